From an optimization exercise on the open Yosys and OpenROAD flow, aimed at small area; shortcuts taken in it are not production practice.
Function was checked by simulation only, so behaviour that the tests miss may differ from the original.
Runs are listed by start time; runs that overlapped did not see each other's results, and the first one shown may already differ from the original design.
Some runs may be left out. An edit can pass the tests and still lose a function that they never use.
Power is estimated from default activity; no workload was simulated.

### flow/run.sh
#!/bin/bash
# synth_recipe.tcl (not shown) runs the flow's synth.tcl, then flattens the netlist and writes it again
# the make line also repeats each setting of config.mk as NAME=value (left out here)
make -C /OpenROAD-flow-scripts/flow DESIGN_CONFIG=/design/flow/config.mk WORK_HOME=/design/flow/orfs CLKGATE_MAP_FILE= SYNTH_SCRIPT=/design/flow/synth_recipe.tcl finish
### flow/config.mk
export PLATFORM = sky130hd
export DESIGN_NAME = systolic_pe_array
export DESIGN_NICKNAME = systolic_pe_array
export VERILOG_FILES = /design/flow/design.v
export SDC_FILE = /design/flow/constraint.sdc
export NUM_CORES = 4
export LEC_CHECK = 0
export CAP_MARGIN = 20
export CORE_MARGIN = 2
export CORE_UTILIZATION = 40
export SLEW_MARGIN = 20
### flow/constraint.sdc
create_clock -name core_clock -period 6.5 [get_ports {clk}]
set_input_delay 1.3000 -clock core_clock [delete_from_list [all_inputs] [get_ports {clk}]]
set_output_delay 1.3000 -clock core_clock [all_outputs]
set_load 0.01 [all_outputs]
### flow/design.v
module pe
#(
	parameter int IN_DATA_WIDTH = 8,
	parameter int OUT_DATA_WIDTH = 24
)
(
	input logic clk,
	input logic rst,
	input logic i_hit,
	input logic [IN_DATA_WIDTH-1:0] i_load_data,
	input logic i_pop,
	input logic [IN_DATA_WIDTH-1:0] i_left_data,
	input logic [OUT_DATA_WIDTH-1:0] i_sum,
	output logic [OUT_DATA_WIDTH-1:0] o_sum
);
logic lp;
logic pp;
logic [IN_DATA_WIDTH-1:0] b0;
logic [IN_DATA_WIDTH-1:0] b1;
logic [IN_DATA_WIDTH-1:0] wgt;
always_ff @(posedge clk) begin
	if (rst)
		lp <= 1'b0;
	else if (i_hit)
		lp <= ~lp;
end
always_ff @(posedge clk) begin
	if (rst)
		pp <= 1'b0;
	else if (i_pop)
		pp <= ~pp;
end
always_ff @(posedge clk) begin
	if (i_hit && !lp)
		b0 <= i_load_data;
	if (i_hit && lp)
		b1 <= i_load_data;
end
assign wgt = pp ? b1 : b0;
assign o_sum = i_sum + i_left_data * wgt;
endmodule
module systolic_pe_array
#(
	parameter int PE_ARRAY_W = 8,
	parameter int PE_ARRAY_H = 8,
	parameter int IN_DATA_WIDTH = 8,
	parameter int OUT_DATA_WIDTH = 24
)
(
	input logic clk,
	input logic rst,
	input logic [PE_ARRAY_W-1:0] i_load_vld,
	input logic [PE_ARRAY_W*$clog2(PE_ARRAY_H)-1:0] i_load_id,
	input logic [PE_ARRAY_W*IN_DATA_WIDTH-1:0] i_load_data,
	input logic [PE_ARRAY_W-1:0] i_pop_vld,
	input logic [PE_ARRAY_W*OUT_DATA_WIDTH-1:0] i_up_data,
	input logic [PE_ARRAY_H*IN_DATA_WIDTH-1:0] i_left_data,
	output logic [PE_ARRAY_W*OUT_DATA_WIDTH-1:0] o_down_data
);
localparam int IDW = $clog2(PE_ARRAY_H);
localparam int W = PE_ARRAY_W;
localparam int H = PE_ARRAY_H;
localparam int DW = IN_DATA_WIDTH;
localparam int SW = OUT_DATA_WIDTH;
localparam int NS = 4*H;         
localparam int PN = 3;           
logic rst_d1, rst_d2;
always_ff @(posedge clk) begin
	rst_d1 <= rst;
	rst_d2 <= rst_d1;
end
logic [H*W*DW-1:0] sr;
generate
	for (genvar i = 0; i < H; i++) begin: gen_row
		always_ff @(posedge clk) begin
			sr[i*W*DW +: DW] <= i_left_data[i*DW +: DW];
			sr[i*W*DW+DW +: (W-1)*DW] <= sr[i*W*DW +: (W-1)*DW];
		end
	end
endgenerate
generate
	for (genvar j = 0; j < W; j++) begin: gen_col
		logic [H-1:0] vld;
		logic [H*IDW-1:0] id;
		logic [H*DW-1:0] data;
		logic [H-1:0] hit;
		logic [H-1:0] pop;
		logic [NS*SW-1:0] ps;
		logic [H*SW-1:0] sum;
		logic ld_vld_d1, pop_d1;
		logic [IDW-1:0] ld_id_d1;
		logic [DW-1:0] ld_data_d1;
		always_ff @(posedge clk) begin
			ld_vld_d1 <= i_load_vld[j];
			vld[0] <= ld_vld_d1;
			ld_id_d1 <= i_load_id[j*IDW +: IDW];
			id[0 +: IDW] <= ld_id_d1;
			ld_data_d1 <= i_load_data[j*DW +: DW];
			data[0 +: DW] <= ld_data_d1;
			pop_d1 <= i_pop_vld[j];
			pop[0] <= pop_d1;
		end
		for (genvar r = 0; r < H; r++) begin: gen_pe
			assign hit[r] = vld[r] && id[r*IDW +: IDW] == r;
			if (r > 0) begin: gen_stage
				logic [PN-2:0] pv;
				always_ff @(posedge clk) begin
					if (rst_d2)
						vld[r] <= 1'b0;
					else
						vld[r] <= vld[r-1] && !hit[r-1];
					id[r*IDW +: IDW] <= id[(r-1)*IDW +: IDW];
					data[r*DW +: DW] <= data[(r-1)*DW +: DW];
					if (rst_d2) begin
						pv <= '0;
						pop[r] <= 1'b0;
					end else begin
						pv <= {pv, pop[r-1]};
						pop[r] <= pv[PN-2];
					end
				end
			end
			pe #(.IN_DATA_WIDTH(DW), .OUT_DATA_WIDTH(SW)) u_pe (
				.clk(clk),
				.rst(rst_d2),
				.i_hit(hit[r]),
				.i_load_data(data[r*DW +: DW]),
				.i_pop(pop[r]),
				.i_left_data(sr[(r*W+j)*DW +: DW]),
				.i_sum(r == 0 ? i_up_data[j*SW +: SW] : ps[(4*r-1)*SW +: SW]),
				.o_sum(sum[r*SW +: SW])
			);
			always_ff @(posedge clk) begin
				ps[4*r*SW +: SW] <= sum[r*SW +: SW];
				ps[(4*r+1)*SW +: 3*SW] <= ps[4*r*SW +: 3*SW];
			end
		end
		assign o_down_data[j*SW +: SW] = ps[(NS-1)*SW +: SW];
	end
endgenerate
endmodule
==> reports/results.tsv, run 1 <==
stage	metric	value	unit
finish	FF+latch area	188000	um^2
cts	H-tree depth	6	
logic_synthesis	Yosys Warn Count	2	
logic_synthesis	Avg Inst Size Synth	11.7	um^2
sta	hold slack	0.256	ns
cts	CTS Buffer Depth	5	
cts	# hold bufs at CTS	0	
power	peak supply drop	466	uV
place	HPWL after detailed placement	635	mm
drt	via count	223000	
die	Die Wd	987	um
logic_synthesis	ys async rst share	0	%
drt	DR pass1 iterations	7	
logic_synthesis	synthesized flop and latch total	8858	
setup_path	slowest cell delay on critical path	0.55	ns
logic_synthesis	post-synthesis sequential area ratio	48.5	%
place	placed insts	46700	
sta	final period utilization	95.4	%
setup_path	crit-path max FO	8	
die	I/O pin total	554	
drt	vias per std cell	4.61	
die	Starting Density	40.1	%
grt	GRT Util Overall	16.1	%
setup_path	worst setup path class	reg2reg	
logic_synthesis	Post-synth EDFFs	1024	
grt	initial antenna violation count	97	
sta	final slew viol count	0	
die	total core area	965000	um^2
sta	fmax	0.161	GHz
logic_synthesis	Main synth FF type	dfxtp_1	
logic_synthesis	Yosys cell types	89	
cts	clock sinks	8858	
grt	pin count of the biggest net entering global routing	115	
finish	fraction of final layout cells with drive strength greater than 1	6.69	%
cts	TritonCTS clock tree	yes	
sta	Slew headroom	23.6	%
setup_path	crit end category	flop	
power	Leak	197	nW
finish	nets@finish	40900	
setup_path	Worst Path Arrival	7.14	ns
die	Chip Height	987	um
setup_path	CP Launch Type	flop	
worst_hold_path	HP Class	reg2reg	
drt	Antenna Nets Post-Route	0	
logic_synthesis	post-synthesis cell count	33000	
power	Pwr per Cell Area	482	nW/um^2
finish	Non-Filler Instances	48400	
cts	CTS Buf Count	897	
sta	final-report setup violation count	0	
setup_path	Slowest-stage cell, CP	fa_1	
logic_synthesis	Cell Area, Synth	387000	um^2
grt	number of global-route vias before repair	228000	
grt	global-route wire length before repair	1260	mm
setup_path	Worst Path Required	7.44	ns
finish	area grow syn2layout	14.5	%
run_status	status	complete, no violations	
grt	GRT Residual Overflow	0	
sta	crit path time final	6.20	ns
sta	Slew @ Worst Pin	1.15	ns
cts	worst skew pair latency	1.11	ns
die	die area	975000	um^2
place	port buffer count	553	
die	cell row count	361	
sta	clk_skew	0.0958	ns
drt	DRT iter0 DRCs	10200	
finish	area of the multi-input gates	184000	um^2
logic_synthesis	syn nets	39200	
flow_run	max_cap viols	0	
finish	# fillers	87300	
sta	Final Hold Fails	0	
cts	CTS root buf	clkbuf_16	
place	Placer Congestion	0.867	
drt	wire length per cell	16.5	um
drt	Post-Route WL	800	mm
drt	DRC viols	0	
finish	final core occ	45.9	%
cts	Reg clk slew, reported paths	0.06	ns
## logic make-up (layout without fill, tap and decap cells)
group | count (synthesis) | count (layout) | share of synthesized area (%)
compound gates | 4016 | 4016 | 6.61
simple gates | 7572 | 7572 | 10.9
flops | 8858 | 8858 | 48.5
mux | 514 | 514 | 1.35
other cells | 0 | 46 | 0
xor+xnor | 2219 | 2219 | 5.03
fa+ha+maj | 5824 | 5824 | 23.4
buf+inv | 4038 | 6505 | 4.11
## sequential cells by signal, indices dropped and copies added (netlist names), 112 cells and up
name and flops:
gen_col.ps 6144, gen_col.data 512, gen_col.gen_pe.u_pe.b0 512, gen_col.gen_pe.u_pe.b1 512, sr 512, gen_col.id 192, gen_col.gen_pe.gen_stage.pv 112
## per-stage QoR
stage | power [W] | setup TNS [ns] | area (um^2) | setup WS (ns)
2_1_floorplan | 0.139 | 0 | 387000 | 0.206
3_3_place_gp | 0.160 | 0 | 411000 | 0.0529
3_5_place_dp | 0.161 | -0.0361 | 411000 | -0.0361
4_1_cts | 0.215 | 0 | 442000 | 0.0357
5_1_grt | 0.229 | -0.00402 | 442000 | -0.00402
6_report | 0.213 | 0 | 443000 | 0.296
## worst max-delay path: cells and delay by family, from the launching register on
family,cells,cell delay [ns]
AO/OA/AOI/OAI,9,1.79
XOR/XNOR,2,0.27
adder cells (fa/ha/maj),6,2.58
buffers and inverters,6,0.59
flip-flops,1,0.40
multiplexers,1,0.19
AND/OR/NAND/NOR,2,0.26
## report_power, final
group	total (W)	switching, W	internal (W)
sequential	0.0835	0.00848	0.0750
clock	0.0529	0.0219	0.0310
combinational	0.0769	0.0425	0.0343
## what timing repair did
item | in CTS | in global routing
pin swaps | 0 | 13
setup buffers | 0 | 5
resized for setup | 3 | 166
setup endpoints to repair | 7 | 301
## cells in the final DEF, fill, tap and decap left out, types with 708 or more instances in the layout
| cell type | count |
|---|---|
| a21oi_1 | 1403 |
| clkbuf_16 | 932 |
| dfxtp_1 | 7793 |
| edfxtp_1 | 1024 |
| fa_1 | 2368 |
| ha_1 | 3452 |
| inv_1 | 3681 |
| nand2_1 | 949 |
| nor2_1 | 934 |
| nor2b_1 | 3506 |
| xnor2_1 | 1510 |
| xor2_1 | 708 |
## final cells by class
class                      instances  share of cell area, %
tap                            12900                   3.64
clock inverter                   500                   1.33
clock buffer                    1178                   5.71
sequential                      8858                   42.4
timing repair buffer            1144                   2.26
inverter                        3683                   3.12
antenna                           46                 0.0260
multi-input combinational      20100                   41.5
## synth_stat cells (all sizes together) (64+ instances only)
cell type / instances / area share (%)
a211oi: 128 / 0.25
a21o: 708 / 1.4
a21oi: 1431 / 1.9
a31oi: 121 / 0.20
and2: 395 / 0.64
and3: 274 / 0.44
buf: 192 / 0.37
clkbuf: 163 / 0.16
dfxtp: 7834 / 41
edfxtp: 1024 / 8.0
fa: 2368 / 12
ha: 3456 / 11
inv: 3682 / 3.6
mux2: 64 / 0.19
mux2i: 450 / 1.2
nand2: 949 / 0.92
nand2b: 578 / 0.94
nand3: 359 / 0.46
nand4: 111 / 0.18
nor2: 935 / 0.91
nor2b: 3506 / 5.7
nor3: 186 / 0.24
nor3b: 123 / 0.24
o211ai: 74 / 0.14
o21a: 163 / 0.32
o21ai: 631 / 0.82
o21bai: 259 / 0.50
xnor2: 1511 / 3.4
xor2: 708 / 1.6
## final timing paths
check / startpoint / endpoint / slack (ns) / depth (start not counted)
setup / recovery: gen_col[0].gen_pe[1].u_pe.pp / gen_col[0].ps[118] / 0.30 / 26
setup reg to reg: gen_col[0].gen_pe[1].u_pe.pp / gen_col[0].ps[118] / 0.30 / 26
hold / removal: gen_col[2].ps[452] / gen_col[2].ps[476] / 0.26 / 0
hold reg to reg: gen_col[2].ps[452] / gen_col[2].ps[476] / 0.26 / 0
## per-layer routing
| layer | vias to the layer above | track usage, % | share of wire [%] |
|---|---|---|---|
| met3 | 1145 | 2.43 | 4.1 |
| met1 | 107000 | 23.4 | 50 |
| met4 | 20 | 4.62 | 2.8 |
| li1 | 111000 | - | - |
| met2 | 3669 | 24.8 | 43 |
| met5 | - | 0 | 0.017 |
==> run 2: changes to the inputs <==
==> flow/design.v (replaced) <==
module pe
#(
	parameter int WDLY = 0       
)
(
	input logic clk,
	input logic rst,
	input logic i_hit,
	input logic [7:0] i_load_data,
	input logic i_pop,
	input logic [7:0] i_left_data,
	input logic [23:0] i_sum,
	output logic [23:0] o_sum,
	output logic [2:0] o_pend
);
logic lp;
logic pp;
logic [7:0] b0;
logic [7:0] b1;
logic [7:0] wgt;
always_ff @(posedge clk) begin
	if (rst)
		lp <= 1'b0;
	else if (i_hit)
		lp <= ~lp;
end
always_ff @(posedge clk) begin
	if (rst)
		pp <= 1'b0;
	else if (i_pop)
		pp <= ~pp;
end
always_ff @(posedge clk) begin
	if (i_hit && !lp)
		b0 <= i_load_data;
	if (i_hit && lp)
		b1 <= i_load_data;
end
generate
	if (WDLY == 0) begin: gen_w0
		assign wgt = pp ? b1 : b0;
	end else begin: gen_wd
		logic [WDLY*8-1:0] wd;
		always_ff @(posedge clk)
			wd <= {wd, pp ? b1 : b0};
		assign wgt = wd[(WDLY-1)*8 +: 8];
	end
endgenerate
logic s1, c1, s2, c2, s3, c3, s4, c4, s5, c5, s6, c6, s7, c7, s8, c8, s9, c9, s10, c10, s11, c11, s12, c12, s13, c13, s14, c14, s15, c15, s16, c16, s17, c17, s18, c18, s19, c19, s20, c20, s21, c21, s22, c22, s23, c23, s24, c24, s25, c25, s26, c26, s27, c27, s28, c28, s29, c29, s30, c30, s31, c31, s32, c32, s33, c33, s34, c34, s35, c35, s36, c36, s37, c37, s38, c38, s39, c39, s40, c40, s41, c41, s42, c42, s43, c43, s44, c44, s45, c45, s46, c46, s47, c47, s48, c48, s49, c49, s50, c50, s51, c51, s52, c52, s53, c53, s54, c54, s55, c55, s56, c56, s57, c57, s58, c58, s59, c59, s60, c60, s61, c61, s62, c62, s63, c63, s64, c64, s65, c65, s66, c66, s67, c67, s68, c68, s69, c69, s70, c70, s71, c71, s72, c72;
ha_p1 u_1 (.x0(i_left_data[0]), .y0(wgt[0]), .i1(i_sum[0]), .s(s1), .co(c1));
fa_p2 u_2 (.x0(i_left_data[0]), .y0(wgt[1]), .x1(i_left_data[1]), .y1(wgt[0]), .i2(i_sum[1]), .s(s2), .co(c2));
ha_p0 u_3 (.i0(c1), .i1(s2), .s(s3), .co(c3));
fa_p2 u_4 (.x0(i_left_data[0]), .y0(wgt[2]), .x1(i_left_data[1]), .y1(wgt[1]), .i2(i_sum[2]), .s(s4), .co(c4));
fa_p1 u_5 (.x0(i_left_data[2]), .y0(wgt[0]), .i1(c2), .i2(s4), .s(s5), .co(c5));
ha_p0 u_6 (.i0(c3), .i1(s5), .s(s6), .co(c6));
fa_p2 u_7 (.x0(i_left_data[0]), .y0(wgt[3]), .x1(i_left_data[1]), .y1(wgt[2]), .i2(i_sum[3]), .s(s7), .co(c7));
fa_p2 u_8 (.x0(i_left_data[2]), .y0(wgt[1]), .x1(i_left_data[3]), .y1(wgt[0]), .i2(c4), .s(s8), .co(c8));
fa_p0 u_9 (.i0(s7), .i1(c5), .i2(s8), .s(s9), .co(c9));
ha_p0 u_10 (.i0(c6), .i1(s9), .s(s10), .co(c10));
fa_p2 u_11 (.x0(i_left_data[0]), .y0(wgt[4]), .x1(i_left_data[1]), .y1(wgt[3]), .i2(i_sum[4]), .s(s11), .co(c11));
fa_p3 u_12 (.x0(i_left_data[2]), .y0(wgt[2]), .x1(i_left_data[3]), .y1(wgt[1]), .x2(i_left_data[4]), .y2(wgt[0]), .s(s12), .co(c12));
fa_p0 u_13 (.i0(c7), .i1(s11), .i2(s12), .s(s13), .co(c13));
fa_p0 u_14 (.i0(c8), .i1(s13), .i2(c9), .s(s14), .co(c14));
ha_p0 u_15 (.i0(c10), .i1(s14), .s(s15), .co(c15));
fa_p2 u_16 (.x0(i_left_data[0]), .y0(wgt[5]), .x1(i_left_data[1]), .y1(wgt[4]), .i2(i_sum[5]), .s(s16), .co(c16));
fa_p3 u_17 (.x0(i_left_data[2]), .y0(wgt[3]), .x1(i_left_data[3]), .y1(wgt[2]), .x2(i_left_data[4]), .y2(wgt[1]), .s(s17), .co(c17));
fa_p1 u_18 (.x0(i_left_data[5]), .y0(wgt[0]), .i1(c11), .i2(c12), .s(s18), .co(c18));
fa_p0 u_19 (.i0(s16), .i1(s17), .i2(c13), .s(s19), .co(c19));
fa_p0 u_20 (.i0(s18), .i1(s19), .i2(c14), .s(s20), .co(c20));
ha_p0 u_21 (.i0(c15), .i1(s20), .s(s21), .co(c21));
fa_p2 u_22 (.x0(i_left_data[0]), .y0(wgt[6]), .x1(i_left_data[1]), .y1(wgt[5]), .i2(i_sum[6]), .s(s22), .co(c22));
fa_p3 u_23 (.x0(i_left_data[2]), .y0(wgt[4]), .x1(i_left_data[3]), .y1(wgt[3]), .x2(i_left_data[4]), .y2(wgt[2]), .s(s23), .co(c23));
fa_p2 u_24 (.x0(i_left_data[5]), .y0(wgt[1]), .x1(i_left_data[6]), .y1(wgt[0]), .i2(c16), .s(s24), .co(c24));
fa_p0 u_25 (.i0(c17), .i1(s22), .i2(s23), .s(s25), .co(c25));
fa_p0 u_26 (.i0(c18), .i1(s24), .i2(s25), .s(s26), .co(c26));
fa_p0 u_27 (.i0(c19), .i1(s26), .i2(c20), .s(s27), .co(c27));
ha_p0 u_28 (.i0(c21), .i1(s27), .s(s28), .co(c28));
fa_p2 u_29 (.x0(i_left_data[0]), .y0(wgt[7]), .x1(i_left_data[1]), .y1(wgt[6]), .i2(i_sum[7]), .s(s29), .co(c29));
fa_p3 u_30 (.x0(i_left_data[2]), .y0(wgt[5]), .x1(i_left_data[3]), .y1(wgt[4]), .x2(i_left_data[4]), .y2(wgt[3]), .s(s30), .co(c30));
fa_p3 u_31 (.x0(i_left_data[5]), .y0(wgt[2]), .x1(i_left_data[6]), .y1(wgt[1]), .x2(i_left_data[7]), .y2(wgt[0]), .s(s31), .co(c31));
fa_p0 u_32 (.i0(c22), .i1(c23), .i2(s29), .s(s32), .co(c32));
fa_p0 u_33 (.i0(s30), .i1(s31), .i2(c24), .s(s33), .co(c33));
fa_p0 u_34 (.i0(c25), .i1(s32), .i2(s33), .s(s34), .co(c34));
fa_p0 u_35 (.i0(c26), .i1(s34), .i2(c27), .s(s35), .co(c35));
ha_p0 u_36 (.i0(c28), .i1(s35), .s(s36), .co(c36));
fa_p2 u_37 (.x0(i_left_data[1]), .y0(wgt[7]), .x1(i_left_data[2]), .y1(wgt[6]), .i2(i_sum[8]), .s(s37), .co(c37));
fa_p3 u_38 (.x0(i_left_data[3]), .y0(wgt[5]), .x1(i_left_data[4]), .y1(wgt[4]), .x2(i_left_data[5]), .y2(wgt[3]), .s(s38), .co(c38));
fa_p2 u_39 (.x0(i_left_data[6]), .y0(wgt[2]), .x1(i_left_data[7]), .y1(wgt[1]), .i2(c29), .s(s39), .co(c39));
fa_p0 u_40 (.i0(c30), .i1(c31), .i2(s37), .s(s40), .co(c40));
fa_p0 u_41 (.i0(s38), .i1(c32), .i2(s39), .s(s41), .co(c41));
fa_p0 u_42 (.i0(s40), .i1(c33), .i2(s41), .s(s42), .co(c42));
fa_p0 u_43 (.i0(c34), .i1(s42), .i2(c35), .s(s43), .co(c43));
ha_p0 u_44 (.i0(c36), .i1(s43), .s(s44), .co(c44));
fa_p2 u_45 (.x0(i_left_data[2]), .y0(wgt[7]), .x1(i_left_data[3]), .y1(wgt[6]), .i2(i_sum[9]), .s(s45), .co(c45));
fa_p3 u_46 (.x0(i_left_data[4]), .y0(wgt[5]), .x1(i_left_data[5]), .y1(wgt[4]), .x2(i_left_data[6]), .y2(wgt[3]), .s(s46), .co(c46));
fa_p1 u_47 (.x0(i_left_data[7]), .y0(wgt[2]), .i1(c37), .i2(c38), .s(s47), .co(c47));
fa_p0 u_48 (.i0(s45), .i1(s46), .i2(c39), .s(s48), .co(c48));
fa_p0 u_49 (.i0(c40), .i1(s47), .i2(c41), .s(s49), .co(c49));
fa_p0 u_50 (.i0(s48), .i1(s49), .i2(c42), .s(s50), .co(c50));
fa_p0 u_51 (.i0(s50), .i1(c43), .i2(c44), .s(s51), .co(c51));
fa_p2 u_52 (.x0(i_left_data[3]), .y0(wgt[7]), .x1(i_left_data[4]), .y1(wgt[6]), .i2(i_sum[10]), .s(s52), .co(c52));
fa_p3 u_53 (.x0(i_left_data[5]), .y0(wgt[5]), .x1(i_left_data[6]), .y1(wgt[4]), .x2(i_left_data[7]), .y2(wgt[3]), .s(s53), .co(c53));
fa_p0 u_54 (.i0(c45), .i1(c46), .i2(s52), .s(s54), .co(c54));
fa_p0 u_55 (.i0(s53), .i1(c47), .i2(s54), .s(s55), .co(c55));
fa_p0 u_56 (.i0(c48), .i1(s55), .i2(c49), .s(s56), .co(c56));
ha_p0 u_57 (.i0(s56), .i1(c50), .s(s57), .co(c57));
fa_p2 u_58 (.x0(i_left_data[4]), .y0(wgt[7]), .x1(i_left_data[5]), .y1(wgt[6]), .i2(i_sum[11]), .s(s58), .co(c58));
fa_p2 u_59 (.x0(i_left_data[6]), .y0(wgt[5]), .x1(i_left_data[7]), .y1(wgt[4]), .i2(c52), .s(s59), .co(c59));
fa_p0 u_60 (.i0(c53), .i1(s58), .i2(c54), .s(s60), .co(c60));
fa_p0 u_61 (.i0(s59), .i1(c55), .i2(s60), .s(s61), .co(c61));
ha_p0 u_62 (.i0(s61), .i1(c56), .s(s62), .co(c62));
fa_p2 u_63 (.x0(i_left_data[5]), .y0(wgt[7]), .x1(i_left_data[6]), .y1(wgt[6]), .i2(i_sum[12]), .s(s63), .co(c63));
fa_p1 u_64 (.x0(i_left_data[7]), .y0(wgt[5]), .i1(c58), .i2(s63), .s(s64), .co(c64));
fa_p0 u_65 (.i0(c59), .i1(s64), .i2(c60), .s(s65), .co(c65));
fa_p0 u_66 (.i0(s65), .i1(c61), .i2(c62), .s(s66), .co(c66));
fa_p2 u_67 (.x0(i_left_data[6]), .y0(wgt[7]), .x1(i_left_data[7]), .y1(wgt[6]), .i2(i_sum[13]), .s(s67), .co(c67));
fa_p0 u_68 (.i0(c63), .i1(s67), .i2(c64), .s(s68), .co(c68));
fa_p0 u_69 (.i0(s68), .i1(c65), .i2(c66), .s(s69), .co(c69));
fa_p1 u_70 (.x0(i_left_data[7]), .y0(wgt[7]), .i1(i_sum[14]), .i2(c67), .s(s70), .co(c70));
fa_p0 u_71 (.i0(s70), .i1(c68), .i2(c69), .s(s71), .co(c71));
fa_p0 u_72 (.i0(i_sum[15]), .i1(c70), .i2(c71), .s(s72), .co(c72));
assign o_sum[0] = s1;
assign o_sum[1] = s3;
assign o_sum[2] = s6;
assign o_sum[3] = s10;
assign o_sum[4] = s15;
assign o_sum[5] = s21;
assign o_sum[6] = s28;
assign o_sum[7] = s36;
assign o_sum[8] = s44;
assign o_sum[9] = s51;
assign o_sum[10] = s57;
assign o_sum[11] = s62;
assign o_sum[12] = s66;
assign o_sum[13] = s69;
assign o_sum[14] = s71;
assign o_sum[15] = s72;
assign o_sum[23:16] = i_sum[23:16];
assign o_pend[0] = c51;    
assign o_pend[1] = c57;    
assign o_pend[2] = c72;    
endmodule
module pe_fix
(
	input logic [23:0] i_sum,
	input logic [2:0] i_pend,
	output logic [23:0] o_sum
);
logic s1, c1, s2, c2, s3, c3, s4, c4, s5, c5, s6, c6, s7, c7, s8, c8, s9, c9, s10, c10, s11, c11, s12, c12, s13, c13, s14, c14;
ha_p0 u_1 (.i0(i_sum[10]), .i1(i_pend[0]), .s(s1), .co(c1));
fa_p0 u_2 (.i0(i_sum[11]), .i1(i_pend[1]), .i2(c1), .s(s2), .co(c2));
ha_p0 u_3 (.i0(i_sum[12]), .i1(c2), .s(s3), .co(c3));
ha_p0 u_4 (.i0(i_sum[13]), .i1(c3), .s(s4), .co(c4));
ha_p0 u_5 (.i0(i_sum[14]), .i1(c4), .s(s5), .co(c5));
ha_p0 u_6 (.i0(i_sum[15]), .i1(c5), .s(s6), .co(c6));
fa_p0 u_7 (.i0(i_sum[16]), .i1(i_pend[2]), .i2(c6), .s(s7), .co(c7));
ha_p0 u_8 (.i0(i_sum[17]), .i1(c7), .s(s8), .co(c8));
ha_p0 u_9 (.i0(i_sum[18]), .i1(c8), .s(s9), .co(c9));
ha_p0 u_10 (.i0(i_sum[19]), .i1(c9), .s(s10), .co(c10));
ha_p0 u_11 (.i0(i_sum[20]), .i1(c10), .s(s11), .co(c11));
ha_p0 u_12 (.i0(i_sum[21]), .i1(c11), .s(s12), .co(c12));
ha_p0 u_13 (.i0(i_sum[22]), .i1(c12), .s(s13), .co(c13));
ha_p0 u_14 (.i0(i_sum[23]), .i1(c13), .s(s14), .co(c14));
assign o_sum[9:0] = i_sum[9:0];
assign o_sum[10] = s1;
assign o_sum[11] = s2;
assign o_sum[12] = s3;
assign o_sum[13] = s4;
assign o_sum[14] = s5;
assign o_sum[15] = s6;
assign o_sum[16] = s7;
assign o_sum[17] = s8;
assign o_sum[18] = s9;
assign o_sum[19] = s10;
assign o_sum[20] = s11;
assign o_sum[21] = s12;
assign o_sum[22] = s13;
assign o_sum[23] = s14;
endmodule
module pe_top
#(
	parameter int WDLY = 0       
)
(
	input logic clk,
	input logic rst,
	input logic i_hit,
	input logic [7:0] i_load_data,
	input logic i_pop,
	input logic [7:0] i_left_data,
	input logic [23:0] i_sum,
	output logic [23:0] o_sum,
	output logic [3:0] o_pend
);
logic lp;
logic pp;
logic [7:0] b0;
logic [7:0] b1;
logic [7:0] wgt;
always_ff @(posedge clk) begin
	if (rst)
		lp <= 1'b0;
	else if (i_hit)
		lp <= ~lp;
end
always_ff @(posedge clk) begin
	if (rst)
		pp <= 1'b0;
	else if (i_pop)
		pp <= ~pp;
end
always_ff @(posedge clk) begin
	if (i_hit && !lp)
		b0 <= i_load_data;
	if (i_hit && lp)
		b1 <= i_load_data;
end
generate
	if (WDLY == 0) begin: gen_w0
		assign wgt = pp ? b1 : b0;
	end else begin: gen_wd
		logic [WDLY*8-1:0] wd;
		always_ff @(posedge clk)
			wd <= {wd, pp ? b1 : b0};
		assign wgt = wd[(WDLY-1)*8 +: 8];
	end
endgenerate
logic s1, c1, s2, c2, s3, c3, s4, c4, s5, c5, s6, c6, s7, c7, s8, c8, s9, c9, s10, c10, s11, c11, s12, c12, s13, c13, s14, c14, s15, c15, s16, c16, s17, c17, s18, c18, s19, c19, s20, c20, s21, c21, s22, c22, s23, c23, s24, c24, s25, c25, s26, c26, s27, c27, s28, c28, s29, c29, s30, c30, s31, c31, s32, c32, s33, c33, s34, c34, s35, c35, s36, c36, s37, c37, s38, c38, s39, c39, s40, c40, s41, c41, s42, c42, s43, c43, s44, c44, s45, c45, s46, c46, s47, c47, s48, c48, s49, c49, s50, c50, s51, c51, s52, c52, s53, c53, s54, c54, s55, c55, s56, c56, s57, c57, s58, c58, s59, c59, s60, c60, s61, c61, s62, c62, s63, c63, s64, c64, s65, c65, s66, c66, s67, c67, s68, c68;
ha_p1 u_1 (.x0(i_left_data[0]), .y0(wgt[0]), .i1(i_sum[0]), .s(s1), .co(c1));
fa_p2 u_2 (.x0(i_left_data[0]), .y0(wgt[1]), .x1(i_left_data[1]), .y1(wgt[0]), .i2(i_sum[1]), .s(s2), .co(c2));
ha_p0 u_3 (.i0(c1), .i1(s2), .s(s3), .co(c3));
fa_p3 u_4 (.x0(i_left_data[0]), .y0(wgt[2]), .x1(i_left_data[1]), .y1(wgt[1]), .x2(i_left_data[2]), .y2(wgt[0]), .s(s4), .co(c4));
fa_p0 u_5 (.i0(s4), .i1(i_sum[2]), .i2(c2), .s(s5), .co(c5));
ha_p0 u_6 (.i0(c3), .i1(s5), .s(s6), .co(c6));
fa_p3 u_7 (.x0(i_left_data[0]), .y0(wgt[3]), .x1(i_left_data[1]), .y1(wgt[2]), .x2(i_left_data[2]), .y2(wgt[1]), .s(s7), .co(c7));
fa_p1 u_8 (.x0(i_left_data[3]), .y0(wgt[0]), .i1(c4), .i2(s7), .s(s8), .co(c8));
fa_p0 u_9 (.i0(i_sum[3]), .i1(s8), .i2(c5), .s(s9), .co(c9));
ha_p0 u_10 (.i0(c6), .i1(s9), .s(s10), .co(c10));
fa_p3 u_11 (.x0(i_left_data[0]), .y0(wgt[4]), .x1(i_left_data[1]), .y1(wgt[3]), .x2(i_left_data[2]), .y2(wgt[2]), .s(s11), .co(c11));
fa_p2 u_12 (.x0(i_left_data[3]), .y0(wgt[1]), .x1(i_left_data[4]), .y1(wgt[0]), .i2(c7), .s(s12), .co(c12));
fa_p0 u_13 (.i0(s11), .i1(i_sum[4]), .i2(c8), .s(s13), .co(c13));
fa_p0 u_14 (.i0(s12), .i1(s13), .i2(c9), .s(s14), .co(c14));
ha_p0 u_15 (.i0(c10), .i1(s14), .s(s15), .co(c15));
fa_p3 u_16 (.x0(i_left_data[0]), .y0(wgt[5]), .x1(i_left_data[1]), .y1(wgt[4]), .x2(i_left_data[2]), .y2(wgt[3]), .s(s16), .co(c16));
fa_p3 u_17 (.x0(i_left_data[3]), .y0(wgt[2]), .x1(i_left_data[4]), .y1(wgt[1]), .x2(i_left_data[5]), .y2(wgt[0]), .s(s17), .co(c17));
fa_p0 u_18 (.i0(c11), .i1(s16), .i2(s17), .s(s18), .co(c18));
fa_p0 u_19 (.i0(i_sum[5]), .i1(c12), .i2(s18), .s(s19), .co(c19));
fa_p0 u_20 (.i0(c13), .i1(s19), .i2(c14), .s(s20), .co(c20));
fa_p3 u_21 (.x0(i_left_data[0]), .y0(wgt[6]), .x1(i_left_data[1]), .y1(wgt[5]), .x2(i_left_data[2]), .y2(wgt[4]), .s(s21), .co(c21));
fa_p3 u_22 (.x0(i_left_data[3]), .y0(wgt[3]), .x1(i_left_data[4]), .y1(wgt[2]), .x2(i_left_data[5]), .y2(wgt[1]), .s(s22), .co(c22));
fa_p1 u_23 (.x0(i_left_data[6]), .y0(wgt[0]), .i1(c16), .i2(c17), .s(s23), .co(c23));
fa_p0 u_24 (.i0(s21), .i1(s22), .i2(i_sum[6]), .s(s24), .co(c24));
fa_p0 u_25 (.i0(c18), .i1(s23), .i2(s24), .s(s25), .co(c25));
ha_p0 u_26 (.i0(c19), .i1(s25), .s(s26), .co(c26));
fa_p3 u_27 (.x0(i_left_data[0]), .y0(wgt[7]), .x1(i_left_data[1]), .y1(wgt[6]), .x2(i_left_data[2]), .y2(wgt[5]), .s(s27), .co(c27));
fa_p3 u_28 (.x0(i_left_data[3]), .y0(wgt[4]), .x1(i_left_data[4]), .y1(wgt[3]), .x2(i_left_data[5]), .y2(wgt[2]), .s(s28), .co(c28));
fa_p2 u_29 (.x0(i_left_data[6]), .y0(wgt[1]), .x1(i_left_data[7]), .y1(wgt[0]), .i2(c21), .s(s29), .co(c29));
fa_p0 u_30 (.i0(c22), .i1(s27), .i2(s28), .s(s30), .co(c30));
fa_p0 u_31 (.i0(i_sum[7]), .i1(c23), .i2(s29), .s(s31), .co(c31));
fa_p0 u_32 (.i0(s30), .i1(c24), .i2(s31), .s(s32), .co(c32));
fa_p0 u_33 (.i0(c25), .i1(s32), .i2(c26), .s(s33), .co(c33));
fa_p3 u_34 (.x0(i_left_data[1]), .y0(wgt[7]), .x1(i_left_data[2]), .y1(wgt[6]), .x2(i_left_data[3]), .y2(wgt[5]), .s(s34), .co(c34));
fa_p3 u_35 (.x0(i_left_data[4]), .y0(wgt[4]), .x1(i_left_data[5]), .y1(wgt[3]), .x2(i_left_data[6]), .y2(wgt[2]), .s(s35), .co(c35));
fa_p1 u_36 (.x0(i_left_data[7]), .y0(wgt[1]), .i1(c27), .i2(c28), .s(s36), .co(c36));
fa_p0 u_37 (.i0(s34), .i1(s35), .i2(i_sum[8]), .s(s37), .co(c37));
fa_p0 u_38 (.i0(c29), .i1(c30), .i2(s36), .s(s38), .co(c38));
fa_p0 u_39 (.i0(c31), .i1(s37), .i2(s38), .s(s39), .co(c39));
fa_p0 u_40 (.i0(c32), .i1(s39), .i2(c33), .s(s40), .co(c40));
fa_p3 u_41 (.x0(i_left_data[2]), .y0(wgt[7]), .x1(i_left_data[3]), .y1(wgt[6]), .x2(i_left_data[4]), .y2(wgt[5]), .s(s41), .co(c41));
fa_p3 u_42 (.x0(i_left_data[5]), .y0(wgt[4]), .x1(i_left_data[6]), .y1(wgt[3]), .x2(i_left_data[7]), .y2(wgt[2]), .s(s42), .co(c42));
fa_p0 u_43 (.i0(c34), .i1(c35), .i2(s41), .s(s43), .co(c43));
fa_p0 u_44 (.i0(s42), .i1(i_sum[9]), .i2(c36), .s(s44), .co(c44));
fa_p0 u_45 (.i0(s43), .i1(c37), .i2(c38), .s(s45), .co(c45));
fa_p0 u_46 (.i0(s44), .i1(s45), .i2(c39), .s(s46), .co(c46));
ha_p0 u_47 (.i0(s46), .i1(c40), .s(s47), .co(c47));
fa_p3 u_48 (.x0(i_left_data[3]), .y0(wgt[7]), .x1(i_left_data[4]), .y1(wgt[6]), .x2(i_left_data[5]), .y2(wgt[5]), .s(s48), .co(c48));
fa_p2 u_49 (.x0(i_left_data[6]), .y0(wgt[4]), .x1(i_left_data[7]), .y1(wgt[3]), .i2(c41), .s(s49), .co(c49));
fa_p0 u_50 (.i0(c42), .i1(s48), .i2(i_sum[10]), .s(s50), .co(c50));
fa_p0 u_51 (.i0(c43), .i1(s49), .i2(c44), .s(s51), .co(c51));
fa_p0 u_52 (.i0(s50), .i1(c45), .i2(s51), .s(s52), .co(c52));
fa_p0 u_53 (.i0(s52), .i1(c46), .i2(c47), .s(s53), .co(c53));
fa_p3 u_54 (.x0(i_left_data[4]), .y0(wgt[7]), .x1(i_left_data[5]), .y1(wgt[6]), .x2(i_left_data[6]), .y2(wgt[5]), .s(s54), .co(c54));
fa_p1 u_55 (.x0(i_left_data[7]), .y0(wgt[4]), .i1(c48), .i2(s54), .s(s55), .co(c55));
fa_p0 u_56 (.i0(i_sum[11]), .i1(c49), .i2(s55), .s(s56), .co(c56));
fa_p0 u_57 (.i0(c50), .i1(s56), .i2(c51), .s(s57), .co(c57));
ha_p0 u_58 (.i0(c52), .i1(s57), .s(s58), .co(c58));
fa_p3 u_59 (.x0(i_left_data[5]), .y0(wgt[7]), .x1(i_left_data[6]), .y1(wgt[6]), .x2(i_left_data[7]), .y2(wgt[5]), .s(s59), .co(c59));
fa_p0 u_60 (.i0(c54), .i1(s59), .i2(i_sum[12]), .s(s60), .co(c60));
fa_p0 u_61 (.i0(c55), .i1(s60), .i2(c56), .s(s61), .co(c61));
fa_p0 u_62 (.i0(s61), .i1(c57), .i2(c58), .s(s62), .co(c62));
fa_p2 u_63 (.x0(i_left_data[6]), .y0(wgt[7]), .x1(i_left_data[7]), .y1(wgt[6]), .i2(c59), .s(s63), .co(c63));
fa_p0 u_64 (.i0(i_sum[13]), .i1(s63), .i2(c60), .s(s64), .co(c64));
fa_p0 u_65 (.i0(s64), .i1(c61), .i2(c62), .s(s65), .co(c65));
fa_p1 u_66 (.x0(i_left_data[7]), .y0(wgt[7]), .i1(i_sum[14]), .i2(c63), .s(s66), .co(c66));
fa_p0 u_67 (.i0(s66), .i1(c64), .i2(c65), .s(s67), .co(c67));
fa_p0 u_68 (.i0(i_sum[15]), .i1(c66), .i2(c67), .s(s68), .co(c68));
assign o_sum[0] = s1;
assign o_sum[1] = s3;
assign o_sum[2] = s6;
assign o_sum[3] = s10;
assign o_sum[4] = s15;
assign o_sum[5] = s20;
assign o_sum[6] = s26;
assign o_sum[7] = s33;
assign o_sum[8] = s40;
assign o_sum[9] = s47;
assign o_sum[10] = s53;
assign o_sum[11] = s58;
assign o_sum[12] = s62;
assign o_sum[13] = s65;
assign o_sum[14] = s67;
assign o_sum[15] = s68;
assign o_sum[23:16] = i_sum[23:16];
assign o_pend[0] = c15;    
assign o_pend[1] = c20;    
assign o_pend[2] = c53;    
assign o_pend[3] = c68;    
endmodule
module pe_top_fix
(
	input logic [23:0] i_sum,
	input logic [3:0] i_pend,
	output logic [23:0] o_sum
);
logic s1, c1, s2, c2, s3, c3, s4, c4, s5, c5, s6, c6, s7, c7, s8, c8, s9, c9, s10, c10, s11, c11, s12, c12, s13, c13, s14, c14, s15, c15, s16, c16, s17, c17, s18, c18, s19, c19;
ha_p0 u_1 (.i0(i_sum[5]), .i1(i_pend[0]), .s(s1), .co(c1));
fa_p0 u_2 (.i0(i_sum[6]), .i1(i_pend[1]), .i2(c1), .s(s2), .co(c2));
ha_p0 u_3 (.i0(i_sum[7]), .i1(c2), .s(s3), .co(c3));
ha_p0 u_4 (.i0(i_sum[8]), .i1(c3), .s(s4), .co(c4));
ha_p0 u_5 (.i0(i_sum[9]), .i1(c4), .s(s5), .co(c5));
ha_p0 u_6 (.i0(i_sum[10]), .i1(c5), .s(s6), .co(c6));
fa_p0 u_7 (.i0(i_sum[11]), .i1(i_pend[2]), .i2(c6), .s(s7), .co(c7));
ha_p0 u_8 (.i0(i_sum[12]), .i1(c7), .s(s8), .co(c8));
ha_p0 u_9 (.i0(i_sum[13]), .i1(c8), .s(s9), .co(c9));
ha_p0 u_10 (.i0(i_sum[14]), .i1(c9), .s(s10), .co(c10));
ha_p0 u_11 (.i0(i_sum[15]), .i1(c10), .s(s11), .co(c11));
fa_p0 u_12 (.i0(i_sum[16]), .i1(i_pend[3]), .i2(c11), .s(s12), .co(c12));
ha_p0 u_13 (.i0(i_sum[17]), .i1(c12), .s(s13), .co(c13));
ha_p0 u_14 (.i0(i_sum[18]), .i1(c13), .s(s14), .co(c14));
ha_p0 u_15 (.i0(i_sum[19]), .i1(c14), .s(s15), .co(c15));
ha_p0 u_16 (.i0(i_sum[20]), .i1(c15), .s(s16), .co(c16));
ha_p0 u_17 (.i0(i_sum[21]), .i1(c16), .s(s17), .co(c17));
ha_p0 u_18 (.i0(i_sum[22]), .i1(c17), .s(s18), .co(c18));
ha_p0 u_19 (.i0(i_sum[23]), .i1(c18), .s(s19), .co(c19));
assign o_sum[4:0] = i_sum[4:0];
assign o_sum[5] = s1;
assign o_sum[6] = s2;
assign o_sum[7] = s3;
assign o_sum[8] = s4;
assign o_sum[9] = s5;
assign o_sum[10] = s6;
assign o_sum[11] = s7;
assign o_sum[12] = s8;
assign o_sum[13] = s9;
assign o_sum[14] = s10;
assign o_sum[15] = s11;
assign o_sum[16] = s12;
assign o_sum[17] = s13;
assign o_sum[18] = s14;
assign o_sum[19] = s15;
assign o_sum[20] = s16;
assign o_sum[21] = s17;
assign o_sum[22] = s18;
assign o_sum[23] = s19;
endmodule
module fa_p0 (input logic i0, input logic i1, input logic i2, output logic s, output logic co);
logic t0;
assign t0 = i0;
logic t1;
assign t1 = i1;
logic t2;
assign t2 = i2;
assign {co, s} = t0 + t1 + t2;
endmodule
module fa_p1 (input logic x0, input logic y0, input logic i1, input logic i2, output logic s, output logic co);
assign s = ~(~(x0 & y0) ^ ~i1 ^ ~i2);
assign co = ~((~(x0 & y0) & ~i1) | (~(x0 & y0) & ~i2) | (~i1 & ~i2));
endmodule
module fa_p2 (input logic x0, input logic y0, input logic x1, input logic y1, input logic i2, output logic s, output logic co);
logic t0;
assign t0 = (x0 & y0);
logic t1;
assign t1 = (x1 & y1);
logic t2;
assign t2 = i2;
assign {co, s} = t0 + t1 + t2;
endmodule
module fa_p3 (input logic x0, input logic y0, input logic x1, input logic y1, input logic x2, input logic y2, output logic s, output logic co);
logic t0;
assign t0 = (x0 & y0);
logic t1;
assign t1 = (x1 & y1);
logic t2;
assign t2 = (x2 & y2);
assign {co, s} = t0 + t1 + t2;
endmodule
module ha_p0 (input logic i0, input logic i1, output logic s, output logic co);
logic t0;
assign t0 = i0;
logic t1;
assign t1 = i1;
assign {co, s} = t0 + t1;
endmodule
module ha_p1 (input logic x0, input logic y0, input logic i1, output logic s, output logic co);
logic t0;
assign t0 = (x0 & y0);
logic t1;
assign t1 = i1;
assign {co, s} = t0 + t1;
endmodule
module systolic_pe_array
#(
	parameter int PE_ARRAY_W = 8,
	parameter int PE_ARRAY_H = 8,
	parameter int IN_DATA_WIDTH = 8,
	parameter int OUT_DATA_WIDTH = 24
)
(
	input logic clk,
	input logic rst,
	input logic [PE_ARRAY_W-1:0] i_load_vld,
	input logic [PE_ARRAY_W*$clog2(PE_ARRAY_H)-1:0] i_load_id,
	input logic [PE_ARRAY_W*IN_DATA_WIDTH-1:0] i_load_data,
	input logic [PE_ARRAY_W-1:0] i_pop_vld,
	input logic [PE_ARRAY_W*OUT_DATA_WIDTH-1:0] i_up_data,
	input logic [PE_ARRAY_H*IN_DATA_WIDTH-1:0] i_left_data,
	output logic [PE_ARRAY_W*OUT_DATA_WIDTH-1:0] o_down_data
);
localparam int IDW = $clog2(PE_ARRAY_H);
localparam int W = PE_ARRAY_W;
localparam int H = PE_ARRAY_H;
localparam int DW = IN_DATA_WIDTH;
localparam int SW = OUT_DATA_WIDTH;
localparam int NS = 4*H;         
localparam int PN = 3;           
localparam int CW = $clog2(H+1);  
localparam int NP_TOP = 4;       
localparam int NP_MID = 3;       
logic rst_d1, rst_d2;
always_ff @(posedge clk) begin
	rst_d1 <= rst;
	rst_d2 <= rst_d1;
end
logic [H*W*DW-1:0] sr;
generate
	for (genvar i = 0; i < H; i++) begin: gen_row
		localparam int NSR = (i == 0) ? W : W - 2;
		always_ff @(posedge clk) begin
			sr[i*W*DW +: DW] <= i_left_data[i*DW +: DW];
			sr[i*W*DW+DW +: (NSR-1)*DW] <= sr[i*W*DW +: (NSR-1)*DW];
		end
		if (NSR < W) begin: gen_unused
			assign sr[i*W*DW+NSR*DW +: (W-NSR)*DW] = '0;
		end
	end
endgenerate
generate
	for (genvar j = 0; j < W; j++) begin: gen_col
		localparam int DL = (j < 2) ? 2 - j : 0;    
		logic [H*CW-1:0] code;
		logic [H*DW-1:0] data;
		logic [H-1:0] hit;
		logic [H-1:0] pop;
		logic rst_c;
		logic [NS*SW-1:0] ps;
		logic [H*SW-1:0] sum;
		logic [H*SW-1:0] fix;
		if (DL == 2) begin: gen_dl2
			logic vld_d1, vld_d2, pop_d1, pop_d2;
			logic [IDW-1:0] id_d1, id_d2;
			logic [DW-1:0] data_d1, data_d2;
			always_ff @(posedge clk) begin
				vld_d1 <= i_load_vld[j];
				vld_d2 <= vld_d1;
				id_d1 <= i_load_id[j*IDW +: IDW];
				id_d2 <= id_d1;
				data_d1 <= i_load_data[j*DW +: DW];
				data_d2 <= data_d1;
				pop_d1 <= i_pop_vld[j];
				pop_d2 <= pop_d1;
			end
			assign code[0 +: CW] = vld_d2 ? CW'(id_d2) + 1'b1 : '0;
			assign data[0 +: DW] = data_d2;
			assign pop[0] = pop_d2;
			assign rst_c = rst_d2;
		end else if (DL == 1) begin: gen_dl1
			logic vld_d1, pop_d1;
			logic [IDW-1:0] id_d1;
			logic [DW-1:0] data_d1;
			always_ff @(posedge clk) begin
				vld_d1 <= i_load_vld[j];
				id_d1 <= i_load_id[j*IDW +: IDW];
				data_d1 <= i_load_data[j*DW +: DW];
				pop_d1 <= i_pop_vld[j];
			end
			assign code[0 +: CW] = vld_d1 ? CW'(id_d1) + 1'b1 : '0;
			assign data[0 +: DW] = data_d1;
			assign pop[0] = pop_d1;
			assign rst_c = rst_d1;
		end else begin: gen_dl0
			assign code[0 +: CW] = i_load_vld[j] ? CW'(i_load_id[j*IDW +: IDW]) + 1'b1 : '0;
			assign data[0 +: DW] = i_load_data[j*DW +: DW];
			assign pop[0] = i_pop_vld[j];
			assign rst_c = rst;
		end
		for (genvar r = 0; r < H; r++) begin: gen_pe
			localparam int CWR = (r == 0) ? CW : $clog2(H - r + 1);
			localparam int OFS = (r == 0) ? 0 : DL - 2;
			assign hit[r] = code[r*CW +: CW] == 1;
			if (r > 0) begin: gen_stage
				logic [PN-2:0] pv;
				logic [CWR-1:0] cr;
				always_ff @(posedge clk) begin
					if (rst_c || code[(r-1)*CW +: CW] < 2)
						cr <= '0;
					else
						cr <= CWR'(code[(r-1)*CW +: CW] - 1'b1);
					data[r*DW +: DW] <= data[(r-1)*DW +: DW];
					if (rst_c) begin
						pv <= '0;
						pop[r] <= 1'b0;
					end else begin
						pv <= {pv, pop[r-1]};
						pop[r] <= pv[PN-2];
					end
				end
				assign code[r*CW +: CW] = CW'(cr);
			end
			if (r == 0) begin: gen_top
				logic [NP_TOP-1:0] pend, pend_r;
				pe_top #(.WDLY(2 - DL)) u_pe (
					.clk(clk),
					.rst(rst_c),
					.i_hit(hit[r]),
					.i_load_data(data[r*DW +: DW]),
					.i_pop(pop[r]),
					.i_left_data(sr[(r*W+j)*DW +: DW]),
					.i_sum(i_up_data[j*SW +: SW]),
					.o_sum(sum[r*SW +: SW]),
					.o_pend(pend)
				);
				pe_top_fix u_fix (
					.i_sum(ps[(4*r+OFS)*SW +: SW]),
					.i_pend(pend_r),
					.o_sum(fix[r*SW +: SW])
				);
				always_ff @(posedge clk)
					pend_r <= pend;
			end else begin: gen_mid
				logic [NP_MID-1:0] pend, pend_r;
				pe u_pe (
					.clk(clk),
					.rst(rst_c),
					.i_hit(hit[r]),
					.i_load_data(data[r*DW +: DW]),
					.i_pop(pop[r]),
					.i_left_data(sr[(r*W+j+DL-2)*DW +: DW]),
					.i_sum(ps[(4*r+OFS-1)*SW +: SW]),
					.o_sum(sum[r*SW +: SW]),
					.o_pend(pend)
				);
				pe_fix u_fix (
					.i_sum(ps[(4*r+OFS)*SW +: SW]),
					.i_pend(pend_r),
					.o_sum(fix[r*SW +: SW])
				);
				always_ff @(posedge clk)
					pend_r <= pend;
			end
			always_ff @(posedge clk) begin
				ps[(4*r+OFS)*SW +: SW] <= sum[r*SW +: SW];
				ps[(4*r+OFS+1)*SW +: SW] <= fix[r*SW +: SW];
			end
		end
		for (genvar k = 2; k < NS; k++) begin: gen_delay
			if (!((k - DL + 2) % 4 == 0 && k - DL + 2 <= 4*(H-1)) && !((k - DL + 1) % 4 == 0 && k - DL + 1 <= 4*(H-1))) begin: gen_d
				always_ff @(posedge clk)
					ps[k*SW +: SW] <= ps[(k-1)*SW +: SW];
			end
		end
		assign o_down_data[j*SW +: SW] = ps[(NS-1)*SW +: SW];
	end
endgenerate
endmodule
--- a/flow/config.mk
+++ b/flow/config.mk
@@ -8,4 +8,8 @@
 export CAP_MARGIN = 20
 export CORE_MARGIN = 2
 export CORE_UTILIZATION = 40
+export CTS_CLUSTER_DIAMETER = 120
+export CTS_CLUSTER_SIZE = 22
 export SLEW_MARGIN = 20
+export SYNTH_HIERARCHICAL = 1
+export SYNTH_MINIMUM_KEEP_SIZE = 0
==> run 2 against run 1 <==
Effect of this change:
- routed wire length shrank 27%
- setup slack gained 0.53 ns
- critical path depth shrank 14
- global-route usage shrank 3.0 points
- die area shrank 8.8%
- highest routed layer unchanged
- still clean on timing, DRC and antenna
- register-to-register slack gained 0.53 ns
- design area shrank 19%
- count of clock-buffer cells in the layout shrank 521
- final cell count shrank 32%
- worst hold slack gained 0.023 ns
- sequential share of layout area grew 9.5 points
- largest cell class unchanged
- core utilization shrank 5.0 points
==> reports/results.tsv, run 2 <==
stage	metric	value	unit
grt	GRT Util Overall	13.0	%
logic_synthesis	ys async rst share	0	%
finish	area grow syn2layout	1.82	%
cts	# hold bufs at CTS	0	
die	Die Wd	943	um
die	total core area	878000	um^2
setup_path	Critical R2R Launch	gen_col[2].gen_pe[7].gen_mid.u_pe.pp	
power	peak supply drop	257	uV
sta	Slew @ Worst Pin	1.14	ns
drt	DRC viols	0	
die	cell row count	344	
cts	H-tree depth	5	
sta	fmax	0.176	GHz
worst_hold_path	Worst Hold End	gen_col[6].ps[131]	
setup_path	Worst Path Required	7.44	ns
cts	worst skew pair latency	1.08	ns
grt	GRT Residual Overflow	0	
die	Starting Density	40.2	%
drt	Post-Route WL	581	mm
setup_path	worst setup path class	reg2reg	
setup_path	crit-path max FO	9	
logic_synthesis	top cell type by total area after synthesis	dfxtp_1	
place	HPWL after detailed placement	450	mm
grt	pin count of the biggest net entering global routing	94	
worst_hold_path	Hold Crit Depth	0	
setup_path	Worst Reg-to-Reg Cells	12	
sta	final period utilization	87.4	%
power	Pwr per Cell Area	438	nW/um^2
cts	Post-CTS Resized	0	
setup_path	Worst Path Arrival	6.62	ns
drt	vias per std cell	4.15	
sta	hold slack	0.279	ns
finish	commonest non-fill, non-tap cells in the layout	7760 x dfxtp_1, 4167 x and2_1, 4032 x fa_1, 1559 x ha_1, 1024 x edfxtp_1	
grt	global-route wire length before repair	912	mm
logic_synthesis	Yosys cell types	44	
grt	initial antenna violation count	72	
sta	Slew headroom	24.1	%
setup_path	crit end category	flop	
drt	DR pass1 iterations	7	
die	die area	889000	um^2
cts	TritonCTS clock tree	yes	
finish	max reg flops	6144	
setup_path	CP Launch Type	flop	
cts	CTS Buf Count	445	
drt	DRT iter0 DRCs	6580	
logic_synthesis	syn nets	29500	
logic_synthesis	Cell Area, Synth	352000	um^2
worst_hold_path	HP Class	reg2reg	
drt	via count	137000	
die	Chip Height	943	um
place	port buffer count	553	
logic_synthesis	post-synthesis cell count	23500	
run_status	status	complete, no violations	
logic_synthesis	Main synth FF type	dfxtp_1	
setup_path	R2R Setup Slk	0.82	ns
finish	fraction of final layout cells with drive strength greater than 1	5.13	%
flow_run	max_cap viols	0	
cts	Reg clk slew, reported paths	0.09	ns
logic_synthesis	Synth top area share	44.1	%
finish	nets@finish	27000	
die	I/O pin total	554	
logic_synthesis	most common cell in the synthesized netlist	dfxtp_1	
sta	crit path time final	5.68	ns
sta	Fin Setup TNS	0	ns
setup_path	Worst setup startpoint	gen_col[2].gen_pe[7].gen_mid.u_pe.pp	
place	Placer Congestion	0.841	
sta	final slew viol count	0	
finish	Most flops, register	gen_col.ps	
cts	clock sinks	8793	
logic_synthesis	post-synthesis sequential area ratio	52.9	%
power	Leak	149	nW
logic_synthesis	most frequent cells after synthesis	7769 x dfxtp_1, 4167 x and2_1, 4032 x fa_1, 3465 x buf_4, 1559 x ha_1	
logic_synthesis	synth top area cells	dfxtp_1 44%, fa_1 23%, edfxtp_1 8.7%, and2_1 7.4%, buf_4 7.4%	
grt	number of global-route vias before repair	152000	
sta	clk_skew	0.0600	ns
sta	final-report setup violation count	0	
logic_synthesis	synthesized flop and latch total	8793	
sta	unrepaired setup endpoints after global routing	no	
sta	Final Hold Fails	0	
logic_synthesis	Post-synth EDFFs	1024	
cts	Post-CTS Setup Inserts	0	
worst_hold_path	Worst Hold Launch	gen_col[6].ps[107]	
logic_synthesis	Yosys Warn Count	18	
drt	wire length per cell	17.7	um
drt	Antenna Nets Post-Route	0	
cts	CTS Buffer Depth	4	
cts	CTS root buf	clkbuf_16	
finish	commonest non-fill, non-tap cell in the layout	dfxtp_1	
logic_synthesis	Avg Inst Size Synth	15.0	um^2
setup_path	R2R Path End	gen_col[2].ps[633]	
-- run 2: cell count changes after synthesis, moves of 920 or more --
cell | previous run | this run
ha_1 | 3456 | 1559
nand2_1 | 949 | 29
nor2b_1 | 3506 | 270
inv_1 | 3682 | 82
fa_1 | 2368 | 4032
xnor2_1 | 1511 | 132
a21oi_1 | 1429 | 24
buf_4 | 192 | 3465
and2_1 | 395 | 4167
-- run 2: worst max-delay path by stage --
stage / slack, ns / to
after floorplan: 1.18 / gen_col[0].ps[15]
after global placement: 0.83 / gen_col[0].ps[15]
after detailed placement: 0.78 / gen_col[2].ps[633]
after global routing: 0.60 / gen_col[2].ps[633]
after CTS: 0.73 / gen_col[2].ps[633]
final: 0.82 / gen_col[2].ps[633]
-- run 2: Yosys stat by module (local to each module, per instance), a selection --
module | area [um^2] | flip-flops and latches
pe_fix | 180 | 0
systolic_pe_array | 157000 | 7537
pe | 892 | 18
ha_p0 | 12.5 | 0
pe_top_fix | 180 | 0
fa_p1 | 26.3 | 0
fa_p3 | 38.8 | 0
fa_p2 | 32.5 | 0
-- run 2: cell type report --
| class | count | area (um^2) |
|---|---|---|
| clock inverter | 40 | 656 |
| timing repair buffer | 603 | 5940 |
| clock buffer | 657 | 12100 |
| tap | 11600 | 14500 |
| fill | 79000 | 519000 |
| sequential | 8793 | 186000 |
| inverter | 82 | 308 |
| multi-input combinational | 11100 | 139000 |
| antenna | 36 | 90.1 |
-- run 2: kinds of logic (layout without fill, tap and decap cells) --
group / after synthesis / count (layout) / synth area share (%)
flops: 8793 / 8793 / 52.9
fa+ha+maj: 5591 / 5591 / 28.4
simple gates: 4750 / 4750 / 8.28
buf+inv: 3638 / 1382 / 7.71
mux: 525 / 525 / 2.22
xor+xnor: 136 / 136 / 0.338
compound gates: 79 / 79 / 0.163
other cells: 0 / 36 / 0
-- run 2: critical path, cell delays in order, from the launching register on --
cell and delay [ns]:
dfxtp_1 0.69, mux2_4 0.39, and2_1 0.17, fa_1 0.49, fa_1 0.43, fa_1 0.48, fa_1 0.44, fa_1 0.42
fa_1 0.44, fa_1 0.43, fa_1 0.47, ha_1 0.24, fa_1 0.46
-- run 2: routing by layer --
metal	up-vias	track usage, %	share of wire, %
met2	1775	19.0	40
met3	667	1.74	3.5
met4	12	2.58	2.0
met5	-	0	0.011
li1	65600	-	-
met1	68400	20.8	54
-- run 2: power breakdown --
| part | internal [W] | total (W) | switching [W] |
|---|---|---|---|
| registers | 0.0748 | 0.0819 | 0.00708 |
| logic | 0.0224 | 0.0454 | 0.0230 |
| clock network | 0.0131 | 0.0298 | 0.0167 |
| total | 0.110 | 0.157 | 0.0468 |
-- run 2: stage by stage --
stage / instances / worst slack [ns] / power [W] / utilization (%) / instance area (um^2)
after floorplan: 23500 / 1.18 / 0.144 / - / 352000
after global placement: 32200 / 0.826 / 0.130 / 39.4 / 346000
after global routing: 32800 / 0.600 / 0.172 / 40.9 / 359000
after CTS: 32800 / 0.727 / 0.161 / 40.9 / 359000
final: 32900 / 0.821 / 0.157 / 40.9 / 359000
after detailed placement: 32200 / 0.780 / 0.130 / 39.4 / 346000
==> run 3: changes to the inputs <==
==> flow/design.v (replaced) <==
module pe
#(
	parameter int WDLY = 0       
)
(
	input logic clk,
	input logic rst,
	input logic i_hit,
	input logic [7:0] i_load_data,
	input logic i_pop,
	input logic [7:0] i_left_data,
	input logic [23:0] i_sum,
	output logic [23:0] o_sum,
	output logic [2:0] o_pend
);
logic lp;
logic pp;
logic [7:0] b0;
logic [7:0] b1;
logic [7:0] wgt;
always_ff @(posedge clk) begin
	if (rst)
		lp <= 1'b0;
	else if (i_hit)
		lp <= ~lp;
end
always_ff @(posedge clk) begin
	if (rst)
		pp <= 1'b0;
	else if (i_pop)
		pp <= ~pp;
end
always_ff @(posedge clk) begin
	if (i_hit && !lp)
		b0 <= i_load_data;
	if (i_hit && lp)
		b1 <= i_load_data;
end
generate
	if (WDLY == 0) begin: gen_w0
		assign wgt = pp ? b1 : b0;
	end else begin: gen_wd
		logic [WDLY*8-1:0] wd;
		always_ff @(posedge clk)
			wd <= {wd, pp ? b1 : b0};
		assign wgt = wd[(WDLY-1)*8 +: 8];
	end
endgenerate
logic p1, s2, c2, p3, p4, s5, c5, s6, c6, p7, p8, s9, c9, p10, s11, c11, s12, c12, p13, p14, s15, c15, p16, p17, s18, c18, s19, c19, s20, c20, p21, p22, s23, c23, p24, p25, p26, s27, c27, s28, c28, s29, c29, s30, c30, p31, p32, s33, c33, p34, p35, p36, s37, c37, p38, s39, c39, s40, c40, s41, c41, s42, c42, p43, p44, s45, c45, p46, p47, p48, s49, c49, p50, p51, s52, c52, s53, c53, s54, c54, s55, c55, s56, c56, p57, p58, s59, c59, p60, p61, p62, s63, c63, p64, p65, p66, s67, c67, s68, c68, s69, c69, s70, c70, s71, c71, s72, c72, p73, p74, s75, c75, p76, p77, p78, s79, c79, p80, p81, s82, c82, s83, c83, s84, c84, s85, c85, s86, c86, s87, c87, p88, p89, s90, c90, p91, p92, p93, s94, c94, p95, s96, c96, s97, c97, s98, c98, s99, c99, s100, c100, p101, p102, s103, c103, p104, p105, p106, s107, c107, s108, c108, s109, c109, s110, c110, s111, c111, p112, p113, s114, c114, p115, p116, s117, c117, s118, c118, s119, c119, s120, c120, p121, p122, s123, c123, p124, s125, c125, s126, c126, s127, c127, p128, p129, s130, c130, s131, c131, s132, c132, p133, s134, c134, s135, c135, s136, c136;
nd2 u_1 (.a(i_left_data[0]), .b(wgt[0]), .y(p1));
xn2 u_2x (.a(i_sum[0]), .b(p1), .y(s2));
or2 u_2o (.a(i_sum[0]), .b(p1), .y(c2));
nd2 u_3 (.a(i_left_data[0]), .b(wgt[1]), .y(p3));
nd2 u_4 (.a(i_left_data[1]), .b(wgt[0]), .y(p4));
fa u_5 (.a(i_sum[1]), .b(p3), .c(p4), .s(s5), .co(c5));
xn2 u_6x (.a(c2), .b(s5), .y(s6));
or2 u_6o (.a(c2), .b(s5), .y(c6));
nd2 u_7 (.a(i_left_data[0]), .b(wgt[2]), .y(p7));
nd2 u_8 (.a(i_left_data[1]), .b(wgt[1]), .y(p8));
fa u_9 (.a(i_sum[2]), .b(p7), .c(p8), .s(s9), .co(c9));
nd2 u_10 (.a(i_left_data[2]), .b(wgt[0]), .y(p10));
fa u_11 (.a(p10), .b(c5), .c(s9), .s(s11), .co(c11));
xn2 u_12x (.a(c6), .b(s11), .y(s12));
or2 u_12o (.a(c6), .b(s11), .y(c12));
nd2 u_13 (.a(i_left_data[0]), .b(wgt[3]), .y(p13));
nd2 u_14 (.a(i_left_data[1]), .b(wgt[2]), .y(p14));
fa u_15 (.a(i_sum[3]), .b(p13), .c(p14), .s(s15), .co(c15));
nd2 u_16 (.a(i_left_data[2]), .b(wgt[1]), .y(p16));
nd2 u_17 (.a(i_left_data[3]), .b(wgt[0]), .y(p17));
fa u_18 (.a(p16), .b(p17), .c(c9), .s(s18), .co(c18));
fa u_19 (.a(s15), .b(c11), .c(s18), .s(s19), .co(c19));
xn2 u_20x (.a(c12), .b(s19), .y(s20));
or2 u_20o (.a(c12), .b(s19), .y(c20));
nd2 u_21 (.a(i_left_data[0]), .b(wgt[4]), .y(p21));
nd2 u_22 (.a(i_left_data[1]), .b(wgt[3]), .y(p22));
fa u_23 (.a(i_sum[4]), .b(p21), .c(p22), .s(s23), .co(c23));
nd2 u_24 (.a(i_left_data[2]), .b(wgt[2]), .y(p24));
nd2 u_25 (.a(i_left_data[3]), .b(wgt[1]), .y(p25));
nd2 u_26 (.a(i_left_data[4]), .b(wgt[0]), .y(p26));
fa u_27 (.a(p24), .b(p25), .c(p26), .s(s27), .co(c27));
fa u_28 (.a(c15), .b(s23), .c(s27), .s(s28), .co(c28));
fa u_29 (.a(c18), .b(s28), .c(c19), .s(s29), .co(c29));
xn2 u_30x (.a(c20), .b(s29), .y(s30));
or2 u_30o (.a(c20), .b(s29), .y(c30));
nd2 u_31 (.a(i_left_data[0]), .b(wgt[5]), .y(p31));
nd2 u_32 (.a(i_left_data[1]), .b(wgt[4]), .y(p32));
fa u_33 (.a(i_sum[5]), .b(p31), .c(p32), .s(s33), .co(c33));
nd2 u_34 (.a(i_left_data[2]), .b(wgt[3]), .y(p34));
nd2 u_35 (.a(i_left_data[3]), .b(wgt[2]), .y(p35));
nd2 u_36 (.a(i_left_data[4]), .b(wgt[1]), .y(p36));
fa u_37 (.a(p34), .b(p35), .c(p36), .s(s37), .co(c37));
nd2 u_38 (.a(i_left_data[5]), .b(wgt[0]), .y(p38));
fa u_39 (.a(p38), .b(c23), .c(c27), .s(s39), .co(c39));
fa u_40 (.a(s33), .b(s37), .c(c28), .s(s40), .co(c40));
fa u_41 (.a(s39), .b(s40), .c(c29), .s(s41), .co(c41));
xn2 u_42x (.a(c30), .b(s41), .y(s42));
or2 u_42o (.a(c30), .b(s41), .y(c42));
nd2 u_43 (.a(i_left_data[0]), .b(wgt[6]), .y(p43));
nd2 u_44 (.a(i_left_data[1]), .b(wgt[5]), .y(p44));
fa u_45 (.a(i_sum[6]), .b(p43), .c(p44), .s(s45), .co(c45));
nd2 u_46 (.a(i_left_data[2]), .b(wgt[4]), .y(p46));
nd2 u_47 (.a(i_left_data[3]), .b(wgt[3]), .y(p47));
nd2 u_48 (.a(i_left_data[4]), .b(wgt[2]), .y(p48));
fa u_49 (.a(p46), .b(p47), .c(p48), .s(s49), .co(c49));
nd2 u_50 (.a(i_left_data[5]), .b(wgt[1]), .y(p50));
nd2 u_51 (.a(i_left_data[6]), .b(wgt[0]), .y(p51));
fa u_52 (.a(p50), .b(p51), .c(c33), .s(s52), .co(c52));
fa u_53 (.a(c37), .b(s45), .c(s49), .s(s53), .co(c53));
fa u_54 (.a(c39), .b(s52), .c(s53), .s(s54), .co(c54));
fa u_55 (.a(c40), .b(s54), .c(c41), .s(s55), .co(c55));
xn2 u_56x (.a(c42), .b(s55), .y(s56));
or2 u_56o (.a(c42), .b(s55), .y(c56));
nd2 u_57 (.a(i_left_data[0]), .b(wgt[7]), .y(p57));
nd2 u_58 (.a(i_left_data[1]), .b(wgt[6]), .y(p58));
fa u_59 (.a(i_sum[7]), .b(p57), .c(p58), .s(s59), .co(c59));
nd2 u_60 (.a(i_left_data[2]), .b(wgt[5]), .y(p60));
nd2 u_61 (.a(i_left_data[3]), .b(wgt[4]), .y(p61));
nd2 u_62 (.a(i_left_data[4]), .b(wgt[3]), .y(p62));
fa u_63 (.a(p60), .b(p61), .c(p62), .s(s63), .co(c63));
nd2 u_64 (.a(i_left_data[5]), .b(wgt[2]), .y(p64));
nd2 u_65 (.a(i_left_data[6]), .b(wgt[1]), .y(p65));
nd2 u_66 (.a(i_left_data[7]), .b(wgt[0]), .y(p66));
fa u_67 (.a(p64), .b(p65), .c(p66), .s(s67), .co(c67));
fa u_68 (.a(c45), .b(c49), .c(s59), .s(s68), .co(c68));
fa u_69 (.a(s63), .b(s67), .c(c52), .s(s69), .co(c69));
fa u_70 (.a(c53), .b(s68), .c(s69), .s(s70), .co(c70));
fa u_71 (.a(c54), .b(s70), .c(c55), .s(s71), .co(c71));
xn2 u_72x (.a(c56), .b(s71), .y(s72));
or2 u_72o (.a(c56), .b(s71), .y(c72));
nd2 u_73 (.a(i_left_data[1]), .b(wgt[7]), .y(p73));
nd2 u_74 (.a(i_left_data[2]), .b(wgt[6]), .y(p74));
fa u_75 (.a(i_sum[8]), .b(p73), .c(p74), .s(s75), .co(c75));
nd2 u_76 (.a(i_left_data[3]), .b(wgt[5]), .y(p76));
nd2 u_77 (.a(i_left_data[4]), .b(wgt[4]), .y(p77));
nd2 u_78 (.a(i_left_data[5]), .b(wgt[3]), .y(p78));
fa u_79 (.a(p76), .b(p77), .c(p78), .s(s79), .co(c79));
nd2 u_80 (.a(i_left_data[6]), .b(wgt[2]), .y(p80));
nd2 u_81 (.a(i_left_data[7]), .b(wgt[1]), .y(p81));
fa u_82 (.a(p80), .b(p81), .c(c59), .s(s82), .co(c82));
fa u_83 (.a(c63), .b(c67), .c(s75), .s(s83), .co(c83));
fa u_84 (.a(s79), .b(c68), .c(s82), .s(s84), .co(c84));
fa u_85 (.a(s83), .b(c69), .c(s84), .s(s85), .co(c85));
fa u_86 (.a(c70), .b(s85), .c(c71), .s(s86), .co(c86));
xn2 u_87x (.a(c72), .b(s86), .y(s87));
or2 u_87o (.a(c72), .b(s86), .y(c87));
nd2 u_88 (.a(i_left_data[2]), .b(wgt[7]), .y(p88));
nd2 u_89 (.a(i_left_data[3]), .b(wgt[6]), .y(p89));
fa u_90 (.a(i_sum[9]), .b(p88), .c(p89), .s(s90), .co(c90));
nd2 u_91 (.a(i_left_data[4]), .b(wgt[5]), .y(p91));
nd2 u_92 (.a(i_left_data[5]), .b(wgt[4]), .y(p92));
nd2 u_93 (.a(i_left_data[6]), .b(wgt[3]), .y(p93));
fa u_94 (.a(p91), .b(p92), .c(p93), .s(s94), .co(c94));
nd2 u_95 (.a(i_left_data[7]), .b(wgt[2]), .y(p95));
fa u_96 (.a(p95), .b(c75), .c(c79), .s(s96), .co(c96));
fa u_97 (.a(s90), .b(s94), .c(c82), .s(s97), .co(c97));
fa u_98 (.a(c83), .b(s96), .c(c84), .s(s98), .co(c98));
fa u_99 (.a(s97), .b(s98), .c(c85), .s(s99), .co(c99));
fa u_100 (.a(s99), .b(c86), .c(c87), .s(s100), .co(c100));
nd2 u_101 (.a(i_left_data[3]), .b(wgt[7]), .y(p101));
nd2 u_102 (.a(i_left_data[4]), .b(wgt[6]), .y(p102));
fa u_103 (.a(i_sum[10]), .b(p101), .c(p102), .s(s103), .co(c103));
nd2 u_104 (.a(i_left_data[5]), .b(wgt[5]), .y(p104));
nd2 u_105 (.a(i_left_data[6]), .b(wgt[4]), .y(p105));
nd2 u_106 (.a(i_left_data[7]), .b(wgt[3]), .y(p106));
fa u_107 (.a(p104), .b(p105), .c(p106), .s(s107), .co(c107));
fa u_108 (.a(c90), .b(c94), .c(s103), .s(s108), .co(c108));
fa u_109 (.a(s107), .b(c96), .c(s108), .s(s109), .co(c109));
fa u_110 (.a(c97), .b(s109), .c(c98), .s(s110), .co(c110));
xn2 u_111x (.a(s110), .b(c99), .y(s111));
or2 u_111o (.a(s110), .b(c99), .y(c111));
nd2 u_112 (.a(i_left_data[4]), .b(wgt[7]), .y(p112));
nd2 u_113 (.a(i_left_data[5]), .b(wgt[6]), .y(p113));
fa u_114 (.a(i_sum[11]), .b(p112), .c(p113), .s(s114), .co(c114));
nd2 u_115 (.a(i_left_data[6]), .b(wgt[5]), .y(p115));
nd2 u_116 (.a(i_left_data[7]), .b(wgt[4]), .y(p116));
fa u_117 (.a(p115), .b(p116), .c(c103), .s(s117), .co(c117));
fa u_118 (.a(c107), .b(s114), .c(c108), .s(s118), .co(c118));
fa u_119 (.a(s117), .b(c109), .c(s118), .s(s119), .co(c119));
xn2 u_120x (.a(s119), .b(c110), .y(s120));
or2 u_120o (.a(s119), .b(c110), .y(c120));
nd2 u_121 (.a(i_left_data[5]), .b(wgt[7]), .y(p121));
nd2 u_122 (.a(i_left_data[6]), .b(wgt[6]), .y(p122));
fa u_123 (.a(i_sum[12]), .b(p121), .c(p122), .s(s123), .co(c123));
nd2 u_124 (.a(i_left_data[7]), .b(wgt[5]), .y(p124));
fa u_125 (.a(p124), .b(c114), .c(s123), .s(s125), .co(c125));
fa u_126 (.a(c117), .b(s125), .c(c118), .s(s126), .co(c126));
fa u_127 (.a(s126), .b(c119), .c(c120), .s(s127), .co(c127));
nd2 u_128 (.a(i_left_data[6]), .b(wgt[7]), .y(p128));
nd2 u_129 (.a(i_left_data[7]), .b(wgt[6]), .y(p129));
fa u_130 (.a(i_sum[13]), .b(p128), .c(p129), .s(s130), .co(c130));
fa u_131 (.a(c123), .b(s130), .c(c125), .s(s131), .co(c131));
fa u_132 (.a(s131), .b(c126), .c(c127), .s(s132), .co(c132));
nd2 u_133 (.a(i_left_data[7]), .b(wgt[7]), .y(p133));
fa u_134 (.a(i_sum[14]), .b(p133), .c(c130), .s(s134), .co(c134));
fa u_135 (.a(s134), .b(c131), .c(c132), .s(s135), .co(c135));
fa u_136 (.a(i_sum[15]), .b(c134), .c(c135), .s(s136), .co(c136));
assign o_sum[0] = s2;
assign o_sum[1] = s6;
assign o_sum[2] = s12;
assign o_sum[3] = s20;
assign o_sum[4] = s30;
assign o_sum[5] = s42;
assign o_sum[6] = s56;
assign o_sum[7] = s72;
assign o_sum[8] = s87;
assign o_sum[9] = s100;
assign o_sum[10] = s111;
assign o_sum[11] = s120;
assign o_sum[12] = s127;
assign o_sum[13] = s132;
assign o_sum[14] = s135;
assign o_sum[15] = s136;
assign o_sum[23:16] = i_sum[23:16];
assign o_pend[0] = c100;    
assign o_pend[1] = c111;    
assign o_pend[2] = c136;    
endmodule
module pe_fix
(
	input logic [23:0] i_sum,
	input logic [2:0] i_pend,
	output logic [23:0] o_sum
);
logic s1, c1, s2, c2, s3, c3, s4, c4, s5, c5, s6, c6, s7, c7, s8, c8, s9, c9, s10, c10, s11, c11, s12, c12, s13, c13, s14, c14;
xn2 u_1x (.a(i_sum[10]), .b(i_pend[0]), .y(s1));
or2 u_1o (.a(i_sum[10]), .b(i_pend[0]), .y(c1));
fa u_2 (.a(i_sum[11]), .b(i_pend[1]), .c(c1), .s(s2), .co(c2));
xn2 u_3x (.a(i_sum[12]), .b(c2), .y(s3));
or2 u_3o (.a(i_sum[12]), .b(c2), .y(c3));
xn2 u_4x (.a(i_sum[13]), .b(c3), .y(s4));
or2 u_4o (.a(i_sum[13]), .b(c3), .y(c4));
xn2 u_5x (.a(i_sum[14]), .b(c4), .y(s5));
or2 u_5o (.a(i_sum[14]), .b(c4), .y(c5));
xn2 u_6x (.a(i_sum[15]), .b(c5), .y(s6));
or2 u_6o (.a(i_sum[15]), .b(c5), .y(c6));
fa u_7 (.a(i_sum[16]), .b(i_pend[2]), .c(c6), .s(s7), .co(c7));
xn2 u_8x (.a(i_sum[17]), .b(c7), .y(s8));
or2 u_8o (.a(i_sum[17]), .b(c7), .y(c8));
xn2 u_9x (.a(i_sum[18]), .b(c8), .y(s9));
or2 u_9o (.a(i_sum[18]), .b(c8), .y(c9));
xn2 u_10x (.a(i_sum[19]), .b(c9), .y(s10));
or2 u_10o (.a(i_sum[19]), .b(c9), .y(c10));
xn2 u_11x (.a(i_sum[20]), .b(c10), .y(s11));
or2 u_11o (.a(i_sum[20]), .b(c10), .y(c11));
xn2 u_12x (.a(i_sum[21]), .b(c11), .y(s12));
or2 u_12o (.a(i_sum[21]), .b(c11), .y(c12));
xn2 u_13x (.a(i_sum[22]), .b(c12), .y(s13));
or2 u_13o (.a(i_sum[22]), .b(c12), .y(c13));
xn2 u_14x (.a(i_sum[23]), .b(c13), .y(s14));
or2 u_14o (.a(i_sum[23]), .b(c13), .y(c14));
assign o_sum[9:0] = i_sum[9:0];
assign o_sum[10] = s1;
assign o_sum[11] = s2;
assign o_sum[12] = s3;
assign o_sum[13] = s4;
assign o_sum[14] = s5;
assign o_sum[15] = s6;
assign o_sum[16] = s7;
assign o_sum[17] = s8;
assign o_sum[18] = s9;
assign o_sum[19] = s10;
assign o_sum[20] = s11;
assign o_sum[21] = s12;
assign o_sum[22] = s13;
assign o_sum[23] = s14;
endmodule
module pe_top
#(
	parameter int WDLY = 0       
)
(
	input logic clk,
	input logic rst,
	input logic i_hit,
	input logic [7:0] i_load_data,
	input logic i_pop,
	input logic [7:0] i_left_data,
	input logic [23:0] i_sum,
	output logic [23:0] o_sum,
	output logic [3:0] o_pend
);
logic lp;
logic pp;
logic [7:0] b0;
logic [7:0] b1;
logic [7:0] wgt;
always_ff @(posedge clk) begin
	if (rst)
		lp <= 1'b0;
	else if (i_hit)
		lp <= ~lp;
end
always_ff @(posedge clk) begin
	if (rst)
		pp <= 1'b0;
	else if (i_pop)
		pp <= ~pp;
end
always_ff @(posedge clk) begin
	if (i_hit && !lp)
		b0 <= i_load_data;
	if (i_hit && lp)
		b1 <= i_load_data;
end
generate
	if (WDLY == 0) begin: gen_w0
		assign wgt = pp ? b1 : b0;
	end else begin: gen_wd
		logic [WDLY*8-1:0] wd;
		always_ff @(posedge clk)
			wd <= {wd, pp ? b1 : b0};
		assign wgt = wd[(WDLY-1)*8 +: 8];
	end
endgenerate
logic p1, s2, c2, p3, p4, s5, c5, s6, c6, p7, p8, p9, s10, c10, s11, c11, s12, c12, p13, p14, p15, s16, c16, p17, s18, c18, s19, c19, s20, c20, p21, p22, p23, s24, c24, p25, p26, s27, c27, s28, c28, s29, c29, s30, c30, p31, p32, p33, s34, c34, p35, p36, p37, s38, c38, s39, c39, s40, c40, s41, c41, p42, p43, p44, s45, c45, p46, p47, p48, s49, c49, p50, s51, c51, s52, c52, s53, c53, s54, c54, p55, p56, p57, s58, c58, p59, p60, p61, s62, c62, p63, p64, s65, c65, s66, c66, s67, c67, s68, c68, s69, c69, p70, p71, p72, s73, c73, p74, p75, p76, s77, c77, p78, s79, c79, s80, c80, s81, c81, s82, c82, s83, c83, p84, p85, p86, s87, c87, p88, p89, p90, s91, c91, s92, c92, s93, c93, s94, c94, s95, c95, s96, c96, p97, p98, p99, s100, c100, p101, p102, s103, c103, s104, c104, s105, c105, s106, c106, s107, c107, p108, p109, p110, s111, c111, p112, s113, c113, s114, c114, s115, c115, s116, c116, p117, p118, p119, s120, c120, s121, c121, s122, c122, s123, c123, p124, p125, s126, c126, s127, c127, s128, c128, p129, s130, c130, s131, c131, s132, c132;
nd2 u_1 (.a(i_left_data[0]), .b(wgt[0]), .y(p1));
xn2 u_2x (.a(p1), .b(i_sum[0]), .y(s2));
or2 u_2o (.a(p1), .b(i_sum[0]), .y(c2));
nd2 u_3 (.a(i_left_data[0]), .b(wgt[1]), .y(p3));
nd2 u_4 (.a(i_left_data[1]), .b(wgt[0]), .y(p4));
fa u_5 (.a(p3), .b(p4), .c(i_sum[1]), .s(s5), .co(c5));
xn2 u_6x (.a(c2), .b(s5), .y(s6));
or2 u_6o (.a(c2), .b(s5), .y(c6));
nd2 u_7 (.a(i_left_data[0]), .b(wgt[2]), .y(p7));
nd2 u_8 (.a(i_left_data[1]), .b(wgt[1]), .y(p8));
nd2 u_9 (.a(i_left_data[2]), .b(wgt[0]), .y(p9));
fa u_10 (.a(p7), .b(p8), .c(p9), .s(s10), .co(c10));
fa u_11 (.a(s10), .b(i_sum[2]), .c(c5), .s(s11), .co(c11));
xn2 u_12x (.a(c6), .b(s11), .y(s12));
or2 u_12o (.a(c6), .b(s11), .y(c12));
nd2 u_13 (.a(i_left_data[0]), .b(wgt[3]), .y(p13));
nd2 u_14 (.a(i_left_data[1]), .b(wgt[2]), .y(p14));
nd2 u_15 (.a(i_left_data[2]), .b(wgt[1]), .y(p15));
fa u_16 (.a(p13), .b(p14), .c(p15), .s(s16), .co(c16));
nd2 u_17 (.a(i_left_data[3]), .b(wgt[0]), .y(p17));
fa u_18 (.a(p17), .b(c10), .c(s16), .s(s18), .co(c18));
fa u_19 (.a(i_sum[3]), .b(s18), .c(c11), .s(s19), .co(c19));
xn2 u_20x (.a(c12), .b(s19), .y(s20));
or2 u_20o (.a(c12), .b(s19), .y(c20));
nd2 u_21 (.a(i_left_data[0]), .b(wgt[4]), .y(p21));
nd2 u_22 (.a(i_left_data[1]), .b(wgt[3]), .y(p22));
nd2 u_23 (.a(i_left_data[2]), .b(wgt[2]), .y(p23));
fa u_24 (.a(p21), .b(p22), .c(p23), .s(s24), .co(c24));
nd2 u_25 (.a(i_left_data[3]), .b(wgt[1]), .y(p25));
nd2 u_26 (.a(i_left_data[4]), .b(wgt[0]), .y(p26));
fa u_27 (.a(p25), .b(p26), .c(c16), .s(s27), .co(c27));
fa u_28 (.a(s24), .b(i_sum[4]), .c(c18), .s(s28), .co(c28));
fa u_29 (.a(s27), .b(s28), .c(c19), .s(s29), .co(c29));
xn2 u_30x (.a(c20), .b(s29), .y(s30));
or2 u_30o (.a(c20), .b(s29), .y(c30));
nd2 u_31 (.a(i_left_data[0]), .b(wgt[5]), .y(p31));
nd2 u_32 (.a(i_left_data[1]), .b(wgt[4]), .y(p32));
nd2 u_33 (.a(i_left_data[2]), .b(wgt[3]), .y(p33));
fa u_34 (.a(p31), .b(p32), .c(p33), .s(s34), .co(c34));
nd2 u_35 (.a(i_left_data[3]), .b(wgt[2]), .y(p35));
nd2 u_36 (.a(i_left_data[4]), .b(wgt[1]), .y(p36));
nd2 u_37 (.a(i_left_data[5]), .b(wgt[0]), .y(p37));
fa u_38 (.a(p35), .b(p36), .c(p37), .s(s38), .co(c38));
fa u_39 (.a(c24), .b(s34), .c(s38), .s(s39), .co(c39));
fa u_40 (.a(i_sum[5]), .b(c27), .c(s39), .s(s40), .co(c40));
fa u_41 (.a(c28), .b(s40), .c(c29), .s(s41), .co(c41));
nd2 u_42 (.a(i_left_data[0]), .b(wgt[6]), .y(p42));
nd2 u_43 (.a(i_left_data[1]), .b(wgt[5]), .y(p43));
nd2 u_44 (.a(i_left_data[2]), .b(wgt[4]), .y(p44));
fa u_45 (.a(p42), .b(p43), .c(p44), .s(s45), .co(c45));
nd2 u_46 (.a(i_left_data[3]), .b(wgt[3]), .y(p46));
nd2 u_47 (.a(i_left_data[4]), .b(wgt[2]), .y(p47));
nd2 u_48 (.a(i_left_data[5]), .b(wgt[1]), .y(p48));
fa u_49 (.a(p46), .b(p47), .c(p48), .s(s49), .co(c49));
nd2 u_50 (.a(i_left_data[6]), .b(wgt[0]), .y(p50));
fa u_51 (.a(p50), .b(c34), .c(c38), .s(s51), .co(c51));
fa u_52 (.a(s45), .b(s49), .c(i_sum[6]), .s(s52), .co(c52));
fa u_53 (.a(c39), .b(s51), .c(s52), .s(s53), .co(c53));
xn2 u_54x (.a(c40), .b(s53), .y(s54));
or2 u_54o (.a(c40), .b(s53), .y(c54));
nd2 u_55 (.a(i_left_data[0]), .b(wgt[7]), .y(p55));
nd2 u_56 (.a(i_left_data[1]), .b(wgt[6]), .y(p56));
nd2 u_57 (.a(i_left_data[2]), .b(wgt[5]), .y(p57));
fa u_58 (.a(p55), .b(p56), .c(p57), .s(s58), .co(c58));
nd2 u_59 (.a(i_left_data[3]), .b(wgt[4]), .y(p59));
nd2 u_60 (.a(i_left_data[4]), .b(wgt[3]), .y(p60));
nd2 u_61 (.a(i_left_data[5]), .b(wgt[2]), .y(p61));
fa u_62 (.a(p59), .b(p60), .c(p61), .s(s62), .co(c62));
nd2 u_63 (.a(i_left_data[6]), .b(wgt[1]), .y(p63));
nd2 u_64 (.a(i_left_data[7]), .b(wgt[0]), .y(p64));
fa u_65 (.a(p63), .b(p64), .c(c45), .s(s65), .co(c65));
fa u_66 (.a(c49), .b(s58), .c(s62), .s(s66), .co(c66));
fa u_67 (.a(i_sum[7]), .b(c51), .c(s65), .s(s67), .co(c67));
fa u_68 (.a(s66), .b(c52), .c(s67), .s(s68), .co(c68));
fa u_69 (.a(c53), .b(s68), .c(c54), .s(s69), .co(c69));
nd2 u_70 (.a(i_left_data[1]), .b(wgt[7]), .y(p70));
nd2 u_71 (.a(i_left_data[2]), .b(wgt[6]), .y(p71));
nd2 u_72 (.a(i_left_data[3]), .b(wgt[5]), .y(p72));
fa u_73 (.a(p70), .b(p71), .c(p72), .s(s73), .co(c73));
nd2 u_74 (.a(i_left_data[4]), .b(wgt[4]), .y(p74));
nd2 u_75 (.a(i_left_data[5]), .b(wgt[3]), .y(p75));
nd2 u_76 (.a(i_left_data[6]), .b(wgt[2]), .y(p76));
fa u_77 (.a(p74), .b(p75), .c(p76), .s(s77), .co(c77));
nd2 u_78 (.a(i_left_data[7]), .b(wgt[1]), .y(p78));
fa u_79 (.a(p78), .b(c58), .c(c62), .s(s79), .co(c79));
fa u_80 (.a(s73), .b(s77), .c(i_sum[8]), .s(s80), .co(c80));
fa u_81 (.a(c65), .b(c66), .c(s79), .s(s81), .co(c81));
fa u_82 (.a(c67), .b(s80), .c(s81), .s(s82), .co(c82));
fa u_83 (.a(c68), .b(s82), .c(c69), .s(s83), .co(c83));
nd2 u_84 (.a(i_left_data[2]), .b(wgt[7]), .y(p84));
nd2 u_85 (.a(i_left_data[3]), .b(wgt[6]), .y(p85));
nd2 u_86 (.a(i_left_data[4]), .b(wgt[5]), .y(p86));
fa u_87 (.a(p84), .b(p85), .c(p86), .s(s87), .co(c87));
nd2 u_88 (.a(i_left_data[5]), .b(wgt[4]), .y(p88));
nd2 u_89 (.a(i_left_data[6]), .b(wgt[3]), .y(p89));
nd2 u_90 (.a(i_left_data[7]), .b(wgt[2]), .y(p90));
fa u_91 (.a(p88), .b(p89), .c(p90), .s(s91), .co(c91));
fa u_92 (.a(c73), .b(c77), .c(s87), .s(s92), .co(c92));
fa u_93 (.a(s91), .b(i_sum[9]), .c(c79), .s(s93), .co(c93));
fa u_94 (.a(s92), .b(c80), .c(c81), .s(s94), .co(c94));
fa u_95 (.a(s93), .b(s94), .c(c82), .s(s95), .co(c95));
xn2 u_96x (.a(s95), .b(c83), .y(s96));
or2 u_96o (.a(s95), .b(c83), .y(c96));
nd2 u_97 (.a(i_left_data[3]), .b(wgt[7]), .y(p97));
nd2 u_98 (.a(i_left_data[4]), .b(wgt[6]), .y(p98));
nd2 u_99 (.a(i_left_data[5]), .b(wgt[5]), .y(p99));
fa u_100 (.a(p97), .b(p98), .c(p99), .s(s100), .co(c100));
nd2 u_101 (.a(i_left_data[6]), .b(wgt[4]), .y(p101));
nd2 u_102 (.a(i_left_data[7]), .b(wgt[3]), .y(p102));
fa u_103 (.a(p101), .b(p102), .c(c87), .s(s103), .co(c103));
fa u_104 (.a(c91), .b(s100), .c(i_sum[10]), .s(s104), .co(c104));
fa u_105 (.a(c92), .b(s103), .c(c93), .s(s105), .co(c105));
fa u_106 (.a(s104), .b(c94), .c(s105), .s(s106), .co(c106));
fa u_107 (.a(s106), .b(c95), .c(c96), .s(s107), .co(c107));
nd2 u_108 (.a(i_left_data[4]), .b(wgt[7]), .y(p108));
nd2 u_109 (.a(i_left_data[5]), .b(wgt[6]), .y(p109));
nd2 u_110 (.a(i_left_data[6]), .b(wgt[5]), .y(p110));
fa u_111 (.a(p108), .b(p109), .c(p110), .s(s111), .co(c111));
nd2 u_112 (.a(i_left_data[7]), .b(wgt[4]), .y(p112));
fa u_113 (.a(p112), .b(c100), .c(s111), .s(s113), .co(c113));
fa u_114 (.a(i_sum[11]), .b(c103), .c(s113), .s(s114), .co(c114));
fa u_115 (.a(c104), .b(s114), .c(c105), .s(s115), .co(c115));
xn2 u_116x (.a(c106), .b(s115), .y(s116));
or2 u_116o (.a(c106), .b(s115), .y(c116));
nd2 u_117 (.a(i_left_data[5]), .b(wgt[7]), .y(p117));
nd2 u_118 (.a(i_left_data[6]), .b(wgt[6]), .y(p118));
nd2 u_119 (.a(i_left_data[7]), .b(wgt[5]), .y(p119));
fa u_120 (.a(p117), .b(p118), .c(p119), .s(s120), .co(c120));
fa u_121 (.a(c111), .b(s120), .c(i_sum[12]), .s(s121), .co(c121));
fa u_122 (.a(c113), .b(s121), .c(c114), .s(s122), .co(c122));
fa u_123 (.a(s122), .b(c115), .c(c116), .s(s123), .co(c123));
nd2 u_124 (.a(i_left_data[6]), .b(wgt[7]), .y(p124));
nd2 u_125 (.a(i_left_data[7]), .b(wgt[6]), .y(p125));
fa u_126 (.a(p124), .b(p125), .c(c120), .s(s126), .co(c126));
fa u_127 (.a(i_sum[13]), .b(s126), .c(c121), .s(s127), .co(c127));
fa u_128 (.a(s127), .b(c122), .c(c123), .s(s128), .co(c128));
nd2 u_129 (.a(i_left_data[7]), .b(wgt[7]), .y(p129));
fa u_130 (.a(p129), .b(i_sum[14]), .c(c126), .s(s130), .co(c130));
fa u_131 (.a(s130), .b(c127), .c(c128), .s(s131), .co(c131));
fa u_132 (.a(i_sum[15]), .b(c130), .c(c131), .s(s132), .co(c132));
assign o_sum[0] = s2;
assign o_sum[1] = s6;
assign o_sum[2] = s12;
assign o_sum[3] = s20;
assign o_sum[4] = s30;
assign o_sum[5] = s41;
assign o_sum[6] = s54;
assign o_sum[7] = s69;
assign o_sum[8] = s83;
assign o_sum[9] = s96;
assign o_sum[10] = s107;
assign o_sum[11] = s116;
assign o_sum[12] = s123;
assign o_sum[13] = s128;
assign o_sum[14] = s131;
assign o_sum[15] = s132;
assign o_sum[23:16] = i_sum[23:16];
assign o_pend[0] = c30;    
assign o_pend[1] = c41;    
assign o_pend[2] = c107;    
assign o_pend[3] = c132;    
endmodule
module pe_top_fix
(
	input logic [23:0] i_sum,
	input logic [3:0] i_pend,
	output logic [23:0] o_sum
);
logic s1, c1, s2, c2, s3, c3, s4, c4, s5, c5, s6, c6, s7, c7, s8, c8, s9, c9, s10, c10, s11, c11, s12, c12, s13, c13, s14, c14, s15, c15, s16, c16, s17, c17, s18, c18, s19, c19;
xn2 u_1x (.a(i_sum[5]), .b(i_pend[0]), .y(s1));
or2 u_1o (.a(i_sum[5]), .b(i_pend[0]), .y(c1));
fa u_2 (.a(i_sum[6]), .b(i_pend[1]), .c(c1), .s(s2), .co(c2));
xn2 u_3x (.a(i_sum[7]), .b(c2), .y(s3));
or2 u_3o (.a(i_sum[7]), .b(c2), .y(c3));
xn2 u_4x (.a(i_sum[8]), .b(c3), .y(s4));
or2 u_4o (.a(i_sum[8]), .b(c3), .y(c4));
xn2 u_5x (.a(i_sum[9]), .b(c4), .y(s5));
or2 u_5o (.a(i_sum[9]), .b(c4), .y(c5));
xn2 u_6x (.a(i_sum[10]), .b(c5), .y(s6));
or2 u_6o (.a(i_sum[10]), .b(c5), .y(c6));
fa u_7 (.a(i_sum[11]), .b(i_pend[2]), .c(c6), .s(s7), .co(c7));
xn2 u_8x (.a(i_sum[12]), .b(c7), .y(s8));
or2 u_8o (.a(i_sum[12]), .b(c7), .y(c8));
xn2 u_9x (.a(i_sum[13]), .b(c8), .y(s9));
or2 u_9o (.a(i_sum[13]), .b(c8), .y(c9));
xn2 u_10x (.a(i_sum[14]), .b(c9), .y(s10));
or2 u_10o (.a(i_sum[14]), .b(c9), .y(c10));
xn2 u_11x (.a(i_sum[15]), .b(c10), .y(s11));
or2 u_11o (.a(i_sum[15]), .b(c10), .y(c11));
fa u_12 (.a(i_sum[16]), .b(i_pend[3]), .c(c11), .s(s12), .co(c12));
xn2 u_13x (.a(i_sum[17]), .b(c12), .y(s13));
or2 u_13o (.a(i_sum[17]), .b(c12), .y(c13));
xn2 u_14x (.a(i_sum[18]), .b(c13), .y(s14));
or2 u_14o (.a(i_sum[18]), .b(c13), .y(c14));
xn2 u_15x (.a(i_sum[19]), .b(c14), .y(s15));
or2 u_15o (.a(i_sum[19]), .b(c14), .y(c15));
xn2 u_16x (.a(i_sum[20]), .b(c15), .y(s16));
or2 u_16o (.a(i_sum[20]), .b(c15), .y(c16));
xn2 u_17x (.a(i_sum[21]), .b(c16), .y(s17));
or2 u_17o (.a(i_sum[21]), .b(c16), .y(c17));
xn2 u_18x (.a(i_sum[22]), .b(c17), .y(s18));
or2 u_18o (.a(i_sum[22]), .b(c17), .y(c18));
xn2 u_19x (.a(i_sum[23]), .b(c18), .y(s19));
or2 u_19o (.a(i_sum[23]), .b(c18), .y(c19));
assign o_sum[4:0] = i_sum[4:0];
assign o_sum[5] = s1;
assign o_sum[6] = s2;
assign o_sum[7] = s3;
assign o_sum[8] = s4;
assign o_sum[9] = s5;
assign o_sum[10] = s6;
assign o_sum[11] = s7;
assign o_sum[12] = s8;
assign o_sum[13] = s9;
assign o_sum[14] = s10;
assign o_sum[15] = s11;
assign o_sum[16] = s12;
assign o_sum[17] = s13;
assign o_sum[18] = s14;
assign o_sum[19] = s15;
assign o_sum[20] = s16;
assign o_sum[21] = s17;
assign o_sum[22] = s18;
assign o_sum[23] = s19;
endmodule
module nd2 (input logic a, input logic b, output logic y);
assign y = ~(a & b);
endmodule
module xn2 (input logic a, input logic b, output logic y);
assign y = ~(a ^ b);
endmodule
module or2 (input logic a, input logic b, output logic y);
assign y = a | b;
endmodule
module fa (input logic a, input logic b, input logic c, output logic s, output logic co);
assign {co, s} = a + b + c;
endmodule
module systolic_pe_array
#(
	parameter int PE_ARRAY_W = 8,
	parameter int PE_ARRAY_H = 8,
	parameter int IN_DATA_WIDTH = 8,
	parameter int OUT_DATA_WIDTH = 24
)
(
	input logic clk,
	input logic rst,
	input logic [PE_ARRAY_W-1:0] i_load_vld,
	input logic [PE_ARRAY_W*$clog2(PE_ARRAY_H)-1:0] i_load_id,
	input logic [PE_ARRAY_W*IN_DATA_WIDTH-1:0] i_load_data,
	input logic [PE_ARRAY_W-1:0] i_pop_vld,
	input logic [PE_ARRAY_W*OUT_DATA_WIDTH-1:0] i_up_data,
	input logic [PE_ARRAY_H*IN_DATA_WIDTH-1:0] i_left_data,
	output logic [PE_ARRAY_W*OUT_DATA_WIDTH-1:0] o_down_data
);
localparam int IDW = $clog2(PE_ARRAY_H);
localparam int W = PE_ARRAY_W;
localparam int H = PE_ARRAY_H;
localparam int DW = IN_DATA_WIDTH;
localparam int SW = OUT_DATA_WIDTH;
localparam int NS = 4*H;         
localparam int PN = 3;           
localparam int CW = $clog2(H+1);  
localparam int NP_TOP = 4;       
localparam int NP_MID = 3;       
logic rst_d1, rst_d2;
always_ff @(posedge clk) begin
	rst_d1 <= rst;
	rst_d2 <= rst_d1;
end
logic [H*W*DW-1:0] sr;
generate
	for (genvar i = 0; i < H; i++) begin: gen_row
		localparam int NSR = (i == 0) ? W : W - 2;
		always_ff @(posedge clk) begin
			sr[i*W*DW +: DW] <= i_left_data[i*DW +: DW];
			sr[i*W*DW+DW +: (NSR-1)*DW] <= sr[i*W*DW +: (NSR-1)*DW];
		end
		if (NSR < W) begin: gen_unused
			assign sr[i*W*DW+NSR*DW +: (W-NSR)*DW] = '0;
		end
	end
endgenerate
generate
	for (genvar j = 0; j < W; j++) begin: gen_col
		localparam int DL = (j < 2) ? 2 - j : 0;    
		logic [H*CW-1:0] code;
		logic [H*DW-1:0] data;
		logic [H-1:0] hit;
		logic [H-1:0] pop;
		logic rst_c;
		logic [NS*SW-1:0] ps;
		logic [H*SW-1:0] sum;
		logic [H*SW-1:0] fix;
		if (DL == 2) begin: gen_dl2
			logic vld_d1, vld_d2, pop_d1, pop_d2;
			logic [IDW-1:0] id_d1, id_d2;
			logic [DW-1:0] data_d1, data_d2;
			always_ff @(posedge clk) begin
				vld_d1 <= i_load_vld[j];
				vld_d2 <= vld_d1;
				id_d1 <= i_load_id[j*IDW +: IDW];
				id_d2 <= id_d1;
				data_d1 <= i_load_data[j*DW +: DW];
				data_d2 <= data_d1;
				pop_d1 <= i_pop_vld[j];
				pop_d2 <= pop_d1;
			end
			assign code[0 +: CW] = vld_d2 ? CW'(id_d2) + 1'b1 : '0;
			assign data[0 +: DW] = data_d2;
			assign pop[0] = pop_d2;
			assign rst_c = rst_d2;
		end else if (DL == 1) begin: gen_dl1
			logic vld_d1, pop_d1;
			logic [IDW-1:0] id_d1;
			logic [DW-1:0] data_d1;
			always_ff @(posedge clk) begin
				vld_d1 <= i_load_vld[j];
				id_d1 <= i_load_id[j*IDW +: IDW];
				data_d1 <= i_load_data[j*DW +: DW];
				pop_d1 <= i_pop_vld[j];
			end
			assign code[0 +: CW] = vld_d1 ? CW'(id_d1) + 1'b1 : '0;
			assign data[0 +: DW] = data_d1;
			assign pop[0] = pop_d1;
			assign rst_c = rst_d1;
		end else begin: gen_dl0
			assign code[0 +: CW] = i_load_vld[j] ? CW'(i_load_id[j*IDW +: IDW]) + 1'b1 : '0;
			assign data[0 +: DW] = i_load_data[j*DW +: DW];
			assign pop[0] = i_pop_vld[j];
			assign rst_c = rst;
		end
		for (genvar r = 0; r < H; r++) begin: gen_pe
			localparam int CWR = (r == 0) ? CW : $clog2(H - r + 1);
			localparam int OFS = (r == 0) ? 0 : DL - 2;
			assign hit[r] = code[r*CW +: CW] == 1;
			if (r > 0) begin: gen_stage
				logic [PN-2:0] pv;
				logic [CWR-1:0] cr;
				always_ff @(posedge clk) begin
					if (rst_c || code[(r-1)*CW +: CW] < 2)
						cr <= '0;
					else
						cr <= CWR'(code[(r-1)*CW +: CW] - 1'b1);
					data[r*DW +: DW] <= data[(r-1)*DW +: DW];
					if (rst_c) begin
						pv <= '0;
						pop[r] <= 1'b0;
					end else begin
						pv <= {pv, pop[r-1]};
						pop[r] <= pv[PN-2];
					end
				end
				assign code[r*CW +: CW] = CW'(cr);
			end
			if (r == 0) begin: gen_top
				logic [NP_TOP-1:0] pend, pend_r;
				pe_top #(.WDLY(2 - DL)) u_pe (
					.clk(clk),
					.rst(rst_c),
					.i_hit(hit[r]),
					.i_load_data(data[r*DW +: DW]),
					.i_pop(pop[r]),
					.i_left_data(sr[(r*W+j)*DW +: DW]),
					.i_sum(~i_up_data[j*SW +: SW]),
					.o_sum(sum[r*SW +: SW]),
					.o_pend(pend)
				);
				pe_top_fix u_fix (
					.i_sum(ps[(4*r+OFS)*SW +: SW]),
					.i_pend(pend_r),
					.o_sum(fix[r*SW +: SW])
				);
				always_ff @(posedge clk)
					pend_r <= pend;
			end else begin: gen_mid
				logic [NP_MID-1:0] pend, pend_r;
				pe u_pe (
					.clk(clk),
					.rst(rst_c),
					.i_hit(hit[r]),
					.i_load_data(data[r*DW +: DW]),
					.i_pop(pop[r]),
					.i_left_data(sr[(r*W+j+DL-2)*DW +: DW]),
					.i_sum(ps[(4*r+OFS-1)*SW +: SW]),
					.o_sum(sum[r*SW +: SW]),
					.o_pend(pend)
				);
				pe_fix u_fix (
					.i_sum(ps[(4*r+OFS)*SW +: SW]),
					.i_pend(pend_r),
					.o_sum(fix[r*SW +: SW])
				);
				always_ff @(posedge clk)
					pend_r <= pend;
			end
			always_ff @(posedge clk) begin
				ps[(4*r+OFS)*SW +: SW] <= sum[r*SW +: SW];
				ps[(4*r+OFS+1)*SW +: SW] <= fix[r*SW +: SW];
			end
		end
		for (genvar k = 2; k < NS; k++) begin: gen_delay
			if (!((k - DL + 2) % 4 == 0 && k - DL + 2 <= 4*(H-1)) && !((k - DL + 1) % 4 == 0 && k - DL + 1 <= 4*(H-1))) begin: gen_d
				always_ff @(posedge clk)
					ps[k*SW +: SW] <= ps[(k-1)*SW +: SW];
			end
		end
		assign o_down_data[j*SW +: SW] = ~ps[(NS-1)*SW +: SW];
	end
endgenerate
endmodule
==> run 3 against run 2 <==
Effect of this change:
- sequential share of layout area up 0.75 points
- count of clock-buffer cells in the layout fell by 11
- fmax decreased by 4.1%
- clock skew is 0.0039 ns higher
- core utilization rose by 0.15 points
- flip-flop and latch count unchanged
- die area down 1.9%
- design area is 1.4% lower
- register-to-register slack got worse by 0.24 ns
- combinational power is 18% higher
- highest routed layer unchanged
==> reports/results.tsv, run 3 <==
stage	metric	value	unit
run_status	status	complete, no violations	
setup_path	Critical R2R Launch	gen_col[3].gen_pe[0].gen_top.pend_r[0]	
drt	Post-Route WL	575	mm
die	die area	872000	um^2
setup_path	Worst Reg-to-Reg Cells	19	
finish	max reg flops	6144	
cts	Post-CTS Resized	0	
drt	wire length per cell	16.6	um
logic_synthesis	Yosys Warn Count	18	
finish	Most flops, register	gen_col.ps	
grt	global-route wire length before repair	911	mm
worst_hold_path	Hold Crit Depth	0	
logic_synthesis	most common cell in the synthesized netlist	dfxtp_1	
grt	number of global-route vias before repair	158000	
power	peak supply drop	265	uV
flow_run	max_cap viols	0	
cts	Reg clk slew, reported paths	0.09	ns
setup_path	Worst Path Required	7.44	ns
sta	crit path time final	5.92	ns
finish	area grow syn2layout	2.35	%
place	placed insts	33900	
logic_synthesis	ys async rst share	0	%
logic_synthesis	post-synthesis cell count	25100	
die	I/O pin total	554	
cts	# hold bufs at CTS	0	
worst_hold_path	HP Class	reg2reg	
grt	pin count of the biggest net entering global routing	66	
drt	DR pass1 iterations	6	
sta	Fin Setup TNS	0	ns
setup_path	worst setup path endpoint	gen_col[3].ps[47]	
place	HPWL after detailed placement	449	mm
grt	GRT Util Overall	13.1	%
power	Leak	129	nW
logic_synthesis	synth top area cells	dfxtp_1 45%, fa_1 23%, edfxtp_1 8.9%, buf_4 7.1%, nand2_1 4.5%	
power	design internal power	0.116	W
finish	commonest non-fill, non-tap cell in the layout	dfxtp_1	
cts	CTS root buf	clkbuf_16	
die	cell row count	341	
logic_synthesis	syn nets	29600	
setup_path	crit end category	flop	
setup_path	crit-path max FO	2	
finish	Non-Filler Instances	34700	
setup_path	worst setup path class	reg2reg	
sta	hold slack	0.296	ns
cts	TritonCTS clock tree	yes	
sta	Slew @ Worst Pin	1.20	ns
power	PnR Total Power	0.166	W
drt	DRC viols	0	
sta	fmax	0.169	GHz
sta	Slew headroom	20.2	%
sta	clk_skew	0.0639	ns
place	Placer Congestion	0.823	
power	Psw	0.0499	W
drt	via count	145000	
finish	fraction of final layout cells with drive strength greater than 1	4.90	%
die	total core area	862000	um^2
logic_synthesis	top cell type by total area after synthesis	dfxtp_1	
cts	Post-CTS Setup Inserts	0	
setup_path	Worst setup startpoint	gen_col[3].gen_pe[0].gen_top.pend_r[0]	
power	Clock power frac	17.9	%
sta	unrepaired setup endpoints after global routing	no	
sta	final slew viol count	0	
cts	CTS Buffer Depth	4	
sta	final-report setup violation count	0	
logic_synthesis	Main synth FF type	dfxtp_1	
power	sequential group share of total power	49.9	%
setup_path	CP Launch Type	flop	
drt	vias per std cell	4.19	
die	Die Wd	934	um
cts	CTS Buf Count	445	
finish	nets@finish	27400	
setup_path	R2R Setup Slk	0.58	ns
finish	commonest non-fill, non-tap cells in the layout	7764 x dfxtp_1, 4121 x nand2_1, 4032 x fa_1, 1619 x xnor2_1, 1416 x or2_1	
sta	Final Hold Fails	0	
logic_synthesis	most frequent cells after synthesis	7769 x dfxtp_1, 4121 x nand2_1, 4032 x fa_1, 3272 x buf_4, 1619 x xnor2_1	
cts	worst skew pair latency	1.09	ns
power	Logic pwr share	32.2	%
die	Starting Density	40.1	%
logic_synthesis	post-synthesis sequential area ratio	53.9	%
die	Chip Height	934	um
setup_path	R2R Path End	gen_col[3].ps[47]	
drt	DRT iter0 DRCs	7913	
logic_synthesis	Synth top area share	45.0	%
power	Pwr per Cell Area	468	nW/um^2
logic_synthesis	Yosys cell types	36	
drt	Antenna Nets Post-Route	0	
logic_synthesis	Post-synth EDFFs	1024	
logic_synthesis	Cell Area, Synth	346000	um^2
grt	GRT Residual Overflow	0	
cts	clock sinks	8793	
grt	initial antenna violation count	69	
logic_synthesis	synthesized flop and latch total	8793	
setup_path	Worst Path Arrival	6.86	ns
logic_synthesis	Avg Inst Size Synth	13.8	um^2
cts	H-tree depth	5	
place	port buffer count	553	
sta	final period utilization	91.1	%
power	Switching Share	30.1	%
==> run 3: cell count changes after synthesis, moves of 385 or more <==
cell | before | now
nand2_1 | 29 | 4121
and2_1 | 4167 | 79
xnor2_1 | 132 | 1619
ha_1 | 1559 | 86
or2_1 | 0 | 1416
inv_1 | 82 | 467
==> run 3: Yosys stat by module, one instance, submodules excluded, excerpt <==
module / cells / cell area (um^2) / times used
pe_fix: 24 / 180 / 56
or2: 1 / 6.26 / 1416
pe: 60 / 892 / 56
fa: 1 / 20.0 / 4032
pe_top_fix: 24 / 180 / 8
systolic_pe_array: 8624 / 157000 / 1
xn2: 1 / 8.76 / 1480
nd2: 1 / 3.75 / 4096
==> run 3: final cells by class <==
cell class / instances / area, um^2
diodes: 69 / 173
clock buffers: 646 / 12000
clock inverters: 38 / 682
fillers: 79000 / 508000
inverters: 467 / 1750
multi-input cells: 12500 / 132000
flip-flops and latches: 8793 / 186000
well taps: 11500 / 14400
repair buffers: 652 / 6300
==> run 3: worst max-delay path: stages, from the launching register on <==
cell and delay (ns):
dfxtp_1 0.32, or2_1 0.24, fa_1 0.40, or2_1 0.26, or2_1 0.25, or2_1 0.26, or2_1 0.24, fa_1 0.41
or2_1 0.27, or2_1 0.25, or2_1 0.26, or2_1 0.25, fa_1 0.62, or2_1 0.34, or2_1 0.26, or2_1 0.26
or2_1 0.25, or2_1 0.25, or2_1 0.24, xnor2_1 0.13
==> run 3: power groups by stage <==
stage               Clock (W)  Combinational, W  Sequential (W)
global placement            0            0.0539          0.0841
floorplan                   0            0.0715          0.0812
global route           0.0331            0.0625          0.0847
detailed placement          0            0.0552          0.0844
finish                 0.0297            0.0534          0.0826
CTS                    0.0312            0.0552          0.0830
==> run 3: cell families after synthesis <==
logic type / after synthesis / share of synthesized area [%]
flip-flops: 8793 / 53.9
AND/OR/NAND/NOR: 6168 / 8.04
adder cells (fa/ha/maj): 4118 / 23.7
buffers and inverters: 3831 / 7.86
XOR/XNOR: 1623 / 4.11
multiplexers: 526 / 2.27
AO/OA/AOI/OAI: 77 / 0.160
==> run 3: per-stage QoR <==
step / utilization [%] / instance area [um^2] / setup slack [ns]
3_3_place_gp: 39.6 / 341000 / 0.495
2_1_floorplan: - / 346000 / 1.05
6_report: 41.0 / 354000 / 0.579
3_5_place_dp: 39.6 / 341000 / 0.596
5_1_grt: 41.0 / 354000 / 0.372
4_1_cts: 41.0 / 354000 / 0.548
==> run 3: worst min path at each step <==
stage	endpoint	slack [ns]	startpoint
floorplan	gen_col[0].gen_dl2.data_d2[0]	0.31	gen_col[0].gen_dl2.data_d1[0]
global placement	gen_col[6].ps[78]	0.31	gen_col[6].ps[54]
detailed placement	gen_col[0].ps[149]	0.31	gen_col[0].ps[125]
CTS	gen_col[2].ps[611]	0.29	gen_col[2].ps[587]
global route	gen_col[3].ps[604]	0.29	gen_col[3].ps[580]
finish	gen_col[6].ps[749]	0.30	gen_col[6].ps[725]
==> run 3: metal layers <==
layer  track usage [%]  vias to the layer above  share of wire [%]
met5                 0                        -              0.035
met4              3.24                       30                2.5
met3              2.09                      800                4.9
met2              19.6                     3221                 41
met1              20.0                    71700                 51
li1                  -                    69500                  -
==> run 4: changes to the inputs <==
==> flow/flow/run.sh (new file) <==
#!/bin/bash
# Standard layout (standard.sh, unchanged synthesis) with two changes:
# the port buffers are buf_1 cells, and CTS inserts no dummy loads.
set -euo pipefail
export BUFFER_PORTS_ARGS="-buffer_cell sky130_fd_sc_hd__buf_1"
export CTS_ARGS="-sink_clustering_enable -repair_clock_nets -dont_use_dummy_load -sink_clustering_size 22 -sink_clustering_max_diameter 120"
bash standard.sh > standard_flow.log 2>&1
==> flow/standard.sh (new file) <==
#!/bin/bash
# synth_recipe.tcl (not shown) runs the flow's synth.tcl, then flattens the netlist and writes it again
# the make line also repeats each setting of config.mk as NAME=value (left out here)
make -C /OpenROAD-flow-scripts/flow DESIGN_CONFIG=/design/flow/config.mk WORK_HOME=/design/flow/orfs CLKGATE_MAP_FILE= SYNTH_SCRIPT=/design/flow/synth_recipe.tcl "${@:-finish}"
removed: flow/run.sh
==> run 4 against run 3 <==
Effect of this change:
- still clean on timing, DRC and antenna
- fmax rose by 1.3%
- global-route usage fell by 0.053 points
- final cell count is 0.71% lower
- worst hold slack got worse by 0.061 ns
- synthesized cell count did not move
==> reports/results.tsv, run 4 <==
stage	metric	value	unit
cts	TritonCTS clock tree	yes	
die	I/O pin total	554	
power	design internal power	0.114	W
setup_path	worst setup path class	reg2reg	
run_status	status	complete, no violations	
logic_synthesis	Cell Area, Synth	346000	um^2
drt	DRT iter0 DRCs	7918	
logic_synthesis	Yosys Warn Count	18	
sta	fmax	0.171	GHz
sta	final-report setup violation count	0	
power	Logic pwr share	32.2	%
drt	Antenna Nets Post-Route	0	
die	total core area	862000	um^2
power	peak supply drop	273	uV
grt	GRT Residual Overflow	0	
finish	max reg flops	6144	
setup_path	Worst Path Required	7.42	ns
logic_synthesis	Synth top area share	45.0	%
die	die area	872000	um^2
sta	Slew headroom	24.3	%
flow_run	max_cap viols	0	
setup_path	R2R Setup Slk	0.65	ns
setup_path	Worst Path Arrival	6.77	ns
place	Placer Congestion	0.820	
place	HPWL after detailed placement	448	mm
logic_synthesis	most common cell in the synthesized netlist	dfxtp_1	
sta	unrepaired setup endpoints after global routing	no	
grt	pin count of the biggest net entering global routing	97	
finish	nets@finish	27300	
finish	# fillers	79200	
finish	area grow syn2layout	0.892	%
setup_path	crit-path max FO	2	
sta	final slew viol count	0	
drt	DR pass1 iterations	6	
drt	vias per std cell	4.21	
logic_synthesis	ys async rst share	0	%
logic_synthesis	syn nets	29600	
logic_synthesis	Yosys cell types	36	
finish	commonest non-fill, non-tap cell in the layout	dfxtp_1	
drt	Post-Route WL	573	mm
logic_synthesis	post-synthesis cell count	25100	
finish	area of the multi-input gates	132000	um^2
finish	fraction of final layout cells with drive strength greater than 1	4.75	%
cts	H-tree depth	5	
cts	Post-CTS Resized	0	
finish	final core occ	40.5	%
power	Psw	0.0492	W
power	Pwr per Cell Area	468	nW/um^2
finish	FF+latch area	186000	um^2
finish	commonest non-fill, non-tap cells in the layout	7766 x dfxtp_1, 4121 x nand2_1, 4032 x fa_1, 1619 x xnor2_1, 1416 x or2_1	
power	Leak	127	nW
logic_synthesis	most frequent cells after synthesis	7769 x dfxtp_1, 4121 x nand2_1, 4032 x fa_1, 3272 x buf_4, 1619 x xnor2_1	
die	Starting Density	40.1	%
logic_synthesis	Main synth FF type	dfxtp_1	
sta	Final Hold Fails	0	
logic_synthesis	synth top area cells	dfxtp_1 45%, fa_1 23%, edfxtp_1 8.9%, buf_4 7.1%, nand2_1 4.5%	
setup_path	slowest cell delay on critical path	0.60	ns
sta	Slew @ Worst Pin	1.13	ns
cts	CTS Buf Count	444	
logic_synthesis	post-synthesis sequential area ratio	53.9	%
grt	GRT Util Overall	13.1	%
power	sequential group share of total power	50.6	%
sta	final period utilization	90.0	%
setup_path	crit end category	flop	
cts	worst skew pair latency	1.06	ns
sta	Fin Setup TNS	0	ns
grt	number of global-route vias before repair	158000	
cts	CTS root buf	clkbuf_16	
die	Chip Height	934	um
setup_path	Slowest-stage cell, CP	fa_1	
logic_synthesis	Avg Inst Size Synth	13.8	um^2
setup_path	CP Launch Type	flop	
cts	Post-CTS Setup Inserts	0	
drt	wire length per cell	16.6	um
drt	DRC viols	0	
cts	Reg clk slew, reported paths	0.09	ns
worst_hold_path	HP Class	reg2reg	
finish	Most flops, register	gen_col.ps	
logic_synthesis	synthesized flop and latch total	8793	
cts	CTS Buffer Depth	4	
setup_path	crit path cell chain	or2_1 > fa_1 > or2_1 > or2_1 > or2_1 > or2_1 > fa_1 > or2_1 > or2_1 > or2_1 > or2_1 > fa_1 > or2_1 > or2_1 > or2_1 > or2_1 > or2_1 > or2_1 > xnor2_1	
drt	via count	145000	
grt	global-route wire length before repair	907	mm
die	cell row count	341	
sta	crit path time final	5.85	ns
logic_synthesis	Post-synth EDFFs	1024	
power	Clock power frac	17.2	%
power	Switching Share	30.1	%
die	Die Wd	934	um
cts	clock sinks	8793	
logic_synthesis	top cell type by total area after synthesis	dfxtp_1	
place	port buffer count	553	
sta	clk_skew	0.148	ns
setup_path	most used cell along the critical path	or2_1	
cts	# hold bufs at CTS	0	
grt	initial antenna violation count	80	
## run 4: power by group through the flow
stage	registers, W	logic (W)	clock network, W
final	0.0826	0.0526	0.0280
after global routing	0.0847	0.0618	0.0313
after CTS	0.0830	0.0544	0.0295
after detailed placement	0.0844	0.0544	0
after global placement	0.0841	0.0532	0
after floorplan	0.0812	0.0715	0
## run 4: per-stage QoR
| step | std cells | instance area (um^2) | hold WS [ns] | power, W | worst slack, ns |
|---|---|---|---|---|---|
| 2_1_floorplan | 25100 | 346000 | 0.310 | 0.153 | 1.05 |
| 3_3_place_gp | 33900 | 337000 | 0.310 | 0.137 | 0.480 |
| 3_5_place_dp | 33900 | 337000 | 0.312 | 0.139 | 0.610 |
| 4_1_cts | 34400 | 349000 | 0.149 | 0.167 | 0.582 |
| 5_1_grt | 34400 | 349000 | 0.212 | 0.178 | 0.357 |
| 6_report | 34400 | 349000 | 0.235 | 0.163 | 0.653 |
## run 4: final cells by class
cell class	instances	share of cell area (%)
flip-flops and latches	8793	53.4
inverters	467	0.503
clock buffers	444	3.19
repair buffers	650	0.812
well taps	11500	4.12
diodes	66	0.0474
multi-input cells	12500	37.9
## run 4: worst paths after layout
kind	from	end	cells past startpoint
min reg2reg	gen_col[7].gen_pe[0].gen_top.u_pe.gen_wd.wd[5]	gen_col[7].gen_pe[0].gen_top.u_pe.gen_wd.wd[13]	0
max reg2reg	gen_col[3].gen_pe[0].gen_top.pend_r[0]	gen_col[3].ps[47]	19
min	gen_col[7].gen_pe[0].gen_top.u_pe.gen_wd.wd[5]	gen_col[7].gen_pe[0].gen_top.u_pe.gen_wd.wd[13]	0
max	gen_col[3].gen_pe[0].gen_top.pend_r[0]	gen_col[3].ps[47]	19
## run 4: kinds of logic (layout without fill, tap and decap cells)
| kind of cell | after synthesis | count (layout) | share of synthesized area [%] |
|---|---|---|---|
| buf+inv | 3831 | 1561 | 7.86 |
| compound gates | 77 | 77 | 0.160 |
| simple gates | 6168 | 6168 | 8.04 |
| mux | 526 | 526 | 2.27 |
| other cells | 0 | 66 | 0 |
| xor+xnor | 1623 | 1623 | 4.11 |
| fa+ha+maj | 4118 | 4118 | 23.7 |
| flops | 8793 | 8793 | 53.9 |
## run 4: per-module statistics from Yosys, one instance, submodules excluded, a selection
module,times used,area [um^2],flops+latches
xn2,1480,8.76,0
nd2,4096,3.75,0
fa,4032,20.0,0
or2,1416,6.26,0
pe_top_fix,8,180,0
pe_fix,56,180,0
pe,56,892,18
systolic_pe_array,1,157000,7537
## run 4: routing by layer
layer	global-route usage (%)	routed length, um
met2	19.5	236000
met3	1.71	25600
met5	0	221
met1	20.0	295000
met4	3.51	16200
## run 4: worst max-delay path, delay by kind of cell (launching register included)
family / cells / cell delay (ns)
adder cells (fa/ha/maj): 3 / 1.39
flip-flops: 1 / 0.32
AND/OR/NAND/NOR: 15 / 3.86
XOR/XNOR: 1 / 0.13
==> run 5: changes to the inputs <==
--- a/flow/design.v
+++ b/flow/design.v
@@ -11,7 +11,7 @@
 	input logic [7:0] i_left_data,
 	input logic [23:0] i_sum,
 	output logic [23:0] o_sum,
-	output logic [2:0] o_pend
+	output logic [1:0] o_pend
 );
 logic lp;
 logic pp;
@@ -166,8 +166,7 @@
 fa u_108 (.a(c90), .b(c94), .c(s103), .s(s108), .co(c108));
 fa u_109 (.a(s107), .b(c96), .c(s108), .s(s109), .co(c109));
 fa u_110 (.a(c97), .b(s109), .c(c98), .s(s110), .co(c110));
-xn2 u_111x (.a(s110), .b(c99), .y(s111));
-or2 u_111o (.a(s110), .b(c99), .y(c111));
+fa u_111 (.a(s110), .b(c99), .c(c100), .s(s111), .co(c111));
 nd2 u_112 (.a(i_left_data[4]), .b(wgt[7]), .y(p112));
 nd2 u_113 (.a(i_left_data[5]), .b(wgt[6]), .y(p113));
 fa u_114 (.a(i_sum[11]), .b(p112), .c(p113), .s(s114), .co(c114));
@@ -211,58 +210,55 @@
 assign o_sum[14] = s135;
 assign o_sum[15] = s136;
 assign o_sum[23:16] = i_sum[23:16];
-assign o_pend[0] = c100;    
-assign o_pend[1] = c111;    
-assign o_pend[2] = c136;    
+assign o_pend[0] = c111;    
+assign o_pend[1] = c136;    
 endmodule
 module pe_fix
 (
 	input logic [23:0] i_sum,
-	input logic [2:0] i_pend,
+	input logic [1:0] i_pend,
 	output logic [23:0] o_sum
 );
-logic s1, c1, s2, c2, s3, c3, s4, c4, s5, c5, s6, c6, s7, c7, s8, c8, s9, c9, s10, c10, s11, c11, s12, c12, s13, c13, s14, c14;
-xn2 u_1x (.a(i_sum[10]), .b(i_pend[0]), .y(s1));
-or2 u_1o (.a(i_sum[10]), .b(i_pend[0]), .y(c1));
-fa u_2 (.a(i_sum[11]), .b(i_pend[1]), .c(c1), .s(s2), .co(c2));
-xn2 u_3x (.a(i_sum[12]), .b(c2), .y(s3));
-or2 u_3o (.a(i_sum[12]), .b(c2), .y(c3));
-xn2 u_4x (.a(i_sum[13]), .b(c3), .y(s4));
-or2 u_4o (.a(i_sum[13]), .b(c3), .y(c4));
-xn2 u_5x (.a(i_sum[14]), .b(c4), .y(s5));
-or2 u_5o (.a(i_sum[14]), .b(c4), .y(c5));
-xn2 u_6x (.a(i_sum[15]), .b(c5), .y(s6));
-or2 u_6o (.a(i_sum[15]), .b(c5), .y(c6));
-fa u_7 (.a(i_sum[16]), .b(i_pend[2]), .c(c6), .s(s7), .co(c7));
-xn2 u_8x (.a(i_sum[17]), .b(c7), .y(s8));
-or2 u_8o (.a(i_sum[17]), .b(c7), .y(c8));
-xn2 u_9x (.a(i_sum[18]), .b(c8), .y(s9));
-or2 u_9o (.a(i_sum[18]), .b(c8), .y(c9));
-xn2 u_10x (.a(i_sum[19]), .b(c9), .y(s10));
-or2 u_10o (.a(i_sum[19]), .b(c9), .y(c10));
-xn2 u_11x (.a(i_sum[20]), .b(c10), .y(s11));
-or2 u_11o (.a(i_sum[20]), .b(c10), .y(c11));
-xn2 u_12x (.a(i_sum[21]), .b(c11), .y(s12));
-or2 u_12o (.a(i_sum[21]), .b(c11), .y(c12));
-xn2 u_13x (.a(i_sum[22]), .b(c12), .y(s13));
-or2 u_13o (.a(i_sum[22]), .b(c12), .y(c13));
-xn2 u_14x (.a(i_sum[23]), .b(c13), .y(s14));
-or2 u_14o (.a(i_sum[23]), .b(c13), .y(c14));
-assign o_sum[9:0] = i_sum[9:0];
-assign o_sum[10] = s1;
-assign o_sum[11] = s2;
-assign o_sum[12] = s3;
-assign o_sum[13] = s4;
-assign o_sum[14] = s5;
-assign o_sum[15] = s6;
-assign o_sum[16] = s7;
-assign o_sum[17] = s8;
-assign o_sum[18] = s9;
-assign o_sum[19] = s10;
-assign o_sum[20] = s11;
-assign o_sum[21] = s12;
-assign o_sum[22] = s13;
-assign o_sum[23] = s14;
+logic s1, c1, s2, c2, s3, c3, s4, c4, s5, c5, s6, c6, s7, c7, s8, c8, s9, c9, s10, c10, s11, c11, s12, c12, s13, c13;
+xn2 u_1x (.a(i_sum[11]), .b(i_pend[0]), .y(s1));
+or2 u_1o (.a(i_sum[11]), .b(i_pend[0]), .y(c1));
+xn2 u_2x (.a(i_sum[12]), .b(c1), .y(s2));
+or2 u_2o (.a(i_sum[12]), .b(c1), .y(c2));
+xn2 u_3x (.a(i_sum[13]), .b(c2), .y(s3));
+or2 u_3o (.a(i_sum[13]), .b(c2), .y(c3));
+xn2 u_4x (.a(i_sum[14]), .b(c3), .y(s4));
+or2 u_4o (.a(i_sum[14]), .b(c3), .y(c4));
+xn2 u_5x (.a(i_sum[15]), .b(c4), .y(s5));
+or2 u_5o (.a(i_sum[15]), .b(c4), .y(c5));
+fa u_6 (.a(i_sum[16]), .b(i_pend[1]), .c(c5), .s(s6), .co(c6));
+xn2 u_7x (.a(i_sum[17]), .b(c6), .y(s7));
+or2 u_7o (.a(i_sum[17]), .b(c6), .y(c7));
+xn2 u_8x (.a(i_sum[18]), .b(c7), .y(s8));
+or2 u_8o (.a(i_sum[18]), .b(c7), .y(c8));
+xn2 u_9x (.a(i_sum[19]), .b(c8), .y(s9));
+or2 u_9o (.a(i_sum[19]), .b(c8), .y(c9));
+xn2 u_10x (.a(i_sum[20]), .b(c9), .y(s10));
+or2 u_10o (.a(i_sum[20]), .b(c9), .y(c10));
+xn2 u_11x (.a(i_sum[21]), .b(c10), .y(s11));
+or2 u_11o (.a(i_sum[21]), .b(c10), .y(c11));
+xn2 u_12x (.a(i_sum[22]), .b(c11), .y(s12));
+or2 u_12o (.a(i_sum[22]), .b(c11), .y(c12));
+xn2 u_13x (.a(i_sum[23]), .b(c12), .y(s13));
+or2 u_13o (.a(i_sum[23]), .b(c12), .y(c13));
+assign o_sum[10:0] = i_sum[10:0];
+assign o_sum[11] = s1;
+assign o_sum[12] = s2;
+assign o_sum[13] = s3;
+assign o_sum[14] = s4;
+assign o_sum[15] = s5;
+assign o_sum[16] = s6;
+assign o_sum[17] = s7;
+assign o_sum[18] = s8;
+assign o_sum[19] = s9;
+assign o_sum[20] = s10;
+assign o_sum[21] = s11;
+assign o_sum[22] = s12;
+assign o_sum[23] = s13;
 endmodule
 module pe_top
 #(
@@ -577,7 +573,7 @@
 localparam int PN = 3;           
 localparam int CW = $clog2(H+1);  
 localparam int NP_TOP = 4;       
-localparam int NP_MID = 3;       
+localparam int NP_MID = 2;       
 logic rst_d1, rst_d2;
 always_ff @(posedge clk) begin
 	rst_d1 <= rst;
==> run 5 against run 4 <==
Effect of this change:
- total power fell by 0.40%
- fmax decreased by 0.17%
- sequential share of layout area hardly changed
- die area down 0.69%
==> reports/results.tsv, run 5 <==
stage	metric	value	unit
run_status	status	complete, no violations	
setup_path	R2R Setup Slk	0.64	ns
grt	GRT Residual Overflow	0	
setup_path	crit-path max FO	2	
grt	initial antenna violation count	75	
setup_path	Worst Path Required	7.40	ns
logic_synthesis	XOR/XNOR Fraction of Synth Area	4.00	%
logic_synthesis	synthesized flop and latch total	8737	
finish	Most flops, register	gen_col.ps	
logic_synthesis	most frequent cells after synthesis	7713 x dfxtp_1, 4121 x nand2_1, 4032 x fa_1, 3216 x buf_4, 1563 x xnor2_1	
cts	H-tree depth	5	
die	Starting Density	40.1	%
worst_hold_path	Worst Hold End	gen_col[7].gen_pe[0].gen_top.u_pe.gen_wd.wd[12]	
setup_path	Worst Path Arrival	6.76	ns
sta	final slew viol count	0	
sta	fmax	0.171	GHz
setup_path	worst setup path class	reg2reg	
sta	clk_skew	0.151	ns
cts	Post-CTS Resized	0	
setup_path	Worst Reg-to-Reg Cells	19	
setup_path	Critical R2R Launch	gen_col[4].gen_pe[0].gen_top.pend_r[0]	
drt	DR pass1 iterations	6	
drt	DRC viols	0	
drt	wire length per cell	16.6	um
finish	nets@finish	27200	
place	Placer Congestion	0.827	
finish	commonest non-fill, non-tap cell in the layout	dfxtp_1	
sta	crit path time final	5.86	ns
sta	unrepaired setup endpoints after global routing	no	
finish	max reg flops	6144	
place	port buffer count	553	
finish	# fillers	78600	
finish	area grow syn2layout	0.987	%
die	die area	866000	um^2
cts	CTS Buf Count	442	
power	Leak	126	nW
place	pre-CTS setup slack	0.558	ns
logic_synthesis	Yosys cell types	36	
grt	number of global-route vias before repair	156000	
die	Die Wd	930	um
worst_hold_path	Hold Crit Depth	0	
setup_path	critical path's top delay family	simple AND/OR/NAND/NOR gates	
cts	CTS root buf	clkbuf_16	
logic_synthesis	syn nets	29400	
grt	GRT Util Overall	13.0	%
sta	Slew headroom	26.7	%
grt	global-route wire length before repair	895	mm
logic_synthesis	Post-synth EDFFs	1024	
finish	area of the multi-input gates	131000	um^2
finish	FF+latch area	185000	um^2
flow_run	max_cap viols	0	
cts	CTS Buffer Depth	4	
setup_path	Slowest-stage cell, CP	fa_1	
sta	final-report setup violation count	0	
logic_synthesis	top cell type by total area after synthesis	dfxtp_1	
finish	fraction of final layout cells with drive strength greater than 1	4.77	%
cts	worst skew pair latency	1.09	ns
logic_synthesis	Synth Area in Compound Gates	0.161	%
die	cell row count	340	
sta	setup ws final	0.643	ns
finish	commonest non-fill, non-tap cells in the layout	7709 x dfxtp_1, 4121 x nand2_1, 4032 x fa_1, 1563 x xnor2_1, 1360 x or2_1	
logic_synthesis	post-synthesis cell count	24900	
power	peak supply drop	262	uV
cts	# hold bufs at CTS	0	
worst_hold_path	Worst Hold Launch	gen_col[7].gen_pe[0].gen_top.u_pe.gen_wd.wd[4]	
logic_synthesis	Synth top area share	45.0	%
logic_synthesis	largest family of logic cells by synthesized area	adder cells	
setup_path	crit end category	flop	
sta	Fin Setup TNS	0	ns
cts	Post-CTS Setup Inserts	0	
logic_synthesis	Avg Inst Size Synth	13.8	um^2
sta	Slew @ Worst Pin	1.10	ns
setup_path	CP Launch Type	flop	
logic_synthesis	ys async rst share	0	%
setup_path	slowest cell delay on critical path	0.63	ns
die	Chip Height	930	um
grt	pin count of the biggest net entering global routing	100	
logic_synthesis	Main synth FF type	dfxtp_1	
logic_synthesis	synth top area cells	dfxtp_1 45%, fa_1 24%, edfxtp_1 9.0%, buf_4 7.0%, nand2_1 4.5%	
cts	TritonCTS clock tree	yes	
worst_hold_path	HP Class	reg2reg	
logic_synthesis	Post-Synth Adder-Cell Area	23.8	%
sta	Final Hold Fails	0	
place	placed instance area	335000	um^2
die	I/O pin total	554	
logic_synthesis	Simple-Gate Fraction of Synth Area	8.00	%
logic_synthesis	Cell Area, Synth	343000	um^2
drt	Post-Route WL	567	mm
setup_path	CP Buf/Inv Count	0	
logic_synthesis	mux contribution to synthesized area	2.29	%
sta	hold slack	0.215	ns
setup_path	most used cell along the critical path	or2_1	
logic_synthesis	most common cell in the synthesized netlist	dfxtp_1	
power	Pwr per Cell Area	469	nW/um^2
setup_path	R2R Path End	gen_col[4].ps[47]	
logic_synthesis	Yosys Warn Count	18	
cts	clock sinks	8737	
finish	final core occ	40.5	%
drt	DRT iter0 DRCs	7778	
setup_path	crit path cell chain	or2_1 > fa_1 > or2_1 > or2_1 > or2_1 > or2_1 > fa_1 > or2_1 > or2_1 > or2_1 > or2_1 > fa_1 > or2_1 > or2_1 > or2_1 > or2_1 > or2_1 > or2_1 > xnor2_1	
drt	Antenna Nets Post-Route	0	
place	HPWL after detailed placement	444	mm
cts	Reg clk slew, reported paths	0.09	ns
sta	final period utilization	90.1	%
drt	vias per std cell	4.20	
logic_synthesis	post-synthesis sequential area ratio	53.9	%
finish	design area	347000	um^2
die	total core area	856000	um^2
drt	via count	144000	
## run 5: layout make-up
type                       instances  share of cell area [%]
timing repair buffer             650                   0.821
multi-input combinational      12400                    37.9
tap                            11500                    4.14
inverter                         467                   0.506
clock buffer                     442                    3.19
sequential                      8737                    53.4
antenna                           51                  0.0368
## run 5: power breakdown
part | internal, W | total, W | leakage (nW) | switching, W
logic | 0.0270 | 0.0528 | 46.4 | 0.0258
registers | 0.0745 | 0.0820 | 74.2 | 0.00744
clock network | 0.0120 | 0.0279 | 5.45 | 0.0158
## run 5: logic make-up after synthesis
logic type,count (synthesis)
compound gates,77
xor+xnor,1567
fa+ha+maj,4118
buf+inv,3775
flops,8737
mux,526
simple gates,6112
## run 5: per-stage QoR
step	power, W	cells
after floorplan	0.152	24900
after global placement	0.137	33700
after detailed placement	0.138	33700
after CTS	0.166	34200
after global routing	0.177	34200
final	0.163	34200
## run 5: worst max path at each step
stage	cells after the start	from	end
global placement	19	gen_col[3].gen_pe[0].gen_top.pend_r[0]	gen_col[3].ps[47]
CTS	19	gen_col[0].gen_pe[0].gen_top.pend_r[0]	gen_col[0].ps[47]
floorplan	20	gen_col[0].gen_pe[0].gen_top.pend_r[0]	gen_col[0].ps[47]
global route	19	gen_col[0].gen_pe[0].gen_top.pend_r[0]	gen_col[0].ps[47]
detailed placement	19	gen_col[3].gen_pe[0].gen_top.pend_r[0]	gen_col[3].ps[47]
finish	19	gen_col[4].gen_pe[0].gen_top.pend_r[0]	gen_col[4].ps[47]
## run 5: per-module statistics from Yosys (local to each module, per instance), a selection
module             cell area [um^2]  flip-flops and latches
systolic_pe_array            156000                    7481
pe                              885                      18
pe_fix                          180                       0
pe_top_fix                      180                       0
fa                             20.0                       0
xn2                            8.76                       0
or2                            6.26                       0
nd2                            3.75                       0
## run 5: per-layer routing
| layer | track usage, % | share of wire (%) | vias up |
|---|---|---|---|
| met4 | 3.38 | 2.7 | 44 |
| li1 | - | - | 68700 |
| met3 | 2.00 | 4.8 | 831 |
| met1 | 19.6 | 51 | 70900 |
| met2 | 19.7 | 42 | 3125 |
| met5 | 0 | 0.049 | - |
==> run 6: changes to the inputs <==
==> flow/flow/run.sh (replaced) <==
#!/bin/bash
# Standard layout (standard.sh, unchanged synthesis) with three changes:
# the port buffers are buf_1 cells, CTS inserts no dummy loads, and the
# weight-select muxes start the floorplan at drive strength 1 (downsize.tcl).
set -euo pipefail
export BUFFER_PORTS_ARGS="-buffer_cell sky130_fd_sc_hd__buf_1"
export CTS_ARGS="-sink_clustering_enable -repair_clock_nets -dont_use_dummy_load -sink_clustering_size 22 -sink_clustering_max_diameter 120"
export PRE_FLOORPLAN_TCL="$PWD/flow/downsize.tcl"
bash standard.sh > standard_flow.log 2>&1
==> flow/flow/downsize.tcl (new file) <==
# Weight-select muxes come out of synthesis as mux2_4; start them at mux2_1 and
# let the flow's own repair size up any that need it.
set n 0
foreach inst [[ord::get_db_block] getInsts] {
  if {[[$inst getMaster] getName] eq "sky130_fd_sc_hd__mux2_4"} {
    replace_cell [get_cells [$inst getName]] sky130_fd_sc_hd__mux2_1
    incr n
  }
}
puts "downsize: replaced $n mux2_4 with mux2_1"
==> run 6 against run 5 <==
Effect of this change:
- still clean
- critical path depth up 1
- design area down 0.50%
- fmax down 3.5%
- critical endpoint is now gen_col[5].ps[47]
==> reports/results.tsv, run 6 <==
stage	metric	value	unit
run_status	status	complete, no violations	
power	Leak	125	nW
grt	GRT Residual Overflow	0	
logic_synthesis	top cell type by total area after synthesis	dfxtp_1	
grt	global-route wire length before repair	959	mm
die	Die Wd	928	um
power	Pwr per Cell Area	477	nW/um^2
die	total core area	851000	um^2
sta	final-report setup violation count	0	
die	cell row count	339	
setup_path	worst setup path class	reg2reg	
finish	fraction of final layout cells with drive strength greater than 1	2.64	%
logic_synthesis	syn nets	29400	
sta	final slew viol count	0	
cts	CTS Buffer Depth	4	
setup_path	Worst Path Arrival	7.01	ns
setup_path	crit-path max FO	2	
logic_synthesis	Main synth FF type	dfxtp_1	
die	die area	861000	um^2
cts	CTS Buf Count	443	
drt	wire length per cell	18.2	um
die	I/O pin total	554	
logic_synthesis	Post-synth EDFFs	1024	
logic_synthesis	Yosys Warn Count	18	
power	peak supply drop	288	uV
sta	final period utilization	93.4	%
logic_synthesis	synth top area cells	dfxtp_1 45%, fa_1 24%, edfxtp_1 9.0%, buf_4 7.0%, nand2_1 4.5%	
drt	DRC viols	0	
sta	crit path time final	6.07	ns
place	HPWL after detailed placement	494	mm
sta	fmax	0.165	GHz
grt	number of global-route vias before repair	161000	
finish	# fillers	78200	
sta	Fin Setup TNS	0	ns
setup_path	crit path cell chain	or2_1 > fa_1 > or2_1 > or2_1 > or2_1 > or2_1 > fa_1 > or2_1 > or2_1 > or2_1 > or2_1 > fa_1 > buf_4 > or2_1 > or2_1 > or2_1 > or2_1 > or2_1 > or2_1 > xnor2_1	
drt	via count	147000	
sta	unrepaired setup endpoints after global routing	no	
grt	GRT Util Overall	14.4	%
cts	clock sinks	8737	
grt	initial antenna violation count	107	
logic_synthesis	post-synthesis cell count	24900	
cts	TritonCTS clock tree	yes	
logic_synthesis	post-synthesis sequential area ratio	53.9	%
logic_synthesis	synthesized flop and latch total	8737	
logic_synthesis	Synth top area share	45.0	%
finish	max reg flops	6144	
cts	# hold bufs at CTS	0	
logic_synthesis	yosys stat chip area	343000	um^2
drt	DRT iter0 DRCs	8444	
place	port buffer count	553	
logic_synthesis	Yosys cell types	36	
drt	Antenna Nets Post-Route	0	
flow_run	max_cap viols	0	
grt	pin count of the biggest net entering global routing	46	
finish	nets@finish	27200	
logic_synthesis	most common cell in the synthesized netlist	dfxtp_1	
drt	vias per std cell	4.31	
sta	Slew @ Worst Pin	1.20	ns
setup_path	most used cell along the critical path	or2_1	
drt	Post-Route WL	620	mm
setup_path	Worst Path Required	7.44	ns
die	Starting Density	40.1	%
setup_path	Slowest-stage cell, CP	fa_1	
cts	Reg clk slew, reported paths	0.09	ns
finish	commonest non-fill, non-tap cells in the layout	7710 x dfxtp_1, 4121 x nand2_1, 4032 x fa_1, 1563 x xnor2_1, 1360 x or2_1	
finish	FF+latch area	185000	um^2
die	Chip Height	928	um
setup_path	R2R Setup Slk	0.43	ns
logic_synthesis	most frequent cells after synthesis	7713 x dfxtp_1, 4121 x nand2_1, 4032 x fa_1, 3216 x buf_4, 1563 x xnor2_1	
cts	H-tree depth	5	
sta	Slew headroom	19.8	%
setup_path	crit end category	flop	
worst_hold_path	HP Class	reg2reg	
cts	Post-CTS Resized	0	
finish	area of the multi-input gates	129000	um^2
cts	worst skew pair latency	1.13	ns
setup_path	CP Launch Type	flop	
finish	Most flops, register	gen_col.ps	
cts	Post-CTS Setup Inserts	0	
cts	CTS root buf	clkbuf_16	
logic_synthesis	ys async rst share	0	%
setup_path	slowest cell delay on critical path	0.50	ns
finish	commonest non-fill, non-tap cell in the layout	dfxtp_1	
drt	DR pass1 iterations	6	
place	Placer Congestion	0.845	
sta	clk_skew	0.172	ns
power	PnR Total Power	0.164	W
sta	Final Hold Fails	0	
run 6: cell counts after synthesis:
Identical to the previous run, type by type.
run 6: path summary, 6_finish.rpt:
path,end,cells after the start,from
max,gen_col[5].ps[47],20,gen_col[5].gen_pe[0].gen_top.pend_r[0]
min,gen_col[5].ps[97],0,gen_col[5].ps[73]
max reg2reg,gen_col[5].ps[47],20,gen_col[5].gen_pe[0].gen_top.pend_r[0]
min reg2reg,gen_col[5].ps[97],0,gen_col[5].ps[73]
run 6: power breakdown:
group	internal [W]	total [W]	switching, W
sequential	0.0745	0.0824	0.00783
clock	0.0121	0.0279	0.0159
combinational	0.0272	0.0541	0.0269
run 6: cells by family (layout without fill, tap and decap cells):
group	after synthesis	count (layout)	share of synthesized area, %
flip-flops	8737	8737	53.9
adder cells (fa/ha/maj)	4118	4118	23.8
AND/OR/NAND/NOR	6112	6112	8.00
buffers and inverters	3775	1588	7.79
other	0	136	0
XOR/XNOR	1567	1567	4.00
AO/OA/AOI/OAI	77	77	0.161
multiplexers	526	526	2.29
run 6: critical path: cells and delay by family, from the launching register on:
family | cells | cell delay, ns
AND/OR/NAND/NOR | 15 | 3.84
adder cells (fa/ha/maj) | 3 | 1.28
flip-flops | 1 | 0.33
buffers and inverters | 1 | 0.26
XOR/XNOR | 1 | 0.13
run 6: final cells by class:
type,instances,share of cell area [%]
tap,11300,4.08
clock buffer,443,3.21
timing repair buffer,678,0.879
sequential,8737,53.7
multi-input combinational,12400,37.5
antenna,136,0.0987
inverter,467,0.508
run 6: modules after synthesis, one instance, submodules excluded, a selection:
module	times used	area, um^2	cells	flops+latches
xn2	1424	8.76	1	0
pe_fix	56	180	24	0
or2	1360	6.26	1	0
systolic_pe_array	1	156000	8568	7481
pe_top_fix	8	180	24	0
nd2	4096	3.75	1	0
run 6: per-stage QoR:
| stage | setup slack [ns] | hold WS (ns) | std cells | cell area (um^2) | utilization, % |
|---|---|---|---|---|---|
| finish | 0.430 | 0.197 | 34100 | 345000 | 40.5 |
| global route | 0.154 | 0.200 | 34100 | 345000 | 40.5 |
| CTS | 0.355 | 0.154 | 34000 | 345000 | 40.5 |
| detailed placement | 0.474 | 0.312 | 33500 | 333000 | 39.2 |
| global placement | 0.379 | 0.310 | 33500 | 333000 | 39.2 |
| floorplan | 1.05 | 0.310 | 24900 | 341000 | - |
run 6: routing by layer:
metal | routed length, um | share of wire (%) | GRT usage (%)
met2 | 278000 | 45 | 23.0
met5 | 41 | 0.0066 | 0
met3 | 28400 | 4.6 | 1.91
met1 | 292000 | 47 | 20.3
met4 | 22100 | 3.6 | 4.62

[port drivers added, routing unchanged]
In the flow no input, the clock included, has a driving cell. The finished layouts below were timed again as built, in two steps.
Step 1 (the two cells are an assumption about what drives the block):
set clk [get_ports {clk}]
set_driving_cell -lib_cell sky130_fd_sc_hd__clkbuf_16 $clk
set_driving_cell -lib_cell sky130_fd_sc_hd__buf_2 [delete_from_list [all_inputs] $clk]
Step 2 adds t to the input delays and takes it off the output delays; t is the mean of the earliest and latest rising clock arrival at the registers after step 1. Input paths then give back, and output paths get back, about the clock's delay inside the block.
Three values: ideal ports, drivers, drivers and shift; two values: the first two.
run | shift t [ns] | slack for setup (ns) | worst setup path at the end | latest minus earliest clock arrival (ns) | worst slew at a driven data input, ns
run 1 | 1.229 | 0.296 / 0.296 / 0.296 | register to register | 0.115 / 0.115 | 0.21
run 2 | 1.195 | 0.821 / 0.821 / 0.821 | register to register | 0.099 / 0.099 | 0.18
run 3 | 1.171 | 0.579 / 0.579 / 0.579 | register to register | 0.111 / 0.111 | 0.25
run 4 | 1.132 | 0.653 / 0.653 / 0.653 | register to register | 0.191 / 0.192 | 0.16
run 5 | 1.139 | 0.643 / 0.643 / 0.643 | register to register | 0.193 / 0.193 | 0.21
run 6 | 1.198 | 0.430 / 0.430 / 0.430 | register to register | 0.188 / 0.188 | 0.23
After both steps every run listed still meets setup and hold.
